This design comes from an exercise in tuning for small area and a short achievable clock period on the open sky130 flow, not from production work.
In this exercise RTL edits were held to simulation tests only and were not proved equivalent to the original.
Runs are listed by start time; runs that overlapped did not see each other's results, and the first one shown may already differ from the original design.
Some runs may be left out. An edit can pass the tests and still lose a function that they never use.
Power is estimated from default activity; no workload was simulated.

## design/flow/design.v

```verilog
module datapath_mi(clk, rst, data, control_word, K, I, alu_status, r0, r1, r2, r3, r4, r5, r6, r7);
	input clk, rst;
	input [21:0] control_word;
	input [7:0] K;
    output [15:0] I;
	output [3:0] alu_status;
	output [7:0] data, r0, r1, r2, r3, r4, r5, r6, r7;
    wire mw, mr;
    assign mw = control_word[17];
    assign mr = control_word[18];
    wire [7:0] addr;
    wire [7:0] ram_data;
    wire ram_oe;
	datapath datapath_inst(clk, rst, data, ram_data, ram_oe, addr, control_word, K, I, alu_status, r0, r1, r2, r3, r4, r5, r6, r7);
	wire ram_cs;
    addr_detect ram_addr_detect_inst(addr, ram_cs);
    defparam ram_addr_detect_inst.base_addr = 8'b0;
    defparam ram_addr_detect_inst.addr_mask = 8'b10000000;  
	ram ram_inst(clk, data, ram_data, ram_oe, addr[6:0], ram_cs, mw, mr);
	defparam ram_inst.DATA_WIDTH = 8;
	defparam ram_inst.ADDR_WIDTH = 7;
endmodule
module datapath(clk, rst, data, ram_data, ram_oe, addr, control_word, K, I, alu_status_latched, r0, r1, r2, r3, r4, r5, r6, r7);
	input clk, rst;
	output [7:0] data;
	input [7:0] ram_data;
	input ram_oe;
	input [21:0] control_word;
	input [7:0] K;
    output [15:0] I;
	output [3:0] alu_status_latched;
	output [7:0] addr, r0, r1, r2, r3, r4, r5, r6, r7;
    wire sl, il, pcl, b_sel, a_sel, en_alu, ci, w;
	wire [2:0] DA, SA, SB, FS;
	wire [3:0] alu_status;
    assign sl = control_word[21];
    assign il = control_word[20];
    assign pcl = control_word[19];
    assign b_sel = control_word[16];
    assign a_sel = control_word[15];
    assign en_alu = control_word[14];
    assign ci = control_word[13];
    assign FS = control_word[12:10];
    assign w = control_word[9];
    assign SB = control_word[8:6];
    assign SA = control_word[5:3];
    assign DA = control_word[2:0];
	wire [7:0] A_before_mux, A_after_mux, B_before_mux, B_after_mux, F, rom_addr;
    wire [15:0] rom_data;
    register_file register_file_inst(clk, rst, data, DA, w, SA, SB, A_before_mux, B_before_mux, r0, r1, r2, r3, r4, r5, r6, r7);
    alu alu_inst(A_after_mux, B_after_mux, FS, ci, F, alu_status);
    assign A_after_mux = a_sel ? rom_addr : A_before_mux;
    assign B_after_mux = b_sel ? K : B_before_mux;
	assign data = en_alu ? F : (ram_oe ? ram_data : 8'b0);
    assign addr = K;
	register_nbit alu_status_reg_inst(clk, rst, sl, alu_status, alu_status_latched);
	defparam alu_status_reg_inst.N = 4;
    rom rom_inst(rom_data, rom_addr);
    register_nbit program_reg_inst(clk, rst, pcl, data, rom_addr);
	defparam program_reg_inst.N = 8;
    register_nbit instruction_reg_inst(clk, rst, il, rom_data, I);
	defparam instruction_reg_inst.N = 16;
endmodule
module register_file(clk, rst, D, DA, w, SA, SB, A, B, r0, r1, r2, r3, r4, r5, r6, r7);
    input clk, rst, w;
	input [7:0] D;  
	input [2:0] DA, SA, SB;  
	output [7:0] A;  
	output [7:0] B;  
	output [7:0] r0, r1, r2, r3, r4, r5, r6, r7;  
	wire [7:0] load_enable;
	decoder_3x8 decoder(load_enable, DA, w);
	wire [7:0] R0, R1, R2, R3, R4, R5, R6, R7;
	register_nbit reg0 (clk, rst, load_enable[0], D, R0);
	register_nbit reg1 (clk, rst, load_enable[1], D, R1);
	register_nbit reg2 (clk, rst, load_enable[2], D, R2);
	register_nbit reg3 (clk, rst, load_enable[3], D, R3);
	register_nbit reg4 (clk, rst, load_enable[4], D, R4);
	register_nbit reg5 (clk, rst, load_enable[5], D, R5);
	register_nbit reg6 (clk, rst, load_enable[6], D, R6);
	assign R7 = 8'b0;
	defparam reg0.N = 8;
	defparam reg1.N = 8;
	defparam reg2.N = 8;
	defparam reg3.N = 8;
	defparam reg4.N = 8;
	defparam reg5.N = 8;
	defparam reg6.N = 8;
	mux8to1nbit mux_a(A, SA, R0, R1, R2, R3, R4, R5, R6, R7);
	mux8to1nbit mux_b(B, SB, R0, R1, R2, R3, R4, R5, R6, R7);
	defparam mux_a.N = 8;
	defparam mux_b.N = 8;
    assign r0 = R0;
    assign r1 = R1;
    assign r2 = R2;
    assign r3 = R3;
    assign r4 = R4;
    assign r5 = R5;
    assign r6 = R6;
    assign r7 = R7;
endmodule
module register_nbit(clk, rst, l, D, Q);
	parameter N = 8;  
	input clk;  
	input rst;  
	input l;  
	input [N-1:0] D;  
	output reg [N-1:0] Q;  
	always @(posedge clk or posedge rst) begin
		if(rst)
			Q <= 0;
		else if(l)
			Q <= D;
		else
			Q <= Q;
	end
endmodule
module decoder_3x8(m, s, en);
	input [2:0] s;  
	input en;  
	output reg [7:0] m;
    always @(s or en) begin
        if(en) begin
            case(s)
                3'b000: m <= 8'b00000001;
                3'b001: m <= 8'b00000010;
                3'b010: m <= 8'b00000100;
                3'b011: m <= 8'b00001000;
                3'b100: m <= 8'b00010000;
                3'b101: m <= 8'b00100000;
                3'b110: m <= 8'b01000000;
                3'b111: m <= 8'b10000000;
                default: m <= 8'b0;
            endcase
        end
        else m <= 8'b0;
    end
endmodule
module alu(A, B, FS, ci, F, status);
	input [7:0] A, B;
	input [2:0] FS;
	input ci;
	output [7:0] F;
	output [3:0] status;
	wire Z, N, C, V;
	assign status = {V, C, N, Z};
	wire [7:0] B_signal;
	assign B_signal = FS[0] & FS[1] ? ~B : B;
	assign N = F[7];
	assign Z = (F == 8'b0) ? 1'b1 : 1'b0;
	assign V = ~(A[7] ^ B_signal[7]) & (F[7] ^ A[7]);
	wire [7:0] and_output, or_output, xor_output, add_output, shift_left, shift_right;
	assign and_output = A & B_signal;
	assign or_output = A | B_signal;
	assign xor_output = A ^ B_signal;
	adder adder(A, B_signal, ci, add_output, C);
	shifter shift_inst(A, B[2:0], shift_left, shift_right);
	mux8to1nbit main_mux(F, FS, and_output, or_output, add_output, add_output, shift_left, shift_right, xor_output, 8'b0);
endmodule
module shifter(in, shift_amount, left, right);
	input [7:0] in;
	input [2:0] shift_amount;
	output [7:0] left, right;
	assign left = in << shift_amount;
	assign right = in >> shift_amount;
endmodule
module adder(A, B, ci, S, co);
	input [7:0] A, B;
	input ci;
	output [7:0] S;
	output co;
	wire [8:0] carry;
	assign carry[0] = ci;
	genvar i;
	generate
	for (i=0; i<8; i=i+1) begin: full_adders  
		full_adder adder_inst(A[i], B[i], carry[i], S[i], carry[i+1]);	
	end
	endgenerate
	assign co = carry[8];
endmodule
module full_adder(a, b, ci, s, co);
	input a, b, ci;
	output s, co;
	assign s = a ^ b ^ ci;
	assign co = a&b | a&ci | b&ci;
endmodule
module mux4to1nbit(F, S, I0, I1, I2, I3);
	parameter N = 8;
	input [N-1:0]I0, I1, I2, I3;
	input [1:0]S;
	output [N-1:0]F;
	assign F = S[1] ? (S[0] ? I3 : I2) : (S[0] ? I1 : I0);
endmodule
module mux8to1nbit(F, S, I0, I1, I2, I3, I4, I5, I6, I7);
	parameter N = 8;
	input [N-1:0]I0, I1, I2, I3, I4, I5, I6, I7;
	input [2:0]S;
	output [N-1:0]F;
	assign F = S[2] ? (S[1] ? (S[0] ? I7 : I6) : (S[0] ? I5 : I4)) : (S[1] ? (S[0] ? I3 : I2) : (S[0] ? I1 : I0));
endmodule
module mux32to1nbit(F, S, I00, I01, I02, I03, I04, I05, I06, I07, I08, I09,
								  I10, I11, I12, I13, I14, I15, I16, I17, I18, I19,
								  I20, I21, I22, I23, I24, I25, I26, I27, I28, I29,
								  I30, I31);
	parameter N = 8;
	output reg [N-1:0]F;  
	input [4:0]S;  
	input [N-1:0]I00, I01, I02, I03, I04, I05, I06, I07, I08, I09;
	input [N-1:0]I10, I11, I12, I13, I14, I15, I16, I17, I18, I19;
	input [N-1:0]I20, I21, I22, I23, I24, I25, I26, I27, I28, I29;
	input [N-1:0]I30, I31;
	always @(*) begin
		case(S)
			5'h00: F <= I00;
			5'h01: F <= I01;
			5'h02: F <= I02;
			5'h03: F <= I03;
			5'h04: F <= I04;
			5'h05: F <= I05;
			5'h06: F <= I06;
			5'h07: F <= I07;
			5'h08: F <= I08;
			5'h09: F <= I09;
			5'h0A: F <= I10;
			5'h0B: F <= I11;
			5'h0C: F <= I12;
			5'h0D: F <= I13;
			5'h0E: F <= I14;
			5'h0F: F <= I15;
			5'h10: F <= I16;
			5'h11: F <= I17;
			5'h12: F <= I18;
			5'h13: F <= I19;
			5'h14: F <= I20;
			5'h15: F <= I21;
			5'h16: F <= I22;
			5'h17: F <= I23;
			5'h18: F <= I24;
			5'h19: F <= I25;
			5'h1A: F <= I26;
			5'h1B: F <= I27;
			5'h1C: F <= I28;
			5'h1D: F <= I29;
			5'h1E: F <= I30;
			5'h1F: F <= I31;
		endcase
	end
endmodule
module mux2to1_64bit(F, S, I0, I1);
	input [63:0] I0, I1;
	input S;
	output [63:0] F;
	assign F = S ? I1 : I0;
endmodule
module rom(I, addr);
	output reg [15:0] I;
	input [7:0] addr;
	always @(addr) begin
		case (addr)
			8'h00: I = 16'h12;
			8'h01: I = 16'h43;
			8'h02: I = 16'h67;
			8'h03: I = 16'h98;
			8'h04: I = 16'h12;
			8'h05: I = 16'h43;
			8'h06: I = 16'h67;
			8'h07: I = 16'h98;
			8'h08: I = 16'h12;
			8'h09: I = 16'h43;
			8'h0A: I = 16'h67;
			8'h0B: I = 16'h98;
			default: I = 16'b0;
		endcase
	end
endmodule
module ram(clk, wdata, rdata, oe, addr, cs, we, re);
    parameter DATA_WIDTH = 8;
    parameter ADDR_WIDTH = 7;
    parameter RAM_DEPTH = 1 << ADDR_WIDTH;
    input clk, cs, we, re;
    input [ADDR_WIDTH - 1:0] addr;
    input [DATA_WIDTH - 1:0] wdata;
    output [DATA_WIDTH - 1:0] rdata;
    output oe;
    reg [DATA_WIDTH - 1:0] mem [0:RAM_DEPTH - 1];
	 assign oe = cs && !we && re;
	 assign rdata = mem[addr];
    always @(posedge clk) begin
	     if(cs && we) mem[addr] <= wdata;
    end
endmodule
module addr_detect(addr, out);
	input [7:0] addr;
	output out;
	parameter base_addr = 8'h00;  
	parameter addr_mask = 8'hFF;  
	assign out = ((addr & addr_mask) == base_addr);
endmodule
```

## design/flow/run.sh

```bash
#!/bin/bash
# synth_recipe.tcl (not shown) runs the flow's synth.tcl, then flattens the netlist and writes it again
# the make line also repeats each setting of config.mk as NAME=value (left out here)
make -C /OpenROAD-flow-scripts/flow DESIGN_CONFIG=/design/flow/config.mk WORK_HOME=/design/flow/orfs CLKGATE_MAP_FILE= SYNTH_SCRIPT=/design/flow/synth_recipe.tcl finish
```

## design/flow/config.mk

```make
export PLATFORM = sky130hd
export DESIGN_NAME = datapath_mi
export DESIGN_NICKNAME = datapath_mi
export VERILOG_FILES = /design/flow/design.v
export SDC_FILE = /design/flow/constraint.sdc
export NUM_CORES = 4
export LEC_CHECK = 0
export CAP_MARGIN = 20
export CORE_MARGIN = 2
export CORE_UTILIZATION = 40
export SLEW_MARGIN = 20
```

## design/flow/constraint.sdc

```tcl
create_clock -name core_clock -period 11.0 [get_ports {clk}]
set_input_delay 2.2000 -clock core_clock [delete_from_list [all_inputs] [get_ports {clk}]]
set_output_delay 2.2000 -clock core_clock [all_outputs]
set_load 0.01 [all_outputs]
```

==> results.yml, run 1 <==
job:
  max-cap-violations: 0
logic_synthesis:
  syn_inst: 2760
  ys_ff_latch: 1097
  ys_types: 81
  synth_seq_area_share_pct: 74.6
  synthTopCellsByArea: "edfxtp_1 70%, a22oi_1 5.3%, dfrtp_1 4.2%, nor2_1 1.9%, a221oi_1 1.7%"
  synth_area_per_cell_sq_um: 15.8
  ys.flop_type: "edfxtp_1"
  yosysWarnings: 6
  yosysMostFrequentCell: "edfxtp_1"
  synthAdderAreaFrac_pct: 0.883
  synth_mux_area_share_pct: 2.85
  synthXorXnorAreaFrac_pct: 0.181
  synth_edf_count: 1024
  synthTopCellsByCount: "1,024 x edfxtp_1, 306 x a22oi_1, 221 x nor2_1, 97 x nand2_1"
  synth_top_family_by_area: "compound AO/OA/AOI/OAI gates"
  synth_top_cell_area_share_pct: 70.5
  async_flop_share_pct: 6.65
  yosysTopAreaCell: "edfxtp_1"
  synth_compound_area_share_pct: 14.1
  syn_area_sq_um: 43600
  synth-simple-area-share_pct: 4.48
place:
  port_buffers: 107
  gp_congestion: 0.895
  hpwl_um: 82800
  dp.cells: 4190
worst_setup_path:
  path_class: "input port to primary output"
  worstRegToRegCells: 23
  cp.required_ns: 8.80
  endpoint_kind: "primary output"
  critical_path_peak_fanout: 19
  timing.rr.start: "datapath_inst.register_file_inst.reg4.Q[0]$_DFFE_PP0P_"
  arrival_ns: 8.16
  critPathLaunchType: "input port"
  r2r_slack_ns: 3.97
  r2r-end: "ram_inst.mem[124][7]$_DFFE_PP_"
  startpoint: "control_word[7]"
  crit_end: "data[6]"
power:
  power_switching_mw: 2.31
  combPwrFrac_pct: 10.1
  p_clk_share_pct: 39.0
  ir_drop_mv: 0.149
  p_per_area_nw_per_um2: 190
  power.leakage_nw: 16.0
  swShare_pct: 24.4
  p_seq_share_pct: 51.0
  intPower_mw: 7.18
clocking:
  clk_latency_ns: 0.72
  htree_levels: 3
  post_cts_buffers: 0
  numCtsBuffers: 108
  path_clk_slew_ns: 0.06
  cts_tree: "yes"
  cts_buffer_depth: 3
  cts_root_buffer: "clkbuf_16"
  cts_sinks: 1097
grt:
  globalRouteOverflowTotal: 0
  grt_pass1_vias: 26200
  grtUsageTotal_pct: 23.5
  antenna_found_initial: 6
  grt_start_max_net_pins: 129
  grt_pass1_wl_um: 191000
timing:
  worst-slew-pin-transition_ns: 1.11
  slew_headroom_pct: 25.5
  rsz0062_at_grt: "no"
  fin_skew_ns: 0.0681
  fin_tns_setup_ns: 0
  maxSlewViolCount: 0
  setup_viol: 0
  timing.final.crit_share_pct: 94.2
  min_period_ns: 10.36
  hold_viol: 0
  fmax_mhz: 96.5
route:
  totalWireLength_um: 134000
  postRouteAntennaNets: 0
  vias_per_cell: 6.23
  post_drt_wl_per_cell_um: 30.5
  vias: 27400
  first_pass_iters: 6
  drc: 0
  drt-initial-drc-count: 3773
floorplan:
  rows: 121
  num_io_pins: 124
  core_area_sq_um: 109000
  start_util_pct: 40.2
  die_x_um: 334
  die_area_sq_um: 112000
  die_h_um: 334
final_layout:
  fill_cells: 9329
  multi_input_area_sq_um: 9920
  fin_cells: 4392
  fin_nets: 2945
  area_growth_pct: 14.7
  drive_above_1_share_pct: 12.0
  regArea_sq_um: 32600
hold_path:
  hp-class: "flip-flop to flip-flop"
run_status:
  status: "finished clean"
-- cell type report --
class | instances | area share, %
Timing Repair Buffer | 214 | 4.03
Antenna cell | 1 | 0.00500
Multi-Input combinational cell | 1416 | 19.8
Clock inverter | 71 | 1.46
Sequential cell | 1097 | 65.1
Inverter | 50 | 0.415
Tap cell | 1414 | 3.54
Clock buffer | 129 | 5.64
-- cells by family after synthesis --
| logic type | count (synthesis) |
|---|---|
| AOI/OAI and AO/OA | 824 |
| other | 1 |
| muxes | 104 |
| buffers and inverters | 262 |
| DFF | 1097 |
| xor gates and xnor gates | 9 |
| adders and majority gates | 26 |
| and+or+nand+nor | 437 |
-- sequential cells by signal, summed over array words and instances (netlist names) --
signal	count
datapath_inst.register_file_inst.reg3.Q	8
datapath_inst.register_file_inst.reg1.Q	8
datapath_inst.program_reg_inst.Q	8
datapath_inst.instruction_reg_inst.Q	5
datapath_inst.register_file_inst.reg6.Q	8
ram_inst.mem	1024
datapath_inst.register_file_inst.reg0.Q	8
datapath_inst.register_file_inst.reg4.Q	8
datapath_inst.alu_status_reg_inst.Q	4
datapath_inst.register_file_inst.reg5.Q	8
datapath_inst.register_file_inst.reg2.Q	8
-- per-layer routing --
layer  global-route usage [%]  vias to the layer above  wire length (um)
met4                     8.58                        4              5260
met5                        0                        -                26
met1                     32.7                    14000             53100
met3                     4.19                      256             13400
met2                     37.2                     1668             62100
li1                         -                    11400                 -
-- cell usage in the layout, fill, tap and decap left out, drive strengths merged, types with 9 or more instances in the layout --
cell              n
a211oi           16
a21oi            89
a221oi           85
a22o             74
a22oi           306
a31oi            74
a41oi            33
buf             111
bufinv           12
clkbuf          129
clkdlybuf4s50   102
clkinv           51
conb             16
dfrtp            73
edfxtp         1024
ha               18
inv              51
mux2             33
mux2i            58
mux4             13
nand2            97
nand2b           10
nand3            18
nand4             9
nor2            222
nor2b            19
nor3             14
nor4             15
o211ai           20
o21ai            56
o221ai            9
-- timing repair --
item                                    in CTS  in global routing
hold buffers                                 0                  0
gates resized for setup                      0                  3
endpoints found under the setup margin       0                  1
-- power groups by stage --
stage                     Clock [mW]  Combinational, mW  Sequential, mW
after floorplan                    0              0.482            4.91
after global placement             0              0.925            4.92
after detailed placement           0              0.945            4.92
after CTS                       3.73              0.948            4.84
after global routing            3.90               1.03            4.84
final                           3.70              0.955            4.84
-- worst min path at each step --
stage,start,end,slack [ns],cells after the start
2_1_floorplan,datapath_inst.program_reg_inst.Q[3]$_DFFE_PP0P_,datapath_inst.program_reg_inst.Q[3]$_DFFE_PP0P_,0.50,2
3_5_place_dp,datapath_inst.alu_status_reg_inst.Q[3]$_DFFE_PP0P_,datapath_inst.alu_status_reg_inst.Q[3]$_DFFE_PP0P_,0.49,2
3_3_place_gp,datapath_inst.alu_status_reg_inst.Q[3]$_DFFE_PP0P_,datapath_inst.alu_status_reg_inst.Q[3]$_DFFE_PP0P_,0.49,2
5_1_grt,datapath_inst.alu_status_reg_inst.Q[3]$_DFFE_PP0P_,datapath_inst.alu_status_reg_inst.Q[3]$_DFFE_PP0P_,0.54,2
6_report,datapath_inst.alu_status_reg_inst.Q[3]$_DFFE_PP0P_,datapath_inst.alu_status_reg_inst.Q[3]$_DFFE_PP0P_,0.50,2
4_1_cts,datapath_inst.alu_status_reg_inst.Q[3]$_DFFE_PP0P_,datapath_inst.alu_status_reg_inst.Q[3]$_DFFE_PP0P_,0.51,2
-- per-stage QoR --
stage | util, % | total power [mW] | setup slack [ns] | hold WS [ns] | area, sq um
after global placement | 42.8 | 5.85 | 0.187 | 0.491 | 46400
final | 46.1 | 9.49 | 0.637 | 0.504 | 50000
after detailed placement | 42.8 | 5.87 | 0.219 | 0.494 | 46400
after CTS | 46.1 | 9.52 | 0.199 | 0.512 | 50000
after global routing | 46.1 | 9.76 | 0.299 | 0.540 | 50000
after floorplan | - | 5.40 | 0.119 | 0.502 | 43700
-- critical path, cell delays in order --
cell	delay (ns)
clkdlybuf4s50_1	0.62
buf_6	0.26
nand3b_1	0.13
o211ai_1	0.13
o211a_1	0.18
xnor2_1	0.16
inv_1	0.13
fa_1	0.21
fa_1	0.18
inv_1	0.06
fa_1	0.45
fa_1	0.46
fa_1	0.47
fa_1	0.46
fa_1	0.48
a211oi_1	0.25
o21ai_0	0.20
a21oi_2	0.53
inv_4	0.04
clkdlybuf4s50_1	0.53
==> run 2: changes to the inputs <==
==> design/flow/design.v (replaced) <==
module datapath_mi(clk, rst, data, control_word, K, I, alu_status, r0, r1, r2, r3, r4, r5, r6, r7);
	input clk, rst;
	input [21:0] control_word;
	input [7:0] K;
	output [15:0] I;
	output [3:0] alu_status;
	output [7:0] data, r0, r1, r2, r3, r4, r5, r6, r7;
	wire sl     = control_word[21];
	wire il     = control_word[20];
	wire pcl    = control_word[19];
	wire mr     = control_word[18];
	wire mw     = control_word[17];
	wire b_sel  = control_word[16];
	wire a_sel  = control_word[15];
	wire en_alu = control_word[14];
	wire ci     = control_word[13];
	wire [2:0] FS = control_word[12:10];
	wire w      = control_word[9];
	wire [2:0] SB = control_word[8:6];
	wire [2:0] SA = control_word[5:3];
	wire [2:0] DA = control_word[2:0];
	reg [7:0] R [0:6];
	reg [7:0] PC;
	reg [7:0] IR;
	reg [3:0] ST;
	reg [7:0] A, B;
	always @* begin
		case (SA)
			3'd0: A = R[0];
			3'd1: A = R[1];
			3'd2: A = R[2];
			3'd3: A = R[3];
			3'd4: A = R[4];
			3'd5: A = R[5];
			3'd6: A = R[6];
			default: A = 8'd0;
		endcase
		if (a_sel) A = PC;
		case (SB)
			3'd0: B = R[0];
			3'd1: B = R[1];
			3'd2: B = R[2];
			3'd3: B = R[3];
			3'd4: B = R[4];
			3'd5: B = R[5];
			3'd6: B = R[6];
			default: B = 8'd0;
		endcase
		if (b_sel) B = K;
	end
	wire inv = FS[0] & FS[1];
	wire [7:0] Bs = B ^ {8{inv}};
	wire [8:0] sum = {1'b0, A} + {1'b0, Bs} + {8'd0, ci};
	reg [7:0] F;
	always @* begin
		case (FS)
			3'b000: F = A & Bs;
			3'b001: F = A | Bs;
			3'b010: F = sum[7:0];
			3'b011: F = sum[7:0];
			3'b100: F = A << B[2:0];
			3'b101: F = A >> B[2:0];
			3'b110: F = A ^ Bs;
			default: F = 8'd0;
		endcase
	end
	wire Z = (F == 8'd0);
	wire N = F[7];
	wire C = sum[8];
	wire V = ~(A[7] ^ Bs[7]) & (F[7] ^ A[7]);
	wire ram_rd = mr & ~mw & ~K[7] & ~en_alu;    
	wire ram_wr = mw & ~K[7];
	wire [7:0] lo = 8'd1 << K[2:0];
	wire [15:0] hi = 16'd1 << K[6:3];
	wire [127:0] rsel, wsel;
	wire [7:0] q [0:127];
	genvar i, b, g;
	generate
		for (i = 0; i < 128; i = i + 1) begin : word
			assign rsel[i] = lo[i % 8] & hi[i / 8] & ram_rd;
			assign wsel[i] = lo[i % 8] & hi[i / 8] & ram_wr;
			reg [7:0] m;
			always @(posedge clk) if (wsel[i]) m <= data;
			assign q[i] = m;
		end
		for (b = 0; b < 8; b = b + 1) begin : rd
			wire [42:0] y;
			for (g = 0; g < 42; g = g + 1) begin : l1
				aoi222 u(.a1(rsel[3*g]), .a2(q[3*g][b]),
					.b1(rsel[3*g+1]), .b2(q[3*g+1][b]),
					.c1(rsel[3*g+2]), .c2(q[3*g+2][b]), .y(y[g]));
			end
			aoi22 l1_last(.a1(rsel[126]), .a2(q[126][b]),
				.b1(rsel[127]), .b2(q[127][b]), .y(y[42]));
			wire [10:0] z;
			for (g = 0; g < 10; g = g + 1) begin : l2
				nand4g u(.a(y[4*g]), .b(y[4*g+1]), .c(y[4*g+2]), .d(y[4*g+3]), .y(z[g]));
			end
			nand3g l2_last(.a(y[40]), .b(y[41]), .c(y[42]), .y(z[10]));
			wire [2:0] u;
			nor4g l3_0(.a(z[0]), .b(z[1]), .c(z[2]), .d(z[3]), .y(u[0]));
			nor4g l3_1(.a(z[4]), .b(z[5]), .c(z[6]), .d(z[7]), .y(u[1]));
			nor3g l3_2(.a(z[8]), .b(z[9]), .c(z[10]), .y(u[2]));
			assign data[b] = (en_alu & F[b]) | ~(u[0] & u[1] & u[2]);
		end
	endgenerate
	reg [7:0] rom;
	always @* begin
		if (PC[7:4] != 4'd0 || PC[3:2] == 2'b11) rom = 8'h00;
		else case (PC[1:0])
			2'd0: rom = 8'h12;
			2'd1: rom = 8'h43;
			2'd2: rom = 8'h67;
			default: rom = 8'h98;
		endcase
	end
	integer j;
	always @(posedge clk or posedge rst) begin
		if (rst) begin
			for (j = 0; j < 7; j = j + 1) R[j] <= 8'd0;
			PC <= 8'd0;
			IR <= 8'd0;
			ST <= 4'd0;
		end else begin
			if (w && DA != 3'd7) R[DA] <= data;
			if (sl) ST <= {V, C, N, Z};
			if (pcl) PC <= data;
			if (il) IR <= rom;
		end
	end
	assign I = {8'd0, IR};
	assign alu_status = ST;
	assign r0 = R[0];
	assign r1 = R[1];
	assign r2 = R[2];
	assign r3 = R[3];
	assign r4 = R[4];
	assign r5 = R[5];
	assign r6 = R[6];
	assign r7 = 8'd0;
endmodule
module aoi222(a1, a2, b1, b2, c1, c2, y);
	input a1, a2, b1, b2, c1, c2;
	output y;
	assign y = ~((a1 & a2) | (b1 & b2) | (c1 & c2));
endmodule
module aoi22(a1, a2, b1, b2, y);
	input a1, a2, b1, b2;
	output y;
	assign y = ~((a1 & a2) | (b1 & b2));
endmodule
module nand4g(a, b, c, d, y);
	input a, b, c, d;
	output y;
	assign y = ~(a & b & c & d);
endmodule
module nand3g(a, b, c, y);
	input a, b, c;
	output y;
	assign y = ~(a & b & c);
endmodule
module nor4g(a, b, c, d, y);
	input a, b, c, d;
	output y;
	assign y = ~(a | b | c | d);
endmodule
module nor3g(a, b, c, y);
	input a, b, c;
	output y;
	assign y = ~(a | b | c);
endmodule
--- a/design/flow/config.mk
+++ b/design/flow/config.mk
@@ -10,2 +10,5 @@
 export CORE_UTILIZATION = 40
+export SETUP_SLACK_MARGIN = 4
 export SLEW_MARGIN = 20
+export SYNTH_HIERARCHICAL = 1
+export SYNTH_MINIMUM_KEEP_SIZE = 0
==> results.yml, run 2 <==
worst_setup_path:
  crit_buf_inv: 7
  endpoint_kind: "primary output"
  critPathLaunchType: "input port"
  r2r-end: "word[95].m[3]$_DFFE_PP_"
  slowest_stage: "fa_2"
  cp_slowest_stage_delay_ns: 0.36
  timing.rr.start: "R[1][1]$_DFFE_PP0P_"
  path_class: "input port to primary output"
  worstRegToRegCells: 20
  cp_common_cell: "a21oi_2"
  r2r_slack_ns: 5.83
  cp_cell_sequence: "buf_12, buf_12, mux2_4, a21oi_2, o211ai_1, a22o_2, inv_4, fa_2, inv_2, fa_2, a21o_1, a21o_1, a21oi_2, o21bai_2, nor4bb_1, a311oi_1, o211ai_1, a21oi_2, buf_6, clkinvlp_4, buf_6"
  critical_path_peak_fanout: 5
  cp.required_ns: 8.80
  cpLargestDelayFamily: "compound AO/OA/AOI/OAI gates"
  arrival_ns: 5.85
logic_synthesis:
  ys.flop_type: "edfxtp_1"
  yosysTopAreaCell: "edfxtp_1"
  syn_area_sq_um: 42100
  synth_top_cell_area_share_pct: 73.1
  synth_edf_count: 1024
  ys_ff_latch: 1097
  async_flop_share_pct: 6.65
  yosysMostFrequentCell: "edfxtp_1"
  synthTopCellsByArea: "edfxtp_1 73%, a222oi_1 8.0%, dfrtp_1 4.3%, nor2_1 3.0%, nand4_1 1.3%"
  synthTopCellsByCount: "1,024 x edfxtp_1, 340 x nor2_1, 336 x a222oi_1, 86 x nand4_1, 82 x nand2_1"
  syn_inst: 2494
  yosysWarnings: 9
  synth_area_per_cell_sq_um: 16.9
  ys_types: 87
  synth_seq_area_share_pct: 77.4
route:
  first_pass_iters: 8
  post_drt_wl_per_cell_um: 28.8
  postRouteAntennaNets: 0
  drc: 0
  top_layer_used: "met5"
  totalWireLength_um: 124000
  met3_length_um: 11600
  vias: 26900
  drt-initial-drc-count: 4521
  dr_wl_met2_um: 59100
  vias_per_cell: 6.25
  wl_met1_um: 50200
floorplan:
  die_area_sq_um: 108000
  core_area_sq_um: 104000
  die_x_um: 328
  rows: 118
  num_io_pins: 124
  die_h_um: 328
  start_util_pct: 40.5
hold_path:
  min-delay-start: "ST[3]$_DFFE_PP0P_"
  holdPathStages: 2
  hp-class: "flip-flop to flip-flop"
  whs_endpoint: "ST[3]$_DFFE_PP0P_"
timing:
  min_period_ns: 8.05
  holdWs_ns: 0.505
  fin_skew_ns: 0.0426
  maxSlewViolCount: 0
  slew_headroom_pct: 35.0
  setup_viol: 0
  rsz0062_at_grt: "yes"
  timing.final.crit_share_pct: 73.1
  worst-slew-pin-transition_ns: 0.974
  fmax_mhz: 124
  fin_tns_setup_ns: 0
  layout_setup_ws_ns: 2.95
  hold_viol: 0
final_layout:
  fin_nets: 2892
  final_cell_mix: "1,024 x edfxtp_1, 336 x a222oi_1, 307 x nor2_1"
  regArea_sq_um: 32600
  final_common_cell: "edfxtp_1"
  area_growth_pct: 20.6
  fin_cells: 4311
  largest_register: "word.m"
  fill_cells: 8675
  largest_register_ffs: 1024
  drive_above_1_share_pct: 19.6
  multi_input_area_sq_um: 9840
  reg_top3: "word.m (1024), R (56), PC (8)"
  fin_area_sq_um: 50800
power:
  p_per_area_nw_per_um2: 187
  intPower_mw: 7.23
  p_clk_share_pct: 38.3
  swShare_pct: 23.7
  power.leakage_nw: 16.7
  combPwrFrac_pct: 10.3
  p_seq_share_pct: 51.4
  power_switching_mw: 2.24
  ir_drop_mv: 0.147
grt:
  grt_start_max_net_pins: 129
  grt_pass1_vias: 26200
  globalRouteOverflowTotal: 0
  antenna_found_initial: 6
  grtUsageTotal_pct: 22.7
  grt_pass1_wl_um: 180000
clocking:
  htree_levels: 3
  cts_sinks: 1097
  cts_buffer_depth: 3
  clk_latency_ns: 0.69
  cts-hold-fix-buffers: 0
  cts_tree: "yes"
  numCtsBuffers: 110
  cts_root_buffer: "clkbuf_16"
  path_clk_slew_ns: 0.05
job:
  max-cap-violations: 0
place:
  place_area_sq_um: 45000
  dp.cells: 3963
  port_buffers: 107
  hpwl_um: 78500
  gp_congestion: 0.893
  dpl_worst_slack_ns: 1.13
run_status:
  status: "finished clean"
[run 2: modules after synthesis (local to each module, per instance)]
module       flops+latches  cells  cell area (sq um)  copies in the design
datapath_mi           1097   2038              37800                     1
aoi22                    0      1               12.5                     8
nor4g                    0      1               12.5                    16
aoi222                   0      1               10.0                   336
nor3g                    0      1               10.0                     8
nand4g                   0      1               6.26                    80
nand3g                   0      1               5.00                     8
[run 2: what timing repair did]
action | CTS | global route
pin swaps | 102 | 40
gates cloned | 8 | 1
setup buffers | 121 | 15
gates resized for setup | 285 | 39
setup endpoints to repair | 497 | 8
[run 2: power by group through the flow]
stage                     logic, mW  registers (mW)  clock network, mW
after CTS                     0.950            4.86               3.69
after global routing           1.05            4.87               3.86
after global placement        0.803            4.95                  0
after floorplan               0.390            4.94                  0
final                         0.978            4.87               3.63
after detailed placement      0.820            4.95                  0
[run 2: cell type report]
cell class	instances	area share, %
inverter	39	0.352
sequential	1097	64.2
timing repair buffer	306	5.76
multi-input combinational	1285	19.4
timing repair inverter	1	0.00986
antenna	1	0.00493
clock buffer	145	5.76
clock inverter	57	1.19
tap	1380	3.40
[run 2: logic make-up (layout without fill, tap and decap cells)]
logic type               after synthesis  count (layout)  synth area share (%)
adder cells (fa/ha/maj)               20              20                 0.630
buffers and inverters                129             548                  1.48
XOR/XNOR                               9               9                 0.187
AND/OR/NAND/NOR                      631             633                  7.22
other                                  1              17               0.00891
AO/OA/AOI/OAI                        555             555                  11.7
multiplexers                          52              52                  1.36
flip-flops                          1097            1097                  77.4
[run 2: how the worst max path moves through the flow]
| stage | from | slack, ns | endpoint | cells past startpoint |
|---|---|---|---|---|
| CTS | control_word[3] | 2.87 | data[6] | 21 |
| finish | control_word[3] | 2.95 | data[6] | 21 |
| global route | control_word[3] | 2.83 | data[6] | 21 |
| detailed placement | control_word[8] | 1.13 | data[4] | 20 |
| global placement | control_word[8] | 1.19 | data[4] | 20 |
| floorplan | control_word[7] | 2.48 | data[6] | 20 |
[run 2: worst min-delay path: cells and delay by family, from the launching register on]
| family | cells | cell delay, ns |
|---|---|---|
| simple gates | 1 | 0.06 |
| flops | 1 | 0.36 |
| compound gates | 1 | 0.05 |
[run 2: metrics by stage]
step,power [mW],util (%)
floorplan,5.33,-
global placement,5.75,43.3
detailed placement,5.77,43.3
CTS,9.50,48.6
global route,9.78,48.9
finish,9.47,48.9
[run 2: per-layer routing]
layer	vias to the layer above	GRT usage (%)
met5	-	0
met4	2	5.69
met3	210	3.88
met2	1567	36.7
met1	13800	31.9
li1	11300	-
==> run 3: changes to the inputs <==
--- a/design/flow/config.mk
+++ b/design/flow/config.mk
@@ -9,3 +9,4 @@
 export CORE_MARGIN = 2
-export CORE_UTILIZATION = 40
+export CORE_UTILIZATION = 55
+export CTS_BUF_LIST = sky130_fd_sc_hd__clkbuf_4
 export SETUP_SLACK_MARGIN = 4
==> results.yml, run 3 <==
run_status:
  status: "finished clean"
final_layout:
  fin_cells: 4154
  final_cell_mix: "1,024 x edfxtp_1, 405 x clkbuf_4, 336 x a222oi_1"
  area_growth_pct: 19.1
  final_common_cell: "edfxtp_1"
  final_util_pct: 66.1
  drive_above_1_share_pct: 26.8
  largest_register: "word.m"
  reg_top3: "word.m (1024), R (56), PC (8)"
  largest_register_ffs: 1024
  fin_nets: 3047
route:
  drt-initial-drc-count: 4909
  vias_per_cell: 6.75
  totalWireLength_um: 126000
  drc: 0
  post_drt_wl_per_cell_um: 30.3
  first_pass_iters: 7
  vias: 28000
  postRouteAntennaNets: 0
clocking:
  numCtsBuffers: 285
  clk_latency_ns: 1.16
  cts_sinks: 1097
  cts_root_buffer: "clkbuf_4"
  path_clk_slew_ns: 0.05
  cts_tree: "yes"
  cts_buffer_depth: 4
  htree_levels: 5
timing:
  hold_viol: 0
  holdWs_ns: 0.505
  maxSlewViolCount: 0
  worst-slew-pin-transition_ns: 0.995
  fmax_mhz: 126
  fin_skew_ns: 0.101
  rsz0062_at_grt: "yes"
  min_period_ns: 7.96
  fin_tns_setup_ns: 0
  timing.final.crit_share_pct: 72.4
  setup_viol: 0
  slew_headroom_pct: 33.4
logic_synthesis:
  synth_edf_count: 1024
  syn_area_sq_um: 42100
  synthTopCellsByArea: "edfxtp_1 73%, a222oi_1 8.0%, dfrtp_1 4.3%, nor2_1 3.0%, nand4_1 1.3%"
  ys.flop_type: "edfxtp_1"
  async_flop_share_pct: 6.65
  synth_area_per_cell_sq_um: 16.9
  syn_inst: 2494
  synth_top_cell_area_share_pct: 73.1
  ys_types: 87
  synthTopCellsByCount: "1,024 x edfxtp_1, 340 x nor2_1, 336 x a222oi_1, 86 x nand4_1, 82 x nand2_1"
  yosysMostFrequentCell: "edfxtp_1"
  ys_ff_latch: 1097
  yosysTopAreaCell: "edfxtp_1"
  yosysWarnings: 9
  synth_seq_area_share_pct: 77.4
worst_setup_path:
  r2r-end: "word[45].m[6]$_DFFE_PP_"
  arrival_ns: 5.76
  critPathLaunchType: "input port"
  cp.required_ns: 8.80
  endpoint_kind: "primary output"
  r2r_slack_ns: 5.59
  critical_path_peak_fanout: 15
  timing.rr.start: "R[6][1]$_DFFE_PP0P_"
  startpoint: "control_word[5]"
  path_class: "input port to primary output"
  crit_end: "data[6]"
  worstRegToRegCells: 21
floorplan:
  rows: 101
  die_x_um: 281
  die_area_sq_um: 78800
  num_io_pins: 124
  core_area_sq_um: 75800
  start_util_pct: 55.5
  die_h_um: 281
grt:
  grt_pass1_wl_um: 180000
  grt_start_max_net_pins: 129
  antenna_found_initial: 7
  globalRouteOverflowTotal: 0
  grtUsageTotal_pct: 31.6
  grt_pass1_vias: 26800
power:
  ir_drop_mv: 0.123
  power.leakage_nw: 16.9
  p_per_area_nw_per_um2: 182
hold_path:
  hp-class: "flip-flop to flip-flop"
place:
  dp.cells: 3555
  port_buffers: 107
  gp_congestion: 0.937
  hpwl_um: 77100
job:
  max-cap-violations: 0
[run 3: cell count changes in the layout (fill, tap and decap cells not counted), sizes merged, moves of 2 or more]
cell         change
diode            +7
buf             -10
bufinv           -5
clkbuf         +258
bufbuf           -2
dlygate4sd2      -5
clkinv           +8
clkinvlp         -4
[run 3: cell families (layout without fill, tap and decap cells)]
family,Yosys count,count (layout),synth area share [%]
buf+inv,129,787,1.48
xor+xnor,9,9,0.187
simple gates,631,632,7.22
mux,52,52,1.36
other cells,1,24,0.00891
compound gates,555,555,11.7
fa+ha+maj,20,20,0.630
flops,1097,1097,77.4
[run 3: power breakdown]
| group | internal (mW) | switching [mW] | leakage [nW] |
|---|---|---|---|
| sequential | 4.77 | 0.103 | 10.4 |
| clock | 1.76 | 1.55 | 2.01 |
| combinational | 0.341 | 0.584 | 4.58 |
| total | 6.87 | 2.24 | 16.9 |
[run 3: final cells by class]
| cell class | count | area, sq um |
|---|---|---|
| diodes | 8 | 20.0 |
| clock inverters | 58 | 328 |
| multi-input cells | 1284 | 9900 |
| flip-flops and latches | 1097 | 32600 |
| fillers | 5577 | 25700 |
| well taps | 978 | 1220 |
| inverters | 39 | 179 |
| repair buffers | 288 | 2890 |
| clock buffers | 402 | 3020 |
[run 3: how the worst min path moves through the flow]
stage                                 start                end  cells after the start
final                     ST[3]$_DFFE_PP0P_  ST[3]$_DFFE_PP0P_                      2
after global routing      IR[1]$_DFFE_PP0P_  IR[1]$_DFFE_PP0P_                      1
after CTS                 ST[3]$_DFFE_PP0P_  ST[3]$_DFFE_PP0P_                      2
after detailed placement  ST[3]$_DFFE_PP0P_  ST[3]$_DFFE_PP0P_                      2
after global placement    ST[3]$_DFFE_PP0P_  ST[3]$_DFFE_PP0P_                      2
after floorplan           PC[3]$_DFFE_PP0P_  PC[3]$_DFFE_PP0P_                      2
[run 3: modules after synthesis, one instance, submodules excluded]
| module | copies in the design | flip-flops and latches |
|---|---|---|
| datapath_mi | 1 | 1097 |
| aoi22 | 8 | 0 |
| nor4g | 16 | 0 |
| aoi222 | 336 | 0 |
| nor3g | 8 | 0 |
| nand4g | 80 | 0 |
| nand3g | 8 | 0 |
[run 3: metal layers]
metal	vias up	GRT usage (%)	share of wire, %
met5	-	0	0
met4	0	11.7	3.1
met3	239	6.63	11
met2	1782	48.0	46
met1	14200	45.5	40
li1	11800	-	-
[run 3: stage by stage]
| step | cell area (sq um) | setup WS (ns) | power (mW) |
|---|---|---|---|
| after floorplan | 42200 | 2.48 | 5.33 |
| after global placement | 44500 | 0.838 | 5.74 |
| after detailed placement | 44500 | 0.735 | 5.75 |
| after CTS | 49300 | 2.99 | 9.13 |
| after global routing | 50100 | 2.93 | 9.48 |
| final | 50100 | 3.04 | 9.11 |
[run 3: what timing repair did]
action                                  in CTS  in global routing
gates cloned                                 2                  3
endpoints found under the hold margin        0                  0
hold buffers                                 0                  0
setup buffers                               75                 51
pin swaps                                   95                 66
gates resized for setup                    316                 84
endpoints found under the setup margin     422                  8
[run 3: critical path: stages]
cell	delay, ns
buf_4	0.18
and2b_2	0.27
a32o_2	0.29
o31ai_4	0.31
nand2_2	0.15
buf_6	0.15
fa_2	0.34
a21o_1	0.16
a21o_1	0.18
buf_4	0.14
a21oi_2	0.11
o21bai_1	0.12
nor4bb_1	0.15
a311oi_1	0.29
o211ai_1	0.22
a21oi_4	0.22
clkinvlp_4	0.12
buf_6	0.14
==> run 4: changes to the inputs <==
--- a/design/flow/design.v
+++ b/design/flow/design.v
@@ -25,47 +25,48 @@
 	reg [3:0] ST;
-	reg [7:0] A, B;
-	always @* begin
-		case (SA)
-			3'd0: A = R[0];
-			3'd1: A = R[1];
-			3'd2: A = R[2];
-			3'd3: A = R[3];
-			3'd4: A = R[4];
-			3'd5: A = R[5];
-			3'd6: A = R[6];
-			default: A = 8'd0;
-		endcase
-		if (a_sel) A = PC;
-		case (SB)
-			3'd0: B = R[0];
-			3'd1: B = R[1];
-			3'd2: B = R[2];
-			3'd3: B = R[3];
-			3'd4: B = R[4];
-			3'd5: B = R[5];
-			3'd6: B = R[6];
-			default: B = 8'd0;
-		endcase
-		if (b_sel) B = K;
-	end
+	wire [7:0] sela, selb;
+	opdec deca(.s(SA), .x(a_sel), .y(sela));
+	opdec decb(.s(SB), .x(b_sel), .y(selb));
+	wire [7:0] A, B;       
 	wire inv = FS[0] & FS[1];
-	wire [7:0] Bs = B ^ {8{inv}};
-	wire [8:0] sum = {1'b0, A} + {1'b0, Bs} + {8'd0, ci};
-	reg [7:0] F;
-	always @* begin
-		case (FS)
-			3'b000: F = A & Bs;
-			3'b001: F = A | Bs;
-			3'b010: F = sum[7:0];
-			3'b011: F = sum[7:0];
-			3'b100: F = A << B[2:0];
-			3'b101: F = A >> B[2:0];
-			3'b110: F = A ^ Bs;
-			default: F = 8'd0;
-		endcase
-	end
-	wire Z = (F == 8'd0);
-	wire N = F[7];
-	wire C = sum[8];
-	wire V = ~(A[7] ^ Bs[7]) & (F[7] ^ A[7]);
+	wire [7:0] g, p;       
+	genvar i, b, k;
+	generate
+		for (b = 0; b < 8; b = b + 1) begin : op
+			mux8 ma(.s(sela), .d({PC[b], R[6][b], R[5][b], R[4][b], R[3][b], R[2][b], R[1][b], R[0][b]}), .y(A[b]));
+			mux8 mb(.s(selb), .d({K[b], R[6][b], R[5][b], R[4][b], R[3][b], R[2][b], R[1][b], R[0][b]}), .y(B[b]));
+			pgx u(.a(A[b]), .b(B[b]), .inv(inv), .g(g[b]), .p(p[b]));
+		end
+	endgenerate
+	wire [7:1] ng1;
+	wire [7:2] np1;
+	aoi21 l1_1(.a1(p[0]), .a2(ci), .b1(g[0]), .y(ng1[1]));
+	generate
+		for (k = 2; k <= 7; k = k + 1) begin : l1
+			aoi21 ug(.a1(p[k-1]), .a2(g[k-2]), .b1(g[k-1]), .y(ng1[k]));
+			nand2g up(.a(p[k-1]), .b(p[k-2]), .y(np1[k]));
+		end
+	endgenerate
+	wire nci, c1;
+	invg ici(.a(ci), .y(nci));
+	invg ic1(.a(ng1[1]), .y(c1));
+	wire [7:2] g2;
+	wire [7:4] p2;
+	oai21 l2_2(.a1(np1[2]), .a2(nci), .b1(ng1[2]), .y(g2[2]));
+	oai21 l2_3(.a1(np1[3]), .a2(ng1[1]), .b1(ng1[3]), .y(g2[3]));
+	generate
+		for (k = 4; k <= 7; k = k + 1) begin : l2
+			oai21 ug(.a1(np1[k]), .a2(ng1[k-2]), .b1(ng1[k]), .y(g2[k]));
+			nor2g up(.a(np1[k]), .b(np1[k-2]), .y(p2[k]));
+		end
+	endgenerate
+	wire [7:4] nc;
+	aoi21 l3_4(.a1(p2[4]), .a2(ci), .b1(g2[4]), .y(nc[4]));
+	aoi21 l3_5(.a1(p2[5]), .a2(c1), .b1(g2[5]), .y(nc[5]));
+	aoi21 l3_6(.a1(p2[6]), .a2(g2[2]), .b1(g2[6]), .y(nc[6]));
+	aoi21 l3_7(.a1(p2[7]), .a2(g2[3]), .b1(g2[7]), .y(nc[7]));
+	wire cout = g[7] | (p[7] & ~nc[7]);
+	wire [7:0] shl, shr;
+	shifter sh(.a(A), .sh(B[2:0]), .l(shl), .r(shr));
+	wire o_and, o_or, o_shl, o_shr, o_xor, add;
+	fdec fd(.fs(FS), .en(en_alu), .o_and(o_and), .o_or(o_or), .o_shl(o_shl), .o_shr(o_shr), .o_xor(o_xor), .add(add));
 	wire ram_rd = mr & ~mw & ~K[7] & ~en_alu;    
@@ -75,4 +76,4 @@
 	wire [127:0] rsel, wsel;
+	wire [7:0] xb;      
 	wire [7:0] q [0:127];
-	genvar i, b, g;
 	generate
@@ -87,6 +88,6 @@
 			wire [42:0] y;
-			for (g = 0; g < 42; g = g + 1) begin : l1
-				aoi222 u(.a1(rsel[3*g]), .a2(q[3*g][b]),
-					.b1(rsel[3*g+1]), .b2(q[3*g+1][b]),
-					.c1(rsel[3*g+2]), .c2(q[3*g+2][b]), .y(y[g]));
+			for (k = 0; k < 42; k = k + 1) begin : l1
+				aoi222 u(.a1(rsel[3*k]), .a2(q[3*k][b]),
+					.b1(rsel[3*k+1]), .b2(q[3*k+1][b]),
+					.c1(rsel[3*k+2]), .c2(q[3*k+2][b]), .y(y[k]));
 			end
@@ -95,4 +96,4 @@
 			wire [10:0] z;
-			for (g = 0; g < 10; g = g + 1) begin : l2
-				nand4g u(.a(y[4*g]), .b(y[4*g+1]), .c(y[4*g+2]), .d(y[4*g+3]), .y(z[g]));
+			for (k = 0; k < 10; k = k + 1) begin : l2
+				nand4g u(.a(y[4*k]), .b(y[4*k+1]), .c(y[4*k+2]), .d(y[4*k+3]), .y(z[k]));
 			end
@@ -103,5 +104,32 @@
 			nor3g l3_2(.a(z[8]), .b(z[9]), .c(z[10]), .y(u[2]));
-			assign data[b] = (en_alu & F[b]) | ~(u[0] & u[1] & u[2]);
-		end
-	endgenerate
+			othbit ob(.o_and(o_and), .o_or(o_or), .o_shl(o_shl), .o_shr(o_shr), .o_xor(o_xor),
+				.g(g[b]), .p(p[b]), .l(shl[b]), .r(shr[b]), .u0(u[0]), .u1(u[1]), .u2(u[2]), .x(xb[b]));
+		end
+	endgenerate
+	finp f0(.p(p[0]), .c(ci),     .add(add), .x(xb[0]), .y(data[0]));
+	finn f1(.p(p[1]), .cn(ng1[1]), .add(add), .x(xb[1]), .y(data[1]));
+	finp f2(.p(p[2]), .c(g2[2]),  .add(add), .x(xb[2]), .y(data[2]));
+	finp f3(.p(p[3]), .c(g2[3]),  .add(add), .x(xb[3]), .y(data[3]));
+	finn f4(.p(p[4]), .cn(nc[4]), .add(add), .x(xb[4]), .y(data[4]));
+	finn f5(.p(p[5]), .cn(nc[5]), .add(add), .x(xb[5]), .y(data[5]));
+	finn f6(.p(p[6]), .cn(nc[6]), .add(add), .x(xb[6]), .y(data[6]));
+	finn f7(.p(p[7]), .cn(nc[7]), .add(add), .x(xb[7]), .y(data[7]));
+	wire [7:0] cin = {~nc[7], ~nc[6], ~nc[5], ~nc[4], g2[3], g2[2], ~ng1[1], ci};
+	reg [7:0] F;
+	always @* begin
+		case (FS)
+			3'b000: F = g;
+			3'b001: F = g | p;
+			3'b010: F = p ^ cin;
+			3'b011: F = p ^ cin;
+			3'b100: F = shl;
+			3'b101: F = shr;
+			3'b110: F = p;
+			default: F = 8'd0;
+		endcase
+	end
+	wire Z = (F == 8'd0);
+	wire N = F[7];
+	wire C = cout;
+	wire V = ~(A[7] ^ B[7] ^ inv) & (F[7] ^ A[7]);
 	reg [7:0] rom;
@@ -141,2 +169,60 @@
 endmodule
+module opdec(s, x, y);
+	input [2:0] s;
+	input x;
+	output [7:0] y;
+	assign y[0] = ~x & (s == 3'd0);
+	assign y[1] = ~x & (s == 3'd1);
+	assign y[2] = ~x & (s == 3'd2);
+	assign y[3] = ~x & (s == 3'd3);
+	assign y[4] = ~x & (s == 3'd4);
+	assign y[5] = ~x & (s == 3'd5);
+	assign y[6] = ~x & (s == 3'd6);
+	assign y[7] = x;
+endmodule
+module mux8(s, d, y);
+	input [7:0] s, d;
+	output y;
+	assign y = |(s & d);
+endmodule
+module pgx(a, b, inv, g, p);
+	input a, b, inv;
+	output g, p;
+	assign g = a & (b ^ inv);
+	assign p = a ^ b ^ inv;
+endmodule
+module shifter(a, sh, l, r);
+	input [7:0] a;
+	input [2:0] sh;
+	output [7:0] l, r;
+	assign l = a << sh;
+	assign r = a >> sh;
+endmodule
+module fdec(fs, en, o_and, o_or, o_shl, o_shr, o_xor, add);
+	input [2:0] fs;
+	input en;
+	output o_and, o_or, o_shl, o_shr, o_xor, add;
+	assign o_and = en & (fs == 3'b000);
+	assign o_or  = en & (fs == 3'b001);
+	assign add   = en & (fs[2:1] == 2'b01);
+	assign o_shl = en & (fs == 3'b100);
+	assign o_shr = en & (fs == 3'b101);
+	assign o_xor = en & (fs == 3'b110);
+endmodule
+module othbit(o_and, o_or, o_shl, o_shr, o_xor, g, p, l, r, u0, u1, u2, x);
+	input o_and, o_or, o_shl, o_shr, o_xor, g, p, l, r, u0, u1, u2;
+	output x;
+	assign x = (o_and & g) | (o_or & (g | p)) | (o_shl & l) | (o_shr & r) | (o_xor & p)
+		| ~(u0 & u1 & u2);
+endmodule
+module finp(p, c, add, x, y);
+	input p, c, add, x;
+	output y;
+	assign y = add ? (p ^ c) : x;
+endmodule
+module finn(p, cn, add, x, y);
+	input p, cn, add, x;
+	output y;
+	assign y = add ? ~(p ^ cn) : x;
+endmodule
 module aoi222(a1, a2, b1, b2, c1, c2, y);
@@ -171 +257,26 @@
 endmodule
+module aoi21(a1, a2, b1, y);
+	input a1, a2, b1;
+	output y;
+	assign y = ~((a1 & a2) | b1);
+endmodule
+module oai21(a1, a2, b1, y);
+	input a1, a2, b1;
+	output y;
+	assign y = ~((a1 | a2) & b1);
+endmodule
+module nand2g(a, b, y);
+	input a, b;
+	output y;
+	assign y = ~(a & b);
+endmodule
+module nor2g(a, b, y);
+	input a, b;
+	output y;
+	assign y = ~(a | b);
+endmodule
+module invg(a, y);
+	input a;
+	output y;
+	assign y = ~a;
+endmodule
--- a/design/flow/config.mk
+++ b/design/flow/config.mk
@@ -10,3 +10,2 @@
 export CORE_UTILIZATION = 55
-export CTS_BUF_LIST = sky130_fd_sc_hd__clkbuf_4
 export SETUP_SLACK_MARGIN = 4
==> results.yml, run 4 <==
run_status:
  status: "finished clean"
clocking:
  clk_latency_ns: 0.68
  numCtsBuffers: 108
  htree_levels: 3
  cts_sinks: 1097
  cts_tree: "yes"
  path_clk_slew_ns: 0.06
  cts_buffer_depth: 3
  cts_root_buffer: "clkbuf_16"
route:
  drt-initial-drc-count: 4598
  post_drt_wl_per_cell_um: 33.1
  totalWireLength_um: 127000
  first_pass_iters: 12
  postRouteAntennaNets: 0
  vias: 26800
  drc: 0
  vias_per_cell: 7.01
floorplan:
  core_area_sq_um: 75600
  start_util_pct: 55.2
  rows: 101
  die_h_um: 280
  num_io_pins: 124
  die_x_um: 280
  die_area_sq_um: 78100
logic_synthesis:
  synth_top_cell_area_share_pct: 73.6
  yosysMostFrequentCell: "edfxtp_1"
  ys_types: 67
  async_flop_share_pct: 6.65
  synth_seq_area_share_pct: 78.0
  yosysTopAreaCell: "edfxtp_1"
  syn_inst: 2344
  synthTopCellsByCount: "1,024 x edfxtp_1, 336 x a222oi_1, 281 x nor2_1, 105 x nand4_1, 73 x dfrtp_1"
  syn_area_sq_um: 41800
  yosysWarnings: 9
  synth_edf_count: 1024
  ys_ff_latch: 1097
  synthTopCellsByArea: "edfxtp_1 74%, a222oi_1 8.1%, dfrtp_1 4.4%, nor2_1 2.5%, mux2_2 1.9%"
  ys.flop_type: "edfxtp_1"
  synth_area_per_cell_sq_um: 17.8
final_layout:
  fin_cells: 3832
  final_cell_mix: "1,024 x edfxtp_1, 336 x a222oi_1, 175 x buf_4"
  fin_nets: 2797
  area_growth_pct: 23.4
  reg_top3: "word.m (1024), R (56), PC (8)"
  final_common_cell: "edfxtp_1"
  largest_register: "word.m"
  largest_register_ffs: 1024
  drive_above_1_share_pct: 28.4
worst_setup_path:
  timing.rr.start: "R[2][0]$_DFFE_PP0P_"
  slowest_stage: "a222oi_1"
  arrival_ns: 5.40
  endpoint_kind: "primary output"
  startpoint: "control_word[14]"
  r2r-end: "word[98].m[6]$_DFFE_PP_"
  r2r_slack_ns: 5.59
  path_class: "input port to primary output"
  crit_end: "data[6]"
  critPathLaunchType: "input port"
  cp_cell_sequence: "buf_12, nor2_4, nand2_4, nor3b_4, buf_6, buf_12, nand2_8, buf_12, buf_4, nor2_4, a222oi_1, nand4_1, nor3_4, and3_4, nand4_1, mux2_4, buf_6"
  cp.required_ns: 8.80
  worstRegToRegCells: 33
  cp_slowest_stage_delay_ns: 0.46
  critical_path_peak_fanout: 8
  cp_common_cell: "buf_12"
place:
  port_buffers: 107
  hpwl_um: 74600
  dp.cells: 3419
  gp_congestion: 0.930
power:
  combPwrFrac_pct: 11.4
  intPower_mw: 7.42
  swShare_pct: 24.2
  power.leakage_nw: 16.9
  total_power_mw: 9.79
  p_clk_share_pct: 38.3
  p_seq_share_pct: 50.3
  ir_drop_mv: 0.147
  power_switching_mw: 2.37
  p_per_area_nw_per_um2: 190
timing:
  fin_skew_ns: 0.0476
  timing.final.crit_share_pct: 69.1
  holdWs_ns: 0.512
  min_period_ns: 7.60
  worst-slew-pin-transition_ns: 1.04
  fin_tns_setup_ns: 0
  setup_viol: 0
  fmax_mhz: 132
  slew_headroom_pct: 30.1
  rsz0062_at_grt: "yes"
  maxSlewViolCount: 0
  hold_viol: 0
grt:
  use_met3_pct: 5.55
  grt_pass1_wl_um: 182000
  use_met1_pct: 46.6
  use_met2_pct: 51.0
  grt-busiest-layer: "met2"
  grtUsageTotal_pct: 32.2
  globalRouteOverflowTotal: 0
  grt_start_max_net_pins: 106
  grt_pass1_vias: 25700
  antenna_found_initial: 1
job:
  max-cap-violations: 0
hold_path:
  hp-class: "flip-flop to flip-flop"
-- run 4: cell types whose count changed after synthesis, moves of 10 or more --
cell and delta:
inv_1 -27, o21ai_0 -10, a31oi_1 -11, a22oi_1 +62
mux2i_1 -25, clkbuf_1 -17, nor2_1 -59, mux2_2 +56
xor2_1 +19, nand2b_1 -11, nand2_1 -34, a21oi_1 -60
ha_1 -15, nand4_1 +19
-- run 4: metal layers --
| metal | part of all wire, % | wire (um) |
|---|---|---|
| met5 | 0.010 | 13 |
| met4 | 3.2 | 4010 |
| met3 | 9.7 | 12300 |
| met2 | 47 | 60200 |
| met1 | 40 | 50200 |
-- run 4: per-module statistics from Yosys (local to each module, per instance), a selection --
module  times used  cells inside  cell area [sq um]  flip-flops and latches
aoi21           11             1               8.76                       0
aoi222         336             1               10.0                       0
finn             5             2               23.8                       0
finp             3             3               17.5                       0
mux8            16             5               36.3                       0
nand2g           6             1               3.75                       0
nand4g          80             1               6.26                       0
oai21            6             1               5.00                       0
othbit           8             5               35.0                       0
pgx              8             3               25.0                       0
-- run 4: how the worst min path moves through the flow --
stage	from	cells past startpoint	slack, ns	end
after floorplan	PC[2]$_DFFE_PP0P_	1	0.50	PC[2]$_DFFE_PP0P_
after global placement	IR[1]$_DFFE_PP0P_	1	0.49	IR[1]$_DFFE_PP0P_
after detailed placement	IR[1]$_DFFE_PP0P_	1	0.50	IR[1]$_DFFE_PP0P_
after CTS	IR[1]$_DFFE_PP0P_	1	0.51	IR[1]$_DFFE_PP0P_
after global routing	IR[1]$_DFFE_PP0P_	1	0.54	IR[1]$_DFFE_PP0P_
final	IR[1]$_DFFE_PP0P_	1	0.51	IR[1]$_DFFE_PP0P_
-- run 4: what timing repair did --
action                                 4_1_cts  5_1_grt
endpoints found under the hold margin        0        0
hold buffers                                 0        0
setup buffers                              172       30
setup endpoints to repair                  575       22
resized for setup                          350       49
gates cloned                                 8        1
pin swaps                                  146       59
-- run 4: cell families (layout without fill, tap and decap cells) --
logic type / after synthesis / in the layout / synth area share (%)
mux: 85 / 88 / 2.34
compound gates: 487 / 488 / 10.8
flops: 1097 / 1097 / 78.0
other cells: 1 / 18 / 0.00898
fa+ha+maj: 3 / 3 / 0.0899
simple gates: 564 / 566 / 7.08
xor+xnor: 31 / 31 / 0.650
buf+inv: 76 / 563 / 0.962
-- run 4: area by class of cell --
| cell class | instances | area (sq um) |
|---|---|---|
| Multi-Input combinational cell | 1192 | 10500 |
| Tap cell | 978 | 1220 |
| Clock buffer | 131 | 2850 |
| Clock inverter | 69 | 810 |
| Fill cell | 4993 | 24100 |
| Inverter | 11 | 41.3 |
| Antenna cell | 2 | 5.00 |
| Sequential cell | 1097 | 32600 |
| Timing Repair Buffer | 352 | 3540 |
-- run 4: critical path: cells and delay by family --
kind            cells  cell delay (ns)
buf+inv             6             0.80
mux                 1             0.39
simple gates        9             1.51
compound gates      1             0.46
-- run 4: stage by stage --
| stage | utilization (%) | setup WS (ns) | area, sq um |
|---|---|---|---|
| after floorplan | - | 3.43 | 42500 |
| after global placement | 59.1 | 1.36 | 44700 |
| after detailed placement | 59.1 | 1.23 | 44700 |
| after CTS | 67.6 | 3.54 | 51100 |
| after global routing | 68.2 | 3.44 | 51500 |
| final | 68.2 | 3.40 | 51500 |
-- run 4: power by group through the flow --
stage	Sequential [mW]	Combinational (mW)	Clock, mW
after floorplan	4.99	0.434	0
after global placement	5.00	0.887	0
after detailed placement	5.00	0.905	0
after CTS	4.92	1.08	3.79
after global routing	4.93	1.18	3.97
final	4.92	1.12	3.75
==> run 5: changes to the inputs <==
--- a/design/flow/config.mk
+++ b/design/flow/config.mk
@@ -10,2 +10,4 @@
 export CORE_UTILIZATION = 55
+export CTS_CLUSTER_DIAMETER = 80
+export CTS_CLUSTER_SIZE = 30
 export SETUP_SLACK_MARGIN = 4
==> results.yml, run 5 <==
grt:
  grt_pass1_wl_um: 179000
  globalRouteOverflowTotal: 0
  grtUsageTotal_pct: 31.7
  grt_start_max_net_pins: 106
  grt_pass1_vias: 24900
  antenna_found_initial: 1
timing:
  fin_tns_setup_ns: 0
  hold_viol: 0
  fmax_mhz: 132
  holdWs_ns: 0.519
  rsz0062_at_grt: "yes"
  worst-slew-pin-transition_ns: 1.04
  slew_headroom_pct: 30.6
  min_period_ns: 7.60
  maxSlewViolCount: 0
  layout_setup_ws_ns: 3.40
  setup_viol: 0
  timing.final.crit_share_pct: 69.1
  fin_skew_ns: 0.0597
logic_synthesis:
  synth_edf_count: 1024
  async_flop_share_pct: 6.65
  synth_seq_area_share_pct: 78.0
  synthTopCellsByArea: "edfxtp_1 74%, a222oi_1 8.1%, dfrtp_1 4.4%, nor2_1 2.5%, mux2_2 1.9%"
  synth_area_per_cell_sq_um: 17.8
  yosysMostFrequentCell: "edfxtp_1"
  ys.flop_type: "edfxtp_1"
  ys_types: 67
  synth_top_cell_area_share_pct: 73.6
  ys_ff_latch: 1097
  synthTopCellsByCount: "1,024 x edfxtp_1, 336 x a222oi_1, 281 x nor2_1, 105 x nand4_1, 73 x dfrtp_1"
  yosysTopAreaCell: "edfxtp_1"
  yosysWarnings: 9
  syn_inst: 2344
  syn_area_sq_um: 41800
floorplan:
  core_area_sq_um: 75600
  die_h_um: 280
  die_x_um: 280
  die_area_sq_um: 78100
  rows: 101
  start_util_pct: 55.2
  num_io_pins: 124
worst_setup_path:
  cpLargestDelayFamily: "simple AND/OR/NAND/NOR gates"
  slowest_stage: "a222oi_1"
  critPathLaunchType: "input port"
  cp_cell_sequence: "buf_8, nor2_4, nand2_4, nor3b_4, buf_4, nand2_8, buf_12, buf_4, nor2_2, a222oi_1, nand4_1, nor4_4, and3_4, nand4_1, mux2_4, buf_6"
  endpoint_kind: "primary output"
  crit_buf_inv: 5
  cp_slowest_stage_delay_ns: 0.47
  critical_path_peak_fanout: 8
  cp.required_ns: 8.80
  path_class: "input port to primary output"
  arrival_ns: 5.40
power:
  ir_drop_mv: 0.150
  p_per_area_nw_per_um2: 164
  power.leakage_nw: 15.8
  total_power_mw: 8.12
final_layout:
  largest_register_ffs: 1024
  drive_above_1_share_pct: 26.4
  reg_top3: "word.m (1024), R (56), PC (8)"
  final_common_cell: "edfxtp_1"
  final_cell_mix: "1,024 x edfxtp_1, 336 x a222oi_1, 172 x buf_4"
  fin_nets: 2737
  area_growth_pct: 18.4
  largest_register: "word.m"
  fill_cells: 5192
clocking:
  cts_tree: "yes"
  cts_root_buffer: "clkbuf_16"
  clk_latency_ns: 0.66
  cts_buffer_depth: 3
  htree_levels: 2
  path_clk_slew_ns: 0.09
  numCtsBuffers: 47
  cts_sinks: 1097
  cts-hold-fix-buffers: 0
route:
  drc: 0
  first_pass_iters: 9
  post_drt_wl_per_cell_um: 33.7
  totalWireLength_um: 125000
  postRouteAntennaNets: 0
  vias: 26300
  vias_per_cell: 7.10
  drt-initial-drc-count: 4661
hold_path:
  hp-class: "flip-flop to flip-flop"
run_status:
  status: "finished clean"
place:
  gp_congestion: 0.930
  dpl_worst_slack_ns: 1.23
  hpwl_um: 74600
  port_buffers: 107
job:
  max-cap-violations: 0
run 5: cell counts after synthesis:
Identical to the previous run, type by type.
run 5: Yosys stat by module, one instance, submodules excluded, excerpt:
| module | cell area, sq um | flops+latches | times used | cells |
|---|---|---|---|---|
| shifter | 478 | 0 | 1 | 64 |
| finn | 23.8 | 0 | 5 | 2 |
| mux8 | 36.3 | 0 | 16 | 5 |
| fdec | 71.3 | 0 | 1 | 6 |
| aoi22 | 12.5 | 0 | 8 | 1 |
| finp | 17.5 | 0 | 3 | 3 |
| opdec | 77.6 | 0 | 2 | 8 |
| invg | 3.75 | 0 | 2 | 1 |
| nand3g | 5.00 | 0 | 8 | 1 |
| nor3g | 10.0 | 0 | 8 | 1 |
| oai21 | 5.00 | 0 | 6 | 1 |
| aoi21 | 8.76 | 0 | 11 | 1 |
| nor4g | 12.5 | 0 | 16 | 1 |
| pgx | 25.0 | 0 | 8 | 3 |
| nor2g | 3.75 | 0 | 4 | 1 |
| nand2g | 3.75 | 0 | 6 | 1 |
run 5: timing repair:
action / CTS / global route
setup buffers: 180 / 22
pin swaps: 149 / 48
cloned: 9 / 1
endpoints found under the setup margin: 574 / 22
gates resized for setup: 340 / 91
endpoints found under the hold margin: 0 / 0
run 5: area by class of cell:
class,count,area (sq um),area share (%)
flip-flops and latches,1097,32600,65.9
multi-input cells,1192,10600,21.5
repair buffers,353,3550,7.18
well taps,978,1220,2.48
clock buffers,49,1200,2.44
clock inverters,21,221,0.448
inverters,11,41.3,0.0835
diodes,1,2.50,0.00506
run 5: kinds of logic (layout without fill, tap and decap cells):
group | after synthesis | in the layout | synth area share [%]
DFF | 1097 | 1097 | 78.0
and+or+nand+nor | 564 | 566 | 7.08
AOI/OAI and AO/OA | 487 | 488 | 10.8
muxes | 85 | 88 | 2.34
buffers and inverters | 76 | 434 | 0.962
xor gates and xnor gates | 31 | 31 | 0.650
adders and majority gates | 3 | 3 | 0.0899
other | 1 | 17 | 0.00898
run 5: where the power goes:
group,switching (mW),internal (mW),total (mW)
registers,0.104,4.81,4.91
clock network,1.27,0.826,2.09
logic,0.697,0.415,1.11
run 5: metrics by stage:
| step | cell area (sq um) | std cells | utilization (%) |
|---|---|---|---|
| 2_1_floorplan | 42500 | 2359 | - |
| 3_3_place_gp | 44700 | 3419 | 59.1 |
| 3_5_place_dp | 44700 | 3419 | 59.1 |
| 4_1_cts | 48900 | 3678 | 64.7 |
| 5_1_grt | 49400 | 3701 | 65.4 |
| 6_report | 49400 | 3702 | 65.4 |
run 5: path summary, 6_finish.rpt:
check	startpoint	end	slack (ns)	depth (start not counted)
max	K[7]	data[6]	3.40	16
min	IR[1]$_DFFE_PP0P_	IR[1]$_DFFE_PP0P_	0.52	1
max reg2reg	R[3][0]$_DFFE_PP0P_	word[114].m[6]$_DFFE_PP_	5.71	31
min reg2reg	IR[1]$_DFFE_PP0P_	IR[1]$_DFFE_PP0P_	0.52	1
max in group asynchronous	rst	ST[0]$_DFFE_PP0P_	8.20	3
min in group asynchronous	rst	R[6][7]$_DFFE_PP0P_	2.19	3
run 5: layer usage:
| metal | GRT usage [%] | routed length [um] |
|---|---|---|
| met1 | 46.9 | 50500 |
| met2 | 50.0 | 58900 |
| met3 | 4.56 | 11500 |
| met4 | 8.60 | 3980 |
| met5 | 0 | 0 |
==> run 6: changes to the inputs <==
--- a/design/flow/design.v
+++ b/design/flow/design.v
@@ -25,8 +25,9 @@
 	reg [3:0] ST;
-	wire [7:0] sela, selb;
-	opdec deca(.s(SA), .x(a_sel), .y(sela));
-	opdec decb(.s(SB), .x(b_sel), .y(selb));
-	wire [7:0] A, B;       
 	wire inv = FS[0] & FS[1];
-	wire [7:0] g, p;       
+	wire [7:0] sela, selbp, selbn;
+	wire selbz;
+	opdec deca(.s(SA), .x(a_sel), .y(sela));
+	bdec decb(.s(SB), .x(b_sel), .inv(inv), .sp(selbp), .sn(selbn), .z(selbz));
+	wire [7:0] A, Bs;
+	wire [7:0] g, p, pn;   
 	genvar i, b, k;
@@ -35,4 +36,7 @@
 			mux8 ma(.s(sela), .d({PC[b], R[6][b], R[5][b], R[4][b], R[3][b], R[2][b], R[1][b], R[0][b]}), .y(A[b]));
-			mux8 mb(.s(selb), .d({K[b], R[6][b], R[5][b], R[4][b], R[3][b], R[2][b], R[1][b], R[0][b]}), .y(B[b]));
-			pgx u(.a(A[b]), .b(B[b]), .inv(inv), .g(g[b]), .p(p[b]));
+			mux16 mb(.sp(selbp), .sn(selbn), .z(selbz),
+				.d({K[b], R[6][b], R[5][b], R[4][b], R[3][b], R[2][b], R[1][b], R[0][b]}), .y(Bs[b]));
+			and2g ug(.a(A[b]), .b(Bs[b]), .y(g[b]));
+			xor2g up(.a(A[b]), .b(Bs[b]), .y(p[b]));
+			xnor2g upn(.a(A[b]), .b(Bs[b]), .y(pn[b]));
 		end
@@ -61,12 +65,23 @@
 	endgenerate
-	wire [7:4] nc;
-	aoi21 l3_4(.a1(p2[4]), .a2(ci), .b1(g2[4]), .y(nc[4]));
-	aoi21 l3_5(.a1(p2[5]), .a2(c1), .b1(g2[5]), .y(nc[5]));
-	aoi21 l3_6(.a1(p2[6]), .a2(g2[2]), .b1(g2[6]), .y(nc[6]));
-	aoi21 l3_7(.a1(p2[7]), .a2(g2[3]), .b1(g2[7]), .y(nc[7]));
-	wire cout = g[7] | (p[7] & ~nc[7]);
-	wire [7:0] shl, shr;
-	shifter sh(.a(A), .sh(B[2:0]), .l(shl), .r(shr));
-	wire o_and, o_or, o_shl, o_shr, o_xor, add;
-	fdec fd(.fs(FS), .en(en_alu), .o_and(o_and), .o_or(o_or), .o_shl(o_shl), .o_shr(o_shr), .o_xor(o_xor), .add(add));
+	wire [7:4] nc4;
+	aoi21 l3_4(.a1(p2[4]), .a2(ci), .b1(g2[4]), .y(nc4[4]));
+	aoi21 l3_5(.a1(p2[5]), .a2(c1), .b1(g2[5]), .y(nc4[5]));
+	aoi21 l3_6(.a1(p2[6]), .a2(g2[2]), .b1(g2[6]), .y(nc4[6]));
+	aoi21 l3_7(.a1(p2[7]), .a2(g2[3]), .b1(g2[7]), .y(nc4[7]));
+	wire [7:0] c, nc;
+	assign c[0] = ci;       assign nc[0] = nci;
+	assign c[1] = c1;       assign nc[1] = ng1[1];
+	assign c[2] = g2[2];    invg in2(.a(g2[2]), .y(nc[2]));
+	assign c[3] = g2[3];    invg in3(.a(g2[3]), .y(nc[3]));
+	generate
+		for (k = 4; k <= 7; k = k + 1) begin : cp
+			assign nc[k] = nc4[k];
+			invg ic(.a(nc4[k]), .y(c[k]));
+		end
+	endgenerate
+	wire cout = g[7] | (p[7] & c[7]);
+	wire s_g, s_p, o_shl, o_shr, add;
+	fdec fd(.fs(FS), .en(en_alu), .s_g(s_g), .s_p(s_p), .o_shl(o_shl), .o_shr(o_shr), .add(add));
+	wire [7:0] shl_s, shr_s;    
+	shdec sd(.sh(Bs[2:0]), .o_shl(o_shl), .o_shr(o_shr), .l(shl_s), .r(shr_s));
 	wire ram_rd = mr & ~mw & ~K[7] & ~en_alu;    
@@ -76,3 +91,2 @@
 	wire [127:0] rsel, wsel;
-	wire [7:0] xb;      
 	wire [7:0] q [0:127];
@@ -104,15 +118,22 @@
 			nor3g l3_2(.a(z[8]), .b(z[9]), .c(z[10]), .y(u[2]));
-			othbit ob(.o_and(o_and), .o_or(o_or), .o_shl(o_shl), .o_shr(o_shr), .o_xor(o_xor),
-				.g(g[b]), .p(p[b]), .l(shl[b]), .r(shr[b]), .u0(u[0]), .u1(u[1]), .u2(u[2]), .x(xb[b]));
+			wire [10:0] xs, xd;
+			assign xs[0] = s_g;  assign xd[0] = g[b];
+			assign xs[1] = s_p;  assign xd[1] = p[b];
+			for (k = 0; k <= b; k = k + 1) begin : sl
+				assign xs[2+k] = shl_s[k];  assign xd[2+k] = A[b-k];
+			end
+			for (k = 0; k <= 7 - b; k = k + 1) begin : sr
+				assign xs[3+b+k] = shr_s[k];  assign xd[3+b+k] = A[b+k];
+			end
+			wire x;
+			ao11 ux(.s(xs), .d(xd), .y(x));
+			wire y1n, y0n, alun;
+			aoi21 u1(.a1(add), .a2(pn[b]), .b1(x), .y(y1n));
+			aoi21 u0(.a1(add), .a2(p[b]), .b1(x), .y(y0n));
+			ao22 uc(.a1(c[b]), .a2(y1n), .b1(nc[b]), .b2(y0n), .y(alun));
+			nand4g ub(.a(u[0]), .b(u[1]), .c(u[2]), .d(alun), .y(data[b]));
 		end
 	endgenerate
-	finp f0(.p(p[0]), .c(ci),     .add(add), .x(xb[0]), .y(data[0]));
-	finn f1(.p(p[1]), .cn(ng1[1]), .add(add), .x(xb[1]), .y(data[1]));
-	finp f2(.p(p[2]), .c(g2[2]),  .add(add), .x(xb[2]), .y(data[2]));
-	finp f3(.p(p[3]), .c(g2[3]),  .add(add), .x(xb[3]), .y(data[3]));
-	finn f4(.p(p[4]), .cn(nc[4]), .add(add), .x(xb[4]), .y(data[4]));
-	finn f5(.p(p[5]), .cn(nc[5]), .add(add), .x(xb[5]), .y(data[5]));
-	finn f6(.p(p[6]), .cn(nc[6]), .add(add), .x(xb[6]), .y(data[6]));
-	finn f7(.p(p[7]), .cn(nc[7]), .add(add), .x(xb[7]), .y(data[7]));
-	wire [7:0] cin = {~nc[7], ~nc[6], ~nc[5], ~nc[4], g2[3], g2[2], ~ng1[1], ci};
+	wire [7:0] shl = A << Bs[2:0];
+	wire [7:0] shr = A >> Bs[2:0];
 	reg [7:0] F;
@@ -122,4 +143,4 @@
 			3'b001: F = g | p;
-			3'b010: F = p ^ cin;
-			3'b011: F = p ^ cin;
+			3'b010: F = p ^ c;
+			3'b011: F = p ^ c;
 			3'b100: F = shl;
@@ -133,3 +154,3 @@
 	wire C = cout;
-	wire V = ~(A[7] ^ B[7] ^ inv) & (F[7] ^ A[7]);
+	wire V = ~(A[7] ^ Bs[7]) & (F[7] ^ A[7]);
 	reg [7:0] rom;
@@ -182,2 +203,20 @@
 endmodule
+module bdec(s, x, inv, sp, sn, z);
+	input [2:0] s;
+	input x, inv;
+	output [7:0] sp, sn;
+	output z;
+	wire [7:0] y;
+	assign y[0] = ~x & (s == 3'd0);
+	assign y[1] = ~x & (s == 3'd1);
+	assign y[2] = ~x & (s == 3'd2);
+	assign y[3] = ~x & (s == 3'd3);
+	assign y[4] = ~x & (s == 3'd4);
+	assign y[5] = ~x & (s == 3'd5);
+	assign y[6] = ~x & (s == 3'd6);
+	assign y[7] = x;
+	assign sp = y & {8{~inv}};
+	assign sn = y & {8{inv}};
+	assign z = ~x & (s == 3'd7) & inv;
+endmodule
 module mux8(s, d, y);
@@ -187,21 +226,26 @@
 endmodule
-module pgx(a, b, inv, g, p);
-	input a, b, inv;
-	output g, p;
-	assign g = a & (b ^ inv);
-	assign p = a ^ b ^ inv;
+module mux16(sp, sn, z, d, y);
+	input [7:0] sp, sn, d;
+	input z;
+	output y;
+	assign y = |(sp & d) | |(sn & ~d) | z;
+endmodule
+module ao11(s, d, y);
+	input [10:0] s, d;
+	output y;
+	assign y = |(s & d);
 endmodule
-module shifter(a, sh, l, r);
-	input [7:0] a;
+module shdec(sh, o_shl, o_shr, l, r);
 	input [2:0] sh;
+	input o_shl, o_shr;
 	output [7:0] l, r;
-	assign l = a << sh;
-	assign r = a >> sh;
+	assign l = {8{o_shl}} & (8'd1 << sh);
+	assign r = {8{o_shr}} & (8'd1 << sh);
 endmodule
-module fdec(fs, en, o_and, o_or, o_shl, o_shr, o_xor, add);
+module fdec(fs, en, s_g, s_p, o_shl, o_shr, add);
 	input [2:0] fs;
 	input en;
-	output o_and, o_or, o_shl, o_shr, o_xor, add;
-	assign o_and = en & (fs == 3'b000);
-	assign o_or  = en & (fs == 3'b001);
+	output s_g, s_p, o_shl, o_shr, add;
+	assign s_g   = en & (fs[2:1] == 2'b00);                     
+	assign s_p   = en & ((fs == 3'b001) | (fs == 3'b110));      
 	assign add   = en & (fs[2:1] == 2'b01);
@@ -209,19 +253,2 @@
 	assign o_shr = en & (fs == 3'b101);
-	assign o_xor = en & (fs == 3'b110);
-endmodule
-module othbit(o_and, o_or, o_shl, o_shr, o_xor, g, p, l, r, u0, u1, u2, x);
-	input o_and, o_or, o_shl, o_shr, o_xor, g, p, l, r, u0, u1, u2;
-	output x;
-	assign x = (o_and & g) | (o_or & (g | p)) | (o_shl & l) | (o_shr & r) | (o_xor & p)
-		| ~(u0 & u1 & u2);
-endmodule
-module finp(p, c, add, x, y);
-	input p, c, add, x;
-	output y;
-	assign y = add ? (p ^ c) : x;
-endmodule
-module finn(p, cn, add, x, y);
-	input p, cn, add, x;
-	output y;
-	assign y = add ? ~(p ^ cn) : x;
 endmodule
@@ -282 +309,21 @@
 endmodule
+module and2g(a, b, y);
+	input a, b;
+	output y;
+	assign y = a & b;
+endmodule
+module xor2g(a, b, y);
+	input a, b;
+	output y;
+	assign y = a ^ b;
+endmodule
+module xnor2g(a, b, y);
+	input a, b;
+	output y;
+	assign y = ~(a ^ b);
+endmodule
+module ao22(a1, a2, b1, b2, y);
+	input a1, a2, b1, b2;
+	output y;
+	assign y = (a1 & a2) | (b1 & b2);
+endmodule
--- a/design/flow/config.mk
+++ b/design/flow/config.mk
@@ -10,4 +10,2 @@
 export CORE_UTILIZATION = 55
-export CTS_CLUSTER_DIAMETER = 80
-export CTS_CLUSTER_SIZE = 30
 export SETUP_SLACK_MARGIN = 4
==> results.yml, run 6 <==
logic_synthesis:
  yosysMostFrequentCell: "edfxtp_1"
  yosysWarnings: 9
  yosysTopAreaCell: "edfxtp_1"
  ys_types: 69
  synthTopCellsByArea: "edfxtp_1 72%, a222oi_1 8.1%, dfrtp_1 4.3%, nor2_1 2.6%, mux2_2 1.7%"
  synth_seq_area_share_pct: 76.5
  synth_top_cell_area_share_pct: 72.2
  ys_ff_latch: 1097
  ys.flop_type: "edfxtp_1"
  synth_area_per_cell_sq_um: 17.4
  synthTopCellsByCount: "1,024 x edfxtp_1, 344 x a222oi_1, 291 x nor2_1, 107 x nand4_1, 73 x dfrtp_1"
  synth_edf_count: 1024
  syn_inst: 2448
  async_flop_share_pct: 6.65
  syn_area_sq_um: 42600
worst_setup_path:
  slowest_stage: "or3b_4"
  cp.required_ns: 8.80
  r2r_slack_ns: 5.42
  timing.rr.start: "R[1][0]$_DFFE_PP0P_"
  path_class: "input port to primary output"
  cp_slowest_stage_delay_ns: 0.45
  r2r-end: "word[52].m[2]$_DFFE_PP_"
  critical_path_peak_fanout: 8
  critPathLaunchType: "input port"
  endpoint_kind: "primary output"
  arrival_ns: 5.58
  worstRegToRegCells: 32
  cp_cell_sequence: "buf_12, and2_4, or3b_4, nor3_4, a21oi_1, nand4_1, or3_4, nor4b_4, buf_4, a22o_1, a221oi_2, and3_1, nand2_2, a21oi_2, a22o_1, nand4_1, buf_6, buf_6"
route:
  vias_per_cell: 6.95
  vias: 27400
  drt-initial-drc-count: 4756
  postRouteAntennaNets: 0
  totalWireLength_um: 129000
  first_pass_iters: 11
  post_drt_wl_per_cell_um: 32.8
  drc: 0
final_layout:
  largest_register: "word.m"
  reg_top3: "word.m (1024), R (56), PC (8)"
  drive_above_1_share_pct: 21.5
  final_cell_mix: "1,024 x edfxtp_1, 344 x a222oi_1, 267 x nor2_1"
  fin_nets: 2836
  fin_cells: 3938
  final_common_cell: "edfxtp_1"
  area_growth_pct: 19.8
  largest_register_ffs: 1024
grt:
  grt-busiest-layer: "met2"
  antenna_found_initial: 4
  grt_pass1_wl_um: 181000
  use_met1_pct: 44.8
  globalRouteOverflowTotal: 0
  grt_start_max_net_pins: 99
  grt_pass1_vias: 26000
  use_met3_pct: 5.39
  use_met2_pct: 50.9
  grtUsageTotal_pct: 31.6
timing:
  min_period_ns: 7.78
  hold_viol: 0
  fin_tns_setup_ns: 0
  setup_viol: 0
  fin_skew_ns: 0.0436
  rsz0062_at_grt: "yes"
  maxSlewViolCount: 0
  worst-slew-pin-transition_ns: 1.11
  slew_headroom_pct: 25.4
  timing.final.crit_share_pct: 70.7
  fmax_mhz: 129
clocking:
  path_clk_slew_ns: 0.06
  cts_sinks: 1097
  cts_root_buffer: "clkbuf_16"
  htree_levels: 3
  cts_buffer_depth: 3
  clk_latency_ns: 0.70
  cts_tree: "yes"
  numCtsBuffers: 109
floorplan:
  rows: 102
  num_io_pins: 124
  start_util_pct: 55.2
  core_area_sq_um: 77100
  die_area_sq_um: 79700
  die_x_um: 282
  die_h_um: 282
hold_path:
  min-delay-start: "IR[1]$_DFFE_PP0P_"
  hp-class: "flip-flop to flip-flop"
  whs_endpoint: "IR[1]$_DFFE_PP0P_"
  holdPathStages: 1
power:
  p_per_area_nw_per_um2: 229
  ir_drop_mv: 0.157
  total_power_mw: 11.7
  power.leakage_nw: 16.7
place:
  port_buffers: 107
  hpwl_um: 77300
  dp.cells: 3585
  gp_congestion: 0.904
run_status:
  status: "finished clean"
job:
  max-cap-violations: 0
==> run 6: changes by cell type after synthesis, sizes merged, moves of 10 or more <==
| cell | previous run | this run |
|---|---|---|
| mux2i | 8 | 58 |
| or3 | 1 | 11 |
| nor2 | 281 | 291 |
| a22o | 0 | 16 |
| inv | 11 | 23 |
| a21oi | 17 | 43 |
| a22oi | 82 | 56 |
==> run 6: layout make-up <==
cell class | count | area, sq um
flip-flops and latches | 1097 | 32600
fillers | 5416 | 26100
multi-input cells | 1284 | 10500
repair buffers | 286 | 3130
clock buffers | 135 | 2850
well taps | 1040 | 1300
clock inverters | 68 | 608
inverters | 23 | 86.3
diodes | 5 | 12.5
==> run 6: kinds of logic (layout without fill, tap and decap cells) <==
| group | Yosys count | in the layout | synth area share (%) |
|---|---|---|---|
| flip-flops | 1097 | 1097 | 76.5 |
| buffers and inverters | 88 | 512 | 1.03 |
| AO/OA/AOI/OAI | 507 | 507 | 11.1 |
| adder cells (fa/ha/maj) | 3 | 3 | 0.0882 |
| multiplexers | 127 | 127 | 3.19 |
| AND/OR/NAND/NOR | 602 | 608 | 7.56 |
| other | 1 | 21 | 0.00881 |
| XOR/XNOR | 23 | 23 | 0.473 |
==> run 6: worst max-delay path, delay by kind of cell <==
family,cells,cell delay (ns)
buf+inv,4,0.58
simple gates,9,1.94
compound gates,5,0.85
==> run 6: worst max-delay path by stage <==
stage / start / to / slack, ns
2_1_floorplan: control_word[11] / data[1] / 1.96
3_3_place_gp: control_word[11] / data[5] / 1.48
3_5_place_dp: control_word[11] / data[5] / 1.45
4_1_cts: control_word[11] / data[4] / 3.33
5_1_grt: control_word[11] / data[0] / 3.15
6_report: control_word[11] / data[6] / 3.22
==> run 6: per-layer routing <==
| layer | vias up | part of all wire [%] |
|---|---|---|
| met4 | 2 | 3.3 |
| li1 | 11400 | - |
| met3 | 257 | 9.9 |
| met2 | 1709 | 48 |
| met5 | - | 0.010 |
| met1 | 14000 | 39 |
==> run 6: stage by stage <==
stage          setup slack (ns)  util [%]  hold slack [ns]  area, sq um
3_3_place_gp               1.48      58.5            0.517        45100
4_1_cts                    3.33      65.2            0.525        50300
2_1_floorplan              1.96         -            0.504        42700
5_1_grt                    3.15      66.2            0.550        51000
6_report                   3.22      66.2            0.518        51000
3_5_place_dp               1.45      58.5            0.507        45100
==> run 6: repair_timing <==
action	CTS	global route
pin swaps	82	27
endpoints found under the setup margin	399	135
gates cloned	8	19
hold buffers	0	0
hold endpoints to repair	0	0
buffers inserted	103	15
gates resized for setup	246	65
==> run 6: Yosys stat by module, one instance, submodules excluded, excerpt <==
| module | cells | area (sq um) |
|---|---|---|
| nand2g | 1 | 3.75 |
| nor3g | 1 | 10.0 |
| nand4g | 1 | 6.26 |
| opdec | 8 | 77.6 |
| shdec | 19 | 235 |
| xnor2g | 1 | 8.76 |
| invg | 1 | 3.75 |
==> run 6: where the power goes <==
part | internal [mW] | leakage [nW] | switching [mW]
clock network | 2.03 | 1.68 | 1.56
logic | 0.985 | 4.75 | 1.57
registers | 5.33 | 10.3 | 0.215
total | 8.35 | 16.7 | 3.35
==> run 7: changes to the inputs <==
==> design/flow/design.v: back to that of run 4 <==
==> design/flow/flow/run.sh (new file) <==
#!/bin/bash
set -euo pipefail
bash standard.sh BUFFER_PORTS_ARGS="-buffer_cell sky130_fd_sc_hd__buf_2" finish > standard_flow.log 2>&1
==> design/flow/standard.sh (new file) <==
#!/bin/bash
# synth_recipe.tcl (not shown) runs the flow's synth.tcl, then flattens the netlist and writes it again
# the make line also repeats each setting of config.mk as NAME=value (left out here)
make -C /OpenROAD-flow-scripts/flow DESIGN_CONFIG=/design/flow/config.mk WORK_HOME=/design/flow/orfs CLKGATE_MAP_FILE= SYNTH_SCRIPT=/design/flow/synth_recipe.tcl "${@:-finish}"
--- a/design/flow/config.mk
+++ b/design/flow/config.mk
@@ -10,2 +10,4 @@
 export CORE_UTILIZATION = 55
+export CTS_CLUSTER_DIAMETER = 80
+export CTS_CLUSTER_SIZE = 25
 export SETUP_SLACK_MARGIN = 4
removed: design/flow/run.sh
==> results.yml, run 7 <==
grt:
  globalRouteOverflowTotal: 0
  grt_pass1_vias: 24600
  grt_start_max_net_pins: 87
  antenna_found_initial: 6
  grtUsageTotal_pct: 31.2
  grt_pass1_wl_um: 175000
final_layout:
  largest_register_ffs: 1024
  fin_nets: 2708
  reg_top3: "word.m (1024), R (56), PC (8)"
  final_cell_mix: "1,024 x edfxtp_1, 336 x a222oi_1, 154 x buf_4"
  largest_register: "word.m"
  drive_above_1_share_pct: 28.3
  area_growth_pct: 16.2
  final_common_cell: "edfxtp_1"
  fin_area_sq_um: 48500
worst_setup_path:
  worstRegToRegCells: 32
  crit_buf_inv: 7
  cp_slowest_stage_delay_ns: 0.50
  cp_cell_sequence: "buf_8, nor2_4, nand2_4, nor3b_4, buf_12, buf_12, nand2_8, buf_16, nor2_4, buf_12, a222oi_1, nand4_1, nor4_4, and3_1, nand4_1, buf_4, mux2_8, buf_6"
  r2r_slack_ns: 5.58
  timing.rr.start: "R[3][0]$_DFFE_PP0P_"
  slowest_stage: "a222oi_1"
  endpoint_kind: "primary output"
  cp_common_cell: "buf_12"
  critical_path_peak_fanout: 8
  path_class: "input port to primary output"
  cp.required_ns: 8.80
  cpLargestDelayFamily: "simple AND/OR/NAND/NOR gates"
  arrival_ns: 5.52
  critPathLaunchType: "input port"
  r2r-end: "word[127].m[5]$_DFFE_PP_"
logic_synthesis:
  synth_edf_count: 1024
  yosysMostFrequentCell: "edfxtp_1"
  synth_seq_area_share_pct: 78.0
  synthTopCellsByArea: "edfxtp_1 74%, a222oi_1 8.1%, dfrtp_1 4.4%, nor2_1 2.5%, mux2_2 1.9%"
  synth_top_cell_area_share_pct: 73.6
  ys_types: 67
  ys_ff_latch: 1097
  synth_area_per_cell_sq_um: 17.8
  syn_inst: 2344
  synthTopCellsByCount: "1,024 x edfxtp_1, 336 x a222oi_1, 281 x nor2_1, 105 x nand4_1, 73 x dfrtp_1"
  yosysWarnings: 9
  syn_area_sq_um: 41800
  async_flop_share_pct: 6.65
  yosysTopAreaCell: "edfxtp_1"
  ys.flop_type: "edfxtp_1"
route:
  postRouteAntennaNets: 0
  drc: 0
  vias: 26200
  totalWireLength_um: 124000
  vias_per_cell: 7.13
  first_pass_iters: 10
  post_drt_wl_per_cell_um: 33.9
  drt-initial-drc-count: 5020
job:
  max-cap-violations: 0
place:
  gp_congestion: 0.917
  hpwl_um: 74100
  port_buffers: 107
  place_area_sq_um: 44100
power:
  ir_drop_mv: 0.205
  total_power_mw: 8.15
  p_per_area_nw_per_um2: 168
  power.leakage_nw: 15.7
floorplan:
  core_area_sq_um: 75600
  start_util_pct: 55.2
  die_h_um: 280
  die_x_um: 280
  die_area_sq_um: 78100
  num_io_pins: 124
  rows: 101
timing:
  rsz0062_at_grt: "yes"
  holdWs_ns: 0.515
  min_period_ns: 7.72
  fin_tns_setup_ns: 0
  maxSlewViolCount: 0
  hold_viol: 0
  timing.final.crit_share_pct: 70.2
  fin_skew_ns: 0.0251
  slew_headroom_pct: 26.4
  fmax_mhz: 129
  worst-slew-pin-transition_ns: 1.10
  setup_viol: 0
clocking:
  cts_buffer_depth: 3
  cts_sinks: 1097
  numCtsBuffers: 53
  htree_levels: 2
  cts_tree: "yes"
  clk_latency_ns: 0.66
  path_clk_slew_ns: 0.10
  cts_root_buffer: "clkbuf_16"
hold_path:
  hp-class: "flip-flop to flip-flop"
  holdPathStages: 1
  min-delay-start: "IR[1]$_DFFE_PP0P_"
  whs_endpoint: "IR[1]$_DFFE_PP0P_"
run_status:
  status: "finished clean"
==> run 7: cell types whose count changed in the layout (fill, tap and decap cells not counted), sizes merged, moves of 9 or more <==
cell	before	now
mux2	69	85
a22oi	56	82
buf	180	312
nor2	291	281
clkinv	55	7
clkdlybuf4s50	78	0
a21oi	43	18
inv	26	16
a22o	16	0
mux2i	58	8
clkdlybuf4s15	9	0
or3	17	1
clkbuf	149	58
==> run 7: stage by stage <==
stage	utilization, %	worst slack [ns]	std cells
floorplan	-	3.43	2359
global placement	58.3	2.06	3406
detailed placement	58.3	2.11	3406
CTS	63.2	3.43	3608
global route	64.2	3.30	3667
finish	64.2	3.28	3668
==> run 7: cells by family (layout without fill, tap and decap cells) <==
kind of cell               after synthesis  count (layout)  synth area share, %
DFF                                   1097            1097                 78.0
and+or+nand+nor                        564             565                 7.08
AOI/OAI and AO/OA                      487             488                 10.8
muxes                                   85              93                 2.34
buffers and inverters                   76             396                0.962
xor gates and xnor gates                31              31                0.650
adders and majority gates                3               3               0.0899
other                                    1              17              0.00898
==> run 7: worst max-delay path by stage <==
stage	from	end	slack (ns)	cells after the start
2_1_floorplan	control_word[6]	data[3]	3.43	9
3_3_place_gp	control_word[14]	data[3]	2.06	14
3_5_place_dp	control_word[14]	data[3]	2.11	14
4_1_cts	K[0]	data[4]	3.43	14
5_1_grt	K[7]	data[5]	3.30	18
6_report	K[7]	data[5]	3.28	18
==> run 7: Yosys stat by module (local to each module, per instance), excerpt <==
module,flip-flops and latches,cells,copies in the design
aoi222,0,1,336
finp,0,3,3
pgx,0,3,8
nor3g,0,1,8
oai21,0,1,6
othbit,0,5,8
==> run 7: metal layers <==
| metal | vias up | share of wire (%) | global-route usage [%] |
|---|---|---|---|
| li1 | 10800 | - | - |
| met1 | 13500 | 39 | 44.4 |
| met2 | 1592 | 48 | 49.4 |
| met3 | 266 | 9.6 | 6.31 |
| met4 | 8 | 3.6 | 9.56 |
| met5 | - | 0.044 | 0 |
==> run 7: timing repair <==
action                                 4_1_cts  5_1_grt
pin swaps                                  109       66
gates resized for setup                    194       51
endpoints found under the hold margin        0        0
setup buffers                              124       56
setup endpoints to repair                  293       41
hold buffers                                 0        0
gates cloned                                 7        3
==> run 7: report_power, final <==
part	leakage [nW]	internal, mW	switching (mW)
clock	0.748	0.930	1.27
sequential	10.4	4.81	0.102
combinational	4.63	0.337	0.701
total	15.7	6.08	2.08
==> run 7: area by class of cell <==
type	count	area (sq um)
antenna	1	2.50
clock buffer	56	1360
clock inverter	15	178
fill	5384	27000
inverter	11	41.3
multi-input combinational	1196	10400
sequential	1097	32600
tap	978	1220
timing repair buffer	314	2740
==> run 7: worst reg2reg max path: cells and delay by family (launching register included) <==
kind	cells	cell delay, ns
buf+inv	24	2.75
flops	1	0.46
compound gates	3	0.71
simple gates	3	0.53
mux	2	0.69
==> run 8: changes to the inputs <==
--- a/design/flow/design.v
+++ b/design/flow/design.v
@@ -21,2 +21,3 @@
 	wire [2:0] DA = control_word[2:0];
+	wire [7:0] bus;       
 	reg [7:0] R [0:6];
@@ -83,3 +84,3 @@
 			reg [7:0] m;
-			always @(posedge clk) if (wsel[i]) m <= data;
+			always @(posedge clk) if (wsel[i]) m <= bus;
 			assign q[i] = m;
@@ -116,2 +117,10 @@
 	finn f7(.p(p[7]), .cn(nc[7]), .add(add), .x(xb[7]), .y(data[7]));
+	finp fi0(.p(p[0]), .c(ci),     .add(add), .x(xb[0]), .y(bus[0]));
+	finn fi1(.p(p[1]), .cn(ng1[1]), .add(add), .x(xb[1]), .y(bus[1]));
+	finp fi2(.p(p[2]), .c(g2[2]),  .add(add), .x(xb[2]), .y(bus[2]));
+	finp fi3(.p(p[3]), .c(g2[3]),  .add(add), .x(xb[3]), .y(bus[3]));
+	finn fi4(.p(p[4]), .cn(nc[4]), .add(add), .x(xb[4]), .y(bus[4]));
+	finn fi5(.p(p[5]), .cn(nc[5]), .add(add), .x(xb[5]), .y(bus[5]));
+	finn fi6(.p(p[6]), .cn(nc[6]), .add(add), .x(xb[6]), .y(bus[6]));
+	finn fi7(.p(p[7]), .cn(nc[7]), .add(add), .x(xb[7]), .y(bus[7]));
 	wire [7:0] cin = {~nc[7], ~nc[6], ~nc[5], ~nc[4], g2[3], g2[2], ~ng1[1], ci};
@@ -152,5 +161,5 @@
 		end else begin
-			if (w && DA != 3'd7) R[DA] <= data;
+			if (w && DA != 3'd7) R[DA] <= bus;
 			if (sl) ST <= {V, C, N, Z};
-			if (pcl) PC <= data;
+			if (pcl) PC <= bus;
 			if (il) IR <= rom;
==> results.yml, run 8 <==
run_status:
  status: "finished clean"
hold_path:
  holdPathStages: 2
  min-delay-start: "ST[1]$_DFFE_PP0P_"
  whs_endpoint: "ST[1]$_DFFE_PP0P_"
  hp-class: "flip-flop to flip-flop"
floorplan:
  die_area_sq_um: 78400
  core_area_sq_um: 75700
  die_h_um: 280
  die_x_um: 280
  rows: 101
  num_io_pins: 124
  start_util_pct: 55.4
logic_synthesis:
  synth_edf_count: 1024
  synth_area_per_cell_sq_um: 17.7
  synthTopCellsByArea: "edfxtp_1 73%, a222oi_1 8.0%, dfrtp_1 4.4%, nor2_1 2.5%, mux2_2 1.9%"
  synth-simple-area-share_pct: 7.08
  syn_area_sq_um: 41900
  ys_types: 67
  syn_inst: 2363
  synth_compound_area_share_pct: 10.8
  synth_top_family_by_area: "compound AO/OA/AOI/OAI gates"
  synth_mux_area_share_pct: 2.51
  synthAdderAreaFrac_pct: 0.0895
  synth_seq_area_share_pct: 77.7
  synthXorXnorAreaFrac_pct: 0.815
  yosysWarnings: 9
  synth_top_cell_area_share_pct: 73.3
  async_flop_share_pct: 6.65
  yosysTopAreaCell: "edfxtp_1"
  yosysMostFrequentCell: "edfxtp_1"
  ys.flop_type: "edfxtp_1"
  synthTopCellsByCount: "1,024 x edfxtp_1, 336 x a222oi_1, 284 x nor2_1, 105 x nand4_1, 73 x dfrtp_1"
  ys_ff_latch: 1097
worst_setup_path:
  cp_slowest_stage_delay_ns: 0.63
  worstRegToRegCells: 10
  r2r_slack_ns: 6.47
  cp.required_ns: 8.80
  critPathLaunchType: "input port"
  slowest_stage: "a222oi_1"
  cp_cell_sequence: "buf_12, nor2_4, nand2_4, nor3_4, buf_12, nand3_4, buf_12, nor2_4, a222oi_1, nand4_1, nor4_4, and3_4, nand4_1, mux2_4, buf_6"
  path_class: "input port to primary output"
  r2r-end: "word[127].m[4]$_DFFE_PP_"
  cp_common_cell: "buf_12"
  timing.rr.start: "R[3][3]$_DFFE_PP0P_"
  critical_path_peak_fanout: 6
  endpoint_kind: "primary output"
  arrival_ns: 5.33
final_layout:
  largest_register: "word.m"
  fin_nets: 2630
  final_common_cell: "edfxtp_1"
  fill_cells: 5386
  area_growth_pct: 12.9
  largest_register_ffs: 1024
  reg_top3: "word.m (1024), R (56), PC (8)"
  final_cell_mix: "1,024 x edfxtp_1, 336 x a222oi_1, 204 x nor2_1"
  regArea_sq_um: 32600
  drive_above_1_share_pct: 23.3
  antenna_cells: 0
  multi_input_area_sq_um: 10100
grt:
  use_met3_pct: 4.69
  grt_pass1_wl_um: 172000
  grtUsageTotal_pct: 30.3
  grt-busiest-layer: "met2"
  antenna_found_initial: 1
  globalRouteOverflowTotal: 0
  grt_pass1_vias: 24400
  use_met2_pct: 49.1
  grt_start_max_net_pins: 116
  use_met1_pct: 43.4
power:
  ir_drop_mv: 0.120
  power.leakage_nw: 15.2
  p_per_area_nw_per_um2: 169
route:
  drc: 0
  postRouteAntennaNets: 0
  drt-initial-drc-count: 4691
  post_drt_wl_per_cell_um: 33.7
  vias: 25800
  totalWireLength_um: 121000
  vias_per_cell: 7.20
  first_pass_iters: 10
clocking:
  path_clk_slew_ns: 0.09
  cts_tree: "yes"
  cts_root_buffer: "clkbuf_16"
  htree_levels: 2
  clk_latency_ns: 0.66
  cts_sinks: 1097
  cts-hold-fix-buffers: 0
  cts_buffer_depth: 3
  numCtsBuffers: 52
timing:
  hold_viol: 0
  layout_setup_ws_ns: 3.47
  setup_viol: 0
  maxSlewViolCount: 0
  rsz0062_at_grt: "yes"
  slew_headroom_pct: 27.9
  fmax_mhz: 133
  timing.final.crit_share_pct: 68.5
  fin_skew_ns: 0.0361
  worst-slew-pin-transition_ns: 1.08
  fin_tns_setup_ns: 0
  holdWs_ns: 0.526
  min_period_ns: 7.53
place:
  port_buffers: 107
  dpl_worst_slack_ns: 2.16
  hpwl_um: 74400
  gp_congestion: 0.897
job:
  max-cap-violations: 0
## run 8: cell count changes after synthesis
| cell | previous run | this run |
|---|---|---|
| a21oi_1 | 6 | 9 |
| mux2_4 | 8 | 13 |
| nor2_1 | 281 | 284 |
| xnor2_1 | 11 | 19 |
## run 8: stage by stage
stage | power, mW | utilization (%) | cells | instance area (sq um)
finish | 7.98 | 62.5 | 3588 | 47300
detailed placement | 5.83 | 57.7 | 3423 | 43700
global route | 8.22 | 62.5 | 3588 | 47300
floorplan | 5.44 | - | 2378 | 42100
global placement | 5.82 | 57.7 | 3423 | 43700
CTS | 8.00 | 62.2 | 3572 | 47100
## run 8: cell type report
| type | instances | area share [%] |
|---|---|---|
| tap | 978 | 2.59 |
| sequential | 1097 | 68.9 |
| timing repair buffer | 227 | 3.98 |
| clock inverter | 9 | 0.286 |
| inverter | 11 | 0.0873 |
| multi-input combinational | 1206 | 21.3 |
| clock buffer | 60 | 2.86 |
## run 8: power by group
group          switching, mW  total (mW)  internal (mW)
clock                   1.25        2.17          0.915
sequential            0.0928        4.90           4.81
combinational          0.633       0.914          0.281
## run 8: critical path, delay by kind of cell
family / cells / cell delay [ns]
buffers and inverters: 4 / 0.54
muxes: 1 / 0.33
AOI/OAI and AO/OA: 1 / 0.63
and+or+nand+nor: 9 / 1.61
## run 8: worst max-delay path by stage
stage,from,to,slack [ns]
2_1_floorplan,control_word[16],data[7],4.06
3_3_place_gp,control_word[16],data[7],2.23
3_5_place_dp,control_word[16],data[7],2.16
4_1_cts,control_word[14],data[1],3.59
5_1_grt,control_word[14],data[5],3.45
6_report,control_word[14],data[5],3.47
## run 8: Yosys stat by module (local to each module, per instance), excerpt
module,times used,area (sq um),cells
opdec,2,77.6,8
fdec,1,71.3,6
mux8,16,36.3,5
othbit,8,35.0,5
finn,10,23.8,2
finp,6,17.5,3
nor4g,16,12.5,1
aoi222,336,10.0,1
aoi21,11,8.76,1
nand4g,80,6.26,1
oai21,6,5.00,1
invg,2,3.75,1
## run 8: kinds of logic (layout without fill, tap and decap cells)
family / Yosys count / after routing
other: 1 / 16
buffers and inverters: 76 / 307
xor gates and xnor gates: 39 / 39
DFF: 1097 / 1097
and+or+nand+nor: 567 / 568
AOI/OAI and AO/OA: 490 / 490
adders and majority gates: 3 / 3
muxes: 90 / 90
## run 8: metal layers
metal	up-vias	wire [um]
met5	-	0
met4	0	3510
li1	10700	-
met3	178	11300
met1	13400	47800
met2	1555	58400
## run 8: what timing repair did
action,in CTS,in global routing
endpoints found under the setup margin,549,8
resized for setup,262,18
pin swaps,134,38
buffers inserted,76,16
hold endpoints to repair,0,0
cloned,4,0
==> run 9: changes to the inputs <==
--- a/design/flow/design.v
+++ b/design/flow/design.v
@@ -74,4 +74,2 @@
 	wire ram_wr = mw & ~K[7];
-	wire [7:0] lo = 8'd1 << K[2:0];
-	wire [15:0] hi = 16'd1 << K[6:3];
 	wire [127:0] rsel, wsel;
@@ -79,6 +77,6 @@
 	wire [7:0] q [0:127];
+	wdec rdec(.a(K[6:0]), .y(rsel));
+	wdece wdec_(.a(K[6:0]), .en(ram_wr), .y(wsel));
 	generate
 		for (i = 0; i < 128; i = i + 1) begin : word
-			assign rsel[i] = lo[i % 8] & hi[i / 8] & ram_rd;
-			assign wsel[i] = lo[i % 8] & hi[i / 8] & ram_wr;
 			reg [7:0] m;
@@ -106,3 +104,3 @@
 			othbit ob(.o_and(o_and), .o_or(o_or), .o_shl(o_shl), .o_shr(o_shr), .o_xor(o_xor),
-				.g(g[b]), .p(p[b]), .l(shl[b]), .r(shr[b]), .u0(u[0]), .u1(u[1]), .u2(u[2]), .x(xb[b]));
+				.g(g[b]), .p(p[b]), .l(shl[b]), .r(shr[b]), .rd(ram_rd), .u0(u[0]), .u1(u[1]), .u2(u[2]), .x(xb[b]));
 		end
@@ -182,11 +180,50 @@
 	output [7:0] y;
-	assign y[0] = ~x & (s == 3'd0);
-	assign y[1] = ~x & (s == 3'd1);
-	assign y[2] = ~x & (s == 3'd2);
-	assign y[3] = ~x & (s == 3'd3);
-	assign y[4] = ~x & (s == 3'd4);
-	assign y[5] = ~x & (s == 3'd5);
-	assign y[6] = ~x & (s == 3'd6);
+	wire [2:0] sn;
+	wire xn;
+	invg i0(.a(s[0]), .y(sn[0]));
+	invg i1(.a(s[1]), .y(sn[1]));
+	invg i2(.a(s[2]), .y(sn[2]));
+	invg ix(.a(x), .y(xn));
+	wire [3:0] n01;
+	nand2g a0(.a(sn[0]), .b(sn[1]), .y(n01[0]));
+	nand2g a1(.a(s[0]),  .b(sn[1]), .y(n01[1]));
+	nand2g a2(.a(sn[0]), .b(s[1]),  .y(n01[2]));
+	nand2g a3(.a(s[0]),  .b(s[1]),  .y(n01[3]));
+	wire [1:0] n2;
+	nand2g b0(.a(sn[2]), .b(xn), .y(n2[0]));
+	nand2g b1(.a(s[2]),  .b(xn), .y(n2[1]));
+	nor2g y0(.a(n01[0]), .b(n2[0]), .y(y[0]));
+	nor2g y1(.a(n01[1]), .b(n2[0]), .y(y[1]));
+	nor2g y2(.a(n01[2]), .b(n2[0]), .y(y[2]));
+	nor2g y3(.a(n01[3]), .b(n2[0]), .y(y[3]));
+	nor2g y4(.a(n01[0]), .b(n2[1]), .y(y[4]));
+	nor2g y5(.a(n01[1]), .b(n2[1]), .y(y[5]));
+	nor2g y6(.a(n01[2]), .b(n2[1]), .y(y[6]));
 	assign y[7] = x;
 endmodule
+module wdec(a, y);
+	input [6:0] a;
+	output [127:0] y;
+	wire [7:0] lo = 8'd1 << a[2:0];
+	wire [15:0] hi = 16'd1 << a[6:3];
+	wire [7:0] lon = ~lo;
+	wire [15:0] hin = ~hi;
+	genvar i;
+	for (i = 0; i < 128; i = i + 1) begin : w
+		nor2g u(.a(lon[i % 8]), .b(hin[i / 8]), .y(y[i]));
+	end
+endmodule
+module wdece(a, en, y);
+	input [6:0] a;
+	input en;
+	output [127:0] y;
+	wire [7:0] lo = 8'd1 << a[2:0];
+	wire [15:0] hi = {16{en}} & (16'd1 << a[6:3]);
+	wire [7:0] lon = ~lo;
+	wire [15:0] hin = ~hi;
+	genvar i;
+	for (i = 0; i < 128; i = i + 1) begin : w
+		nor2g u(.a(lon[i % 8]), .b(hin[i / 8]), .y(y[i]));
+	end
+endmodule
 module mux8(s, d, y);
@@ -220,7 +257,7 @@
 endmodule
-module othbit(o_and, o_or, o_shl, o_shr, o_xor, g, p, l, r, u0, u1, u2, x);
-	input o_and, o_or, o_shl, o_shr, o_xor, g, p, l, r, u0, u1, u2;
+module othbit(o_and, o_or, o_shl, o_shr, o_xor, g, p, l, r, rd, u0, u1, u2, x);
+	input o_and, o_or, o_shl, o_shr, o_xor, g, p, l, r, rd, u0, u1, u2;
 	output x;
 	assign x = (o_and & g) | (o_or & (g | p)) | (o_shl & l) | (o_shr & r) | (o_xor & p)
-		| ~(u0 & u1 & u2);
+		| (rd & ~(u0 & u1 & u2));
 endmodule
==> results.yml, run 9 <==
grt:
  use_met2_pct: 47.7
  grt_pass1_wl_um: 175000
  globalRouteOverflowTotal: 0
  antenna_found_initial: 2
  use_met3_pct: 5.14
  grt-busiest-layer: "met2"
  use_met1_pct: 45.8
  grt_start_max_net_pins: 96
  grt_pass1_vias: 24500
  grtUsageTotal_pct: 30.9
worst_setup_path:
  critical_path_peak_fanout: 17
  critPathLaunchType: "input port"
  path_class: "input port to primary output"
  cp_cell_sequence: "buf_6, nand3b_1, buf_12, buf_12, nor2_1, a222oi_1, nand4_1, nor4_4, and3_4, o2111ai_2, mux2_4, buf_2"
  cp_slowest_stage_delay_ns: 0.59
  slowest_stage: "nor4_4"
  cp.required_ns: 8.80
  arrival_ns: 5.33
  endpoint_kind: "primary output"
  cp_common_cell: "buf_12"
logic_synthesis:
  ys_ff_latch: 1097
  ys.flop_type: "edfxtp_1"
  yosysWarnings: 9
  async_flop_share_pct: 6.65
  synth-simple-area-share_pct: 7.30
  synthXorXnorAreaFrac_pct: 0.766
  synthTopCellsByArea: "edfxtp_1 73%, a222oi_1 7.9%, dfrtp_1 4.3%, nor2_1 2.6%, mux2_2 1.7%"
  synth_seq_area_share_pct: 77.0
  synth_top_cell_area_share_pct: 72.7
  synth_compound_area_share_pct: 11.3
  synth_area_per_cell_sq_um: 17.7
  synthTopCellsByCount: "1,024 x edfxtp_1, 336 x a222oi_1, 298 x nor2_1, 102 x nand4_1, 73 x dfrtp_1"
  ys_types: 81
  synth_top_family_by_area: "compound AO/OA/AOI/OAI gates"
  syn_inst: 2397
  yosysMostFrequentCell: "edfxtp_1"
  synth_mux_area_share_pct: 2.56
  syn_area_sq_um: 42300
  yosysTopAreaCell: "edfxtp_1"
  synthAdderAreaFrac_pct: 0.0887
  synth_edf_count: 1024
final_layout:
  largest_register: "word.m"
  multi_input_area_sq_um: 10200
  final_common_cell: "edfxtp_1"
  area_growth_pct: 13.1
  regArea_sq_um: 32600
  final_cell_mix: "1,024 x edfxtp_1, 336 x a222oi_1, 212 x nor2_1"
  final_util_pct: 62.9
  fin_nets: 2701
  reg_top3: "word.m (1024), R (56), PC (8)"
  largest_register_ffs: 1024
  fill_cells: 5503
  drive_above_1_share_pct: 22.6
  fin_area_sq_um: 47900
place:
  place_area_sq_um: 44100
  gp_congestion: 0.945
  port_buffers: 107
  hpwl_um: 74000
clocking:
  cts_root_buffer: "clkbuf_16"
  cts_tree: "yes"
  clk_latency_ns: 0.67
  cts-hold-fix-buffers: 0
  path_clk_slew_ns: 0.07
  cts_buffer_depth: 3
  numCtsBuffers: 52
  cts_sinks: 1097
  htree_levels: 2
route:
  postRouteAntennaNets: 0
  post_drt_wl_per_cell_um: 33.4
  vias: 26500
  vias_per_cell: 7.13
  drt-initial-drc-count: 5268
  totalWireLength_um: 124000
  drc: 0
  first_pass_iters: 9
floorplan:
  die_x_um: 281
  start_util_pct: 55.6
  rows: 101
  die_area_sq_um: 79200
  die_h_um: 281
  num_io_pins: 124
  core_area_sq_um: 76100
job:
  max-cap-violations: 0
timing:
  hold_viol: 0
  maxSlewViolCount: 0
  fin_tns_setup_ns: 0
  slew_headroom_pct: 24.7
  timing.final.crit_share_pct: 68.4
  min_period_ns: 7.53
  fmax_mhz: 133
  fin_skew_ns: 0.0391
  setup_viol: 0
  worst-slew-pin-transition_ns: 1.13
  rsz0062_at_grt: "yes"
power:
  power.leakage_nw: 15.4
  ir_drop_mv: 0.117
  p_per_area_nw_per_um2: 168
run_status:
  status: "finished clean"
hold_path:
  hp-class: "flip-flop to flip-flop"
==> run 9: cell types whose count changed in the layout (fill, tap and decap cells not counted), sizes merged, moves of 9 or more <==
cell     previous run  this run
buf               226       243
inv                16        32
nor2              284       298
o2111ai             1        11
nand2              48        39
==> run 9: kinds of logic (layout without fill, tap and decap cells) <==
group | after synthesis | after routing
AND/OR/NAND/NOR | 578 | 578
multiplexers | 93 | 93
XOR/XNOR | 37 | 37
buffers and inverters | 74 | 344
other | 1 | 17
adder cells (fa/ha/maj) | 3 | 3
flip-flops | 1097 | 1097
AO/OA/AOI/OAI | 514 | 514
==> run 9: area by class of cell <==
type / count / area share [%]
sequential: 1097 / 68.1
multi-input combinational: 1241 / 21.3
timing repair buffer: 243 / 4.54
clock buffer: 59 / 2.82
tap: 1030 / 2.69
clock inverter: 11 / 0.308
inverter: 31 / 0.248
antenna: 1 / 0.00523
==> run 9: per-module statistics from Yosys (local to each module, per instance), a selection <==
module / cells / flops+latches
aoi21: 1 / 0
aoi22: 1 / 0
aoi222: 1 / 0
datapath_mi: 1297 / 1097
finp: 3 / 0
invg: 1 / 0
mux8: 5 / 0
nand4g: 1 / 0
nor2g: 1 / 0
nor4g: 1 / 0
oai21: 1 / 0
opdec: 1 / 0
wdece: 37 / 0
==> run 9: through the flow <==
| stage | power, mW | instances | setup slack [ns] | hold WS [ns] |
|---|---|---|---|---|
| 2_1_floorplan | 5.45 | 2412 | 4.03 | 0.504 |
| 3_3_place_gp | 5.86 | 3534 | 2.61 | 0.467 |
| 3_5_place_dp | 5.88 | 3534 | 2.54 | 0.471 |
| 4_1_cts | 8.06 | 3682 | 3.60 | 0.488 |
| 5_1_grt | 8.30 | 3712 | 3.47 | 0.542 |
| 6_report | 8.06 | 3713 | 3.47 | 0.486 |
==> run 9: report_power, final <==
part           switching [mW]  internal, mW
sequential             0.0935          4.79
combinational           0.695         0.328
clock                    1.26         0.893
total                    2.05          6.01
==> run 9: worst paths after layout <==
path                       depth (start not counted)                       to                start  slack [ns]
setup / recovery                                  12                  data[7]                 K[1]        3.47
hold / removal                                     2        ST[1]$_DFFE_PP0P_    ST[1]$_DFFE_PP0P_        0.49
setup reg to reg                                  12  word[74].m[7]$_DFFE_PP_  R[3][2]$_DFFE_PP0P_        6.62
hold reg to reg                                    2        ST[1]$_DFFE_PP0P_    ST[1]$_DFFE_PP0P_        0.49
max in group asynchronous                          3        ST[2]$_DFFE_PP0P_                  rst        8.53
min in group asynchronous                          3      R[5][1]$_DFFE_PP0P_                  rst        1.85
==> run 9: repair_timing <==
item,in CTS,in global routing
resized for setup,174,62
pin swaps,110,58
endpoints found under the hold margin,0,0
buffers inserted,72,30
cloned,6,0
setup endpoints to repair,272,8
==> run 9: routing by layer <==
| layer | wire length, um | part of all wire [%] |
|---|---|---|
| met1 | 49400 | 40 |
| met5 | 0 | 0 |
| met3 | 13200 | 11 |
| met4 | 4170 | 3.4 |
| met2 | 57400 | 46 |
==> run 9: worst max-delay path: cells and delay by family <==
kind	cells	cell delay [ns]
AND/OR/NAND/NOR	5	1.47
buffers and inverters	4	0.60
multiplexers	1	0.30
AO/OA/AOI/OAI	2	0.73
==> run 10: changes to the inputs <==
==> design/flow/design.v: back to that of run 8 <==
--- a/design/flow/config.mk
+++ b/design/flow/config.mk
@@ -9,3 +9,3 @@
 export CORE_MARGIN = 2
-export CORE_UTILIZATION = 55
+export CORE_UTILIZATION = 65
 export CTS_CLUSTER_DIAMETER = 80
@@ -16 +16,2 @@
 export SYNTH_MINIMUM_KEEP_SIZE = 0
+export TNS_END_PERCENT = 0
==> results.yml, run 10 <==
run_status:
  status: "finished clean"
place:
  place_area_sq_um: 43500
  hpwl_um: 70700
  gp_congestion: 0.946
  port_buffers: 107
logic_synthesis:
  ys.flop_type: "edfxtp_1"
  synthAdderAreaFrac_pct: 0.0895
  synth_compound_area_share_pct: 10.8
  async_flop_share_pct: 6.65
  yosysTopAreaCell: "edfxtp_1"
  synth_top_family_by_area: "compound AO/OA/AOI/OAI gates"
  yosysMostFrequentCell: "edfxtp_1"
  ys_ff_latch: 1097
  synth_top_cell_area_share_pct: 73.3
  synth_area_per_cell_sq_um: 17.7
  synthTopCellsByCount: "1,024 x edfxtp_1, 336 x a222oi_1, 284 x nor2_1, 105 x nand4_1, 73 x dfrtp_1"
  synth_edf_count: 1024
  ys_types: 67
  synth-simple-area-share_pct: 7.08
  syn_area_sq_um: 41900
  synth_mux_area_share_pct: 2.51
  syn_inst: 2363
  yosysWarnings: 9
  synthXorXnorAreaFrac_pct: 0.815
  synth_seq_area_share_pct: 77.7
  synthTopCellsByArea: "edfxtp_1 73%, a222oi_1 8.0%, dfrtp_1 4.4%, nor2_1 2.5%, mux2_2 1.9%"
grt:
  grt_pass1_wl_um: 165000
  grt_pass1_vias: 24500
  grtUsageTotal_pct: 34.1
  grt_start_max_net_pins: 104
  antenna_found_initial: 1
  globalRouteOverflowTotal: 0
timing:
  slew_headroom_pct: 27.6
  fmax_mhz: 132
  maxSlewViolCount: 0
  hold_viol: 0
  min_period_ns: 7.55
  fin_tns_setup_ns: 0
  fin_skew_ns: 0.0453
  rsz0062_at_grt: "yes"
  worst-slew-pin-transition_ns: 1.09
  timing.final.crit_share_pct: 68.7
  setup_viol: 0
floorplan:
  die_x_um: 258
  die_area_sq_um: 66500
  num_io_pins: 124
  rows: 93
  die_h_um: 258
  core_area_sq_um: 64100
  start_util_pct: 65.4
route:
  post_drt_wl_per_cell_um: 33.0
  vias: 25800
  drc: 0
  top_layer_used: "met5"
  totalWireLength_um: 114000
  met3_length_um: 13200
  dr_wl_met2_um: 53300
  first_pass_iters: 10
  vias_per_cell: 7.47
  postRouteAntennaNets: 0
  wl_met1_um: 43400
  drt-initial-drc-count: 5482
hold_path:
  min-delay-start: "ST[1]$_DFFE_PP0P_"
  holdPathStages: 2
  whs_endpoint: "ST[1]$_DFFE_PP0P_"
  hp-class: "flip-flop to flip-flop"
final_layout:
  final_cell_mix: "1,024 x edfxtp_1, 336 x a222oi_1, 242 x nor2_1"
  largest_register_ffs: 1024
  largest_register: "word.m"
  reg_top3: "word.m (1024), R (56), PC (8)"
  drive_above_1_share_pct: 20.7
  area_growth_pct: 10.9
  antenna_cells: 0
  final_common_cell: "edfxtp_1"
  fin_area_sq_um: 46500
  fin_nets: 2612
clocking:
  path_clk_slew_ns: 0.09
  cts-hold-fix-buffers: 0
  cts_buffer_depth: 3
  cts_sinks: 1097
  clk_latency_ns: 0.65
  cts_root_buffer: "clkbuf_16"
  htree_levels: 2
  numCtsBuffers: 50
  cts_tree: "yes"
worst_setup_path:
  slowest_stage: "nor4_4"
  critPathLaunchType: "input port"
  crit_buf_inv: 3
  cp_slowest_stage_delay_ns: 0.57
  startpoint: "K[2]"
  worstRegToRegCells: 13
  cpLargestDelayFamily: "simple AND/OR/NAND/NOR gates"
  cp_cell_sequence: "buf_4, nor2b_4, nand2_4, buf_12, nor2_1, a222oi_1, nand4_1, nor4_4, and3_4, nand4_1, nor2_1, a21oi_1, buf_2"
  r2r_slack_ns: 6.42
  arrival_ns: 5.35
  timing.rr.start: "R[3][0]$_DFFE_PP0P_"
  critical_path_peak_fanout: 8
  cp.required_ns: 8.80
  path_class: "input port to primary output"
  r2r-end: "R[0][0]$_DFFE_PP0P_"
  endpoint_kind: "primary output"
power:
  ir_drop_mv: 0.129
  power.leakage_nw: 15.1
  p_per_area_nw_per_um2: 170
job:
  max-cap-violations: 0
==> run 10: cell types whose count changed in the layout (fill, tap and decap cells not counted), sizes merged, moves of 9 or more <==
cell and delta:
buf -34, inv -20, nor2 -14, o2111ai -10
clkbuf +9, nand2 +9
==> run 10: power by group <==
part	switching [mW]	leakage (nW)	internal, mW	total [mW]
Clock	1.20	0.711	0.911	2.11
Sequential	0.0941	10.4	4.81	4.90
Combinational	0.610	3.98	0.268	0.878
Total	1.90	15.1	5.99	7.89
==> run 10: cell type report <==
cell class / instances / area (sq um)
Clock inverter: 5 / 85.1
Inverter: 11 / 41.3
Fill cell: 3895 / 17600
Multi-Input combinational cell: 1205 / 9660
Sequential cell: 1097 / 32600
Tap cell: 855 / 1070
Timing Repair Buffer: 212 / 1680
Clock buffer: 68 / 1380
==> run 10: per-module statistics from Yosys, one instance, submodules excluded, excerpt <==
module	cells	copies in the design	area (sq um)	flip-flops and latches
opdec	8	2	77.6	0
fdec	6	1	71.3	0
mux8	5	16	36.3	0
pgx	3	8	25.0	0
finn	2	10	23.8	0
nor3g	1	8	10.0	0
aoi21	1	11	8.76	0
nand4g	1	80	6.26	0
oai21	1	6	5.00	0
nand3g	1	8	5.00	0
invg	1	2	3.75	0
nand2g	1	6	3.75	0
==> run 10: tightest hold or removal path, cell delays in order (launching register included) <==
cell and delay (ns):
dfrtp_1 0.38, inv_1 0.06, mux2i_1 0.05
==> run 10: worst max path at each step <==
| stage | endpoint | slack [ns] | depth (start not counted) |
|---|---|---|---|
| finish | data[2] | 3.45 | 13 |
| global route | data[5] | 3.43 | 15 |
| CTS | data[2] | 3.53 | 13 |
| detailed placement | data[7] | 2.47 | 12 |
| global placement | data[7] | 2.59 | 12 |
| floorplan | word[0].m[2]$_DFFE_PP_ | 3.56 | 9 |
==> run 10: timing repair <==
| action | CTS | global route |
|---|---|---|
| pin swaps | 74 | 32 |
| cloned | 3 | 0 |
| setup buffers | 57 | 12 |
| gates resized for setup | 157 | 34 |
| setup endpoints to repair | 529 | 8 |
==> run 10: stage by stage <==
stage / power, mW / utilization (%) / hold WS (ns) / setup WS [ns] / std cells
after floorplan: 5.44 / - / 0.504 / 3.56 / 2378
after global placement: 5.79 / 67.9 / 0.489 / 2.59 / 3308
after detailed placement: 5.81 / 67.9 / 0.508 / 2.47 / 3308
after CTS: 7.89 / 72.1 / 0.530 / 3.53 / 3441
after global routing: 8.13 / 72.5 / 0.552 / 3.43 / 3453
final: 7.89 / 72.5 / 0.526 / 3.45 / 3453
==> run 10: layer usage <==
layer  track usage [%]  vias up
met5                 0        -
met4              11.0        2
met3              6.43      232
met2              53.1     1864
met1              49.6    13100
li1                  -    10600
==> run 10: cells by family (layout without fill, tap and decap cells) <==
family,count (synthesis),count (layout)
flip-flops,1097,1097
AND/OR/NAND/NOR,567,567
AO/OA/AOI/OAI,490,490
multiplexers,90,90
buffers and inverters,76,296
XOR/XNOR,39,39
adder cells (fa/ha/maj),3,3
other,1,16
==> run 11: changes to the inputs <==
--- a/design/flow/design.v
+++ b/design/flow/design.v
@@ -74,11 +74,10 @@
 	wire ram_wr = mw & ~K[7];
-	wire [7:0] lo = 8'd1 << K[2:0];
-	wire [15:0] hi = 16'd1 << K[6:3];
 	wire [127:0] rsel, wsel;
 	wire [7:0] xb;      
+	wire [7:0] ramn;    
 	wire [7:0] q [0:127];
+	wdec rdec(.a(K[6:0]), .y(rsel));
+	wdece wdec_(.a(K[6:0]), .en(ram_wr), .y(wsel));
 	generate
 		for (i = 0; i < 128; i = i + 1) begin : word
-			assign rsel[i] = lo[i % 8] & hi[i / 8] & ram_rd;
-			assign wsel[i] = lo[i % 8] & hi[i / 8] & ram_wr;
 			reg [7:0] m;
@@ -105,22 +104,25 @@
 			nor3g l3_2(.a(z[8]), .b(z[9]), .c(z[10]), .y(u[2]));
+			wire ro, rn;
+			nand3g l4(.a(u[0]), .b(u[1]), .c(u[2]), .y(ro));
+			nand2g l5(.a(ram_rd), .b(ro), .y(rn));
+			assign ramn[b] = rn;
 			othbit ob(.o_and(o_and), .o_or(o_or), .o_shl(o_shl), .o_shr(o_shr), .o_xor(o_xor),
-				.g(g[b]), .p(p[b]), .l(shl[b]), .r(shr[b]), .u0(u[0]), .u1(u[1]), .u2(u[2]), .x(xb[b]));
+				.g(g[b]), .p(p[b]), .l(shl[b]), .r(shr[b]), .x(xb[b]));
+		end
+	endgenerate
+	wire [7:0] alun;
+	finp f0(.p(p[0]), .c(ci),     .add(add), .x(xb[0]), .y(alun[0]));
+	finn f1(.p(p[1]), .cn(ng1[1]), .add(add), .x(xb[1]), .y(alun[1]));
+	finp f2(.p(p[2]), .c(g2[2]),  .add(add), .x(xb[2]), .y(alun[2]));
+	finp f3(.p(p[3]), .c(g2[3]),  .add(add), .x(xb[3]), .y(alun[3]));
+	finn f4(.p(p[4]), .cn(nc[4]), .add(add), .x(xb[4]), .y(alun[4]));
+	finn f5(.p(p[5]), .cn(nc[5]), .add(add), .x(xb[5]), .y(alun[5]));
+	finn f6(.p(p[6]), .cn(nc[6]), .add(add), .x(xb[6]), .y(alun[6]));
+	finn f7(.p(p[7]), .cn(nc[7]), .add(add), .x(xb[7]), .y(alun[7]));
+	generate
+		for (b = 0; b < 8; b = b + 1) begin : bo
+			nand2g uo(.a(ramn[b]), .b(alun[b]), .y(data[b]));
+			nand2g ui(.a(ramn[b]), .b(alun[b]), .y(bus[b]));
 		end
 	endgenerate
-	finp f0(.p(p[0]), .c(ci),     .add(add), .x(xb[0]), .y(data[0]));
-	finn f1(.p(p[1]), .cn(ng1[1]), .add(add), .x(xb[1]), .y(data[1]));
-	finp f2(.p(p[2]), .c(g2[2]),  .add(add), .x(xb[2]), .y(data[2]));
-	finp f3(.p(p[3]), .c(g2[3]),  .add(add), .x(xb[3]), .y(data[3]));
-	finn f4(.p(p[4]), .cn(nc[4]), .add(add), .x(xb[4]), .y(data[4]));
-	finn f5(.p(p[5]), .cn(nc[5]), .add(add), .x(xb[5]), .y(data[5]));
-	finn f6(.p(p[6]), .cn(nc[6]), .add(add), .x(xb[6]), .y(data[6]));
-	finn f7(.p(p[7]), .cn(nc[7]), .add(add), .x(xb[7]), .y(data[7]));
-	finp fi0(.p(p[0]), .c(ci),     .add(add), .x(xb[0]), .y(bus[0]));
-	finn fi1(.p(p[1]), .cn(ng1[1]), .add(add), .x(xb[1]), .y(bus[1]));
-	finp fi2(.p(p[2]), .c(g2[2]),  .add(add), .x(xb[2]), .y(bus[2]));
-	finp fi3(.p(p[3]), .c(g2[3]),  .add(add), .x(xb[3]), .y(bus[3]));
-	finn fi4(.p(p[4]), .cn(nc[4]), .add(add), .x(xb[4]), .y(bus[4]));
-	finn fi5(.p(p[5]), .cn(nc[5]), .add(add), .x(xb[5]), .y(bus[5]));
-	finn fi6(.p(p[6]), .cn(nc[6]), .add(add), .x(xb[6]), .y(bus[6]));
-	finn fi7(.p(p[7]), .cn(nc[7]), .add(add), .x(xb[7]), .y(bus[7]));
 	wire [7:0] cin = {~nc[7], ~nc[6], ~nc[5], ~nc[4], g2[3], g2[2], ~ng1[1], ci};
@@ -182,11 +184,50 @@
 	output [7:0] y;
-	assign y[0] = ~x & (s == 3'd0);
-	assign y[1] = ~x & (s == 3'd1);
-	assign y[2] = ~x & (s == 3'd2);
-	assign y[3] = ~x & (s == 3'd3);
-	assign y[4] = ~x & (s == 3'd4);
-	assign y[5] = ~x & (s == 3'd5);
-	assign y[6] = ~x & (s == 3'd6);
+	wire [2:0] sn;
+	wire xn;
+	invg i0(.a(s[0]), .y(sn[0]));
+	invg i1(.a(s[1]), .y(sn[1]));
+	invg i2(.a(s[2]), .y(sn[2]));
+	invg ix(.a(x), .y(xn));
+	wire [3:0] n01;
+	nand2g a0(.a(sn[0]), .b(sn[1]), .y(n01[0]));
+	nand2g a1(.a(s[0]),  .b(sn[1]), .y(n01[1]));
+	nand2g a2(.a(sn[0]), .b(s[1]),  .y(n01[2]));
+	nand2g a3(.a(s[0]),  .b(s[1]),  .y(n01[3]));
+	wire [1:0] n2;
+	nand2g b0(.a(sn[2]), .b(xn), .y(n2[0]));
+	nand2g b1(.a(s[2]),  .b(xn), .y(n2[1]));
+	nor2g y0(.a(n01[0]), .b(n2[0]), .y(y[0]));
+	nor2g y1(.a(n01[1]), .b(n2[0]), .y(y[1]));
+	nor2g y2(.a(n01[2]), .b(n2[0]), .y(y[2]));
+	nor2g y3(.a(n01[3]), .b(n2[0]), .y(y[3]));
+	nor2g y4(.a(n01[0]), .b(n2[1]), .y(y[4]));
+	nor2g y5(.a(n01[1]), .b(n2[1]), .y(y[5]));
+	nor2g y6(.a(n01[2]), .b(n2[1]), .y(y[6]));
 	assign y[7] = x;
 endmodule
+module wdec(a, y);
+	input [6:0] a;
+	output [127:0] y;
+	wire [7:0] lo = 8'd1 << a[2:0];
+	wire [15:0] hi = 16'd1 << a[6:3];
+	wire [7:0] lon = ~lo;
+	wire [15:0] hin = ~hi;
+	genvar i;
+	for (i = 0; i < 128; i = i + 1) begin : w
+		nor2g u(.a(lon[i % 8]), .b(hin[i / 8]), .y(y[i]));
+	end
+endmodule
+module wdece(a, en, y);
+	input [6:0] a;
+	input en;
+	output [127:0] y;
+	wire [7:0] lo = 8'd1 << a[2:0];
+	wire [15:0] hi = {16{en}} & (16'd1 << a[6:3]);
+	wire [7:0] lon = ~lo;
+	wire [15:0] hin = ~hi;
+	genvar i;
+	for (i = 0; i < 128; i = i + 1) begin : w
+		nor2g u(.a(lon[i % 8]), .b(hin[i / 8]), .y(y[i]));
+	end
+endmodule
 module mux8(s, d, y);
@@ -220,7 +261,6 @@
 endmodule
-module othbit(o_and, o_or, o_shl, o_shr, o_xor, g, p, l, r, u0, u1, u2, x);
-	input o_and, o_or, o_shl, o_shr, o_xor, g, p, l, r, u0, u1, u2;
+module othbit(o_and, o_or, o_shl, o_shr, o_xor, g, p, l, r, x);
+	input o_and, o_or, o_shl, o_shr, o_xor, g, p, l, r;
 	output x;
-	assign x = (o_and & g) | (o_or & (g | p)) | (o_shl & l) | (o_shr & r) | (o_xor & p)
-		| ~(u0 & u1 & u2);
+	assign x = (o_and & g) | (o_or & (g | p)) | (o_shl & l) | (o_shr & r) | (o_xor & p);
 endmodule
@@ -229,3 +269,3 @@
 	output y;
-	assign y = add ? (p ^ c) : x;
+	assign y = ~(add ? (p ^ c) : x);
 endmodule
@@ -234,3 +274,3 @@
 	output y;
-	assign y = add ? ~(p ^ cn) : x;
+	assign y = ~(add ? ~(p ^ cn) : x);
 endmodule
==> results.yml, run 11 <==
power:
  power.leakage_nw: 15.3
  power_switching_mw: 2.05
  intPower_mw: 6.03
  combPwrFrac_pct: 12.8
  p_seq_share_pct: 61.2
  ir_drop_mv: 0.149
  p_clk_share_pct: 26.0
  swShare_pct: 25.3
  p_per_area_nw_per_um2: 171
route:
  vias_per_cell: 7.50
  drt-initial-drc-count: 5186
  postRouteAntennaNets: 0
  totalWireLength_um: 117000
  first_pass_iters: 10
  drc: 0
  vias: 26400
  post_drt_wl_per_cell_um: 33.2
logic_synthesis:
  yosysTopAreaCell: "edfxtp_1"
  ys.flop_type: "edfxtp_1"
  ys_types: 79
  syn_inst: 2391
  synthTopCellsByArea: "edfxtp_1 73%, a222oi_1 8.0%, dfrtp_1 4.3%, nor2_1 2.6%, mux2_2 1.7%"
  synth_top_cell_area_share_pct: 73.1
  synth_area_per_cell_sq_um: 17.6
  syn_area_sq_um: 42100
  yosysMostFrequentCell: "edfxtp_1"
  synth_seq_area_share_pct: 77.4
  async_flop_share_pct: 6.65
  synthTopCellsByCount: "1,024 x edfxtp_1, 336 x a222oi_1, 292 x nor2_1, 102 x nand4_1, 73 x dfrtp_1"
  yosysWarnings: 9
  synth_edf_count: 1024
  ys_ff_latch: 1097
timing:
  timing.final.crit_share_pct: 65.5
  fin_skew_ns: 0.0387
  hold_viol: 0
  rsz0062_at_grt: "yes"
  setup_viol: 0
  fmax_mhz: 139
  slew_headroom_pct: 27.0
  worst-slew-pin-transition_ns: 1.10
  maxSlewViolCount: 0
  fin_tns_setup_ns: 0
  min_period_ns: 7.21
worst_setup_path:
  arrival_ns: 5.01
  slowest_stage: "a222oi_1"
  cp_common_cell: "nand2_1"
  cpLargestDelayFamily: "simple AND/OR/NAND/NOR gates"
  cp_slowest_stage_delay_ns: 0.54
  path_class: "input port to primary output"
  crit_buf_inv: 4
  cp_cell_sequence: "buf_6, clkbuf_16, buf_4, nand4bb_4, nor2_1, a222oi_1, nand4_1, nor4_4, nand3_2, nand2_1, nand2_1, buf_2"
  endpoint_kind: "primary output"
  critPathLaunchType: "input port"
  cp.required_ns: 8.80
  r2r_slack_ns: 6.49
  critical_path_peak_fanout: 8
final_layout:
  regArea_sq_um: 32600
  fin_nets: 2680
  multi_input_area_sq_um: 9990
  largest_register: "word.m"
  area_growth_pct: 12.0
  largest_register_ffs: 1024
  final_cell_mix: "1,024 x edfxtp_1, 336 x a222oi_1, 245 x nor2_1"
  fin_cells: 3525
  final_common_cell: "edfxtp_1"
  fill_cells: 3897
  drive_above_1_share_pct: 20.7
  reg_top3: "word.m (1024), R (56), PC (8)"
place:
  dp.cells: 3349
  gp_congestion: 1.00
  port_buffers: 107
  hpwl_um: 71600
clocking:
  clk_latency_ns: 0.66
  cts_root_buffer: "clkbuf_16"
  htree_levels: 2
  cts_buffer_depth: 3
  cts_sinks: 1097
  path_clk_slew_ns: 0.09
  cts-hold-fix-buffers: 0
  numCtsBuffers: 51
  cts_tree: "yes"
floorplan:
  die_area_sq_um: 66800
  die_h_um: 258
  num_io_pins: 124
  die_x_um: 258
  rows: 93
  start_util_pct: 65.5
  core_area_sq_um: 64200
grt:
  globalRouteOverflowTotal: 0
  antenna_found_initial: 1
  grt_pass1_vias: 24600
  grt_start_max_net_pins: 107
  grtUsageTotal_pct: 34.0
  grt_pass1_wl_um: 165000
run_status:
  status: "finished clean"
job:
  max-cap-violations: 0
hold_path:
  hp-class: "flip-flop to flip-flop"
run 11: stage by stage:
| step | utilization [%] | total power [mW] | hold WS [ns] | setup WS [ns] | instance area (sq um) |
|---|---|---|---|---|---|
| floorplan | - | 5.50 | 0.504 | 4.23 | 42100 |
| global placement | 68.0 | 5.90 | 0.493 | 2.68 | 43700 |
| detailed placement | 68.0 | 5.92 | 0.517 | 2.61 | 43700 |
| CTS | 71.7 | 7.99 | 0.538 | 3.74 | 46000 |
| global route | 73.3 | 8.29 | 0.560 | 3.74 | 47100 |
| finish | 73.3 | 8.08 | 0.538 | 3.79 | 47100 |
run 11: worst paths after layout:
check	to	depth (start not counted)	startpoint
max	data[2]	12	K[4]
min	IR[1]$_DFFE_PP0P_	1	IR[1]$_DFFE_PP0P_
max reg2reg	word[79].m[7]$_DFFE_PP_	14	R[4][0]$_DFFE_PP0P_
min reg2reg	IR[1]$_DFFE_PP0P_	1	IR[1]$_DFFE_PP0P_
max in group asynchronous	ST[1]$_DFFE_PP0P_	3	rst
min in group asynchronous	R[5][7]$_DFFE_PP0P_	3	rst
run 11: modules after synthesis, one instance, submodules excluded, excerpt:
module / flops+latches / cell area, sq um
aoi21: 0 / 8.76
aoi22: 0 / 12.5
aoi222: 0 / 10.0
fdec: 0 / 71.3
finn: 0 / 18.8
mux8: 0 / 36.3
nand2g: 0 / 3.75
nand3g: 0 / 5.00
nor2g: 0 / 3.75
nor3g: 0 / 10.0
nor4g: 0 / 12.5
opdec: 0 / 7.51
othbit: 0 / 27.5
pgx: 0 / 25.0
wdece: 0 / 228
run 11: power groups by stage:
stage                     logic (mW)  registers, mW  clock network, mW
after floorplan                0.463           5.04                  0
after global placement         0.868           5.03                  0
after detailed placement       0.887           5.03                  0
after CTS                      0.945           4.93               2.11
after global routing            1.10           4.95               2.25
final                           1.03           4.94               2.10
run 11: cell families after synthesis:
logic type / Yosys count / share of synthesized area (%)
xor gates and xnor gates: 29 / 0.604
muxes: 91 / 2.41
buffers and inverters: 66 / 0.952
other: 1 / 0.00892
and+or+nand+nor: 604 / 7.48
adders and majority gates: 3 / 0.0893
AOI/OAI and AO/OA: 500 / 11.0
DFF: 1097 / 77.4
run 11: layer usage:
layer,vias to the layer above,wire length [um],track usage [%]
li1,10800,-,-
met1,13300,42400,49.0
met2,2022,55400,53.5
met3,268,14400,5.75
met4,0,4650,12.3
met5,-,0,0
run 11: what timing repair did:
item,in CTS,in global routing
pin swaps,47,81
resized for setup,94,113
endpoints found under the setup margin,9,8
setup buffers,44,47
gates cloned,0,7
run 11: area by class of cell:
cell class	count	area share (%)
well taps	855	2.27
repair buffers	229	4.08
diodes	2	0.0106
clock buffers	67	2.88
flip-flops and latches	1097	69.2
clock inverters	9	0.191
multi-input cells	1243	21.2
inverters	23	0.189
run 11: worst register-to-register path: cells and delay by family (launching register included):
kind	cells	cell delay (ns)
and+or+nand+nor	2	0.72
muxes	1	0.12
buffers and inverters	4	1.37
DFF	1	0.50
xor gates and xnor gates	3	0.69
AOI/OAI and AO/OA	4	0.71
==> run 12: changes to the inputs <==
--- a/design/flow/config.mk
+++ b/design/flow/config.mk
@@ -9,3 +9,3 @@
 export CORE_MARGIN = 2
-export CORE_UTILIZATION = 65
+export CORE_UTILIZATION = 75
 export CTS_CLUSTER_DIAMETER = 80
==> results.yml, run 12 <==
run_status:
  status: "finished clean"
logic_synthesis:
  synthTopCellsByCount: "1,024 x edfxtp_1, 336 x a222oi_1, 292 x nor2_1, 102 x nand4_1, 73 x dfrtp_1"
  async_flop_share_pct: 6.65
  ys.flop_type: "edfxtp_1"
  yosysWarnings: 9
  syn_inst: 2391
  yosysMostFrequentCell: "edfxtp_1"
  synthTopCellsByArea: "edfxtp_1 73%, a222oi_1 8.0%, dfrtp_1 4.3%, nor2_1 2.6%, mux2_2 1.7%"
  synth_area_per_cell_sq_um: 17.6
  yosysTopAreaCell: "edfxtp_1"
  synth_top_cell_area_share_pct: 73.1
  ys_ff_latch: 1097
  synth_edf_count: 1024
  ys_types: 79
  syn_area_sq_um: 42100
  synth_seq_area_share_pct: 77.4
floorplan:
  start_util_pct: 76.0
  die_area_sq_um: 58000
  rows: 86
  num_io_pins: 124
  die_h_um: 241
  core_area_sq_um: 55300
  die_x_um: 241
route:
  drt-initial-drc-count: 7140
  drc: 0
  first_pass_iters: 13
  vias: 27700
  vias_per_cell: 8.14
  totalWireLength_um: 122000
  post_drt_wl_per_cell_um: 35.8
  postRouteAntennaNets: 0
worst_setup_path:
  cp.required_ns: 8.80
  cp_common_cell: "buf_4"
  path_class: "input port to primary output"
  critPathLaunchType: "input port"
  critical_path_peak_fanout: 8
  arrival_ns: 5.18
  slowest_stage: "a222oi_1"
  endpoint_kind: "primary output"
  cp_slowest_stage_delay_ns: 0.60
  cp_cell_sequence: "buf_6, bufbuf_16, buf_4, nand4b_1, buf_4, nor2_1, a222oi_1, nand4_1, nor3_4, nand3_2, nand2_2, nand2_1, buf_2"
final_layout:
  final_cell_mix: "1,024 x edfxtp_1, 336 x a222oi_1, 238 x nor2_1"
  reg_top3: "word.m (1024), R (56), PC (8)"
  final_common_cell: "edfxtp_1"
  largest_register_ffs: 1024
  area_growth_pct: 11.5
  fin_area_sq_um: 46900
  fin_nets: 2671
  final_util_pct: 84.8
  drive_above_1_share_pct: 21.0
  largest_register: "word.m"
timing:
  worst-slew-pin-transition_ns: 1.04
  timing.final.crit_share_pct: 67.1
  rsz0062_at_grt: "yes"
  hold_viol: 0
  setup_viol: 0
  fin_skew_ns: 0.0337
  fin_tns_setup_ns: 0
  slew_headroom_pct: 31.0
  min_period_ns: 7.38
  layout_setup_ws_ns: 3.62
  fmax_mhz: 136
  maxSlewViolCount: 0
job:
  max-cap-violations: 0
power:
  ir_drop_mv: 0.173
  p_per_area_nw_per_um2: 172
  power.leakage_nw: 15.2
  total_power_mw: 8.06
clocking:
  htree_levels: 2
  cts_tree: "yes"
  cts_buffer_depth: 3
  clk_latency_ns: 0.65
  path_clk_slew_ns: 0.09
  cts_sinks: 1097
  numCtsBuffers: 50
  cts_root_buffer: "clkbuf_16"
  cts-hold-fix-buffers: 0
grt:
  grt_pass1_vias: 25800
  grtUsageTotal_pct: 42.0
  grt_pass1_wl_um: 173000
  globalRouteOverflowTotal: 0
  antenna_found_initial: 3
  grt_start_max_net_pins: 106
place:
  place_area_sq_um: 43500
  port_buffers: 107
  dpl_worst_slack_ns: 2.73
  gp_congestion: 0.995
  hpwl_um: 72100
hold_path:
  hp-class: "flip-flop to flip-flop"
[run 12: cell counts after synthesis]
Identical to the previous run, type by type.
[run 12: critical path: cells and delay by family]
kind	cells	cell delay (ns)
buffers and inverters	5	0.87
AO/OA/AOI/OAI	1	0.60
AND/OR/NAND/NOR	7	1.47
[run 12: per-layer routing]
layer / up-vias / part of all wire [%] / track usage (%)
met5: - / 0.088 / 0.673
li1: 10800 / - / -
met1: 13400 / 32 / 56.3
met4: 8 / 7.1 / 22.3
met3: 558 / 15 / 9.86
met2: 2885 / 46 / 65.5
[run 12: worst paths after layout]
path / to / cells after the start / slack, ns / startpoint
worst min-delay path: ST[1]$_DFFE_PP0P_ / 2 / 0.53 / ST[1]$_DFFE_PP0P_
max in group asynchronous: R[5][6]$_DFFE_PP0P_ / 3 / 8.54 / rst
worst min register to register: ST[1]$_DFFE_PP0P_ / 2 / 0.53 / ST[1]$_DFFE_PP0P_
min in group asynchronous: R[1][1]$_DFFE_PP0P_ / 3 / 1.86 / rst
worst max-delay path: data[6] / 13 / 3.62 / K[5]
worst max register to register: PC[6]$_DFFE_PP0P_ / 14 / 6.66 / R[4][0]$_DFFE_PP0P_
[run 12: logic make-up after synthesis]
| group | after synthesis | synth area share, % |
|---|---|---|
| buffers and inverters | 66 | 0.952 |
| AOI/OAI and AO/OA | 500 | 11.0 |
| other | 1 | 0.00892 |
| xor gates and xnor gates | 29 | 0.604 |
| and+or+nand+nor | 604 | 7.48 |
| DFF | 1097 | 77.4 |
| adders and majority gates | 3 | 0.0893 |
| muxes | 91 | 2.41 |
[run 12: Yosys stat by module, one instance, submodules excluded, a selection]
| module | flops+latches | cells inside | copies in the design |
|---|---|---|---|
| nor4g | 0 | 1 | 16 |
| finn | 0 | 2 | 5 |
| finp | 0 | 2 | 3 |
| aoi222 | 0 | 1 | 336 |
| nor3g | 0 | 1 | 8 |
| nor2g | 0 | 1 | 274 |
| wdec | 0 | 28 | 1 |
| shifter | 0 | 62 | 1 |
| datapath_mi | 1097 | 1297 | 1 |
[run 12: area by class of cell]
type	instances	area, sq um
Sequential cell	1097	32600
Multi-Input combinational cell	1243	10100
Fill cell	2489	8410
Timing Repair Buffer	221	1830
Clock buffer	67	1340
Tap cell	748	936
Inverter	23	88.8
Clock inverter	5	63.8
Antenna cell	2	5.00
[run 12: what timing repair did]
action,in CTS,in global routing
resized for setup,163,53
buffers inserted,63,21
pin swaps,79,57
setup endpoints to repair,8,8
gates cloned,3,2
[run 12: per-stage QoR]
| step | cells | hold slack (ns) |
|---|---|---|
| 3_5_place_dp | 3243 | 0.516 |
| 3_3_place_gp | 3242 | 0.464 |
| 4_1_cts | 3381 | 0.539 |
| 2_1_floorplan | 2406 | 0.504 |
| 6_report | 3406 | 0.528 |
| 5_1_grt | 3405 | 0.558 |
[run 12: where the power goes]
group          switching [mW]  leakage (nW)  internal (mW)
combinational           0.732          4.18          0.317
clock                    1.21         0.675          0.864
sequential              0.113          10.4           4.83
total                    2.05          15.2           6.01
==> run 13: changes to the inputs <==
--- a/design/flow/design.v
+++ b/design/flow/design.v
@@ -26,7 +26,8 @@
 	reg [3:0] ST;
-	wire [7:0] sela, selb;
-	opdec deca(.s(SA), .x(a_sel), .y(sela));
-	opdec decb(.s(SB), .x(b_sel), .y(selb));
-	wire [7:0] A, B;       
 	wire inv = FS[0] & FS[1];
+	wire [7:0] sela, selbp, selbn;
+	wire selbz;
+	opdec deca(.s(SA), .x(a_sel), .y(sela));
+	bdec decb(.s(SB), .x(b_sel), .f(FS[1:0]), .sp(selbp), .sn(selbn), .z(selbz));
+	wire [7:0] A, Bs;
 	wire [7:0] g, p;       
@@ -36,4 +37,6 @@
 			mux8 ma(.s(sela), .d({PC[b], R[6][b], R[5][b], R[4][b], R[3][b], R[2][b], R[1][b], R[0][b]}), .y(A[b]));
-			mux8 mb(.s(selb), .d({K[b], R[6][b], R[5][b], R[4][b], R[3][b], R[2][b], R[1][b], R[0][b]}), .y(B[b]));
-			pgx u(.a(A[b]), .b(B[b]), .inv(inv), .g(g[b]), .p(p[b]));
+			mux16 mb(.sp(selbp), .sn(selbn), .z(selbz),
+				.d({K[b], R[6][b], R[5][b], R[4][b], R[3][b], R[2][b], R[1][b], R[0][b]}), .y(Bs[b]));
+			and2g ug(.a(A[b]), .b(Bs[b]), .y(g[b]));
+			xor2g up(.a(A[b]), .b(Bs[b]), .y(p[b]));
 		end
@@ -69,3 +72,3 @@
 	wire [7:0] shl, shr;
-	shifter sh(.a(A), .sh(B[2:0]), .l(shl), .r(shr));
+	shifter sh(.a(A), .sh(Bs[2:0]), .l(shl), .r(shr));    
 	wire o_and, o_or, o_shl, o_shr, o_xor, add;
@@ -144,3 +147,3 @@
 	wire C = cout;
-	wire V = ~(A[7] ^ B[7] ^ inv) & (F[7] ^ A[7]);
+	wire V = ~(A[7] ^ Bs[7]) & (F[7] ^ A[7]);
 	reg [7:0] rom;
@@ -232,2 +235,41 @@
 endmodule
+module bdec(s, x, f, sp, sn, z);
+	input [2:0] s;
+	input x;
+	input [1:0] f;     
+	output [7:0] sp, sn;
+	output z;
+	wire [2:0] sn_;
+	wire xn, invn, inv;
+	invg i0(.a(s[0]), .y(sn_[0]));
+	invg i1(.a(s[1]), .y(sn_[1]));
+	invg i2(.a(s[2]), .y(sn_[2]));
+	invg ix(.a(x), .y(xn));
+	nand2g iv(.a(f[0]), .b(f[1]), .y(invn));
+	invg iv2(.a(invn), .y(inv));
+	wire [3:0] n01;
+	nand2g a0(.a(sn_[0]), .b(sn_[1]), .y(n01[0]));
+	nand2g a1(.a(s[0]),   .b(sn_[1]), .y(n01[1]));
+	nand2g a2(.a(sn_[0]), .b(s[1]),   .y(n01[2]));
+	nand2g a3(.a(s[0]),   .b(s[1]),   .y(n01[3]));
+	wire [1:0] n2p, n2n;
+	nand3g b0(.a(sn_[2]), .b(xn), .c(invn), .y(n2p[0]));
+	nand3g b1(.a(s[2]),   .b(xn), .c(invn), .y(n2p[1]));
+	nand3g c0(.a(sn_[2]), .b(xn), .c(inv),  .y(n2n[0]));
+	nand3g c1(.a(s[2]),   .b(xn), .c(inv),  .y(n2n[1]));
+	genvar i;
+	for (i = 0; i < 7; i = i + 1) begin : r
+		nor2g p(.a(n01[i % 4]), .b(n2p[i / 4]), .y(sp[i]));
+		nor2g n(.a(n01[i % 4]), .b(n2n[i / 4]), .y(sn[i]));
+	end
+	nor2g z7(.a(n01[3]), .b(n2n[1]), .y(z));
+	nor2g kp(.a(xn), .b(inv), .y(sp[7]));
+	nor2g kn(.a(xn), .b(invn), .y(sn[7]));
+endmodule
+module mux16(sp, sn, z, d, y);
+	input [7:0] sp, sn, d;
+	input z;
+	output y;
+	assign y = |(sp & d) | |(sn & ~d) | z;
+endmodule
 module mux8(s, d, y);
@@ -237,8 +279,2 @@
 endmodule
-module pgx(a, b, inv, g, p);
-	input a, b, inv;
-	output g, p;
-	assign g = a & (b ^ inv);
-	assign p = a ^ b ^ inv;
-endmodule
 module shifter(a, sh, l, r);
@@ -331 +367,11 @@
 endmodule
+module and2g(a, b, y);
+	input a, b;
+	output y;
+	assign y = a & b;
+endmodule
+module xor2g(a, b, y);
+	input a, b;
+	output y;
+	assign y = a ^ b;
+endmodule
--- a/design/flow/config.mk
+++ b/design/flow/config.mk
@@ -9,3 +9,3 @@
 export CORE_MARGIN = 2
-export CORE_UTILIZATION = 75
+export CORE_UTILIZATION = 65
 export CTS_CLUSTER_DIAMETER = 80
==> results.yml, run 13 <==
worst_setup_path:
  cpLargestDelayFamily: "simple AND/OR/NAND/NOR gates"
  endpoint_kind: "primary output"
  crit_buf_inv: 4
  path_depth: 12
  cp_cell_sequence: "buf_4, nand3b_1, buf_12, buf_4, nor2_1, a222oi_1, nand4_1, nor4_4, nand3_2, nand2_2, nand2_1, buf_2"
  slowest_stage: "a222oi_1"
  path_class: "input port to primary output"
  worstRegToRegCells: 14
  arrival_ns: 5.10
  cp_slowest_stage_delay_ns: 0.59
  critical_path_peak_fanout: 17
  cp_common_cell: "buf_4"
  critPathLaunchType: "input port"
  cp.required_ns: 8.80
logic_synthesis:
  ys.flop_type: "edfxtp_1"
  yosysMostFrequentCell: "edfxtp_1"
  ys_types: 69
  synth_seq_area_share_pct: 76.7
  syn_area_sq_um: 42500
  synth_edf_count: 1024
  ys_ff_latch: 1097
  synthTopCellsByArea: "edfxtp_1 72%, a222oi_1 7.9%, dfrtp_1 4.3%, nor2_1 2.6%, mux2_2 1.8%"
  synth_area_per_cell_sq_um: 17.4
  syn_inst: 2444
  async_flop_share_pct: 6.65
  synth_top_cell_area_share_pct: 72.4
  yosysTopAreaCell: "edfxtp_1"
  yosysWarnings: 9
  synthTopCellsByCount: "1,024 x edfxtp_1, 336 x a222oi_1, 299 x nor2_1, 103 x nand4_1, 74 x mux2i_1"
timing:
  fin_tns_setup_ns: 0
  worst-slew-pin-transition_ns: 1.14
  fmax_mhz: 137
  fin_skew_ns: 0.0395
  layout_setup_ws_ns: 3.70
  rsz0062_at_grt: "yes"
  timing.final.crit_share_pct: 66.4
  hold_viol: 0
  maxSlewViolCount: 0
  min_period_ns: 7.30
  slew_headroom_pct: 24.2
  setup_viol: 0
grt:
  grt_start_max_net_pins: 102
  globalRouteOverflowTotal: 0
  grt_pass1_wl_um: 173000
  grt_pass1_vias: 25400
  grtUsageTotal_pct: 35.5
  antenna_found_initial: 1
clocking:
  cts_buffer_depth: 3
  htree_levels: 2
  path_clk_slew_ns: 0.10
  numCtsBuffers: 51
  cts_sinks: 1097
  cts-hold-fix-buffers: 0
  clk_latency_ns: 0.66
  cts_tree: "yes"
  cts_root_buffer: "clkbuf_16"
route:
  drc: 0
  drt-initial-drc-count: 5072
  vias_per_cell: 7.57
  post_drt_wl_per_cell_um: 33.7
  vias: 26800
  postRouteAntennaNets: 0
  first_pass_iters: 10
  totalWireLength_um: 119000
hold_path:
  hp-class: "flip-flop to flip-flop"
  holdPathStages: 1
floorplan:
  die_area_sq_um: 67400
  rows: 93
  core_area_sq_um: 64500
  die_x_um: 260
  die_h_um: 260
  num_io_pins: 124
  start_util_pct: 65.9
run_status:
  status: "finished clean"
final_layout:
  reg_top3: "word.m (1024), R (56), PC (8)"
  antenna_cells: 0
  largest_register: "word.m"
  final_common_cell: "edfxtp_1"
  regArea_sq_um: 32600
  fill_cells: 3934
  drive_above_1_share_pct: 20.1
  final_cell_mix: "1,024 x edfxtp_1, 336 x a222oi_1, 263 x nor2_1"
  multi_input_area_sq_um: 10600
  final_util_pct: 73.6
  fin_nets: 2716
  largest_register_ffs: 1024
  area_growth_pct: 11.8
power:
  p_per_area_nw_per_um2: 168
  total_power_mw: 7.98
  ir_drop_mv: 0.146
  power.leakage_nw: 15.4
place:
  hpwl_um: 73600
  gp_congestion: 1.01
  dpl_worst_slack_ns: 2.59
  port_buffers: 107
job:
  max-cap-violations: 0
## run 13: final cells by class
class | instances | area share (%)
repair buffers | 208 | 3.48
clock buffers | 54 | 2.71
clock inverters | 10 | 0.293
multi-input cells | 1293 | 22.4
inverters | 30 | 0.261
well taps | 855 | 2.25
flip-flops and latches | 1097 | 68.6
## run 13: per-module statistics from Yosys, one instance, submodules excluded, excerpt
module	flip-flops and latches	area (sq um)	copies in the design	cells inside
aoi21	0	8.76	11	1
aoi222	0	10.0	336	1
nand3g	0	5.00	20	1
nand4g	0	6.26	80	1
othbit	0	27.5	8	4
wdece	0	228	1	37
xor2g	0	8.76	8	1
## run 13: path summary, 6_finish.rpt
check                                     from  slack (ns)                   to
min in group asynchronous                  rst        1.85  R[5][4]$_DFFE_PP0P_
setup reg to reg           R[0][2]$_DFFE_PP0P_        6.45  R[0][3]$_DFFE_PP0P_
hold reg to reg              IR[1]$_DFFE_PP0P_        0.53    IR[1]$_DFFE_PP0P_
max in group asynchronous                  rst        8.55    PC[7]$_DFFE_PP0P_
hold / removal               IR[1]$_DFFE_PP0P_        0.53    IR[1]$_DFFE_PP0P_
setup / recovery                          K[2]        3.70              data[2]
## run 13: power by group
part / switching (mW) / internal [mW] / leakage, nW
registers: 0.123 / 4.78 / 10.4
clock network: 1.23 / 0.877 / 0.693
logic: 0.661 / 0.314 / 4.32
## run 13: metrics by stage
step	cells	area [sq um]	hold WS [ns]
3_5_place_dp	3403	44100	0.511
3_3_place_gp	3403	44100	0.497
5_1_grt	3547	47500	0.572
4_1_cts	3527	47100	0.532
6_report	3547	47500	0.534
2_1_floorplan	2459	42500	0.504
## run 13: worst reg2reg max path: cells and delay by family, from the launching register on
| kind | cells | cell delay (ns) |
|---|---|---|
| and+or+nand+nor | 4 | 1.33 |
| buffers and inverters | 4 | 1.33 |
| muxes | 3 | 0.69 |
| DFF | 1 | 0.52 |
| xor gates and xnor gates | 2 | 0.43 |
| AOI/OAI and AO/OA | 1 | 0.18 |
## run 13: layer usage
layer	part of all wire (%)	track usage (%)	routed length [um]	up-vias
met4	4.6	13.4	5540	0
met2	47	55.7	56700	2044
met5	0	0	0	-
met3	12	6.23	14400	294
li1	-	-	-	11000
met1	36	50.6	42700	13500
## run 13: timing repair
action,4_1_cts,5_1_grt
setup buffers,56,20
setup endpoints to repair,58,8
pin swaps,112,50
gates resized for setup,200,42
gates cloned,4,0
## run 13: cell families after synthesis
logic type / Yosys count / share of synthesized area, %
xor+xnor: 22 / 0.454
fa+ha+maj: 3 / 0.0884
flops: 1097 / 76.7
buf+inv: 71 / 0.970
compound gates: 478 / 10.3
simple gates: 627 / 7.75
other cells: 1 / 0.00883
mux: 145 / 3.65
==> run 14: changes to the inputs <==
--- a/design/flow/design.v
+++ b/design/flow/design.v
@@ -26,8 +26,7 @@
 	reg [3:0] ST;
-	wire inv = FS[0] & FS[1];
-	wire [7:0] sela, selbp, selbn;
-	wire selbz;
+	wire [7:0] sela, selb;
 	opdec deca(.s(SA), .x(a_sel), .y(sela));
-	bdec decb(.s(SB), .x(b_sel), .f(FS[1:0]), .sp(selbp), .sn(selbn), .z(selbz));
-	wire [7:0] A, Bs;
+	opdec decb(.s(SB), .x(b_sel), .y(selb));
+	wire [7:0] A, B;       
+	wire inv = FS[0] & FS[1];
 	wire [7:0] g, p;       
@@ -37,6 +36,4 @@
 			mux8 ma(.s(sela), .d({PC[b], R[6][b], R[5][b], R[4][b], R[3][b], R[2][b], R[1][b], R[0][b]}), .y(A[b]));
-			mux16 mb(.sp(selbp), .sn(selbn), .z(selbz),
-				.d({K[b], R[6][b], R[5][b], R[4][b], R[3][b], R[2][b], R[1][b], R[0][b]}), .y(Bs[b]));
-			and2g ug(.a(A[b]), .b(Bs[b]), .y(g[b]));
-			xor2g up(.a(A[b]), .b(Bs[b]), .y(p[b]));
+			mux8 mb(.s(selb), .d({K[b], R[6][b], R[5][b], R[4][b], R[3][b], R[2][b], R[1][b], R[0][b]}), .y(B[b]));
+			pgx u(.a(A[b]), .b(B[b]), .inv(inv), .g(g[b]), .p(p[b]));
 		end
@@ -72,6 +69,5 @@
 	wire [7:0] shl, shr;
-	shifter sh(.a(A), .sh(Bs[2:0]), .l(shl), .r(shr));    
+	shifter sh(.a(A), .sh(B[2:0]), .l(shl), .r(shr));
 	wire o_and, o_or, o_shl, o_shr, o_xor, add;
 	fdec fd(.fs(FS), .en(en_alu), .o_and(o_and), .o_or(o_or), .o_shl(o_shl), .o_shr(o_shr), .o_xor(o_xor), .add(add));
-	wire ram_rd = mr & ~mw & ~K[7] & ~en_alu;    
 	wire ram_wr = mw & ~K[7];
@@ -79,5 +75,5 @@
 	wire [7:0] xb;      
-	wire [7:0] ramn;    
+	wire [23:0] ru;     
 	wire [7:0] q [0:127];
-	wdec rdec(.a(K[6:0]), .y(rsel));
+	rdec rdec_(.k(K), .mr(mr), .mw(mw), .en(en_alu), .y(rsel));
 	wdece wdec_(.a(K[6:0]), .en(ram_wr), .y(wsel));
@@ -107,6 +103,3 @@
 			nor3g l3_2(.a(z[8]), .b(z[9]), .c(z[10]), .y(u[2]));
-			wire ro, rn;
-			nand3g l4(.a(u[0]), .b(u[1]), .c(u[2]), .y(ro));
-			nand2g l5(.a(ram_rd), .b(ro), .y(rn));
-			assign ramn[b] = rn;
+			assign ru[3*b+2:3*b] = u;
 			othbit ob(.o_and(o_and), .o_or(o_or), .o_shl(o_shl), .o_shr(o_shr), .o_xor(o_xor),
@@ -126,4 +119,4 @@
 		for (b = 0; b < 8; b = b + 1) begin : bo
-			nand2g uo(.a(ramn[b]), .b(alun[b]), .y(data[b]));
-			nand2g ui(.a(ramn[b]), .b(alun[b]), .y(bus[b]));
+			nand4g uo(.a(ru[3*b]), .b(ru[3*b+1]), .c(ru[3*b+2]), .d(alun[b]), .y(data[b]));
+			nand4g ui(.a(ru[3*b]), .b(ru[3*b+1]), .c(ru[3*b+2]), .d(alun[b]), .y(bus[b]));
 		end
@@ -147,3 +140,3 @@
 	wire C = cout;
-	wire V = ~(A[7] ^ Bs[7]) & (F[7] ^ A[7]);
+	wire V = ~(A[7] ^ B[7] ^ inv) & (F[7] ^ A[7]);
 	reg [7:0] rom;
@@ -210,7 +203,9 @@
 endmodule
-module wdec(a, y);
-	input [6:0] a;
+module rdec(k, mr, mw, en, y);
+	input [7:0] k;
+	input mr, mw, en;
 	output [127:0] y;
-	wire [7:0] lo = 8'd1 << a[2:0];
-	wire [15:0] hi = 16'd1 << a[6:3];
+	wire rd = mr & ~mw & ~k[7] & ~en;
+	wire [7:0] lo = 8'd1 << k[2:0];
+	wire [15:0] hi = {16{rd}} & (16'd1 << k[6:3]);
 	wire [7:0] lon = ~lo;
@@ -235,41 +230,2 @@
 endmodule
-module bdec(s, x, f, sp, sn, z);
-	input [2:0] s;
-	input x;
-	input [1:0] f;     
-	output [7:0] sp, sn;
-	output z;
-	wire [2:0] sn_;
-	wire xn, invn, inv;
-	invg i0(.a(s[0]), .y(sn_[0]));
-	invg i1(.a(s[1]), .y(sn_[1]));
-	invg i2(.a(s[2]), .y(sn_[2]));
-	invg ix(.a(x), .y(xn));
-	nand2g iv(.a(f[0]), .b(f[1]), .y(invn));
-	invg iv2(.a(invn), .y(inv));
-	wire [3:0] n01;
-	nand2g a0(.a(sn_[0]), .b(sn_[1]), .y(n01[0]));
-	nand2g a1(.a(s[0]),   .b(sn_[1]), .y(n01[1]));
-	nand2g a2(.a(sn_[0]), .b(s[1]),   .y(n01[2]));
-	nand2g a3(.a(s[0]),   .b(s[1]),   .y(n01[3]));
-	wire [1:0] n2p, n2n;
-	nand3g b0(.a(sn_[2]), .b(xn), .c(invn), .y(n2p[0]));
-	nand3g b1(.a(s[2]),   .b(xn), .c(invn), .y(n2p[1]));
-	nand3g c0(.a(sn_[2]), .b(xn), .c(inv),  .y(n2n[0]));
-	nand3g c1(.a(s[2]),   .b(xn), .c(inv),  .y(n2n[1]));
-	genvar i;
-	for (i = 0; i < 7; i = i + 1) begin : r
-		nor2g p(.a(n01[i % 4]), .b(n2p[i / 4]), .y(sp[i]));
-		nor2g n(.a(n01[i % 4]), .b(n2n[i / 4]), .y(sn[i]));
-	end
-	nor2g z7(.a(n01[3]), .b(n2n[1]), .y(z));
-	nor2g kp(.a(xn), .b(inv), .y(sp[7]));
-	nor2g kn(.a(xn), .b(invn), .y(sn[7]));
-endmodule
-module mux16(sp, sn, z, d, y);
-	input [7:0] sp, sn, d;
-	input z;
-	output y;
-	assign y = |(sp & d) | |(sn & ~d) | z;
-endmodule
 module mux8(s, d, y);
@@ -279,2 +235,8 @@
 endmodule
+module pgx(a, b, inv, g, p);
+	input a, b, inv;
+	output g, p;
+	assign g = a & (b ^ inv);
+	assign p = a ^ b ^ inv;
+endmodule
 module shifter(a, sh, l, r);
@@ -367,11 +329 @@
 endmodule
-module and2g(a, b, y);
-	input a, b;
-	output y;
-	assign y = a & b;
-endmodule
-module xor2g(a, b, y);
-	input a, b;
-	output y;
-	assign y = a ^ b;
-endmodule
==> results.yml, run 14 <==
logic_synthesis:
  synthTopCellsByCount: "1,024 x edfxtp_1, 336 x a222oi_1, 300 x nor2_1, 121 x nand4_1, 73 x dfrtp_1"
  synth_top_cell_area_share_pct: 73.3
  synthAdderAreaFrac_pct: 0.0895
  async_flop_share_pct: 6.65
  yosysWarnings: 9
  yosysMostFrequentCell: "edfxtp_1"
  synth_compound_area_share_pct: 10.9
  yosysTopAreaCell: "edfxtp_1"
  ys_ff_latch: 1097
  synth_edf_count: 1024
  synth_seq_area_share_pct: 77.6
  synth-simple-area-share_pct: 7.55
  synth_top_family_by_area: "compound AO/OA/AOI/OAI gates"
  ys.flop_type: "edfxtp_1"
  syn_area_sq_um: 42000
  syn_inst: 2369
  synthXorXnorAreaFrac_pct: 0.647
  ys_types: 76
  synthTopCellsByArea: "edfxtp_1 73%, a222oi_1 8.0%, dfrtp_1 4.4%, nor2_1 2.7%, mux2_2 1.9%"
  synth_mux_area_share_pct: 2.35
  synth_area_per_cell_sq_um: 17.7
power:
  intPower_mw: 6.07
  swShare_pct: 25.3
  p_clk_share_pct: 25.3
  power.leakage_nw: 15.3
  total_power_mw: 8.12
  p_per_area_nw_per_um2: 172
  power_switching_mw: 2.05
  ir_drop_mv: 0.152
  combPwrFrac_pct: 13.6
  p_seq_share_pct: 61.1
floorplan:
  num_io_pins: 124
  start_util_pct: 65.4
  core_area_sq_um: 64100
  die_x_um: 258
  die_h_um: 258
  rows: 93
  die_area_sq_um: 66600
timing:
  min_period_ns: 7.37
  hold_viol: 0
  setup_viol: 0
  maxSlewViolCount: 0
  fin_tns_setup_ns: 0
  slew_headroom_pct: 25.7
  fin_skew_ns: 0.0307
  rsz0062_at_grt: "yes"
  timing.final.crit_share_pct: 67.0
  worst-slew-pin-transition_ns: 1.11
  fmax_mhz: 136
clocking:
  numCtsBuffers: 50
  cts_tree: "yes"
  cts_buffer_depth: 3
  cts-hold-fix-buffers: 0
  path_clk_slew_ns: 0.08
  cts_sinks: 1097
  htree_levels: 2
  cts_root_buffer: "clkbuf_16"
  clk_latency_ns: 0.65
worst_setup_path:
  slowest_stage: "nor4_4"
  path_class: "input port to primary output"
  cpLargestDelayFamily: "simple AND/OR/NAND/NOR gates"
  cp_common_cell: "nand4_1"
  critPathLaunchType: "input port"
  arrival_ns: 5.17
  critical_path_peak_fanout: 14
  cp.required_ns: 8.80
  crit_buf_inv: 5
  cp_slowest_stage_delay_ns: 0.61
  endpoint_kind: "primary output"
  cp_cell_sequence: "buf_2, nor4b_4, buf_12, buf_4, nand4_1, buf_12, nor2_1, a222oi_1, nand4_1, nor4_4, nand4_1, buf_2"
final_layout:
  drive_above_1_share_pct: 21.9
  largest_register_ffs: 1024
  reg_top3: "word.m (1024), R (56), PC (8)"
  fin_nets: 2675
  area_growth_pct: 12.4
  largest_register: "word.m"
  final_common_cell: "edfxtp_1"
  final_cell_mix: "1,024 x edfxtp_1, 336 x a222oi_1, 262 x nor2_1"
route:
  vias: 26400
  vias_per_cell: 7.54
  totalWireLength_um: 116000
  post_drt_wl_per_cell_um: 33.2
  first_pass_iters: 10
  drt-initial-drc-count: 5085
  drc: 0
  postRouteAntennaNets: 0
grt:
  grtUsageTotal_pct: 34.5
  antenna_found_initial: 2
  grt_start_max_net_pins: 99
  globalRouteOverflowTotal: 0
  grt_pass1_wl_um: 167000
  grt_pass1_vias: 24800
place:
  hpwl_um: 72200
  port_buffers: 107
  gp_congestion: 0.976
run_status:
  status: "finished clean"
job:
  max-cap-violations: 0
hold_path:
  hp-class: "flip-flop to flip-flop"
-- run 14: changes by cell type after synthesis, moves of 9 or more --
cell | previous run | this run
nand2_1 | 59 | 36
inv_1 | 27 | 17
or3_1 | 13 | 4
nand4_1 | 103 | 121
mux2i_1 | 74 | 17
o21ai_1 | 15 | 6
and2_1 | 11 | 1
a22oi_1 | 32 | 64
nand3_1 | 47 | 31
-- run 14: per-module statistics from Yosys, one instance, submodules excluded, a selection --
module	cell area (sq um)	copies in the design	cells	flops+latches
invg	3.75	10	1	0
opdec	7.51	2	1	0
nor2g	3.75	274	1	0
rdec	234	1	35	0
wdece	228	1	37	0
aoi22	12.5	8	1	0
nor3g	10.0	8	1	0
nand3g	5.00	8	1	0
datapath_mi	34100	1	1283	1097
finp	18.8	3	2	0
finn	18.8	5	2	0
pgx	25.0	8	3	0
aoi222	10.0	336	1	0
fdec	71.3	1	6	0
-- run 14: final cells by class --
type,instances,area (sq um)
clock inverter,5,63.8
fill,3853,17000
antenna,1,2.50
tap,855,1070
sequential,1097,32600
timing repair buffer,244,2040
inverter,18,90.1
multi-input combinational,1229,10000
clock buffer,57,1300
-- run 14: kinds of logic (layout without fill, tap and decap cells) --
kind of cell / count (synthesis) / count (layout)
adders and majority gates: 3 / 3
AOI/OAI and AO/OA: 490 / 490
muxes: 89 / 89
and+or+nand+nor: 600 / 600
DFF: 1097 / 1097
xor gates and xnor gates: 31 / 31
buffers and inverters: 58 / 324
other: 1 / 17
-- run 14: metrics by stage --
stage / area, sq um / cells / utilization [%] / hold slack (ns) / setup WS, ns
after floorplan: 42100 / 2384 / - / 0.504 / 3.49
after CTS: 46700 / 3485 / 72.8 / 0.529 / 3.76
after global routing: 47200 / 3506 / 73.6 / 0.564 / 3.48
final: 47200 / 3506 / 73.6 / 0.527 / 3.63
after global placement: 43700 / 3334 / 68.1 / 0.488 / 2.55
after detailed placement: 43700 / 3334 / 68.1 / 0.499 / 2.57
-- run 14: worst reg2reg max path, stage by stage, from the launching register on --
cell	delay, ns
dfrtp_1	0.46
a22oi_2	0.25
nand4_1	0.16
buf_6	0.17
xor2_4	0.18
xor2_2	0.27
buf_6	0.16
nand2_1	0.10
nor2_1	0.16
a21oi_2	0.09
xnor2_1	0.27
mux2i_4	0.15
nand4_1	0.28
buf_4	0.59
buf_4	0.67
-- run 14: worst paths after layout --
check	startpoint	endpoint	slack [ns]	cells past startpoint
setup / recovery	control_word[18]	data[7]	3.63	12
hold / removal	ST[3]$_DFFE_PP0P_	ST[3]$_DFFE_PP0P_	0.53	2
setup reg to reg	R[0][1]$_DFFE_PP0P_	word[77].m[5]$_DFFE_PP_	6.64	14
hold reg to reg	ST[3]$_DFFE_PP0P_	ST[3]$_DFFE_PP0P_	0.53	2
max in group asynchronous	rst	ST[0]$_DFFE_PP0P_	8.57	3
min in group asynchronous	rst	R[4][1]$_DFFE_PP0P_	1.82	3
-- run 14: power by group through the flow --
stage	Clock (mW)	Sequential (mW)	Combinational [mW]
floorplan	0	5.10	0.474
global placement	0	5.04	0.888
detailed placement	0	5.04	0.907
CTS	2.08	4.95	1.03
global route	2.20	4.97	1.16
finish	2.06	4.96	1.10
-- run 14: per-layer routing --
| metal | wire (um) | global-route usage, % | up-vias |
|---|---|---|---|
| met5 | 0 | 0 | - |
| met4 | 4540 | 11.5 | 0 |
| met3 | 14000 | 6.82 | 274 |
| met2 | 55200 | 54.6 | 2003 |
| met1 | 42500 | 49.1 | 13400 |
| li1 | - | - | 10800 |
-- run 14: timing repair --
item	in CTS	in global routing
gates resized for setup	165	56
cloned	1	0
endpoints found under the setup margin	8	8
pin swaps	79	48
buffers inserted	88	19
==> run 15: changes to the inputs <==
--- a/design/flow/design.v
+++ b/design/flow/design.v
@@ -72,2 +72,3 @@
 	fdec fd(.fs(FS), .en(en_alu), .o_and(o_and), .o_or(o_or), .o_shl(o_shl), .o_shr(o_shr), .o_xor(o_xor), .add(add));
+	wire ram_rd = mr & ~mw & ~K[7] & ~en_alu;    
 	wire ram_wr = mw & ~K[7];
@@ -75,5 +76,5 @@
 	wire [7:0] xb;      
-	wire [23:0] ru;     
+	wire [7:0] ramn;    
 	wire [7:0] q [0:127];
-	rdec rdec_(.k(K), .mr(mr), .mw(mw), .en(en_alu), .y(rsel));
+	wdec rdec(.a(K[6:0]), .y(rsel));
 	wdece wdec_(.a(K[6:0]), .en(ram_wr), .y(wsel));
@@ -94,12 +95,19 @@
 				.b1(rsel[127]), .b2(q[127][b]), .y(y[42]));
-			wire [10:0] z;
-			for (k = 0; k < 10; k = k + 1) begin : l2
+			wire [11:0] z;
+			for (k = 0; k < 7; k = k + 1) begin : l2
 				nand4g u(.a(y[4*k]), .b(y[4*k+1]), .c(y[4*k+2]), .d(y[4*k+3]), .y(z[k]));
 			end
-			nand3g l2_last(.a(y[40]), .b(y[41]), .c(y[42]), .y(z[10]));
-			wire [2:0] u;
-			nor4g l3_0(.a(z[0]), .b(z[1]), .c(z[2]), .d(z[3]), .y(u[0]));
-			nor4g l3_1(.a(z[4]), .b(z[5]), .c(z[6]), .d(z[7]), .y(u[1]));
-			nor3g l3_2(.a(z[8]), .b(z[9]), .c(z[10]), .y(u[2]));
-			assign ru[3*b+2:3*b] = u;
+			for (k = 0; k < 5; k = k + 1) begin : l2b
+				nand3g u(.a(y[28+3*k]), .b(y[29+3*k]), .c(y[30+3*k]), .y(z[7+k]));
+			end
+			wire [5:0] u;
+			for (k = 0; k < 6; k = k + 1) begin : l3
+				nor2g n(.a(z[2*k]), .b(z[2*k+1]), .y(u[k]));
+			end
+			wire [1:0] ro;
+			nand3g l4_0(.a(u[0]), .b(u[1]), .c(u[2]), .y(ro[0]));
+			nand3g l4_1(.a(u[3]), .b(u[4]), .c(u[5]), .y(ro[1]));
+			wire rn;
+			oai21 l5(.a1(ro[0]), .a2(ro[1]), .b1(ram_rd), .y(rn));
+			assign ramn[b] = rn;
 			othbit ob(.o_and(o_and), .o_or(o_or), .o_shl(o_shl), .o_shr(o_shr), .o_xor(o_xor),
@@ -119,4 +127,4 @@
 		for (b = 0; b < 8; b = b + 1) begin : bo
-			nand4g uo(.a(ru[3*b]), .b(ru[3*b+1]), .c(ru[3*b+2]), .d(alun[b]), .y(data[b]));
-			nand4g ui(.a(ru[3*b]), .b(ru[3*b+1]), .c(ru[3*b+2]), .d(alun[b]), .y(bus[b]));
+			nand2g uo(.a(ramn[b]), .b(alun[b]), .y(data[b]));
+			nand2g ui(.a(ramn[b]), .b(alun[b]), .y(bus[b]));
 		end
@@ -203,9 +211,7 @@
 endmodule
-module rdec(k, mr, mw, en, y);
-	input [7:0] k;
-	input mr, mw, en;
+module wdec(a, y);
+	input [6:0] a;
 	output [127:0] y;
-	wire rd = mr & ~mw & ~k[7] & ~en;
-	wire [7:0] lo = 8'd1 << k[2:0];
-	wire [15:0] hi = {16{rd}} & (16'd1 << k[6:3]);
+	wire [7:0] lo = 8'd1 << a[2:0];
+	wire [15:0] hi = 16'd1 << a[6:3];
 	wire [7:0] lon = ~lo;
@@ -294,12 +300,2 @@
 endmodule
-module nor4g(a, b, c, d, y);
-	input a, b, c, d;
-	output y;
-	assign y = ~(a | b | c | d);
-endmodule
-module nor3g(a, b, c, y);
-	input a, b, c;
-	output y;
-	assign y = ~(a | b | c);
-endmodule
 module aoi21(a1, a2, b1, y);
==> results.yml, run 15 <==
timing:
  timing.final.crit_share_pct: 64.0
  layout_setup_ws_ns: 3.96
  fmax_mhz: 142
  slew_headroom_pct: 27.7
  fin_tns_setup_ns: 0
  hold_viol: 0
  maxSlewViolCount: 0
  min_period_ns: 7.04
  setup_viol: 0
  fin_skew_ns: 0.0324
  worst-slew-pin-transition_ns: 1.09
  rsz0062_at_grt: "yes"
route:
  drt-initial-drc-count: 4801
  vias: 26100
  postRouteAntennaNets: 0
  drc: 0
  post_drt_wl_per_cell_um: 32.0
  totalWireLength_um: 113000
  vias_per_cell: 7.38
  first_pass_iters: 10
worst_setup_path:
  path_class: "input port to primary output"
  arrival_ns: 4.84
  critical_path_peak_fanout: 17
  cp_cell_sequence: "buf_4, nand3b_1, buf_4, buf_4, nor2_1, a222oi_1, nand4_1, nor2_2, nand3_2, o21ai_4, nand2_1, buf_2"
  slowest_stage: "a222oi_1"
  crit_buf_inv: 4
  critPathLaunchType: "input port"
  cp_common_cell: "buf_4"
  endpoint_kind: "primary output"
  cpLargestDelayFamily: "simple AND/OR/NAND/NOR gates"
  cp_slowest_stage_delay_ns: 0.47
  cp.required_ns: 8.80
logic_synthesis:
  synth_edf_count: 1024
  syn_area_sq_um: 42000
  async_flop_share_pct: 6.65
  synth_area_per_cell_sq_um: 17.3
  yosysWarnings: 9
  synthTopCellsByArea: "edfxtp_1 73%, a222oi_1 8.0%, dfrtp_1 4.3%, nor2_1 3.0%, mux2_2 1.7%"
  synth_top_cell_area_share_pct: 73.2
  synth_seq_area_share_pct: 77.5
  yosysMostFrequentCell: "edfxtp_1"
  syn_inst: 2431
  yosysTopAreaCell: "edfxtp_1"
  synthTopCellsByCount: "1,024 x edfxtp_1, 340 x nor2_1, 336 x a222oi_1, 78 x nand4_1"
  ys.flop_type: "edfxtp_1"
  ys_ff_latch: 1097
  ys_types: 78
power:
  combPwrFrac_pct: 12.7
  power.leakage_nw: 15.3
  intPower_mw: 6.08
  ir_drop_mv: 0.139
  total_power_mw: 8.14
  p_per_area_nw_per_um2: 173
  power_switching_mw: 2.06
  swShare_pct: 25.3
  p_clk_share_pct: 26.7
  p_seq_share_pct: 60.6
clocking:
  cts_tree: "yes"
  path_clk_slew_ns: 0.08
  numCtsBuffers: 51
  clk_latency_ns: 0.66
  htree_levels: 2
  cts_root_buffer: "clkbuf_16"
  cts-hold-fix-buffers: 0
  cts_sinks: 1097
  cts_buffer_depth: 3
final_layout:
  area_growth_pct: 11.8
  fill_cells: 4031
  largest_register_ffs: 1024
  final_cell_mix: "1,024 x edfxtp_1, 336 x a222oi_1, 266 x nor2_1"
  drive_above_1_share_pct: 21.2
  reg_top3: "word.m (1024), R (56), PC (8)"
  final_common_cell: "edfxtp_1"
  largest_register: "word.m"
  fin_nets: 2689
job:
  max-cap-violations: 0
place:
  dpl_worst_slack_ns: 2.65
  port_buffers: 107
  hpwl_um: 68500
  gp_congestion: 0.974
floorplan:
  core_area_sq_um: 64200
  rows: 93
  die_x_um: 258
  num_io_pins: 124
  start_util_pct: 65.4
  die_area_sq_um: 66700
  die_h_um: 258
grt:
  grt_pass1_wl_um: 164000
  globalRouteOverflowTotal: 0
  grt_start_max_net_pins: 104
  grtUsageTotal_pct: 33.3
  antenna_found_initial: 2
  grt_pass1_vias: 24800
run_status:
  status: "finished clean"
hold_path:
  hp-class: "flip-flop to flip-flop"
[run 15: cell count changes in the layout (fill, tap and decap cells not counted), sizes merged, moves of 12 or more]
cell    change
o21ai      +12
nand3      +42
nand4      -43
clkbuf     +13
buf        -47
nor4       -18
nor2       +39
nand2      +18
[run 15: logic make-up (layout without fill, tap and decap cells)]
family / count (synthesis) / count (layout) / synth area share, %
XOR/XNOR: 29 / 29 / 0.604
buffers and inverters: 66 / 297 / 0.953
AND/OR/NAND/NOR: 636 / 636 / 7.30
flip-flops: 1097 / 1097 / 77.5
AO/OA/AOI/OAI: 508 / 508 / 11.1
multiplexers: 91 / 91 / 2.41
other: 1 / 18 / 0.00892
adder cells (fa/ha/maj): 3 / 3 / 0.0893
[run 15: layer usage]
layer  up-vias  GRT usage, %  part of all wire [%]
li1      10800             -                     -
met1     13300          48.1                    38
met2      1694          52.7                    48
met3       267          5.70                    11
met4         0          11.4                   3.8
met5         -             0                     0
[run 15: final cells by class]
type / instances / area, sq um / share of cell area (%)
Inverter: 23 / 103 / 0.218
Sequential cell: 1097 / 32600 / 69.4
Multi-Input combinational cell: 1283 / 10200 / 21.7
Clock inverter: 7 / 101 / 0.216
Clock buffer: 69 / 1410 / 3.00
Timing Repair Buffer: 198 / 1510 / 3.22
Antenna cell: 2 / 5.00 / 0.0107
Tap cell: 855 / 1070 / 2.28
[run 15: per-stage QoR]
stage	hold WS, ns	cells	utilization [%]	instance area [sq um]
after floorplan	0.504	2446	-	42100
after global placement	0.476	3384	67.9	43600
after detailed placement	0.509	3384	67.9	43600
after CTS	0.528	3511	72.0	46200
after global routing	0.559	3534	73.1	47000
final	0.520	3534	73.1	47000
[run 15: modules after synthesis, one instance, submodules excluded, a selection]
module       flip-flops and latches  area, sq um  cells inside
shifter                           0          478            62
aoi21                             0         8.76             1
nand3g                            0         5.00             1
othbit                            0         27.5             4
aoi222                            0         10.0             1
nand2g                            0         3.75             1
invg                              0         3.75             1
datapath_mi                    1097        34200          1297
finp                              0         18.8             2
fdec                              0         71.3             6
pgx                               0         25.0             3
opdec                             0         7.51             1
nor2g                             0         3.75             1
finn                              0         18.8             2
[run 15: path summary, 6_finish.rpt]
kind | startpoint | endpoint | slack, ns | cells past startpoint
worst min-delay path | ST[1]$_DFFE_PP0P_ | ST[1]$_DFFE_PP0P_ | 0.52 | 2
worst max register to register | R[3][1]$_DFFE_PP0P_ | word[59].m[6]$_DFFE_PP_ | 6.64 | 14
min in group asynchronous | rst | R[3][5]$_DFFE_PP0P_ | 1.84 | 3
worst max-delay path | K[2] | data[1] | 3.96 | 12
worst min register to register | ST[1]$_DFFE_PP0P_ | ST[1]$_DFFE_PP0P_ | 0.52 | 2
max in group asynchronous | rst | ST[1]$_DFFE_PP0P_ | 8.53 | 3
[run 15: power groups by stage]
stage,Sequential (mW),Combinational [mW],Clock [mW]
finish,4.93,1.03,2.18
global route,4.94,1.10,2.32
detailed placement,5.02,0.867,0
CTS,4.93,0.951,2.18
floorplan,5.04,0.458,0
global placement,5.02,0.848,0
[run 15: worst register-to-register path: cells and delay by family (launching register included)]
kind / cells / cell delay, ns
and+or+nand+nor: 2 / 0.77
muxes: 1 / 0.13
AOI/OAI and AO/OA: 4 / 0.68
xor gates and xnor gates: 3 / 0.61
buffers and inverters: 4 / 1.27
DFF: 1 / 0.45
[run 15: repair_timing]
| action | 4_1_cts | 5_1_grt |
|---|---|---|
| pin swaps | 49 | 75 |
| gates cloned | 1 | 3 |
| setup buffers | 50 | 17 |
| endpoints found under the setup margin | 8 | 8 |
| gates resized for setup | 146 | 119 |
==> run 16: changes to the inputs <==
--- a/design/flow/config.mk
+++ b/design/flow/config.mk
@@ -10,4 +10,5 @@
 export CORE_UTILIZATION = 65
-export CTS_CLUSTER_DIAMETER = 80
-export CTS_CLUSTER_SIZE = 25
+export CTS_BUF_LIST = sky130_fd_sc_hd__clkbuf_8
+export CTS_CLUSTER_DIAMETER = 60
+export CTS_CLUSTER_SIZE = 16
 export SETUP_SLACK_MARGIN = 4
==> results.yml, run 16 <==
route:
  first_pass_iters: 9
  post_drt_wl_per_cell_um: 31.6
  vias_per_cell: 7.33
  drt-initial-drc-count: 4705
  vias: 26100
  totalWireLength_um: 112000
  postRouteAntennaNets: 0
  drc: 0
logic_synthesis:
  yosysMostFrequentCell: "edfxtp_1"
  yosysTopAreaCell: "edfxtp_1"
  ys.flop_type: "edfxtp_1"
  ys_ff_latch: 1097
  synth_edf_count: 1024
  syn_inst: 2431
  synthXorXnorAreaFrac_pct: 0.604
  synth_top_family_by_area: "compound AO/OA/AOI/OAI gates"
  synth_top_cell_area_share_pct: 73.2
  ys_types: 78
  synth_area_per_cell_sq_um: 17.3
  syn_area_sq_um: 42000
  synth_seq_area_share_pct: 77.5
  async_flop_share_pct: 6.65
  synthAdderAreaFrac_pct: 0.0893
  synth_mux_area_share_pct: 2.41
  synthTopCellsByArea: "edfxtp_1 73%, a222oi_1 8.0%, dfrtp_1 4.3%, nor2_1 3.0%, mux2_2 1.7%"
  synth-simple-area-share_pct: 7.30
  synthTopCellsByCount: "1,024 x edfxtp_1, 340 x nor2_1, 336 x a222oi_1, 78 x nand4_1"
  synth_compound_area_share_pct: 11.1
  yosysWarnings: 9
clocking:
  cts_sinks: 1097
  cts_buffer_depth: 3
  cts_root_buffer: "clkbuf_8"
  htree_levels: 3
  path_clk_slew_ns: 0.08
  cts-hold-fix-buffers: 0
  clk_latency_ns: 0.74
  numCtsBuffers: 81
  cts_tree: "yes"
final_layout:
  final_util_pct: 72.5
  area_growth_pct: 10.9
  drive_above_1_share_pct: 21.3
  multi_input_area_sq_um: 10000
  final_common_cell: "edfxtp_1"
  largest_register_ffs: 1024
  fill_cells: 4060
  largest_register: "word.m"
  regArea_sq_um: 32600
  reg_top3: "word.m (1024), R (56), PC (8)"
  final_cell_mix: "1,024 x edfxtp_1, 336 x a222oi_1, 275 x nor2_1"
  fin_nets: 2713
worst_setup_path:
  critPathLaunchType: "input port"
  r2r_slack_ns: 6.71
  path_class: "input port to primary output"
  cp.required_ns: 8.80
  critical_path_peak_fanout: 17
  endpoint_kind: "primary output"
  arrival_ns: 4.85
timing:
  worst-slew-pin-transition_ns: 1.11
  fmax_mhz: 142
  min_period_ns: 7.05
  timing.final.crit_share_pct: 64.1
  maxSlewViolCount: 0
  rsz0062_at_grt: "yes"
  slew_headroom_pct: 26.0
  fin_skew_ns: 0.0407
  setup_viol: 0
  fin_tns_setup_ns: 0
  hold_viol: 0
power:
  p_seq_share_pct: 62.5
  swShare_pct: 26.0
  total_power_mw: 7.89
  p_clk_share_pct: 24.7
  ir_drop_mv: 0.144
  p_per_area_nw_per_um2: 169
  power_switching_mw: 2.05
  combPwrFrac_pct: 12.7
  intPower_mw: 5.84
  power.leakage_nw: 15.1
floorplan:
  start_util_pct: 65.4
  num_io_pins: 124
  core_area_sq_um: 64200
  die_x_um: 258
  rows: 93
  die_area_sq_um: 66700
  die_h_um: 258
grt:
  grt_pass1_vias: 25000
  grt_start_max_net_pins: 104
  globalRouteOverflowTotal: 0
  grtUsageTotal_pct: 33.6
  antenna_found_initial: 2
  grt_pass1_wl_um: 164000
hold_path:
  hp-class: "flip-flop to flip-flop"
run_status:
  status: "finished clean"
job:
  max-cap-violations: 0
place:
  port_buffers: 107
  hpwl_um: 68500
  gp_congestion: 0.974
==> run 16: final timing paths <==
check                               startpoint                      end  cells after the start
max                                       K[2]                  data[4]                     12
min                          ST[1]$_DFFE_PP0P_        ST[1]$_DFFE_PP0P_                      2
max reg2reg                R[3][1]$_DFFE_PP0P_  word[54].m[6]$_DFFE_PP_                     13
min reg2reg                  ST[1]$_DFFE_PP0P_        ST[1]$_DFFE_PP0P_                      2
max in group asynchronous                  rst        ST[1]$_DFFE_PP0P_                      3
min in group asynchronous                  rst      R[5][5]$_DFFE_PP0P_                      3
==> run 16: per-stage QoR <==
stage,worst slack (ns),hold slack [ns],cell area [sq um],cells
floorplan,4.23,0.504,42100,2446
global placement,2.63,0.476,43600,3384
detailed placement,2.65,0.509,43600,3384
CTS,3.97,0.531,46000,3544
global route,3.93,0.561,46600,3557
finish,3.95,0.511,46600,3557
==> run 16: cell families after synthesis <==
group,count (synthesis)
DFF,1097
buffers and inverters,66
xor gates and xnor gates,29
other,1
and+or+nand+nor,636
AOI/OAI and AO/OA,508
muxes,91
adders and majority gates,3
==> run 16: worst max-delay path, cell delays in order <==
cell      delay [ns]
buf_4           0.19
nand3b_1        0.14
buf_4           0.18
buf_4           0.23
nor2_1          0.18
a222oi_1        0.47
nand4_1         0.27
nor2_2          0.27
nand3_2         0.23
o21ai_2         0.24
nand2_1         0.08
buf_2           0.17
==> run 16: Yosys stat by module, one instance, submodules excluded, excerpt <==
module / cells / flip-flops and latches
finn: 2 / 0
shifter: 62 / 0
wdece: 37 / 0
nand3g: 1 / 0
finp: 2 / 0
invg: 1 / 0
nand2g: 1 / 0
wdec: 28 / 0
nand4g: 1 / 0
pgx: 3 / 0
oai21: 1 / 0
aoi222: 1 / 0
mux8: 5 / 0
othbit: 4 / 0
==> run 16: layout make-up <==
class | instances | share of cell area, %
Sequential cell | 1097 | 69.9
Antenna cell | 2 | 0.0107
Timing Repair Buffer | 192 | 3.17
Clock inverter | 21 | 0.317
Tap cell | 855 | 2.30
Multi-Input combinational cell | 1283 | 21.5
Inverter | 23 | 0.250
Clock buffer | 84 | 2.48
==> run 16: layer usage <==
layer	part of all wire, %	routed length (um)	vias up	GRT usage [%]
met5	0	0	-	0
met4	3.6	4000	0	11.9
li1	-	-	10900	-
met1	38	42400	13200	48.5
met3	11	12600	255	6.21
met2	48	53400	1757	52.5
==> run 16: power groups by stage <==
stage / clock network (mW) / logic, mW / registers (mW)
after global placement: 0 / 0.848 / 5.02
after floorplan: 0 / 0.458 / 5.04
final: 1.95 / 1.00 / 4.94
after detailed placement: 0 / 0.867 / 5.02
after CTS: 1.98 / 0.953 / 4.93
after global routing: 2.12 / 1.07 / 4.94
==> run 16: what timing repair did <==
action,in CTS,in global routing
pin swaps,47,57
gates cloned,1,0
hold endpoints to repair,0,0
gates resized for setup,136,117
buffers inserted,54,11
setup endpoints to repair,8,8
==> run 17: changes to the inputs <==
--- a/design/flow/design.v
+++ b/design/flow/design.v
@@ -117,10 +117,15 @@
 	wire [7:0] alun;
-	finp f0(.p(p[0]), .c(ci),     .add(add), .x(xb[0]), .y(alun[0]));
-	finn f1(.p(p[1]), .cn(ng1[1]), .add(add), .x(xb[1]), .y(alun[1]));
-	finp f2(.p(p[2]), .c(g2[2]),  .add(add), .x(xb[2]), .y(alun[2]));
-	finp f3(.p(p[3]), .c(g2[3]),  .add(add), .x(xb[3]), .y(alun[3]));
-	finn f4(.p(p[4]), .cn(nc[4]), .add(add), .x(xb[4]), .y(alun[4]));
-	finn f5(.p(p[5]), .cn(nc[5]), .add(add), .x(xb[5]), .y(alun[5]));
-	finn f6(.p(p[6]), .cn(nc[6]), .add(add), .x(xb[6]), .y(alun[6]));
-	finn f7(.p(p[7]), .cn(nc[7]), .add(add), .x(xb[7]), .y(alun[7]));
+	wire [7:0] y1, y0;
+	wire [7:0] cpos = {1'b0, 1'b0, 1'b0, 1'b0, g2[3], g2[2], 1'b0, ci};    
+	wire [7:0] cneg = {nc[7], nc[6], nc[5], nc[4], 1'b0, 1'b0, ng1[1], 1'b0};  
+	generate
+		for (b = 0; b < 8; b = b + 1) begin : fv
+			selv sv(.add(add), .p(p[b]), .x(xb[b]), .y1(y1[b]), .y0(y0[b]));
+			if (b == 0 || b == 2 || b == 3) begin : tp
+				muxi m(.s(cpos[b]), .a1(y1[b]), .a0(y0[b]), .y(alun[b]));
+			end else begin : tn
+				muxi m(.s(cneg[b]), .a1(y0[b]), .a0(y1[b]), .y(alun[b]));
+			end
+		end
+	endgenerate
 	generate
@@ -270,11 +275,12 @@
 endmodule
-module finp(p, c, add, x, y);
-	input p, c, add, x;
-	output y;
-	assign y = ~(add ? (p ^ c) : x);
+module selv(add, p, x, y1, y0);
+	input add, p, x;
+	output y1, y0;
+	assign y1 = (add & ~p) | x;
+	assign y0 = (add & p) | x;
 endmodule
-module finn(p, cn, add, x, y);
-	input p, cn, add, x;
+module muxi(s, a1, a0, y);
+	input s, a1, a0;
 	output y;
-	assign y = ~(add ? ~(p ^ cn) : x);
+	assign y = ~(s ? a1 : a0);
 endmodule
--- a/design/flow/config.mk
+++ b/design/flow/config.mk
@@ -10,5 +10,4 @@
 export CORE_UTILIZATION = 65
-export CTS_BUF_LIST = sky130_fd_sc_hd__clkbuf_8
-export CTS_CLUSTER_DIAMETER = 60
-export CTS_CLUSTER_SIZE = 16
+export CTS_CLUSTER_DIAMETER = 80
+export CTS_CLUSTER_SIZE = 25
 export SETUP_SLACK_MARGIN = 4
==> results.yml, run 17 <==
final_layout:
  final_util_pct: 73.5
  largest_register_ffs: 1024
  fin_cells: 3561
  final_common_cell: "edfxtp_1"
  largest_register: "word.m"
  area_growth_pct: 12.1
  reg_top3: "word.m (1024), R (56), PC (8)"
  final_cell_mix: "1,024 x edfxtp_1, 336 x a222oi_1, 281 x nor2_1"
  fin_nets: 2719
  drive_above_1_share_pct: 21.8
  fin_area_sq_um: 47200
route:
  postRouteAntennaNets: 0
  vias: 26500
  vias_per_cell: 7.44
  drc: 0
  first_pass_iters: 9
  post_drt_wl_per_cell_um: 32.2
  totalWireLength_um: 115000
  drt-initial-drc-count: 5074
power:
  combPwrFrac_pct: 14.5
  p_seq_share_pct: 60.6
  ir_drop_mv: 0.166
  power.leakage_nw: 15.5
  swShare_pct: 26.0
  power_switching_mw: 2.15
  intPower_mw: 6.13
  p_clk_share_pct: 24.9
  p_per_area_nw_per_um2: 175
logic_synthesis:
  synth_seq_area_share_pct: 77.4
  synthTopCellsByArea: "edfxtp_1 73%, a222oi_1 8.0%, dfrtp_1 4.3%, nor2_1 3.0%, mux2_2 1.7%"
  syn_inst: 2447
  syn_area_sq_um: 42100
  yosysMostFrequentCell: "edfxtp_1"
  ys.flop_type: "edfxtp_1"
  async_flop_share_pct: 6.65
  synth_top_cell_area_share_pct: 73.0
  yosysWarnings: 9
  yosysTopAreaCell: "edfxtp_1"
  ys_types: 79
  ys_ff_latch: 1097
  synth_area_per_cell_sq_um: 17.2
  synthTopCellsByCount: "1,024 x edfxtp_1, 340 x nor2_1, 336 x a222oi_1, 78 x nand4_1"
  synth_edf_count: 1024
clocking:
  cts_root_buffer: "clkbuf_16"
  clk_latency_ns: 0.64
  cts_tree: "yes"
  cts_sinks: 1097
  path_clk_slew_ns: 0.09
  numCtsBuffers: 50
  cts_buffer_depth: 3
  htree_levels: 2
floorplan:
  die_area_sq_um: 66800
  num_io_pins: 124
  start_util_pct: 65.6
  die_h_um: 259
  core_area_sq_um: 64200
  rows: 93
  die_x_um: 259
grt:
  grtUsageTotal_pct: 33.6
  grt_pass1_vias: 24800
  antenna_found_initial: 1
  grt_start_max_net_pins: 96
  grt_pass1_wl_um: 165000
  globalRouteOverflowTotal: 0
worst_setup_path:
  cp.required_ns: 8.80
  arrival_ns: 4.85
  path_class: "input port to primary output"
  endpoint_kind: "primary output"
  critical_path_peak_fanout: 17
  critPathLaunchType: "input port"
job:
  max-cap-violations: 0
timing:
  worst-slew-pin-transition_ns: 1.11
  setup_viol: 0
  rsz0062_at_grt: "yes"
  timing.final.crit_share_pct: 64.1
  maxSlewViolCount: 0
  fin_tns_setup_ns: 0
  layout_setup_ws_ns: 3.95
  hold_viol: 0
  fmax_mhz: 142
  slew_headroom_pct: 26.3
  min_period_ns: 7.05
  fin_skew_ns: 0.0201
place:
  hpwl_um: 69100
  dpl_worst_slack_ns: 2.74
  port_buffers: 107
  gp_congestion: 0.907
  dp.cells: 3403
  place_area_sq_um: 43700
hold_path:
  hp-class: "flip-flop to flip-flop"
run_status:
  status: "finished clean"
## run 17: cell types whose count changed in the layout (fill, tap and decap cells not counted), sizes merged
cell | previous run | this run
inv | 35 | 33
clkinvlp | 5 | 0
xnor2 | 7 | 2
bufbuf | 1 | 0
buf | 191 | 211
diode | 2 | 1
clkbuf | 84 | 69
a21o | 1 | 17
xor2 | 22 | 19
## run 17: metrics by stage
step	hold slack [ns]	total power, mW
after floorplan	0.504	5.65
after global placement	0.482	6.08
after detailed placement	0.494	6.11
after CTS	0.514	8.20
after global routing	0.553	8.51
final	0.518	8.28
## run 17: path summary, 6_finish.rpt
kind	from	to	slack [ns]	cells past startpoint
max in group asynchronous	rst	R[4][0]$_DFFE_PP0P_	8.56	3
worst min register to register	ST[1]$_DFFE_PP0P_	ST[1]$_DFFE_PP0P_	0.52	2
worst min-delay path	ST[1]$_DFFE_PP0P_	ST[1]$_DFFE_PP0P_	0.52	2
worst max register to register	R[5][0]$_DFFE_PP0P_	R[0][5]$_DFFE_PP0P_	6.76	14
worst max-delay path	K[1]	data[1]	3.95	11
min in group asynchronous	rst	R[5][7]$_DFFE_PP0P_	1.84	3
## run 17: logic make-up after synthesis
kind of cell	after synthesis	share of synthesized area [%]
DFF	1097	77.4
buffers and inverters	74	1.02
AOI/OAI and AO/OA	524	11.4
muxes	91	2.40
and+or+nand+nor	636	7.29
adders and majority gates	3	0.0891
other	1	0.00890
xor gates and xnor gates	21	0.437
## run 17: final cells by class
class	count	area, sq um
timing repair buffer	213	1640
clock buffer	67	1340
tap	855	1070
multi-input combinational	1291	10400
antenna	1	2.50
clock inverter	6	43.8
sequential	1097	32600
inverter	31	146
fill	3931	17000
## run 17: power by group through the flow
stage          logic [mW]  registers (mW)  clock network (mW)
6_report             1.20            5.02                2.06
5_1_grt              1.27            5.03                2.21
4_1_cts              1.12            5.01                2.08
3_5_place_dp         1.01            5.10                   0
3_3_place_gp        0.983            5.10                   0
2_1_floorplan       0.522            5.13                   0
## run 17: critical path, stage by stage
cell      delay, ns
buf_4          0.18
or3b_4         0.27
buf_4          0.19
nor2_1         0.16
a222oi_1       0.59
nand4_1        0.33
nor2_4         0.24
nand3_2        0.17
o21ai_4        0.24
nand2_2        0.11
buf_2          0.16
## run 17: modules after synthesis (local to each module, per instance), a selection
module | times used | flip-flops and latches | cells | area, sq um
aoi21 | 11 | 0 | 1 | 8.76
shifter | 1 | 0 | 62 | 478
selv | 8 | 0 | 3 | 20.0
datapath_mi | 1 | 1097 | 1297 | 34200
opdec | 2 | 0 | 1 | 7.51
aoi222 | 336 | 0 | 1 | 10.0
mux8 | 16 | 0 | 5 | 36.3
nand3g | 56 | 0 | 1 | 5.00
muxi | 8 | 0 | 1 | 10.0
nor2g | 322 | 0 | 1 | 3.75
oai21 | 14 | 0 | 1 | 5.00
nand2g | 34 | 0 | 1 | 3.75
nand4g | 56 | 0 | 1 | 6.26
wdec | 1 | 0 | 28 | 246
invg | 10 | 0 | 1 | 3.75
othbit | 8 | 0 | 4 | 27.5
## run 17: layer usage
layer / global-route usage (%) / wire length (um) / up-vias
met5: 0 / 0 / -
met4: 9.78 / 3460 / 0
met3: 6.24 / 14100 / 214
met2: 52.3 / 54100 / 1927
met1: 49.5 / 43000 / 13400
li1: - / - / 10900
## run 17: timing repair
action | in CTS | in global routing
endpoints found under the setup margin | 8 | 8
buffers inserted | 53 | 27
gates cloned | 0 | 4
pin swaps | 60 | 96
gates resized for setup | 156 | 151
hold buffers | 0 | 0
==> run 18: changes to the inputs <==
--- a/design/flow/config.mk
+++ b/design/flow/config.mk
@@ -10,4 +10,5 @@
 export CORE_UTILIZATION = 65
-export CTS_CLUSTER_DIAMETER = 80
-export CTS_CLUSTER_SIZE = 25
+export CTS_BUF_LIST = sky130_fd_sc_hd__clkbuf_8
+export CTS_CLUSTER_DIAMETER = 60
+export CTS_CLUSTER_SIZE = 16
 export SETUP_SLACK_MARGIN = 4
==> results.yml, run 18 <==
power:
  swShare_pct: 26.8
  p_clk_share_pct: 24.1
  power_switching_mw: 2.19
  combPwrFrac_pct: 14.6
  p_per_area_nw_per_um2: 173
  intPower_mw: 5.99
  p_seq_share_pct: 61.3
  ir_drop_mv: 0.162
  power.leakage_nw: 15.5
worst_setup_path:
  slowest_stage: "a222oi_1"
  cpLargestDelayFamily: "simple AND/OR/NAND/NOR gates"
  cp_cell_sequence: "clkbuf_4, clkbuf_16, nand4bb_1, nor2_1, a222oi_1, nand4_1, nor2_1, nand3_2, o21ai_4, nand2_2, buf_2"
  cp_slowest_stage_delay_ns: 0.58
  startpoint: "K[3]"
  path_class: "input port to primary output"
  cp.required_ns: 8.80
  crit_buf_inv: 3
  endpoint_kind: "primary output"
  critPathLaunchType: "input port"
  timing.rr.start: "R[5][0]$_DFFE_PP0P_"
  cp_common_cell: "nor2_1"
  critical_path_peak_fanout: 8
  r2r_slack_ns: 6.66
  arrival_ns: 4.84
floorplan:
  die_h_um: 259
  die_x_um: 259
  die_area_sq_um: 66800
  start_util_pct: 65.6
  num_io_pins: 124
  rows: 93
  core_area_sq_um: 64200
grt:
  use_met2_pct: 52.3
  grt_pass1_vias: 25100
  grt_start_max_net_pins: 96
  use_met3_pct: 6.90
  antenna_found_initial: 2
  grtUsageTotal_pct: 33.8
  grt-busiest-layer: "met2"
  use_met1_pct: 49.3
  globalRouteOverflowTotal: 0
  grt_pass1_wl_um: 165000
logic_synthesis:
  yosysWarnings: 9
  ys_types: 79
  ys_ff_latch: 1097
  ys.flop_type: "edfxtp_1"
  synthTopCellsByCount: "1,024 x edfxtp_1, 340 x nor2_1, 336 x a222oi_1, 78 x nand4_1"
  synth_edf_count: 1024
  synthTopCellsByArea: "edfxtp_1 73%, a222oi_1 8.0%, dfrtp_1 4.3%, nor2_1 3.0%, mux2_2 1.7%"
  synth_area_per_cell_sq_um: 17.2
  async_flop_share_pct: 6.65
  synth_seq_area_share_pct: 77.4
  synth_top_cell_area_share_pct: 73.0
  syn_area_sq_um: 42100
  yosysTopAreaCell: "edfxtp_1"
  syn_inst: 2447
  yosysMostFrequentCell: "edfxtp_1"
final_layout:
  fin_area_sq_um: 47200
  largest_register_ffs: 1024
  fin_nets: 2751
  area_growth_pct: 12.0
  reg_top3: "word.m (1024), R (56), PC (8)"
  final_common_cell: "edfxtp_1"
  final_cell_mix: "1,024 x edfxtp_1, 336 x a222oi_1, 262 x nor2_1"
  largest_register: "word.m"
  drive_above_1_share_pct: 23.6
clocking:
  htree_levels: 3
  cts_sinks: 1097
  numCtsBuffers: 81
  cts_buffer_depth: 3
  path_clk_slew_ns: 0.08
  cts-hold-fix-buffers: 0
  clk_latency_ns: 0.75
  cts_tree: "yes"
  cts_root_buffer: "clkbuf_8"
timing:
  rsz0062_at_grt: "yes"
  fmax_mhz: 142
  layout_setup_ws_ns: 3.96
  setup_viol: 0
  fin_tns_setup_ns: 0
  slew_headroom_pct: 25.7
  fin_skew_ns: 0.0529
  hold_viol: 0
  worst-slew-pin-transition_ns: 1.11
  min_period_ns: 7.04
  timing.final.crit_share_pct: 64.0
  maxSlewViolCount: 0
route:
  drt-initial-drc-count: 5081
  drc: 0
  vias_per_cell: 7.44
  totalWireLength_um: 115000
  vias: 26700
  first_pass_iters: 9
  postRouteAntennaNets: 0
  post_drt_wl_per_cell_um: 32.1
hold_path:
  hp-class: "flip-flop to flip-flop"
  min-delay-start: "ST[1]$_DFFE_PP0P_"
place:
  port_buffers: 107
  hpwl_um: 69100
  place_area_sq_um: 43700
  dpl_worst_slack_ns: 2.74
  gp_congestion: 0.907
job:
  max-cap-violations: 0
run_status:
  status: "finished clean"
[run 18: changes by cell type in the layout (fill, tap and decap cells not counted), moves of 3 or more]
| cell | change |
|---|---|
| a22oi_1 | +4 |
| clkbuf_1 | -15 |
| clkbuf_8 | +83 |
| nor2_1 | -19 |
| a22oi_2 | -4 |
| clkinvlp_4 | +3 |
| nor2_4 | +3 |
| buf_4 | +4 |
| clkbuf_16 | -51 |
| nor2_2 | +16 |
| inv_1 | +10 |
| buf_2 | -3 |
[run 18: worst paths after layout]
check | cells past startpoint | to
max | 11 | data[0]
min | 2 | ST[1]$_DFFE_PP0P_
max reg2reg | 15 | R[0][5]$_DFFE_PP0P_
min reg2reg | 2 | ST[1]$_DFFE_PP0P_
max in group asynchronous | 3 | ST[0]$_DFFE_PP0P_
min in group asynchronous | 3 | R[6][3]$_DFFE_PP0P_
[run 18: Yosys stat by module, one instance, submodules excluded, a selection]
module	flops+latches	copies in the design	cell area, sq um	cells inside
aoi21	0	11	8.76	1
aoi22	0	8	12.5	1
datapath_mi	1097	1	34200	1297
invg	0	10	3.75	1
mux8	0	16	36.3	5
opdec	0	2	7.51	1
pgx	0	8	25.0	3
selv	0	8	20.0	3
shifter	0	1	478	62
wdece	0	1	228	37
[run 18: logic make-up after synthesis]
logic type / Yosys count / synth area share, %
other: 1 / 0.00890
buffers and inverters: 74 / 1.02
AND/OR/NAND/NOR: 636 / 7.29
AO/OA/AOI/OAI: 524 / 11.4
flip-flops: 1097 / 77.4
multiplexers: 91 / 2.40
adder cells (fa/ha/maj): 3 / 0.0891
XOR/XNOR: 21 / 0.437
[run 18: worst register-to-register path: stages (launching register included)]
cell     delay (ns)
dfrtp_1        0.46
a22oi_2        0.21
nand4_1        0.20
buf_6          0.19
buf_4          0.15
mux2i_2        0.15
or2_1          0.24
a21oi_1        0.32
a22oi_2        0.09
nand3_1        0.15
a21o_1         0.15
mux2i_4        0.08
buf_4          0.14
nand2_4        0.44
buf_4          0.88
mux2_2         0.41
[run 18: power groups by stage]
stage	combinational [mW]	sequential [mW]	clock (mW)
after floorplan	0.522	5.13	0
after global placement	0.983	5.10	0
after detailed placement	1.01	5.10	0
after CTS	1.13	5.01	2.00
after global routing	1.27	5.03	2.13
final	1.19	5.02	1.97
[run 18: per-layer routing]
layer,vias up,wire length [um]
li1,11000,-
met1,13600,43700
met2,1916,54000
met3,265,13200
met4,0,4480
met5,-,0
[run 18: what timing repair did]
action	CTS	global route
hold endpoints to repair	0	0
endpoints found under the setup margin	8	8
resized for setup	152	174
pin swaps	61	112
buffers inserted	56	26
gates cloned	0	3
[run 18: layout make-up]
| class | count | area (sq um) |
|---|---|---|
| Antenna cell | 2 | 5.00 |
| Multi-Input combinational cell | 1291 | 10400 |
| Sequential cell | 1097 | 32600 |
| Fill cell | 3954 | 17100 |
| Clock buffer | 83 | 1140 |
| Timing Repair Buffer | 214 | 1650 |
| Clock inverter | 22 | 178 |
| Tap cell | 855 | 1070 |
| Inverter | 31 | 144 |
[run 18: through the flow]
step,hold slack (ns),power (mW),util [%],std cells
4_1_cts,0.511,8.13,71.9,3564
6_report,0.512,8.18,73.4,3595
3_5_place_dp,0.494,6.11,68.0,3403
5_1_grt,0.555,8.42,73.4,3594
3_3_place_gp,0.482,6.08,68.0,3403
2_1_floorplan,0.504,5.65,-,2462
==> run 19: changes to the inputs <==
--- a/design/flow/design.v
+++ b/design/flow/design.v
@@ -219,10 +219,24 @@
 	output [127:0] y;
-	wire [7:0] lo = 8'd1 << a[2:0];
-	wire [15:0] hi = 16'd1 << a[6:3];
-	wire [7:0] lon = ~lo;
-	wire [15:0] hin = ~hi;
+	wire [7:0] lon0, lon1;
+	wire [15:0] hin;
+	pdec3 pl0(.a(a[2:0]), .yn(lon0));
+	pdec3 pl1(.a(a[2:0]), .yn(lon1));
+	pdec4 ph(.a(a[6:3]), .yn(hin));
 	genvar i;
-	for (i = 0; i < 128; i = i + 1) begin : w
-		nor2g u(.a(lon[i % 8]), .b(hin[i / 8]), .y(y[i]));
+	for (i = 0; i < 64; i = i + 1) begin : w
+		nor2g u(.a(lon0[i % 8]), .b(hin[i / 8]), .y(y[i]));
 	end
+	for (i = 64; i < 128; i = i + 1) begin : w1
+		nor2g u(.a(lon1[i % 8]), .b(hin[i / 8]), .y(y[i]));
+	end
+endmodule
+module pdec3(a, yn);
+	input [2:0] a;
+	output [7:0] yn;
+	assign yn = ~(8'd1 << a);
+endmodule
+module pdec4(a, yn);
+	input [3:0] a;
+	output [15:0] yn;
+	assign yn = ~(16'd1 << a);
 endmodule
==> results.yml, run 19 <==
logic_synthesis:
  yosysWarnings: 9
  synth_edf_count: 1024
  syn_area_sq_um: 42100
  syn_inst: 2456
  ys_types: 79
  synth_area_per_cell_sq_um: 17.2
  ys.flop_type: "edfxtp_1"
  ys_ff_latch: 1097
  yosysMostFrequentCell: "edfxtp_1"
  synth_seq_area_share_pct: 77.3
  synthTopCellsByArea: "edfxtp_1 73%, a222oi_1 8.0%, dfrtp_1 4.3%, nor2_1 3.1%, mux2_2 1.8%"
  synth_top_cell_area_share_pct: 73.0
  yosysTopAreaCell: "edfxtp_1"
  async_flop_share_pct: 6.65
  synthTopCellsByCount: "1,024 x edfxtp_1, 343 x nor2_1, 336 x a222oi_1, 78 x nand4_1, 74 x nand3_1"
route:
  vias: 27000
  drt-initial-drc-count: 5862
  vias_per_cell: 7.52
  totalWireLength_um: 116000
  postRouteAntennaNets: 0
  post_drt_wl_per_cell_um: 32.4
  first_pass_iters: 10
  drc: 0
clocking:
  cts_buffer_depth: 3
  numCtsBuffers: 80
  cts_tree: "yes"
  cts-hold-fix-buffers: 0
  cts_root_buffer: "clkbuf_8"
  cts_sinks: 1097
  clk_latency_ns: 0.74
  htree_levels: 3
  path_clk_slew_ns: 0.10
power:
  power.leakage_nw: 15.2
  p_per_area_nw_per_um2: 175
  ir_drop_mv: 0.172
  total_power_mw: 8.11
final_layout:
  fin_area_sq_um: 46500
  final_cell_mix: "1,024 x edfxtp_1, 336 x a222oi_1, 316 x nor2_1"
  largest_register: "word.m"
  fin_nets: 2748
  fin_cells: 3585
  area_growth_pct: 10.3
  final_common_cell: "edfxtp_1"
  fill_cells: 4001
  drive_above_1_share_pct: 20.4
  final_util_pct: 72.3
  largest_register_ffs: 1024
  reg_top3: "word.m (1024), R (56), PC (8)"
grt:
  grt_pass1_vias: 25400
  globalRouteOverflowTotal: 0
  grtUsageTotal_pct: 34.4
  antenna_found_initial: 1
  grt_pass1_wl_um: 168000
  grt_start_max_net_pins: 94
floorplan:
  die_area_sq_um: 66900
  start_util_pct: 65.6
  die_x_um: 259
  core_area_sq_um: 64200
  die_h_um: 259
  num_io_pins: 124
  rows: 93
worst_setup_path:
  cp.required_ns: 8.80
  cp_slowest_stage_delay_ns: 0.54
  arrival_ns: 5.11
  slowest_stage: "a222oi_1"
  endpoint_kind: "primary output"
  path_class: "input port to primary output"
  critical_path_peak_fanout: 25
  cp_cell_sequence: "buf_2, buf_8, nand4bb_2, nor2_1, a222oi_1, nand4_1, nor2_1, nand3_1, o21ai_4, nand2_1, buf_2"
  r2r_slack_ns: 6.50
  critPathLaunchType: "input port"
timing:
  timing.final.crit_share_pct: 66.5
  fmax_mhz: 137
  worst-slew-pin-transition_ns: 1.08
  rsz0062_at_grt: "yes"
  maxSlewViolCount: 0
  setup_viol: 0
  fin_skew_ns: 0.0466
  fin_tns_setup_ns: 0
  slew_headroom_pct: 28.2
  min_period_ns: 7.31
  hold_viol: 0
hold_path:
  hp-class: "flip-flop to flip-flop"
place:
  hpwl_um: 72000
  dp.cells: 3412
  place_area_sq_um: 43700
  gp_congestion: 0.917
  port_buffers: 107
job:
  max-cap-violations: 0
run_status:
  status: "finished clean"
## run 19: cell types whose count changed in the layout (fill, tap and decap cells not counted), sizes merged, moves of 3 or more
cell / change
a211oi: +7
buf: -10
o21ai: -3
or3b: +3
clkbuf: -3
o22ai: -3
mux2i: -6
nor2: +3
nand3b: +3
nor2b: +5
## run 19: critical path: cells and delay by family
kind                   cells  cell delay (ns)
AOI/OAI and AO/OA          2             0.84
buffers and inverters      3             0.54
and+or+nand+nor            6             1.49
## run 19: per-stage QoR
step / setup slack (ns) / hold WS, ns
CTS: 3.86 / 0.517
finish: 3.69 / 0.514
global route: 3.74 / 0.548
detailed placement: 2.79 / 0.494
global placement: 2.81 / 0.486
floorplan: 4.23 / 0.504
## run 19: power by group
part           internal (mW)  switching (mW)
sequential              4.91           0.119
clock                  0.694            1.24
combinational          0.338           0.817
total                   5.94            2.17
## run 19: repair_timing
action	4_1_cts	5_1_grt
gates cloned	2	0
resized for setup	161	50
endpoints found under the setup margin	8	8
buffers inserted	61	11
pin swaps	47	33
## run 19: final timing paths
path                                      from                 endpoint  depth (start not counted)
max                                       K[5]                  data[1]                         11
min                          IR[1]$_DFFE_PP0P_        IR[1]$_DFFE_PP0P_                          1
max reg2reg                R[5][0]$_DFFE_PP0P_  word[69].m[6]$_DFFE_PP_                         12
min reg2reg                  IR[1]$_DFFE_PP0P_        IR[1]$_DFFE_PP0P_                          1
max in group asynchronous                  rst        ST[0]$_DFFE_PP0P_                          3
min in group asynchronous                  rst      R[6][0]$_DFFE_PP0P_                          3
## run 19: kinds of logic (layout without fill, tap and decap cells)
| family | after synthesis | count (layout) | share of synthesized area (%) |
|---|---|---|---|
| xor gates and xnor gates | 21 | 21 | 0.436 |
| DFF | 1097 | 1097 | 77.3 |
| adders and majority gates | 3 | 3 | 0.0891 |
| and+or+nand+nor | 652 | 652 | 7.52 |
| muxes | 86 | 86 | 2.29 |
| other | 1 | 17 | 0.00890 |
| buffers and inverters | 72 | 330 | 0.953 |
| AOI/OAI and AO/OA | 524 | 524 | 11.4 |
## run 19: final cells by class
cell class	instances	area [sq um]	share of cell area, %
multi-input combinational	1302	10000	21.5
timing repair buffer	202	1420	3.05
clock inverter	16	140	0.302
sequential	1097	32600	70.1
inverter	30	135	0.291
antenna	1	2.50	0.00539
clock buffer	82	1130	2.43
tap	855	1070	2.30
## run 19: per-module statistics from Yosys (local to each module, per instance), excerpt
module / area (sq um) / times used / flip-flops and latches / cells inside
aoi222: 10.0 / 336 / 0 / 1
muxi: 10.0 / 8 / 0 / 1
mux8: 36.3 / 16 / 0 / 5
selv: 20.0 / 8 / 0 / 3
nand2g: 3.75 / 34 / 0 / 1
nand4g: 6.26 / 56 / 0 / 1
pgx: 25.0 / 8 / 0 / 3
nor2g: 3.75 / 322 / 0 / 1
invg: 3.75 / 10 / 0 / 1
opdec: 7.51 / 2 / 0 / 1
othbit: 27.5 / 8 / 0 / 4
shifter: 450 / 1 / 0 / 63
nand3g: 5.00 / 56 / 0 / 1
## run 19: routing by layer
metal	vias up	share of wire (%)	global-route usage [%]
li1	11000	-	-
met4	0	3.6	11.2
met5	-	0	0
met2	2043	46	51.9
met3	285	13	6.10
met1	13600	38	52.0

==> separate check: timing with driven ports <==
Ports are ideal in the flow. The routed layouts listed here were re-timed in OpenROAD. Step 1: set_driving_cell puts a clkbuf_16 on clk and a buf_2 on each other input, an assumption about the parent block. Step 2 moves the port delays by t, midway between the first and last clock arrival at a register: inputs arrive t later, outputs are due t later. That takes back most of the time a late clock gives input paths. Three values: ideal ports, drivers, drivers and shift; two values: the first two.
| run | t, ns | setup WS [ns] | hold slack, ns | pins driven straight from the clock port |
|---|---|---|---|---|
| run 1 | 0.749 | 0.637 / 0.612 / 0.612 | 0.504 / 0.504 / 0.504 | 1 |
| run 2 | 0.738 | 2.954 / 2.904 / 2.904 | 0.505 / 0.505 / 0.505 | 1 |
| run 3 | 1.174 | 3.041 / 2.877 / 2.877 | 0.505 / 0.505 / 0.505 | 1 |
| run 4 | 0.725 | 3.401 / 3.336 / 2.964 | 0.512 / 0.512 / 0.512 | 1 |
| run 5 | 0.699 | 3.402 / 3.340 / 3.103 | 0.519 / 0.519 / 0.519 | 1 |
| run 6 | 0.753 | 3.218 / 3.164 / 3.051 | 0.518 / 0.518 / 0.518 | 1 |
| run 7 | 0.716 | 3.275 / 3.210 / 2.963 | 0.515 / 0.515 / 0.515 | 1 |
| run 8 | 0.709 | 3.467 / 3.406 / 3.406 | 0.526 / 0.526 / 0.526 | 1 |
| run 9 | 0.710 | 3.472 / 3.414 / 3.414 | 0.486 / 0.486 / 0.486 | 1 |
| run 10 | 0.693 | 3.447 / 3.401 / 3.401 | 0.526 / 0.526 / 0.526 | 1 |
| run 11 | 0.708 | 3.795 / 3.673 / 3.673 | 0.538 / 0.538 / 0.538 | 1 |
| run 12 | 0.697 | 3.624 / 3.539 / 3.539 | 0.528 / 0.528 / 0.528 | 1 |
| run 13 | 0.713 | 3.699 / 3.628 / 3.628 | 0.534 / 0.534 / 0.534 | 1 |
| run 14 | 0.707 | 3.633 / 3.583 / 3.583 | 0.527 / 0.527 / 0.527 | 1 |
| run 15 | 0.707 | 3.964 / 3.902 / 3.902 | 0.520 / 0.520 / 0.520 | 1 |
| run 16 | 0.782 | 3.948 / 3.884 / 3.884 | 0.511 / 0.511 / 0.511 | 1 |
| run 17 | 0.696 | 3.947 / 3.897 / 3.897 | 0.518 / 0.518 / 0.518 | 1 |
| run 18 | 0.787 | 3.963 / 3.893 / 3.893 | 0.512 / 0.512 / 0.512 | 1 |
| run 19 | 0.776 | 3.685 / 3.664 / 3.664 | 0.514 / 0.514 / 0.514 | 1 |
After both steps setup and hold are still met in every run listed. For run 4, which loses most, drivers alone change the setup slack by -0.065 ns; drivers and shift together by -0.437 ns.
